This is an optimization exercise on Yosys and OpenROAD, whose aim is small area, not a production implementation.
RTL that was checked went through simulation tests only; none was proved equivalent to the original.
The runs stand in the order in which they began. Some may have run side by side, so a run need not build on the results above it, and the first need not be the original design.
Some runs may be left out. An edit can pass the tests and still lose a function that they never use.
Function not checked in runs 1 and 2: the RTL went through the layout flow alone.
No activity file was given, so power comes from the tool's default toggle rates.

--- flow/config.mk ---
export PLATFORM = sky130hd
export DESIGN_NAME = KamppherGuard
export DESIGN_NICKNAME = KamppherGuard
export VERILOG_FILES = /design/flow/design.v
export SDC_FILE = /design/flow/constraint.sdc
export NUM_CORES = 4
export LEC_CHECK = 0
export CAP_MARGIN = 20
export CORE_MARGIN = 2
export CORE_UTILIZATION = 40
export SLEW_MARGIN = 20
--- flow/constraint.sdc ---
create_clock -name core_clock -period 10.0 [get_ports {clock}]
set_input_delay 2.0000 -clock core_clock [delete_from_list [all_inputs] [get_ports {clock}]]
set_output_delay 2.0000 -clock core_clock [all_outputs]
set_load 0.01 [all_outputs]
--- flow/design.v ---
module SpiSlaveReceiver(
  input         clock,
  input         reset,
  input  [7:0]  io_InputBuffer,
  input         io_BufferChanged,
  input  [31:0] io_DataBlockSize,
  output        io_CommandReadFinished,
  output        io_ArgumentReadFinished,
  output        io_ReadSuccess,
  output [5:0]  io_Command,
  output [31:0] io_CommandArgument,
  output [31:0] io_WritingAddress,
  output        io_WaitingWriteToken,
  output [2:0]  io____state
);
  reg  writestate_isMultiple;  
  reg [1:0] state;  
  reg [1:0] writestate;  
  reg  readSuccess;  
  reg  commandVec_0;  
  reg  commandVec_1;  
  reg  commandVec_2;  
  reg  commandVec_3;  
  reg  commandVec_4;  
  reg  commandVec_5;  
  reg  commandArgumentVec_0;  
  reg  commandArgumentVec_1;  
  reg  commandArgumentVec_2;  
  reg  commandArgumentVec_3;  
  reg  commandArgumentVec_4;  
  reg  commandArgumentVec_5;  
  reg  commandArgumentVec_6;  
  reg  commandArgumentVec_7;  
  reg  commandArgumentVec_8;  
  reg  commandArgumentVec_9;  
  reg  commandArgumentVec_10;  
  reg  commandArgumentVec_11;  
  reg  commandArgumentVec_12;  
  reg  commandArgumentVec_13;  
  reg  commandArgumentVec_14;  
  reg  commandArgumentVec_15;  
  reg  commandArgumentVec_16;  
  reg  commandArgumentVec_17;  
  reg  commandArgumentVec_18;  
  reg  commandArgumentVec_19;  
  reg  commandArgumentVec_20;  
  reg  commandArgumentVec_21;  
  reg  commandArgumentVec_22;  
  reg  commandArgumentVec_23;  
  reg  commandArgumentVec_24;  
  reg  commandArgumentVec_25;  
  reg  commandArgumentVec_26;  
  reg  commandArgumentVec_27;  
  reg  commandArgumentVec_28;  
  reg  commandArgumentVec_29;  
  reg  commandArgumentVec_30;  
  reg  commandArgumentVec_31;  
  wire [2:0] _T_2;  
  wire [2:0] _T_4;  
  wire [5:0] commandVecAsUInt;  
  wire [7:0] _T_12;  
  wire [15:0] _T_20;  
  wire [7:0] _T_27;  
  wire [15:0] _T_35;  
  wire [31:0] commandArgumentVecAsUInt;  
  reg [31:0] writingAddress;  
  reg [31:0] counter;  
  reg  _T_39;  
  wire  _T_40;  
  reg  _T_41;  
  wire  _T_42;  
  wire  _T_43;  
  wire  _T_44;  
  wire  _T_45;  
  wire  _T_46;  
  wire  _T_47;  
  wire  _T_49;  
  wire  _T_50;  
  wire  _T_51;  
  wire  _T_52;  
  wire  _T_53;  
  wire  _T_54;  
  wire  _T_55;  
  wire  _T_56;  
  wire  _T_57;  
  wire  _T_66;  
  wire  _T_75;  
  wire  _T_84;  
  wire [31:0] _T_94;  
  wire  _T_95;  
  wire  _T_106;  
  wire  _T_107;  
  wire  _T_108;  
  wire  _T_109;  
  wire  _T_110;  
  wire  _T_111;  
  wire  _T_112;  
  wire  _T_113;  
  wire  _T_114;  
  wire  _T_117;  
  wire  _T_118;  
  wire [31:0] _T_121;  
  assign _T_2 = {commandVec_2,commandVec_1,commandVec_0};  
  assign _T_4 = {commandVec_5,commandVec_4,commandVec_3};  
  assign commandVecAsUInt = {commandVec_5,commandVec_4,commandVec_3,commandVec_2,commandVec_1,commandVec_0};  
  assign _T_12 = {commandArgumentVec_7,commandArgumentVec_6,commandArgumentVec_5,commandArgumentVec_4,commandArgumentVec_3,commandArgumentVec_2,commandArgumentVec_1,commandArgumentVec_0};  
  assign _T_20 = {commandArgumentVec_15,commandArgumentVec_14,commandArgumentVec_13,commandArgumentVec_12,commandArgumentVec_11,commandArgumentVec_10,commandArgumentVec_9,commandArgumentVec_8,_T_12};  
  assign _T_27 = {commandArgumentVec_23,commandArgumentVec_22,commandArgumentVec_21,commandArgumentVec_20,commandArgumentVec_19,commandArgumentVec_18,commandArgumentVec_17,commandArgumentVec_16};  
  assign _T_35 = {commandArgumentVec_31,commandArgumentVec_30,commandArgumentVec_29,commandArgumentVec_28,commandArgumentVec_27,commandArgumentVec_26,commandArgumentVec_25,commandArgumentVec_24,_T_27};  
  assign commandArgumentVecAsUInt = {commandArgumentVec_31,commandArgumentVec_30,commandArgumentVec_29,commandArgumentVec_28,commandArgumentVec_27,commandArgumentVec_26,commandArgumentVec_25,commandArgumentVec_24,_T_27,_T_20};  
  assign _T_40 = io_BufferChanged & _T_39;  
  assign _T_42 = _T_41 == 1'h0;  
  assign _T_43 = _T_40 & _T_42;  
  assign _T_44 = 2'h0 == state;  
  assign _T_45 = io_InputBuffer[7];  
  assign _T_46 = _T_45 == 1'h0;  
  assign _T_47 = io_InputBuffer[6];  
  assign _T_49 = _T_46 & _T_47;  
  assign _T_50 = io_InputBuffer[0];  
  assign _T_51 = io_InputBuffer[1];  
  assign _T_52 = io_InputBuffer[2];  
  assign _T_53 = io_InputBuffer[3];  
  assign _T_54 = io_InputBuffer[4];  
  assign _T_55 = io_InputBuffer[5];  
  assign _T_56 = 2'h1 == state;  
  assign _T_57 = 32'h0 == counter;  
  assign _T_66 = 32'h1 == counter;  
  assign _T_75 = 32'h2 == counter;  
  assign _T_84 = 32'h3 == counter;  
  assign _T_94 = counter + 32'h1;  
  assign _T_95 = 2'h2 == state;  
  assign _T_106 = commandVecAsUInt == 6'h18;  
  assign _T_107 = commandVecAsUInt == 6'h19;  
  assign _T_108 = 2'h3 == state;  
  assign _T_109 = 2'h0 == writestate;  
  assign _T_110 = io_InputBuffer == 8'hfd;  
  assign _T_111 = io_InputBuffer == 8'hfc;  
  assign _T_112 = io_InputBuffer == 8'hfe;  
  assign _T_113 = 2'h1 == writestate;  
  assign _T_114 = counter == io_DataBlockSize;  
  assign _T_117 = 2'h2 == writestate;  
  assign _T_118 = counter == 32'h2;  
  assign _T_121 = writingAddress + io_DataBlockSize;  
  assign io_CommandReadFinished = state > 2'h0;  
  assign io_ArgumentReadFinished = state > 2'h1;  
  assign io_ReadSuccess = readSuccess;  
  assign io_Command = {_T_4,_T_2};  
  assign io_CommandArgument = {_T_35,_T_20};  
  assign io_WritingAddress = writingAddress;  
  assign io_WaitingWriteToken = writestate == 2'h0;  
  assign io____state = {{1'd0}, state};  
  always @(posedge clock) begin
    if (_T_43) begin
      if (!(_T_44)) begin
        if (!(_T_56)) begin
          if (_T_95) begin
            if (_T_50) begin
              if (_T_106) begin
                writestate_isMultiple <= 1'h0;
              end else begin
                writestate_isMultiple <= _T_107;
              end
            end
          end
        end
      end
    end
    if (reset) begin
      state <= 2'h0;
    end else begin
      if (_T_43) begin
        if (_T_44) begin
          if (_T_49) begin
            state <= 2'h1;
          end
        end else begin
          if (_T_56) begin
            if (!(_T_57)) begin
              if (!(_T_66)) begin
                if (!(_T_75)) begin
                  if (_T_84) begin
                    state <= 2'h2;
                  end
                end
              end
            end
          end else begin
            if (_T_95) begin
              if (_T_50) begin
                if (_T_106) begin
                  state <= 2'h3;
                end else begin
                  if (_T_107) begin
                    state <= 2'h3;
                  end else begin
                    state <= 2'h0;
                  end
                end
              end else begin
                state <= 2'h0;
              end
            end else begin
              if (_T_108) begin
                if (_T_109) begin
                  if (_T_110) begin
                    state <= 2'h0;
                  end
                end else begin
                  if (!(_T_113)) begin
                    if (_T_117) begin
                      if (_T_118) begin
                        if (writestate_isMultiple) begin
                          state <= 2'h3;
                        end else begin
                          state <= 2'h0;
                        end
                      end
                    end
                  end
                end
              end
            end
          end
        end
      end
    end
    if (reset) begin
      writestate <= 2'h0;
    end else begin
      if (_T_43) begin
        if (!(_T_44)) begin
          if (!(_T_56)) begin
            if (_T_95) begin
              if (_T_50) begin
                writestate <= 2'h0;
              end
            end else begin
              if (_T_108) begin
                if (_T_109) begin
                  if (!(_T_110)) begin
                    if (writestate_isMultiple) begin
                      if (_T_111) begin
                        writestate <= 2'h1;
                      end
                    end else begin
                      if (_T_112) begin
                        writestate <= 2'h1;
                      end
                    end
                  end
                end else begin
                  if (_T_113) begin
                    if (_T_114) begin
                      writestate <= 2'h2;
                    end
                  end else begin
                    if (_T_117) begin
                      if (_T_118) begin
                        writestate <= 2'h0;
                      end
                    end
                  end
                end
              end
            end
          end
        end
      end
    end
    if (reset) begin
      readSuccess <= 1'h0;
    end else begin
      if (_T_43) begin
        if (_T_44) begin
          readSuccess <= 1'h0;
        end else begin
          if (!(_T_56)) begin
            if (_T_95) begin
              readSuccess <= _T_50;
            end
          end
        end
      end
    end
    if (_T_43) begin
      if (_T_44) begin
        if (_T_49) begin
          commandVec_0 <= _T_50;
        end
      end
    end
    if (_T_43) begin
      if (_T_44) begin
        if (_T_49) begin
          commandVec_1 <= _T_51;
        end
      end
    end
    if (_T_43) begin
      if (_T_44) begin
        if (_T_49) begin
          commandVec_2 <= _T_52;
        end
      end
    end
    if (_T_43) begin
      if (_T_44) begin
        if (_T_49) begin
          commandVec_3 <= _T_53;
        end
      end
    end
    if (_T_43) begin
      if (_T_44) begin
        if (_T_49) begin
          commandVec_4 <= _T_54;
        end
      end
    end
    if (_T_43) begin
      if (_T_44) begin
        if (_T_49) begin
          commandVec_5 <= _T_55;
        end
      end
    end
    if (_T_43) begin
      if (!(_T_44)) begin
        if (_T_56) begin
          if (!(_T_57)) begin
            if (!(_T_66)) begin
              if (!(_T_75)) begin
                if (_T_84) begin
                  commandArgumentVec_0 <= _T_50;
                end
              end
            end
          end
        end
      end
    end
    if (_T_43) begin
      if (!(_T_44)) begin
        if (_T_56) begin
          if (!(_T_57)) begin
            if (!(_T_66)) begin
              if (!(_T_75)) begin
                if (_T_84) begin
                  commandArgumentVec_1 <= _T_51;
                end
              end
            end
          end
        end
      end
    end
    if (_T_43) begin
      if (!(_T_44)) begin
        if (_T_56) begin
          if (!(_T_57)) begin
            if (!(_T_66)) begin
              if (!(_T_75)) begin
                if (_T_84) begin
                  commandArgumentVec_2 <= _T_52;
                end
              end
            end
          end
        end
      end
    end
    if (_T_43) begin
      if (!(_T_44)) begin
        if (_T_56) begin
          if (!(_T_57)) begin
            if (!(_T_66)) begin
              if (!(_T_75)) begin
                if (_T_84) begin
                  commandArgumentVec_3 <= _T_53;
                end
              end
            end
          end
        end
      end
    end
    if (_T_43) begin
      if (!(_T_44)) begin
        if (_T_56) begin
          if (!(_T_57)) begin
            if (!(_T_66)) begin
              if (!(_T_75)) begin
                if (_T_84) begin
                  commandArgumentVec_4 <= _T_54;
                end
              end
            end
          end
        end
      end
    end
    if (_T_43) begin
      if (!(_T_44)) begin
        if (_T_56) begin
          if (!(_T_57)) begin
            if (!(_T_66)) begin
              if (!(_T_75)) begin
                if (_T_84) begin
                  commandArgumentVec_5 <= _T_55;
                end
              end
            end
          end
        end
      end
    end
    if (_T_43) begin
      if (!(_T_44)) begin
        if (_T_56) begin
          if (!(_T_57)) begin
            if (!(_T_66)) begin
              if (!(_T_75)) begin
                if (_T_84) begin
                  commandArgumentVec_6 <= _T_47;
                end
              end
            end
          end
        end
      end
    end
    if (_T_43) begin
      if (!(_T_44)) begin
        if (_T_56) begin
          if (!(_T_57)) begin
            if (!(_T_66)) begin
              if (!(_T_75)) begin
                if (_T_84) begin
                  commandArgumentVec_7 <= _T_45;
                end
              end
            end
          end
        end
      end
    end
    if (_T_43) begin
      if (!(_T_44)) begin
        if (_T_56) begin
          if (!(_T_57)) begin
            if (!(_T_66)) begin
              if (_T_75) begin
                commandArgumentVec_8 <= _T_50;
              end
            end
          end
        end
      end
    end
    if (_T_43) begin
      if (!(_T_44)) begin
        if (_T_56) begin
          if (!(_T_57)) begin
            if (!(_T_66)) begin
              if (_T_75) begin
                commandArgumentVec_9 <= _T_51;
              end
            end
          end
        end
      end
    end
    if (_T_43) begin
      if (!(_T_44)) begin
        if (_T_56) begin
          if (!(_T_57)) begin
            if (!(_T_66)) begin
              if (_T_75) begin
                commandArgumentVec_10 <= _T_52;
              end
            end
          end
        end
      end
    end
    if (_T_43) begin
      if (!(_T_44)) begin
        if (_T_56) begin
          if (!(_T_57)) begin
            if (!(_T_66)) begin
              if (_T_75) begin
                commandArgumentVec_11 <= _T_53;
              end
            end
          end
        end
      end
    end
    if (_T_43) begin
      if (!(_T_44)) begin
        if (_T_56) begin
          if (!(_T_57)) begin
            if (!(_T_66)) begin
              if (_T_75) begin
                commandArgumentVec_12 <= _T_54;
              end
            end
          end
        end
      end
    end
    if (_T_43) begin
      if (!(_T_44)) begin
        if (_T_56) begin
          if (!(_T_57)) begin
            if (!(_T_66)) begin
              if (_T_75) begin
                commandArgumentVec_13 <= _T_55;
              end
            end
          end
        end
      end
    end
    if (_T_43) begin
      if (!(_T_44)) begin
        if (_T_56) begin
          if (!(_T_57)) begin
            if (!(_T_66)) begin
              if (_T_75) begin
                commandArgumentVec_14 <= _T_47;
              end
            end
          end
        end
      end
    end
    if (_T_43) begin
      if (!(_T_44)) begin
        if (_T_56) begin
          if (!(_T_57)) begin
            if (!(_T_66)) begin
              if (_T_75) begin
                commandArgumentVec_15 <= _T_45;
              end
            end
          end
        end
      end
    end
    if (_T_43) begin
      if (!(_T_44)) begin
        if (_T_56) begin
          if (!(_T_57)) begin
            if (_T_66) begin
              commandArgumentVec_16 <= _T_50;
            end
          end
        end
      end
    end
    if (_T_43) begin
      if (!(_T_44)) begin
        if (_T_56) begin
          if (!(_T_57)) begin
            if (_T_66) begin
              commandArgumentVec_17 <= _T_51;
            end
          end
        end
      end
    end
    if (_T_43) begin
      if (!(_T_44)) begin
        if (_T_56) begin
          if (!(_T_57)) begin
            if (_T_66) begin
              commandArgumentVec_18 <= _T_52;
            end
          end
        end
      end
    end
    if (_T_43) begin
      if (!(_T_44)) begin
        if (_T_56) begin
          if (!(_T_57)) begin
            if (_T_66) begin
              commandArgumentVec_19 <= _T_53;
            end
          end
        end
      end
    end
    if (_T_43) begin
      if (!(_T_44)) begin
        if (_T_56) begin
          if (!(_T_57)) begin
            if (_T_66) begin
              commandArgumentVec_20 <= _T_54;
            end
          end
        end
      end
    end
    if (_T_43) begin
      if (!(_T_44)) begin
        if (_T_56) begin
          if (!(_T_57)) begin
            if (_T_66) begin
              commandArgumentVec_21 <= _T_55;
            end
          end
        end
      end
    end
    if (_T_43) begin
      if (!(_T_44)) begin
        if (_T_56) begin
          if (!(_T_57)) begin
            if (_T_66) begin
              commandArgumentVec_22 <= _T_47;
            end
          end
        end
      end
    end
    if (_T_43) begin
      if (!(_T_44)) begin
        if (_T_56) begin
          if (!(_T_57)) begin
            if (_T_66) begin
              commandArgumentVec_23 <= _T_45;
            end
          end
        end
      end
    end
    if (_T_43) begin
      if (!(_T_44)) begin
        if (_T_56) begin
          if (_T_57) begin
            commandArgumentVec_24 <= _T_50;
          end
        end
      end
    end
    if (_T_43) begin
      if (!(_T_44)) begin
        if (_T_56) begin
          if (_T_57) begin
            commandArgumentVec_25 <= _T_51;
          end
        end
      end
    end
    if (_T_43) begin
      if (!(_T_44)) begin
        if (_T_56) begin
          if (_T_57) begin
            commandArgumentVec_26 <= _T_52;
          end
        end
      end
    end
    if (_T_43) begin
      if (!(_T_44)) begin
        if (_T_56) begin
          if (_T_57) begin
            commandArgumentVec_27 <= _T_53;
          end
        end
      end
    end
    if (_T_43) begin
      if (!(_T_44)) begin
        if (_T_56) begin
          if (_T_57) begin
            commandArgumentVec_28 <= _T_54;
          end
        end
      end
    end
    if (_T_43) begin
      if (!(_T_44)) begin
        if (_T_56) begin
          if (_T_57) begin
            commandArgumentVec_29 <= _T_55;
          end
        end
      end
    end
    if (_T_43) begin
      if (!(_T_44)) begin
        if (_T_56) begin
          if (_T_57) begin
            commandArgumentVec_30 <= _T_47;
          end
        end
      end
    end
    if (_T_43) begin
      if (!(_T_44)) begin
        if (_T_56) begin
          if (_T_57) begin
            commandArgumentVec_31 <= _T_45;
          end
        end
      end
    end
    if (_T_43) begin
      if (!(_T_44)) begin
        if (!(_T_56)) begin
          if (_T_95) begin
            if (_T_50) begin
              if (_T_106) begin
                writingAddress <= commandArgumentVecAsUInt;
              end else begin
                if (_T_107) begin
                  writingAddress <= commandArgumentVecAsUInt;
                end
              end
            end
          end else begin
            if (_T_108) begin
              if (!(_T_109)) begin
                if (!(_T_113)) begin
                  if (_T_117) begin
                    if (_T_118) begin
                      writingAddress <= _T_121;
                    end
                  end
                end
              end
            end
          end
        end
      end
    end
    if (_T_43) begin
      if (_T_44) begin
        if (_T_49) begin
          counter <= 32'h0;
        end
      end else begin
        if (_T_56) begin
          counter <= _T_94;
        end else begin
          if (!(_T_95)) begin
            if (_T_108) begin
              if (_T_109) begin
                counter <= 32'h1;
              end else begin
                if (_T_113) begin
                  if (_T_114) begin
                    counter <= 32'h1;
                  end else begin
                    counter <= _T_94;
                  end
                end else begin
                  if (_T_117) begin
                    if (_T_118) begin
                      counter <= 32'h0;
                    end else begin
                      counter <= _T_94;
                    end
                  end
                end
              end
            end
          end
        end
      end
    end
    _T_39 <= io_BufferChanged;
    _T_41 <= _T_39;
  end
endmodule
module SpiController(
  input         clock,
  input         reset,
  input  [5:0]  io_SlaveCommand,
  input  [31:0] io_SlaveCommandArgument,
  input         io_SlaveCommandReadFinished,
  input         io_SlaveArgumentReadFinished,
  input         io_SlaveReadSuccess,
  output [31:0] io_DataBlockSize
);
  reg [31:0] dataBlockSize;  
  reg  _T;  
  wire  _T_1;  
  reg  _T_2;  
  wire  _T_3;  
  wire  _T_4;  
  wire  _T_5;  
  assign _T_1 = io_SlaveArgumentReadFinished & _T;  
  assign _T_3 = _T_2 == 1'h0;  
  assign _T_4 = _T_1 & _T_3;  
  assign _T_5 = 6'h10 == io_SlaveCommand;  
  assign io_DataBlockSize = dataBlockSize;  
  always @(posedge clock) begin
    if (reset) begin
      dataBlockSize <= 32'h200;
    end else begin
      if (_T_4) begin
        if (_T_5) begin
          dataBlockSize <= io_SlaveCommandArgument;
        end
      end
    end
    _T <= io_SlaveArgumentReadFinished;
    _T_2 <= _T;
  end
endmodule
module SpiMasterReceiver(
  input         clock,
  input         reset,
  input  [7:0]  io_InputBuffer,
  input         io_BufferChanged,
  input  [31:0] io_DataBlockSize,
  input         io_CommandReadFinished,
  input  [5:0]  io_Command,
  output [31:0] io_DataBlocksCount,
  output        io_IsDataReading,
  output [2:0]  io____state,
  output        io_IsBusy
);
  reg [2:0] state;  
  reg [31:0] counter;  
  reg  initialized;  
  reg  dataReading;  
  reg  _T_1;  
  wire  _T_2;  
  reg  _T_3;  
  wire  _T_4;  
  wire  _T_5;  
  wire  _T_6;  
  wire  _T_7;  
  wire  _T_8;  
  wire  _T_9;  
  wire  _T_10;  
  wire  _T_11;  
  wire  _T_12;  
  wire  _T_13;  
  wire  _T_14;  
  wire  _T_15;  
  wire  _T_16;  
  wire  _T_17;  
  wire  _T_18;  
  wire  _T_19;  
  wire  _T_20;  
  wire  _T_21;  
  wire  _T_22;  
  wire  _T_23;  
  wire  _T_24;  
  reg [5:0] _T_25;  
  wire  _T_26;  
  wire  _T_27;  
  wire [31:0] _T_29;  
  wire  _T_30;  
  wire  _T_31;  
  wire [7:0] _T_32;  
  wire  _T_33;  
  wire  _T_34;  
  reg [5:0] _T_35;  
  wire  _T_36;  
  wire  _T_41;  
  wire [31:0] _T_42;  
  wire  _T_43;  
  wire  _T_45;  
  reg [5:0] _T_46;  
  wire  _T_47;  
  wire  _T_57;  
  reg [5:0] _T_58;  
  wire  _T_59;  
  wire  _T_60;  
  assign _T_2 = io_BufferChanged & _T_1;  
  assign _T_4 = _T_3 == 1'h0;  
  assign _T_5 = _T_2 & _T_4;  
  assign _T_6 = initialized | io_CommandReadFinished;  
  assign _T_7 = 3'h0 == state;  
  assign _T_8 = io_InputBuffer == 8'hff;  
  assign _T_9 = 3'h1 == state;  
  assign _T_10 = io_InputBuffer[7];  
  assign _T_11 = _T_10 == 1'h0;  
  assign _T_12 = initialized & _T_11;  
  assign _T_13 = io_Command == 6'hc;  
  assign _T_14 = io_Command == 6'h8;  
  assign _T_15 = io_Command == 6'h3a;  
  assign _T_16 = _T_14 | _T_15;  
  assign _T_17 = io_Command == 6'h11;  
  assign _T_18 = io_Command == 6'h12;  
  assign _T_19 = _T_17 | _T_18;  
  assign _T_20 = io_Command == 6'h9;  
  assign _T_21 = _T_19 | _T_20;  
  assign _T_22 = io_Command == 6'ha;  
  assign _T_23 = _T_21 | _T_22;  
  assign _T_24 = 3'h2 == state;  
  assign _T_26 = io_Command != _T_25;  
  assign _T_27 = counter == 32'h3;  
  assign _T_29 = counter + 32'h1;  
  assign _T_30 = 3'h3 == state;  
  assign _T_31 = io_InputBuffer == 8'hfe;  
  assign _T_32 = io_InputBuffer & 8'he0;  
  assign _T_33 = _T_32 == 8'h0;  
  assign _T_34 = 3'h4 == state;  
  assign _T_36 = io_Command != _T_35;  
  assign _T_41 = _T_20 | _T_22;  
  assign _T_42 = _T_41 ? 32'h10 : io_DataBlockSize;  
  assign _T_43 = _T_29 == _T_42;  
  assign _T_45 = 3'h5 == state;  
  assign _T_47 = io_Command != _T_46;  
  assign _T_57 = 3'h6 == state;  
  assign _T_59 = io_Command != _T_58;  
  assign _T_60 = counter == 32'h0;  
  assign io_DataBlocksCount = counter;  
  assign io_IsDataReading = dataReading;  
  assign io____state = state;  
  assign io_IsBusy = state == 3'h0;  
  always @(posedge clock) begin
    if (reset) begin
      state <= 3'h1;
    end else begin
      if (_T_5) begin
        if (_T_7) begin
          if (_T_8) begin
            state <= 3'h1;
          end
        end else begin
          if (_T_9) begin
            if (_T_12) begin
              if (_T_13) begin
                state <= 3'h0;
              end else begin
                if (_T_16) begin
                  state <= 3'h2;
                end else begin
                  if (_T_23) begin
                    state <= 3'h3;
                  end else begin
                    state <= 3'h1;
                  end
                end
              end
            end
          end else begin
            if (_T_24) begin
              if (_T_26) begin
                state <= 3'h1;
              end else begin
                if (_T_27) begin
                  state <= 3'h1;
                end else begin
                  state <= 3'h2;
                end
              end
            end else begin
              if (_T_30) begin
                if (_T_31) begin
                  state <= 3'h4;
                end else begin
                  if (_T_33) begin
                    state <= 3'h1;
                  end
                end
              end else begin
                if (_T_34) begin
                  if (_T_36) begin
                    state <= 3'h1;
                  end else begin
                    if (_T_43) begin
                      state <= 3'h6;
                    end else begin
                      state <= 3'h5;
                    end
                  end
                end else begin
                  if (_T_45) begin
                    if (_T_47) begin
                      state <= 3'h1;
                    end else begin
                      if (_T_43) begin
                        state <= 3'h6;
                      end
                    end
                  end else begin
                    if (_T_57) begin
                      if (_T_59) begin
                        state <= 3'h1;
                      end else begin
                        if (_T_60) begin
                          state <= 3'h6;
                        end else begin
                          state <= 3'h1;
                        end
                      end
                    end
                  end
                end
              end
            end
          end
        end
      end
    end
    if (reset) begin
      counter <= 32'h0;
    end else begin
      if (_T_5) begin
        if (!(_T_7)) begin
          if (_T_9) begin
            counter <= 32'h0;
          end else begin
            if (_T_24) begin
              if (!(_T_26)) begin
                if (!(_T_27)) begin
                  counter <= _T_29;
                end
              end
            end else begin
              if (!(_T_30)) begin
                if (!(_T_34)) begin
                  if (_T_45) begin
                    if (!(_T_47)) begin
                      if (_T_43) begin
                        counter <= 32'h0;
                      end else begin
                        counter <= _T_29;
                      end
                    end
                  end else begin
                    if (_T_57) begin
                      if (!(_T_59)) begin
                        if (_T_60) begin
                          counter <= 32'h1;
                        end
                      end
                    end
                  end
                end
              end
            end
          end
        end
      end
    end
    if (reset) begin
      initialized <= 1'h0;
    end else begin
      if (_T_5) begin
        initialized <= _T_6;
      end
    end
    if (reset) begin
      dataReading <= 1'h0;
    end else begin
      if (_T_5) begin
        if (!(_T_7)) begin
          if (!(_T_9)) begin
            if (!(_T_24)) begin
              if (!(_T_30)) begin
                if (_T_34) begin
                  if (_T_36) begin
                    dataReading <= 1'h0;
                  end else begin
                    dataReading <= 1'h1;
                  end
                end else begin
                  if (_T_45) begin
                    if (_T_47) begin
                      dataReading <= 1'h0;
                    end
                  end else begin
                    if (_T_57) begin
                      dataReading <= 1'h0;
                    end
                  end
                end
              end
            end
          end
        end
      end
    end
    _T_1 <= io_BufferChanged;
    _T_3 <= _T_1;
    _T_25 <= io_Command;
    _T_35 <= io_Command;
    _T_46 <= io_Command;
    _T_58 <= io_Command;
  end
endmodule
module MBRProcessor(
  input         clock,
  input         reset,
  input         io_IsReading,
  input  [7:0]  io_Buffer,
  input  [31:0] io_MasterCommandArgument,
  input  [31:0] io_DataBlocksCount,
  output [31:0] io_Partition1Start,
  output [31:0] io_Partition2Start,
  output [31:0] io_Partition3Start,
  output [31:0] io_Partition4Start
);
  reg [31:0] prevDataBlocksCount;  
  reg [1:0] late;  
  reg [7:0] PartitionStart_0_0;  
  reg [7:0] PartitionStart_0_1;  
  reg [7:0] PartitionStart_0_2;  
  reg [7:0] PartitionStart_0_3;  
  reg [7:0] PartitionStart_1_0;  
  reg [7:0] PartitionStart_1_1;  
  reg [7:0] PartitionStart_1_2;  
  reg [7:0] PartitionStart_1_3;  
  reg [7:0] PartitionStart_2_0;  
  reg [7:0] PartitionStart_2_1;  
  reg [7:0] PartitionStart_2_2;  
  reg [7:0] PartitionStart_2_3;  
  reg [7:0] PartitionStart_3_0;  
  reg [7:0] PartitionStart_3_1;  
  reg [7:0] PartitionStart_3_2;  
  reg [7:0] PartitionStart_3_3;  
  wire [15:0] _T_5;  
  wire [15:0] _T_6;  
  wire [15:0] _T_8;  
  wire [15:0] _T_9;  
  wire [15:0] _T_11;  
  wire [15:0] _T_12;  
  wire [15:0] _T_14;  
  wire [15:0] _T_15;  
  reg [7:0] buf_;  
  reg [31:0] mca;  
  reg [31:0] dbc;  
  wire [31:0] currentLogicalBlock;  
  reg  _T_19;  
  wire  _T_20;  
  reg  _T_21;  
  wire  _T_22;  
  wire  _T_23;  
  wire  _T_24;  
  wire  _T_25;  
  wire  _T_26;  
  wire [1:0] _T_28;  
  wire  _T_29;  
  wire  _T_30;  
  wire  _T_31;  
  wire  _T_32;  
  wire  _T_33;  
  wire  _T_34;  
  wire  _T_35;  
  wire  _T_36;  
  wire  _T_37;  
  wire  _T_38;  
  wire  _T_39;  
  wire  _T_40;  
  wire  _T_41;  
  wire  _T_42;  
  wire  _T_43;  
  wire  _T_44;  
  wire  _T_45;  
  assign _T_5 = {PartitionStart_0_1,PartitionStart_0_0};  
  assign _T_6 = {PartitionStart_0_3,PartitionStart_0_2};  
  assign _T_8 = {PartitionStart_1_1,PartitionStart_1_0};  
  assign _T_9 = {PartitionStart_1_3,PartitionStart_1_2};  
  assign _T_11 = {PartitionStart_2_1,PartitionStart_2_0};  
  assign _T_12 = {PartitionStart_2_3,PartitionStart_2_2};  
  assign _T_14 = {PartitionStart_3_1,PartitionStart_3_0};  
  assign _T_15 = {PartitionStart_3_3,PartitionStart_3_2};  
  assign currentLogicalBlock = mca + dbc;  
  assign _T_20 = io_IsReading & _T_19;  
  assign _T_22 = _T_21 == 1'h0;  
  assign _T_23 = _T_20 & _T_22;  
  assign _T_24 = prevDataBlocksCount != io_DataBlocksCount;  
  assign _T_25 = _T_23 | _T_24;  
  assign _T_26 = late > 2'h1;  
  assign _T_28 = late - 2'h1;  
  assign _T_29 = late == 2'h1;  
  assign _T_30 = 32'h1c6 == currentLogicalBlock;  
  assign _T_31 = 32'h1c7 == currentLogicalBlock;  
  assign _T_32 = 32'h1c8 == currentLogicalBlock;  
  assign _T_33 = 32'h1c9 == currentLogicalBlock;  
  assign _T_34 = 32'h1d6 == currentLogicalBlock;  
  assign _T_35 = 32'h1d7 == currentLogicalBlock;  
  assign _T_36 = 32'h1d8 == currentLogicalBlock;  
  assign _T_37 = 32'h1d9 == currentLogicalBlock;  
  assign _T_38 = 32'h1e6 == currentLogicalBlock;  
  assign _T_39 = 32'h1e7 == currentLogicalBlock;  
  assign _T_40 = 32'h1e8 == currentLogicalBlock;  
  assign _T_41 = 32'h1e9 == currentLogicalBlock;  
  assign _T_42 = 32'h1f6 == currentLogicalBlock;  
  assign _T_43 = 32'h1f7 == currentLogicalBlock;  
  assign _T_44 = 32'h1f8 == currentLogicalBlock;  
  assign _T_45 = 32'h1f9 == currentLogicalBlock;  
  assign io_Partition1Start = {_T_6,_T_5};  
  assign io_Partition2Start = {_T_9,_T_8};  
  assign io_Partition3Start = {_T_12,_T_11};  
  assign io_Partition4Start = {_T_15,_T_14};  
  always @(posedge clock) begin
    prevDataBlocksCount <= io_DataBlocksCount;
    if (reset) begin
      late <= 2'h0;
    end else begin
      if (io_IsReading) begin
        if (_T_25) begin
          late <= 2'h3;
        end else begin
          if (_T_26) begin
            late <= _T_28;
          end else begin
            if (_T_29) begin
              late <= 2'h0;
            end
          end
        end
      end
    end
    if (reset) begin
      PartitionStart_0_0 <= 8'h0;
    end else begin
      if (io_IsReading) begin
        if (!(_T_25)) begin
          if (!(_T_26)) begin
            if (_T_29) begin
              if (_T_30) begin
                PartitionStart_0_0 <= buf_;
              end
            end
          end
        end
      end
    end
    if (reset) begin
      PartitionStart_0_1 <= 8'h0;
    end else begin
      if (io_IsReading) begin
        if (!(_T_25)) begin
          if (!(_T_26)) begin
            if (_T_29) begin
              if (!(_T_30)) begin
                if (_T_31) begin
                  PartitionStart_0_1 <= buf_;
                end
              end
            end
          end
        end
      end
    end
    if (reset) begin
      PartitionStart_0_2 <= 8'h0;
    end else begin
      if (io_IsReading) begin
        if (!(_T_25)) begin
          if (!(_T_26)) begin
            if (_T_29) begin
              if (!(_T_30)) begin
                if (!(_T_31)) begin
                  if (_T_32) begin
                    PartitionStart_0_2 <= buf_;
                  end
                end
              end
            end
          end
        end
      end
    end
    if (reset) begin
      PartitionStart_0_3 <= 8'h0;
    end else begin
      if (io_IsReading) begin
        if (!(_T_25)) begin
          if (!(_T_26)) begin
            if (_T_29) begin
              if (!(_T_30)) begin
                if (!(_T_31)) begin
                  if (!(_T_32)) begin
                    if (_T_33) begin
                      PartitionStart_0_3 <= buf_;
                    end
                  end
                end
              end
            end
          end
        end
      end
    end
    if (reset) begin
      PartitionStart_1_0 <= 8'h0;
    end else begin
      if (io_IsReading) begin
        if (!(_T_25)) begin
          if (!(_T_26)) begin
            if (_T_29) begin
              if (!(_T_30)) begin
                if (!(_T_31)) begin
                  if (!(_T_32)) begin
                    if (!(_T_33)) begin
                      if (_T_34) begin
                        PartitionStart_1_0 <= buf_;
                      end
                    end
                  end
                end
              end
            end
          end
        end
      end
    end
    if (reset) begin
      PartitionStart_1_1 <= 8'h0;
    end else begin
      if (io_IsReading) begin
        if (!(_T_25)) begin
          if (!(_T_26)) begin
            if (_T_29) begin
              if (!(_T_30)) begin
                if (!(_T_31)) begin
                  if (!(_T_32)) begin
                    if (!(_T_33)) begin
                      if (!(_T_34)) begin
                        if (_T_35) begin
                          PartitionStart_1_1 <= buf_;
                        end
                      end
                    end
                  end
                end
              end
            end
          end
        end
      end
    end
    if (reset) begin
      PartitionStart_1_2 <= 8'h0;
    end else begin
      if (io_IsReading) begin
        if (!(_T_25)) begin
          if (!(_T_26)) begin
            if (_T_29) begin
              if (!(_T_30)) begin
                if (!(_T_31)) begin
                  if (!(_T_32)) begin
                    if (!(_T_33)) begin
                      if (!(_T_34)) begin
                        if (!(_T_35)) begin
                          if (_T_36) begin
                            PartitionStart_1_2 <= buf_;
                          end
                        end
                      end
                    end
                  end
                end
              end
            end
          end
        end
      end
    end
    if (reset) begin
      PartitionStart_1_3 <= 8'h0;
    end else begin
      if (io_IsReading) begin
        if (!(_T_25)) begin
          if (!(_T_26)) begin
            if (_T_29) begin
              if (!(_T_30)) begin
                if (!(_T_31)) begin
                  if (!(_T_32)) begin
                    if (!(_T_33)) begin
                      if (!(_T_34)) begin
                        if (!(_T_35)) begin
                          if (!(_T_36)) begin
                            if (_T_37) begin
                              PartitionStart_1_3 <= buf_;
                            end
                          end
                        end
                      end
                    end
                  end
                end
              end
            end
          end
        end
      end
    end
    if (reset) begin
      PartitionStart_2_0 <= 8'h0;
    end else begin
      if (io_IsReading) begin
        if (!(_T_25)) begin
          if (!(_T_26)) begin
            if (_T_29) begin
              if (!(_T_30)) begin
                if (!(_T_31)) begin
                  if (!(_T_32)) begin
                    if (!(_T_33)) begin
                      if (!(_T_34)) begin
                        if (!(_T_35)) begin
                          if (!(_T_36)) begin
                            if (!(_T_37)) begin
                              if (_T_38) begin
                                PartitionStart_2_0 <= buf_;
                              end
                            end
                          end
                        end
                      end
                    end
                  end
                end
              end
            end
          end
        end
      end
    end
    if (reset) begin
      PartitionStart_2_1 <= 8'h0;
    end else begin
      if (io_IsReading) begin
        if (!(_T_25)) begin
          if (!(_T_26)) begin
            if (_T_29) begin
              if (!(_T_30)) begin
                if (!(_T_31)) begin
                  if (!(_T_32)) begin
                    if (!(_T_33)) begin
                      if (!(_T_34)) begin
                        if (!(_T_35)) begin
                          if (!(_T_36)) begin
                            if (!(_T_37)) begin
                              if (!(_T_38)) begin
                                if (_T_39) begin
                                  PartitionStart_2_1 <= buf_;
                                end
                              end
                            end
                          end
                        end
                      end
                    end
                  end
                end
              end
            end
          end
        end
      end
    end
    if (reset) begin
      PartitionStart_2_2 <= 8'h0;
    end else begin
      if (io_IsReading) begin
        if (!(_T_25)) begin
          if (!(_T_26)) begin
            if (_T_29) begin
              if (!(_T_30)) begin
                if (!(_T_31)) begin
                  if (!(_T_32)) begin
                    if (!(_T_33)) begin
                      if (!(_T_34)) begin
                        if (!(_T_35)) begin
                          if (!(_T_36)) begin
                            if (!(_T_37)) begin
                              if (!(_T_38)) begin
                                if (!(_T_39)) begin
                                  if (_T_40) begin
                                    PartitionStart_2_2 <= buf_;
                                  end
                                end
                              end
                            end
                          end
                        end
                      end
                    end
                  end
                end
              end
            end
          end
        end
      end
    end
    if (reset) begin
      PartitionStart_2_3 <= 8'h0;
    end else begin
      if (io_IsReading) begin
        if (!(_T_25)) begin
          if (!(_T_26)) begin
            if (_T_29) begin
              if (!(_T_30)) begin
                if (!(_T_31)) begin
                  if (!(_T_32)) begin
                    if (!(_T_33)) begin
                      if (!(_T_34)) begin
                        if (!(_T_35)) begin
                          if (!(_T_36)) begin
                            if (!(_T_37)) begin
                              if (!(_T_38)) begin
                                if (!(_T_39)) begin
                                  if (!(_T_40)) begin
                                    if (_T_41) begin
                                      PartitionStart_2_3 <= buf_;
                                    end
                                  end
                                end
                              end
                            end
                          end
                        end
                      end
                    end
                  end
                end
              end
            end
          end
        end
      end
    end
    if (reset) begin
      PartitionStart_3_0 <= 8'h0;
    end else begin
      if (io_IsReading) begin
        if (!(_T_25)) begin
          if (!(_T_26)) begin
            if (_T_29) begin
              if (!(_T_30)) begin
                if (!(_T_31)) begin
                  if (!(_T_32)) begin
                    if (!(_T_33)) begin
                      if (!(_T_34)) begin
                        if (!(_T_35)) begin
                          if (!(_T_36)) begin
                            if (!(_T_37)) begin
                              if (!(_T_38)) begin
                                if (!(_T_39)) begin
                                  if (!(_T_40)) begin
                                    if (!(_T_41)) begin
                                      if (_T_42) begin
                                        PartitionStart_3_0 <= buf_;
                                      end
                                    end
                                  end
                                end
                              end
                            end
                          end
                        end
                      end
                    end
                  end
                end
              end
            end
          end
        end
      end
    end
    if (reset) begin
      PartitionStart_3_1 <= 8'h0;
    end else begin
      if (io_IsReading) begin
        if (!(_T_25)) begin
          if (!(_T_26)) begin
            if (_T_29) begin
              if (!(_T_30)) begin
                if (!(_T_31)) begin
                  if (!(_T_32)) begin
                    if (!(_T_33)) begin
                      if (!(_T_34)) begin
                        if (!(_T_35)) begin
                          if (!(_T_36)) begin
                            if (!(_T_37)) begin
                              if (!(_T_38)) begin
                                if (!(_T_39)) begin
                                  if (!(_T_40)) begin
                                    if (!(_T_41)) begin
                                      if (!(_T_42)) begin
                                        if (_T_43) begin
                                          PartitionStart_3_1 <= buf_;
                                        end
                                      end
                                    end
                                  end
                                end
                              end
                            end
                          end
                        end
                      end
                    end
                  end
                end
              end
            end
          end
        end
      end
    end
    if (reset) begin
      PartitionStart_3_2 <= 8'h0;
    end else begin
      if (io_IsReading) begin
        if (!(_T_25)) begin
          if (!(_T_26)) begin
            if (_T_29) begin
              if (!(_T_30)) begin
                if (!(_T_31)) begin
                  if (!(_T_32)) begin
                    if (!(_T_33)) begin
                      if (!(_T_34)) begin
                        if (!(_T_35)) begin
                          if (!(_T_36)) begin
                            if (!(_T_37)) begin
                              if (!(_T_38)) begin
                                if (!(_T_39)) begin
                                  if (!(_T_40)) begin
                                    if (!(_T_41)) begin
                                      if (!(_T_42)) begin
                                        if (!(_T_43)) begin
                                          if (_T_44) begin
                                            PartitionStart_3_2 <= buf_;
                                          end
                                        end
                                      end
                                    end
                                  end
                                end
                              end
                            end
                          end
                        end
                      end
                    end
                  end
                end
              end
            end
          end
        end
      end
    end
    if (reset) begin
      PartitionStart_3_3 <= 8'h0;
    end else begin
      if (io_IsReading) begin
        if (!(_T_25)) begin
          if (!(_T_26)) begin
            if (_T_29) begin
              if (!(_T_30)) begin
                if (!(_T_31)) begin
                  if (!(_T_32)) begin
                    if (!(_T_33)) begin
                      if (!(_T_34)) begin
                        if (!(_T_35)) begin
                          if (!(_T_36)) begin
                            if (!(_T_37)) begin
                              if (!(_T_38)) begin
                                if (!(_T_39)) begin
                                  if (!(_T_40)) begin
                                    if (!(_T_41)) begin
                                      if (!(_T_42)) begin
                                        if (!(_T_43)) begin
                                          if (!(_T_44)) begin
                                            if (_T_45) begin
                                              PartitionStart_3_3 <= buf_;
                                            end
                                          end
                                        end
                                      end
                                    end
                                  end
                                end
                              end
                            end
                          end
                        end
                      end
                    end
                  end
                end
              end
            end
          end
        end
      end
    end
    if (reset) begin
      buf_ <= 8'h0;
    end else begin
      if (io_IsReading) begin
        if (_T_25) begin
          buf_ <= io_Buffer;
        end
      end
    end
    if (reset) begin
      mca <= 32'h0;
    end else begin
      if (io_IsReading) begin
        if (_T_25) begin
          mca <= io_MasterCommandArgument;
        end
      end
    end
    if (reset) begin
      dbc <= 32'h0;
    end else begin
      if (io_IsReading) begin
        if (_T_25) begin
          dbc <= io_DataBlocksCount;
        end
      end
    end
    _T_19 <= io_IsReading;
    _T_21 <= _T_19;
  end
endmodule
module AddressConverter(
  input         clock,
  input         reset,
  input  [31:0] io_InputPartition1Start,
  input  [31:0] io_InputPartition2Start,
  input  [31:0] io_InputPartition3Start,
  input  [31:0] io_InputPartition4Start,
  output [31:0] io_OutputPartition1Start,
  output [31:0] io_OutputPartition2Start,
  output [31:0] io_OutputPartition3Start,
  output [31:0] io_OutputPartition4Start
);
  wire [40:0] _T;  
  wire [31:0] p1conved;  
  wire [40:0] _T_2;  
  wire [31:0] p2conved;  
  wire [40:0] _T_4;  
  wire [31:0] p3conved;  
  wire [40:0] _T_6;  
  wire [31:0] p4conved;  
  wire  _T_8;  
  wire  _T_9;  
  wire  _T_11;  
  wire  _T_12;  
  wire  _T_14;  
  wire  _T_15;  
  wire  _T_17;  
  wire  _T_18;  
  assign _T = {io_InputPartition1Start, 9'h0};  
  assign p1conved = _T[31:0];  
  assign _T_2 = {io_InputPartition2Start, 9'h0};  
  assign p2conved = _T_2[31:0];  
  assign _T_4 = {io_InputPartition3Start, 9'h0};  
  assign p3conved = _T_4[31:0];  
  assign _T_6 = {io_InputPartition4Start, 9'h0};  
  assign p4conved = _T_6[31:0];  
  assign _T_8 = p1conved != 32'h0;  
  assign _T_9 = _T_8 == 1'h0;  
  assign _T_11 = p2conved != 32'h0;  
  assign _T_12 = _T_11 == 1'h0;  
  assign _T_14 = p3conved != 32'h0;  
  assign _T_15 = _T_14 == 1'h0;  
  assign _T_17 = p4conved != 32'h0;  
  assign _T_18 = _T_17 == 1'h0;  
  assign io_OutputPartition1Start = _T_9 ? 32'hffffffff : p1conved;  
  assign io_OutputPartition2Start = _T_12 ? 32'hffffffff : p2conved;  
  assign io_OutputPartition3Start = _T_15 ? 32'hffffffff : p3conved;  
  assign io_OutputPartition4Start = _T_18 ? 32'hffffffff : p4conved;  
endmodule
module WritingAddressVerifier(
  input         clock,
  input         reset,
  input  [5:0]  io_MasterCommand,
  input  [31:0] io_MasterWritingAddress,
  input         io_MasterCommandReadSuccess,
  input         io_PartitionWriteEnables_0,
  input         io_PartitionWriteEnables_1,
  input         io_PartitionWriteEnables_2,
  input         io_PartitionWriteEnables_3,
  input         io_PartitionWriteEnables_4,
  input  [31:0] io_Partition1Start,
  input  [31:0] io_Partition2Start,
  input  [31:0] io_Partition3Start,
  input  [31:0] io_Partition4Start,
  output        io_IsOk,
  output        io___dbgInfo_0,
  output        io___dbgInfo_1,
  output        io___dbgInfo_2,
  output        io___dbgInfo_3,
  output        io___dbgInfo_4
);
  wire  isInMBR;  
  wire  _T_1;  
  wire  _T_2;  
  wire  isInPartition1;  
  wire  _T_4;  
  wire  _T_5;  
  wire  isInPartition2;  
  wire  _T_7;  
  wire  _T_8;  
  wire  isInPartition3;  
  wire  isInPartition4;  
  wire  _T_11;  
  wire  _T_12;  
  wire  _T_13;  
  wire  _T_14;  
  wire  _T_15;  
  wire  _T_16;  
  wire  _T_17;  
  wire  _T_18;  
  wire  _T_19;  
  wire  _T_20;  
  wire  _T_21;  
  wire  _T_22;  
  wire  _T_23;  
  wire  _T_25;  
  wire  _T_26;  
  wire  _T_27;  
  wire  _T_28;  
  assign isInMBR = io_MasterWritingAddress < io_Partition1Start;  
  assign _T_1 = io_MasterWritingAddress >= io_Partition1Start;  
  assign _T_2 = io_MasterWritingAddress < io_Partition2Start;  
  assign isInPartition1 = _T_1 & _T_2;  
  assign _T_4 = io_MasterWritingAddress >= io_Partition2Start;  
  assign _T_5 = io_MasterWritingAddress < io_Partition3Start;  
  assign isInPartition2 = _T_4 & _T_5;  
  assign _T_7 = io_MasterWritingAddress >= io_Partition3Start;  
  assign _T_8 = io_MasterWritingAddress < io_Partition4Start;  
  assign isInPartition3 = _T_7 & _T_8;  
  assign isInPartition4 = io_MasterWritingAddress >= io_Partition4Start;  
  assign _T_11 = ~ isInMBR;  
  assign _T_12 = _T_11 | io_PartitionWriteEnables_0;  
  assign _T_13 = ~ isInPartition1;  
  assign _T_14 = _T_13 | io_PartitionWriteEnables_1;  
  assign _T_15 = _T_12 & _T_14;  
  assign _T_16 = ~ isInPartition2;  
  assign _T_17 = _T_16 | io_PartitionWriteEnables_2;  
  assign _T_18 = _T_15 & _T_17;  
  assign _T_19 = ~ isInPartition3;  
  assign _T_20 = _T_19 | io_PartitionWriteEnables_3;  
  assign _T_21 = _T_18 & _T_20;  
  assign _T_22 = ~ isInPartition4;  
  assign _T_23 = _T_22 | io_PartitionWriteEnables_4;  
  assign _T_25 = io_MasterCommand == 6'h18;  
  assign _T_26 = io_MasterCommand == 6'h19;  
  assign _T_27 = _T_25 | _T_26;  
  assign _T_28 = _T_27 & io_MasterCommandReadSuccess;  
  assign io_IsOk = _T_21 & _T_23;  
  assign io___dbgInfo_0 = _T_28 & isInMBR;  
  assign io___dbgInfo_1 = _T_28 & isInPartition1;  
  assign io___dbgInfo_2 = _T_28 & isInPartition2;  
  assign io___dbgInfo_3 = _T_28 & isInPartition3;  
  assign io___dbgInfo_4 = _T_28 & isInPartition4;  
endmodule
module KamppherGuard(
  input         clock,
  input         reset,
  input  [7:0]  io_MOSIBuffer,
  input  [7:0]  io_MISOBuffer,
  input         io_BufferChanged,
  input  [4:0]  io_PartitionWriteEnables,
  output        io_IsOk,
  output [4:0]  io_WriteRegion,
  output [5:0]  io_Command,
  output        io_CommandReadFinished,
  output        io_ArgumentReadFinished,
  output        io_ReadSuccess,
  output        io_WaitingWriteToken,
  output        io_IsDataReading,
  output        io_IsBusy,
  output [31:0] io_DataBlockSize,
  output [31:0] io_Partition1Start,
  output [31:0] io_Partition2Start,
  output [31:0] io_Partition3Start,
  output [31:0] io_Partition4Start
);
  wire        slave_CommandReadFinished;
  wire        slave_ArgumentReadFinished;
  wire        slave_ReadSuccess;
  wire [5:0]  slave_Command;
  wire [31:0] slave_CommandArgument;
  wire [31:0] slave_WritingAddress;
  wire        slave_WaitingWriteToken;
  wire [2:0]  slave_state;
  wire [31:0] ctrl_DataBlockSize;
  wire [31:0] master_DataBlocksCount;
  wire        master_IsDataReading;
  wire [2:0]  master_state;
  wire        master_IsBusy;
  wire [31:0] mbr_p1, mbr_p2, mbr_p3, mbr_p4;
  wire [31:0] conv_p1, conv_p2, conv_p3, conv_p4;
  wire        verif_IsOk;
  wire        verif_dbg0, verif_dbg1, verif_dbg2, verif_dbg3, verif_dbg4;
  SpiSlaveReceiver slave (
    .clock(clock),
    .reset(reset),
    .io_InputBuffer(io_MOSIBuffer),
    .io_BufferChanged(io_BufferChanged),
    .io_DataBlockSize(ctrl_DataBlockSize),
    .io_CommandReadFinished(slave_CommandReadFinished),
    .io_ArgumentReadFinished(slave_ArgumentReadFinished),
    .io_ReadSuccess(slave_ReadSuccess),
    .io_Command(slave_Command),
    .io_CommandArgument(slave_CommandArgument),
    .io_WritingAddress(slave_WritingAddress),
    .io_WaitingWriteToken(slave_WaitingWriteToken),
    .io____state(slave_state)
  );
  SpiController ctrl (
    .clock(clock),
    .reset(reset),
    .io_SlaveCommand(slave_Command),
    .io_SlaveCommandArgument(slave_CommandArgument),
    .io_SlaveCommandReadFinished(slave_CommandReadFinished),
    .io_SlaveArgumentReadFinished(slave_ArgumentReadFinished),
    .io_SlaveReadSuccess(slave_ReadSuccess),
    .io_DataBlockSize(ctrl_DataBlockSize)
  );
  SpiMasterReceiver master (
    .clock(clock),
    .reset(reset),
    .io_InputBuffer(io_MISOBuffer),
    .io_BufferChanged(io_BufferChanged),
    .io_DataBlockSize(ctrl_DataBlockSize),
    .io_CommandReadFinished(slave_CommandReadFinished),
    .io_Command(slave_Command),
    .io_DataBlocksCount(master_DataBlocksCount),
    .io_IsDataReading(master_IsDataReading),
    .io____state(master_state),
    .io_IsBusy(master_IsBusy)
  );
  MBRProcessor mbr (
    .clock(clock),
    .reset(reset),
    .io_IsReading(master_IsDataReading),
    .io_Buffer(io_MISOBuffer),
    .io_MasterCommandArgument(slave_CommandArgument),
    .io_DataBlocksCount(master_DataBlocksCount),
    .io_Partition1Start(mbr_p1),
    .io_Partition2Start(mbr_p2),
    .io_Partition3Start(mbr_p3),
    .io_Partition4Start(mbr_p4)
  );
  AddressConverter conv (
    .clock(clock),
    .reset(reset),
    .io_InputPartition1Start(mbr_p1),
    .io_InputPartition2Start(mbr_p2),
    .io_InputPartition3Start(mbr_p3),
    .io_InputPartition4Start(mbr_p4),
    .io_OutputPartition1Start(conv_p1),
    .io_OutputPartition2Start(conv_p2),
    .io_OutputPartition3Start(conv_p3),
    .io_OutputPartition4Start(conv_p4)
  );
  WritingAddressVerifier verif (
    .clock(clock),
    .reset(reset),
    .io_MasterCommand(slave_Command),
    .io_MasterWritingAddress(slave_WritingAddress),
    .io_MasterCommandReadSuccess(slave_ReadSuccess),
    .io_PartitionWriteEnables_0(io_PartitionWriteEnables[0]),
    .io_PartitionWriteEnables_1(io_PartitionWriteEnables[1]),
    .io_PartitionWriteEnables_2(io_PartitionWriteEnables[2]),
    .io_PartitionWriteEnables_3(io_PartitionWriteEnables[3]),
    .io_PartitionWriteEnables_4(io_PartitionWriteEnables[4]),
    .io_Partition1Start(conv_p1),
    .io_Partition2Start(conv_p2),
    .io_Partition3Start(conv_p3),
    .io_Partition4Start(conv_p4),
    .io_IsOk(verif_IsOk),
    .io___dbgInfo_0(verif_dbg0),
    .io___dbgInfo_1(verif_dbg1),
    .io___dbgInfo_2(verif_dbg2),
    .io___dbgInfo_3(verif_dbg3),
    .io___dbgInfo_4(verif_dbg4)
  );
  assign io_IsOk                 = verif_IsOk;
  assign io_WriteRegion          = {verif_dbg4, verif_dbg3, verif_dbg2, verif_dbg1, verif_dbg0};
  assign io_Command              = slave_Command;
  assign io_CommandReadFinished  = slave_CommandReadFinished;
  assign io_ArgumentReadFinished = slave_ArgumentReadFinished;
  assign io_ReadSuccess          = slave_ReadSuccess;
  assign io_WaitingWriteToken    = slave_WaitingWriteToken;
  assign io_IsDataReading        = master_IsDataReading;
  assign io_IsBusy               = master_IsBusy;
  assign io_DataBlockSize        = ctrl_DataBlockSize;
  assign io_Partition1Start      = mbr_p1;
  assign io_Partition2Start      = mbr_p2;
  assign io_Partition3Start      = mbr_p3;
  assign io_Partition4Start      = mbr_p4;
endmodule
--- flow/run.sh ---
#!/bin/bash
# synth_recipe.tcl (not shown) runs the flow's synth.tcl, then flattens the netlist and writes it again
# the make line also repeats each setting of config.mk as NAME=value (left out here)
make -C /OpenROAD-flow-scripts/flow DESIGN_CONFIG=/design/flow/config.mk WORK_HOME=/design/flow/orfs CLKGATE_MAP_FILE= SYNTH_SCRIPT=/design/flow/synth_recipe.tcl finish
==> impl_metrics.env, run 1 <==
export IMPL_grt_max_degree=91
export IMPL_die_w_um=257.8
export IMPL_initial_core_util_pct=40.24
export IMPL_skew_ns=0.02948
export IMPL_area_delta_synth_final_pct=16.40
export IMPL_hpwlAfterDp_um=66800
export IMPL_fin_cells=3910
export IMPL_syn_num_nets=3141
export IMPL_synth_area_leader_cell="dfxtp_1"
export IMPL_overflow=0
export IMPL_crit_required_ns=8.00
export IMPL_worstMarginPinSlew_ns=1.233
export IMPL_report_final_hold_viol_count=0
export IMPL_synth_top_area_share_pct=24.87
export IMPL_path_clk_slew_ns=0.06
export IMPL_vias=22920
export IMPL_die_y_um=257.8
export IMPL_cp_arrival_ns=5.42
export IMPL_dr_pass1_iters=5
export IMPL_drt_wl_total_um=90300
export IMPL_dieArea_um2=66440
export IMPL_cts_tree="yes"
export IMPL_synth_edf_count=103
export IMPL_hold_path_class="flop to flop"
export IMPL_layout_drive_gt1_share_pct=4.781
export IMPL_grt_usage_pct=26.50
export IMPL_path_class="flop to output pin"
export IMPL_synthDistinctLibCells=96
export IMPL_ys_ff_latch=423
export IMPL_setup_viol=0
export IMPL_synth_top_cells_by_count="340 x nand2_1, 334 x nor2_1, 320 x dfxtp_1"
export IMPL_fp_coreArea_um2=64000
export IMPL_hold_path_startpoint="ctrl._T"
export IMPL_first_global_vias=21850
export IMPL_startpoint_type="flop"
export IMPL_finalSetupTns_ns=0
export IMPL_status="complete, no violations"
export IMPL_wl_per_cell_um=23.09
export IMPL_cts_resized=0
export IMPL_antenna_found_initial=1
export IMPL_numCtsBuffers=49
export IMPL_clock_sinks=423
export IMPL_startpoint="mbr.PartitionStart_0_2[3]"
export IMPL_drc=0
export IMPL_synth_top_cells_by_area="dfxtp_1 25%, edfxtp_1 12%, ha_1 9.9%, mux2i_1 7.6%, nand2_1 5.0%"
export IMPL_crit_fanout=14
export IMPL_clockRootBuffer="clkbuf_16"
export IMPL_htree_levels=2
export IMPL_min_period_ns=7.423
export IMPL_nets=3246
export IMPL_rsz0062_at_grt="false"
export IMPL_synthArstFlopShare_pct=0
export IMPL_fillers=6129
export IMPL_setup_slack_ns=2.577
export IMPL_drtIter0Drc=2039
export IMPL_reg2reg_from="master.counter[0]"
export IMPL_rows=93
export IMPL_slew_limit_headroom_pct=17.20
export IMPL_slew_viol_final=0
export IMPL_cts_hold_buf=0
export IMPL_ys_seq_area_share_pct=36.88
export IMPL_clock_latency_ns=0.60
export IMPL_ant_nets=0
export IMPL_synth_area_um2=25760
export IMPL_synth_avg_cell_area_um2=8.848
export IMPL_synth_main_ff_cell="dfxtp_1"
export IMPL_fin_crit_sh_pct=74.23
export IMPL_synth_cells=2911
export IMPL_synth_most_common_cell="nand2_1"
export IMPL_max_cap_violations=0
export IMPL_pre_cts_ws_ns=3.215
export IMPL_grt_pass1_wl_um=136200
export IMPL_cts_buffer_depth=3
export IMPL_ios=202
export IMPL_cp_end_kind="output pin"
export IMPL_max_freq_mhz=134.7
export IMPL_place_congestion=0.9382
export IMPL_ys_warn_count=4
export IMPL_avgViaCountPerCell=5.862
export IMPL_portBuffers=201
export IMPL_dp_cells=3820
export IMPL_final_core_util_pct=46.84
export IMPL_post_cts_buffers=0
==> routing by layer <==
metal | track usage (%) | up-vias | share of wire (%)
met5 | 0 | - | 0
met4 | 9.136 | 0 | 3.6
met3 | 4.319 | 168 | 7.4
met2 | 41.41 | 921 | 44
met1 | 37.06 | 11100 | 45
li1 | - | 10730 | -
==> path summary, 6_finish.rpt <==
check                           depth (start not counted)  slack, ns            endpoint
worst max-delay path                                   15       2.58   io_WriteRegion[1]
worst min-delay path                                    0       0.35           ctrl._T_2
worst max register to register                         11       4.65  master.counter[26]
worst min register to register                          0       0.35           ctrl._T_2
==> worst max-delay path: stages (launching register included) <==
cell	delay, ns
dfxtp_1	0.33
nor4_1	0.35
nand4_1	0.14
nor2_1	0.59
buf_4	0.33
nor2_1	0.06
ha_1	0.29
nand4_1	0.13
nor2_1	0.17
nand3_1	0.12
or3_1	0.42
or2_2	0.32
or3_1	0.40
a21oi_1	0.41
and3_1	0.22
clkdlybuf4s50_1	0.54
==> placed cells by master, fill, tap and decap left out, types with 64 or more instances in the layout <==
cell type	netlist	routed
a21o_1	72	72
a21oi_1	131	131
clkdlybuf4s50_1	0	200
dfxtp_1	320	320
edfxtp_1	103	103
ha_1	204	203
inv_1	67	66
mux2i_1	195	195
nand2_1	340	339
nand3_1	70	70
nand4_1	74	74
nor2_1	334	334
o21ai_0	89	89
xnor2_1	126	126
xor2_1	64	64
==> stage by stage <==
stage	instance area [um2]	hold WS (ns)
2_1_floorplan	25760	0.3233
3_3_place_gp	28280	0.3287
3_5_place_dp	28280	0.3359
4_1_cts	29980	0.3496
5_1_grt	29980	0.3602
6_report	29980	0.3532
==> kinds of logic after synthesis <==
logic type,synth area share (%)
AOI/OAI and AO/OA,14.40
xor gates and xnor gates,6.548
adders and majority gates,10.07
buffers and inverters,3.833
DFF,36.88
muxes,7.622
and+or+nand+nor,20.65
==> state kept, by name, summed over array words and instances, names as in the netlist, 32 cells and up <==
register and count:
ctrl.dataBlockSize 32, mbr.prevDataBlocksCount 32, slave.counter 32, mbr.dbc 32, master.counter 32, slave.writingAddress 32, mbr.mca 32
==> cell type report <==
| class | count | area, um2 | area share [%] |
|---|---|---|---|
| multi-input combinational | 2253 | 15290 | 51.02 |
| sequential | 423 | 9499 | 31.69 |
| inverter | 67 | 254.0 | 0.8472 |
| timing repair buffer | 222 | 2167 | 7.229 |
| antenna | 1 | 2.502 | 0.008347 |
| clock inverter | 20 | 196.4 | 0.6553 |
| clock buffer | 69 | 1495 | 4.987 |
| tap | 855 | 1070 | 3.568 |
Power of run 1 is not shown: the default activity estimate is doubtful for this run.
==> run 2, diff against run 1 <==
==> flow/design.v (replaced) <==
module KamppherGuard(
  input         clock,
  input         reset,
  input  [7:0]  io_MOSIBuffer,
  input  [7:0]  io_MISOBuffer,
  input         io_BufferChanged,
  input  [4:0]  io_PartitionWriteEnables,
  output        io_IsOk,
  output [4:0]  io_WriteRegion,
  output [5:0]  io_Command,
  output        io_CommandReadFinished,
  output        io_ArgumentReadFinished,
  output        io_ReadSuccess,
  output        io_WaitingWriteToken,
  output        io_IsDataReading,
  output        io_IsBusy,
  output [31:0] io_DataBlockSize,
  output [31:0] io_Partition1Start,
  output [31:0] io_Partition2Start,
  output [31:0] io_Partition3Start,
  output [31:0] io_Partition4Start
);
  reg bc1, bc2;
  wire stb = io_BufferChanged & bc1 & ~bc2;
  always @(posedge clock) begin
    bc1 <= io_BufferChanged;
    bc2 <= bc1;
  end
  wire [7:0] mo = io_MOSIBuffer;
  wire [7:0] mi = io_MISOBuffer;
  reg  [1:0]  sstate;
  reg  [1:0]  wstate;
  reg         isMultiple;
  reg         readSuccess;
  reg  [5:0]  command;
  reg  [31:0] argument;
  reg  [31:0] writingAddress;
  reg  [31:0] scnt;
  reg  [31:0] dataBlockSize;
  wire s0 = sstate == 2'd0;
  wire s1 = sstate == 2'd1;
  wire s2 = sstate == 2'd2;
  wire s3 = sstate == 2'd3;
  wire w0 = wstate == 2'd0;
  wire w1 = wstate == 2'd1;
  wire w2 = wstate == 2'd2;
  wire cmdStart = ~mo[7] & mo[6];
  wire isCmd24 = command == 6'd24;
  wire isCmd25 = command == 6'd25;
  wire isWrite = isCmd24 | isCmd25;
  wire [31:0] scntInc = scnt + 32'd1;
  wire scntEqBs = scnt == dataBlockSize;
  wire argLast = scnt[1:0] == 2'd3;
  wire crcLast = scnt == 32'd2;
  wire tokenOk = isMultiple ? (mo == 8'hfc) : (mo == 8'hfe);
  always @(posedge clock) begin
    if (reset) begin
      sstate <= 2'd0;
    end else if (stb) begin
      case (sstate)
        2'd0: if (cmdStart) sstate <= 2'd1;
        2'd1: if (argLast) sstate <= 2'd2;
        2'd2: sstate <= (mo[0] & isWrite) ? 2'd3 : 2'd0;
        2'd3: begin
          if (w0) begin
            if (mo == 8'hfd) sstate <= 2'd0;
          end else if (w2 & crcLast) begin
            sstate <= isMultiple ? 2'd3 : 2'd0;
          end
        end
      endcase
    end
    if (reset) begin
      wstate <= 2'd0;
    end else if (stb) begin
      if (s2) begin
        if (mo[0]) wstate <= 2'd0;
      end else if (s3) begin
        if (w0) begin
          if (mo != 8'hfd && tokenOk) wstate <= 2'd1;
        end else if (w1) begin
          if (scntEqBs) wstate <= 2'd2;
        end else if (w2) begin
          if (crcLast) wstate <= 2'd0;
        end
      end
    end
    if (reset) begin
      readSuccess <= 1'b0;
    end else if (stb) begin
      if (s0) readSuccess <= 1'b0;
      else if (s2) readSuccess <= mo[0];
    end
    if (stb & s2 & mo[0]) isMultiple <= ~isCmd24 & isCmd25;
    if (stb & s0 & cmdStart) command <= mo[5:0];
    if (stb & s1) begin
      case (scnt[1:0])
        2'd0: argument[31:24] <= mo;
        2'd1: argument[23:16] <= mo;
        2'd2: argument[15:8] <= mo;
        2'd3: argument[7:0] <= mo;
      endcase
    end
    if (stb) begin
      if (s2) begin
        if (mo[0] & isWrite) writingAddress <= argument;
      end else if (s3 & w2 & crcLast) begin
        writingAddress <= writingAddress + dataBlockSize;
      end
    end
    if (stb) begin
      if (s0) begin
        if (cmdStart) scnt <= 32'd0;
      end else if (s1) begin
        scnt <= scntInc;
      end else if (s3) begin
        if (w0) scnt <= 32'd1;
        else if (w1) scnt <= scntEqBs ? 32'd1 : scntInc;
        else if (w2) scnt <= crcLast ? 32'd0 : scntInc;
      end
    end
  end
  wire argRead = sstate[1];
  reg arf1, arf2;
  always @(posedge clock) begin
    arf1 <= argRead;
    arf2 <= arf1;
    if (reset) dataBlockSize <= 32'h200;
    else if (argRead & arf1 & ~arf2 & (command == 6'd16)) dataBlockSize <= argument;
  end
  reg  [2:0]  mstate;
  reg  [31:0] mcnt;
  reg         initialized;
  reg         dataReading;
  reg         mcntChanged;
  wire m0 = mstate == 3'd0;
  wire m1 = mstate == 3'd1;
  wire m2 = mstate == 3'd2;
  wire m3 = mstate == 3'd3;
  wire m4 = mstate == 3'd4;
  wire m5 = mstate == 3'd5;
  wire m6 = mstate == 3'd6;
  wire isCsd = (command == 6'd9) | (command == 6'd10);
  wire [31:0] mcntInc = mcnt + 32'd1;
  wire packetEnd = mcntInc == (isCsd ? 32'd16 : dataBlockSize);
  wire mcntZero = mcnt == 32'd0;
  always @(posedge clock) begin
    if (reset) begin
      mstate <= 3'd1;
      mcnt <= 32'd0;
      initialized <= 1'b0;
      dataReading <= 1'b0;
    end else if (stb) begin
      initialized <= initialized | ~s0;
      case (mstate)
        3'd0: if (mi == 8'hff) mstate <= 3'd1;
        3'd1: begin
          mcnt <= 32'd0;
          if (initialized & ~mi[7]) begin
            if (command == 6'd12) mstate <= 3'd0;
            else if (command == 6'd8 || command == 6'd58) mstate <= 3'd2;
            else if (command == 6'd17 || command == 6'd18 || isCsd) mstate <= 3'd3;
            else mstate <= 3'd1;
          end
        end
        3'd2: begin
          if (mcnt == 32'd3) mstate <= 3'd1;
          else mcnt <= mcntInc;
        end
        3'd3: begin
          if (mi == 8'hfe) mstate <= 3'd4;
          else if (mi[7:5] == 3'd0) mstate <= 3'd1;
        end
        3'd4: begin
          dataReading <= 1'b1;
          mstate <= packetEnd ? 3'd6 : 3'd5;
        end
        3'd5: begin
          if (packetEnd) begin
            mstate <= 3'd6;
            mcnt <= 32'd0;
          end else begin
            mcnt <= mcntInc;
          end
        end
        3'd6: begin
          dataReading <= 1'b0;
          if (mcntZero) mcnt <= 32'd1;
          else mstate <= 3'd1;
        end
        default: ;
      endcase
    end
    if (reset) mcntChanged <= ~mcntZero;
    else if (stb) begin
      case (mstate)
        3'd1: mcntChanged <= ~mcntZero;
        3'd2: mcntChanged <= mcnt != 32'd3;
        3'd5: mcntChanged <= packetEnd ? ~mcntZero : 1'b1;
        3'd6: mcntChanged <= mcntZero;
        default: mcntChanged <= 1'b0;
      endcase
    end else mcntChanged <= 1'b0;
  end
  reg        rd1, rd2;
  reg  [1:0] late;
  reg  [7:0] capBuf;
  reg  [3:0] capSel;
  reg  [7:0] pstart [0:15];
  wire [31:0] byteAddr = argument + mcnt;
  wire addrHit = (byteAddr[31:6] == 26'h7) &
                 ((byteAddr[3:0] == 4'd6) | (byteAddr[3:0] == 4'd7) |
                  (byteAddr[3:0] == 4'd8) | (byteAddr[3:0] == 4'd9));
  wire [1:0] addrByte = byteAddr[3:0] - 4'd6;
  wire trig = (dataReading & rd1 & ~rd2) | mcntChanged;
  wire capture = dataReading & ~trig & (late == 2'd1);
  always @(posedge clock) begin
    rd1 <= dataReading;
    rd2 <= rd1;
    if (reset) begin
      late <= 2'd0;
    end else if (dataReading) begin
      if (trig) late <= addrHit ? 2'd3 : 2'd0;
      else if (late != 2'd0) late <= late - 2'd1;
    end
    if (dataReading & trig) begin
      capBuf <= mi;
      capSel <= {byteAddr[5:4], addrByte};
    end
  end
  genvar gi;
  generate
    for (gi = 0; gi < 16; gi = gi + 1) begin : g_pstart
      always @(posedge clock) begin
        if (reset) pstart[gi] <= 8'h00;
        else if (capture & (capSel == gi)) pstart[gi] <= capBuf;
      end
    end
  endgenerate
  wire [31:0] p1 = {pstart[3], pstart[2], pstart[1], pstart[0]};
  wire [31:0] p2 = {pstart[7], pstart[6], pstart[5], pstart[4]};
  wire [31:0] p3 = {pstart[11], pstart[10], pstart[9], pstart[8]};
  wire [31:0] p4 = {pstart[15], pstart[14], pstart[13], pstart[12]};
  wire addrMax = &writingAddress;
  wire [22:0] waHi = writingAddress[31:9];
  wire lt1 = (p1[22:0] == 23'd0) ? ~addrMax : (waHi < p1[22:0]);
  wire lt2 = (p2[22:0] == 23'd0) ? ~addrMax : (waHi < p2[22:0]);
  wire lt3 = (p3[22:0] == 23'd0) ? ~addrMax : (waHi < p3[22:0]);
  wire lt4 = (p4[22:0] == 23'd0) ? ~addrMax : (waHi < p4[22:0]);
  wire inMBR = lt1;
  wire inP1 = ~lt1 & lt2;
  wire inP2 = ~lt2 & lt3;
  wire inP3 = ~lt3 & lt4;
  wire inP4 = ~lt4;
  wire [4:0] pwe = io_PartitionWriteEnables;
  wire writeCmd = isWrite & readSuccess;
  assign io_IsOk = (~inMBR | pwe[0]) & (~inP1 | pwe[1]) & (~inP2 | pwe[2]) &
                   (~inP3 | pwe[3]) & (~inP4 | pwe[4]);
  assign io_WriteRegion = {5{writeCmd}} & {inP4, inP3, inP2, inP1, inMBR};
  assign io_Command              = command;
  assign io_CommandReadFinished  = ~s0;
  assign io_ArgumentReadFinished = argRead;
  assign io_ReadSuccess          = readSuccess;
  assign io_WaitingWriteToken    = w0;
  assign io_IsDataReading        = dataReading;
  assign io_IsBusy               = m0;
  assign io_DataBlockSize        = dataBlockSize;
  assign io_Partition1Start      = p1;
  assign io_Partition2Start      = p2;
  assign io_Partition3Start      = p3;
  assign io_Partition4Start      = p4;
endmodule
==> run 2 against run 1 <==
Effect of this change: sequential cell count decreased by 97; clock skew decreased by 0.0039 ns; non-clock buffer count decreased by 4; highest routed layer unchanged.
==> impl_metrics.env, run 2 <==
export IMPL_synth_most_common_cell="nor2_1"
export IMPL_antenna_cells=0
export IMPL_synthMuxAreaShare_pct=6.316
export IMPL_slew_viol_final=0
export IMPL_slew_limit_headroom_pct=33.25
export IMPL_synthDistinctLibCells=83
export IMPL_synth_cells=2344
export IMPL_synth_avg_cell_area_um2=8.739
export IMPL_min_period_ns=6.173
export IMPL_hpwlAfterDp_um=56170
export IMPL_synth_top_area_share_pct=20.62
export IMPL_grt_pass1_wl_um=113200
export IMPL_layout_drive_gt1_share_pct=4.228
export IMPL_cts_hold_buf=0
export IMPL_final_cell_mix="267 x nor2_1, 216 x nand2_1, 211 x dfxtp_1, 200 x clkdlybuf4s50_1, 161 x ha_1"
export IMPL_ios=202
export IMPL_portBuffers=201
export IMPL_synth_edf_count=115
export IMPL_synthAdderAreaFrac_pct=10.03
export IMPL_area_delta_synth_final_pct=18.95
export IMPL_ys_seq_area_share_pct=37.48
export IMPL_max_cap_violations=0
export IMPL_largest_reg_flops=128
export IMPL_critPathBufInv=1
export IMPL_place_congestion=0.9562
export IMPL_clock_sinks=326
export IMPL_hold_path_startpoint="bc1"
export IMPL_cts_tree="yes"
export IMPL_crit_fanout=6
export IMPL_hold_path_class="flop to flop"
export IMPL_status="complete, no violations"
export IMPL_avgViaCountPerCell=5.865
export IMPL_fin_cells=3203
export IMPL_synth_area_leader_cell="dfxtp_1"
export IMPL_clockRootBuffer="clkbuf_16"
export IMPL_vias=18780
export IMPL_ant_nets=0
export IMPL_wl_per_cell_um=23.44
export IMPL_rows=82
export IMPL_worstMarginPinSlew_ns=1.001
export IMPL_cp_top_family="compound AO/OA/AOI/OAI gates"
export IMPL_die_y_um=230.3
export IMPL_max_freq_mhz=162.0
export IMPL_regMostFlops="pstart"
export IMPL_drtIter0Drc=1757
export IMPL_grt_max_degree=88
export IMPL_finalSetupTns_ns=0
export IMPL_final_core_util_pct=48.37
export IMPL_syn_num_nets=2531
export IMPL_numCtsBuffers=40
export IMPL_grt_usage_pct=27.79
export IMPL_drc=0
export IMPL_synthArstFlopShare_pct=0
export IMPL_reg2reg_from="mcnt[1]"
export IMPL_cp_depth=13
export IMPL_cp_arrival_ns=4.17
export IMPL_synth_top_cells_by_area="dfxtp_1 21%, edfxtp_1 17%, ha_1 9.8%, mux2i_1 6.2%, nor2_1 4.9%"
export IMPL_setup_viol=0
export IMPL_fp_coreArea_um2=50380
export IMPL_report_final_hold_viol_count=0
export IMPL_first_global_vias=18070
export IMPL_synth_main_ff_cell="dfxtp_1"
export IMPL_startpoint="writingAddress[17]"
export IMPL_register_area_um2=7677
export IMPL_hold_depth=0
export IMPL_drt_wl_total_um=75070
export IMPL_ys_warn_count=2
export IMPL_dieArea_um2=53040
export IMPL_skew_ns=0.02556
export IMPL_multi_input_area_um2=11910
export IMPL_final_common_cell="nor2_1"
export IMPL_post_cts_buffers=0
export IMPL_overflow=0
export IMPL_synth_top_family_by_area="simple AND/OR/NAND/NOR gates"
export IMPL_cts_resized=0
export IMPL_rsz0062_at_grt="false"
export IMPL_synth_compound_area_share_pct=15.34
export IMPL_dp_cells=3131
export IMPL_synth_area_um2=20480
export IMPL_antenna_found_initial=0
export IMPL_fillers=4776
export IMPL_slowest_stage="o41ai_2"
export IMPL_ys_ff_latch=326
export IMPL_cts_buffer_depth=3
export IMPL_synth_top_cells_by_count="268 x nor2_1, 216 x nand2_1, 211 x dfxtp_1"
export IMPL_crit_required_ns=8.00
export IMPL_startpoint_type="flop"
export IMPL_clock_latency_ns=0.57
export IMPL_synth_xor_area_share_pct=6.896
export IMPL_initial_core_util_pct=40.66
export IMPL_path_clk_slew_ns=0.06
export IMPL_nets=2689
export IMPL_fin_crit_sh_pct=61.73
export IMPL_cp_end_kind="output pin"
export IMPL_synthSimpleGateAreaFrac_pct=19.39
export IMPL_die_w_um=230.3
export IMPL_cp_cell_sequence="ha_1 > a21oi_1 > nor2b_1 > o21ai_0 > nand2b_1 > a21oi_1 > nor2b_1 > o211ai_1 > a211oi_1 > o41ai_2 > mux2i_1 > nor3_1 > clkdlybuf4s50_1"
export IMPL_path_class="flop to output pin"
export IMPL_max_stage_delay_ns=0.68
export IMPL_dr_pass1_iters=5
export IMPL_htree_levels=2
export IMPL_reg2reg_depth=12
run 2: cell count changes after synthesis, moves of 32 or more:
cell | previous run | this run
clkbuf_1 | 129 | 85
dfxtp_1 | 320 | 211
nor2_1 | 334 | 268
xnor2_1 | 126 | 94
inv_1 | 67 | 136
ha_1 | 204 | 161
mux2i_1 | 195 | 127
nand2_1 | 340 | 216
run 2: layout make-up:
class / instances / share of cell area (%)
multi-input combinational: 1779 / 48.89
sequential: 326 / 31.51
timing repair buffer: 218 / 8.770
clock buffer: 46 / 4.282
tap: 672 / 3.451
inverter: 137 / 2.110
clock inverter: 25 / 0.9859
run 2: path summary, 6_finish.rpt:
| kind | slack (ns) | to |
|---|---|---|
| worst max register to register | 5.03 | mcnt[6] |
| worst min register to register | 0.35 | bc2 |
| worst min-delay path | 0.35 | bc2 |
| worst max-delay path | 3.83 | io_IsOk |
run 2: cell families after synthesis:
| kind of cell | count (synthesis) |
|---|---|
| xor gates and xnor gates | 158 |
| and+or+nand+nor | 831 |
| adders and majority gates | 163 |
| buffers and inverters | 239 |
| DFF | 326 |
| AOI/OAI and AO/OA | 498 |
| muxes | 129 |
run 2: through the flow:
stage                     setup WS [ns]  hold WS (ns)  instance area, um2
after detailed placement          4.110        0.3363               23070
after CTS                         3.476        0.3548               24350
final                             3.827        0.3516               24370
after global routing              3.461        0.3605               24370
after global placement            4.191        0.3360               23060
after floorplan                   4.562        0.3306               20480
run 2: routing by layer:
metal  GRT usage, %  vias to the layer above  wire [um]
met5              0                        -          0
met4          10.40                        0       2810
met3          4.750                      148       5273
li1               -                     8780          -
met1          36.87                     9096      32650
met2          45.24                      760      34330
Power of run 2 is not shown: the default activity estimate is doubtful for this run.
==> run 3, diff against run 2 <==
==> flow/design.v (replaced) <==
module SpiSlaveReceiver(
  input         clock,
  input         reset,
  input         io_Strobe,
  input  [7:0]  io_InputBuffer,
  input  [31:0] io_DataBlockSize,
  output        io_CommandReadFinished,
  output        io_ArgumentReadFinished,
  output        io_ReadSuccess,
  output [5:0]  io_Command,
  output [31:0] io_CommandArgument,
  output [31:0] io_WritingAddress,
  output        io_WaitingWriteToken
);
  function automatic [31:0] inc32(input [31:0] x);
    integer i;
    reg c;
    begin
      c = 1'b1;
      for (i = 0; i < 32; i = i + 1) begin
        inc32[i] = x[i] ^ c;
        c = c & x[i];
      end
    end
  endfunction
  function automatic [31:0] add32(input [31:0] a, input [31:0] b);
    integer i;
    reg c;
    begin
      c = 1'b0;
      for (i = 0; i < 32; i = i + 1) begin
        add32[i] = a[i] ^ b[i] ^ c;
        c = (a[i] & b[i]) | (c & (a[i] ^ b[i]));
      end
    end
  endfunction
  wire       stb = io_Strobe;
  wire [7:0] mo = io_InputBuffer;
  reg  [1:0]  state;
  reg  [1:0]  writestate;
  reg         isMultiple;
  reg         readSuccess;
  reg  [5:0]  command;
  reg  [31:0] argument;
  reg  [31:0] writingAddress;
  reg  [31:0] counter;
  wire s0 = state == 2'd0;
  wire s1 = state == 2'd1;
  wire s2 = state == 2'd2;
  wire s3 = state == 2'd3;
  wire w0 = writestate == 2'd0;
  wire w1 = writestate == 2'd1;
  wire w2 = writestate == 2'd2;
  wire cmdStart = ~mo[7] & mo[6];
  wire isCmd24 = command == 6'd24;
  wire isCmd25 = command == 6'd25;
  wire isWrite = isCmd24 | isCmd25;
  wire [31:0] counterInc = inc32(counter);
  wire blockEnd = counter == io_DataBlockSize;
  wire argLast = counter[1:0] == 2'd3;
  wire crcLast = counter == 32'd2;
  wire tokenOk = isMultiple ? (mo == 8'hfc) : (mo == 8'hfe);
  always @(posedge clock) begin
    if (reset) begin
      state <= 2'd0;
    end else if (stb) begin
      case (state)
        2'd0: if (cmdStart) state <= 2'd1;
        2'd1: if (argLast) state <= 2'd2;
        2'd2: state <= (mo[0] & isWrite) ? 2'd3 : 2'd0;
        2'd3: begin
          if (w0) begin
            if (mo == 8'hfd) state <= 2'd0;
          end else if (w2 & crcLast) begin
            state <= isMultiple ? 2'd3 : 2'd0;
          end
        end
      endcase
    end
    if (reset) begin
      writestate <= 2'd0;
    end else if (stb) begin
      if (s2) begin
        if (mo[0]) writestate <= 2'd0;
      end else if (s3) begin
        if (w0) begin
          if (tokenOk) writestate <= 2'd1;
        end else if (w1) begin
          if (blockEnd) writestate <= 2'd2;
        end else if (w2) begin
          if (crcLast) writestate <= 2'd0;
        end
      end
    end
    if (reset) begin
      readSuccess <= 1'b0;
    end else if (stb) begin
      if (s0) readSuccess <= 1'b0;
      else if (s2) readSuccess <= mo[0];
    end
    if (stb & s2 & mo[0]) isMultiple <= isCmd25;
    if (stb & s0 & cmdStart) command <= mo[5:0];
    if (stb & s1) begin
      case (counter[1:0])
        2'd0: argument[31:24] <= mo;
        2'd1: argument[23:16] <= mo;
        2'd2: argument[15:8] <= mo;
        2'd3: argument[7:0] <= mo;
      endcase
    end
    if (stb) begin
      if (s2) begin
        if (mo[0] & isWrite) writingAddress <= argument;
      end else if (s3 & w2 & crcLast) begin
        writingAddress <= add32(writingAddress, io_DataBlockSize);
      end
    end
    if (stb) begin
      if (s0) begin
        if (cmdStart) counter <= 32'd0;
      end else if (s1) begin
        counter <= counterInc;
      end else if (s3) begin
        if (w0) counter <= 32'd1;
        else if (w1) counter <= blockEnd ? 32'd1 : counterInc;
        else if (w2) counter <= crcLast ? 32'd0 : counterInc;
      end
    end
  end
  assign io_CommandReadFinished  = ~s0;
  assign io_ArgumentReadFinished = state[1];
  assign io_ReadSuccess          = readSuccess;
  assign io_Command              = command;
  assign io_CommandArgument      = argument;
  assign io_WritingAddress       = writingAddress;
  assign io_WaitingWriteToken    = w0;
endmodule
module SpiController(
  input         clock,
  input         reset,
  input  [5:0]  io_SlaveCommand,
  input  [31:0] io_SlaveCommandArgument,
  input         io_SlaveArgumentReadFinished,
  output [31:0] io_DataBlockSize
);
  reg [31:0] dataBlockSize;
  reg        arf1, arf2;
  wire load = io_SlaveArgumentReadFinished & arf1 & ~arf2 & (io_SlaveCommand == 6'd16);
  always @(posedge clock) begin
    arf1 <= io_SlaveArgumentReadFinished;
    arf2 <= arf1;
    if (reset | load)
      dataBlockSize <= reset ? 32'h200 : io_SlaveCommandArgument;
  end
  assign io_DataBlockSize = dataBlockSize;
endmodule
module SpiMasterReceiver(
  input         clock,
  input         reset,
  input         io_Strobe,
  input  [7:0]  io_InputBuffer,
  input  [31:0] io_DataBlockSize,
  input         io_CommandReadFinished,
  input  [5:0]  io_Command,
  output [31:0] io_DataBlocksCount,
  output        io_DataBlocksCountChanged,
  output        io_IsDataReading,
  output        io_IsBusy
);
  function automatic [31:0] inc32(input [31:0] x);
    integer i;
    reg c;
    begin
      c = 1'b1;
      for (i = 0; i < 32; i = i + 1) begin
        inc32[i] = x[i] ^ c;
        c = c & x[i];
      end
    end
  endfunction
  wire       stb = io_Strobe;
  wire [7:0] mi = io_InputBuffer;
  reg  [2:0]  state;
  reg  [31:0] counter;
  reg         initialized;
  reg         dataReading;
  reg         counterChanged;
  wire isCsd = (io_Command == 6'd9) | (io_Command == 6'd10);
  wire [31:0] counterInc = inc32(counter);
  wire packetEnd = counterInc == (isCsd ? 32'd16 : io_DataBlockSize);
  wire counterZero = counter == 32'd0;
  always @(posedge clock) begin
    if (reset) begin
      state <= 3'd1;
      counter <= 32'd0;
      initialized <= 1'b0;
      dataReading <= 1'b0;
    end else if (stb) begin
      initialized <= initialized | io_CommandReadFinished;
      case (state)
        3'd0: if (mi == 8'hff) state <= 3'd1;
        3'd1: begin
          counter <= 32'd0;
          if (initialized & ~mi[7]) begin
            if (io_Command == 6'd12) state <= 3'd0;
            else if (io_Command == 6'd8 || io_Command == 6'd58) state <= 3'd2;
            else if (io_Command == 6'd17 || io_Command == 6'd18 || isCsd) state <= 3'd3;
            else state <= 3'd1;
          end
        end
        3'd2: begin
          if (counter == 32'd3) state <= 3'd1;
          else counter <= counterInc;
        end
        3'd3: begin
          if (mi == 8'hfe) state <= 3'd4;
          else if (mi[7:5] == 3'd0) state <= 3'd1;
        end
        3'd4: begin
          dataReading <= 1'b1;
          state <= packetEnd ? 3'd6 : 3'd5;
        end
        3'd5: begin
          if (packetEnd) begin
            state <= 3'd6;
            counter <= 32'd0;
          end else begin
            counter <= counterInc;
          end
        end
        3'd6: begin
          dataReading <= 1'b0;
          if (counterZero) counter <= 32'd1;
          else state <= 3'd1;
        end
        default: ;
      endcase
    end
    if (reset) counterChanged <= ~counterZero;
    else if (stb) begin
      case (state)
        3'd1: counterChanged <= ~counterZero;
        3'd2: counterChanged <= counter != 32'd3;
        3'd5: counterChanged <= packetEnd ? ~counterZero : 1'b1;
        3'd6: counterChanged <= counterZero;
        default: counterChanged <= 1'b0;
      endcase
    end else counterChanged <= 1'b0;
  end
  assign io_DataBlocksCount = counter;
  assign io_DataBlocksCountChanged = counterChanged;
  assign io_IsDataReading = dataReading;
  assign io_IsBusy = state == 3'd0;
endmodule
module MBRProcessor(
  input         clock,
  input         reset,
  input         io_IsReading,
  input  [7:0]  io_Buffer,
  input  [31:0] io_MasterCommandArgument,
  input  [31:0] io_DataBlocksCount,
  input         io_DataBlocksCountChanged,
  output [31:0] io_Partition1Start,
  output [31:0] io_Partition2Start,
  output [31:0] io_Partition3Start,
  output [31:0] io_Partition4Start
);
  function automatic [31:0] add32(input [31:0] a, input [31:0] b);
    integer i;
    reg c;
    begin
      c = 1'b0;
      for (i = 0; i < 32; i = i + 1) begin
        add32[i] = a[i] ^ b[i] ^ c;
        c = (a[i] & b[i]) | (c & (a[i] ^ b[i]));
      end
    end
  endfunction
  reg        rd1, rd2;
  reg  [1:0] late;
  reg  [7:0] capBuf;
  reg  [3:0] capSel;
  reg  [7:0] pstart [0:15];
  wire [31:0] byteAddr = add32(io_MasterCommandArgument, io_DataBlocksCount);
  wire addrHit = (byteAddr[31:6] == 26'h7) &
                 ((byteAddr[3:0] == 4'd6) | (byteAddr[3:0] == 4'd7) |
                  (byteAddr[3:0] == 4'd8) | (byteAddr[3:0] == 4'd9));
  wire [1:0] addrByte = byteAddr[3:0] - 4'd6;
  wire trig = (io_IsReading & rd1 & ~rd2) | io_DataBlocksCountChanged;
  wire capture = io_IsReading & ~trig & (late == 2'd1);
  always @(posedge clock) begin
    rd1 <= io_IsReading;
    rd2 <= rd1;
    if (reset) begin
      late <= 2'd0;
    end else if (io_IsReading) begin
      if (trig) late <= addrHit ? 2'd3 : 2'd0;
      else if (late != 2'd0) late <= late - 2'd1;
    end
    if (io_IsReading & trig) begin
      capBuf <= io_Buffer;
      capSel <= {byteAddr[5:4], addrByte};
    end
  end
  wire [7:0] wdata = reset ? 8'h00 : capBuf;
  genvar gi;
  generate
    for (gi = 0; gi < 16; gi = gi + 1) begin : g_pstart
      always @(posedge clock) begin
        if (reset | (capture & (capSel == gi))) pstart[gi] <= wdata;
      end
    end
  endgenerate
  assign io_Partition1Start = {pstart[3], pstart[2], pstart[1], pstart[0]};
  assign io_Partition2Start = {pstart[7], pstart[6], pstart[5], pstart[4]};
  assign io_Partition3Start = {pstart[11], pstart[10], pstart[9], pstart[8]};
  assign io_Partition4Start = {pstart[15], pstart[14], pstart[13], pstart[12]};
endmodule
module AddressConverter(
  input  [31:0] io_InputPartition1Start,
  input  [31:0] io_InputPartition2Start,
  input  [31:0] io_InputPartition3Start,
  input  [31:0] io_InputPartition4Start,
  output [22:0] io_OutputPartition1Sector,
  output [22:0] io_OutputPartition2Sector,
  output [22:0] io_OutputPartition3Sector,
  output [22:0] io_OutputPartition4Sector,
  output [3:0]  io_OutputZero
);
  assign io_OutputPartition1Sector = io_InputPartition1Start[22:0];
  assign io_OutputPartition2Sector = io_InputPartition2Start[22:0];
  assign io_OutputPartition3Sector = io_InputPartition3Start[22:0];
  assign io_OutputPartition4Sector = io_InputPartition4Start[22:0];
  assign io_OutputZero = {io_InputPartition4Start[22:0] == 23'd0,
                          io_InputPartition3Start[22:0] == 23'd0,
                          io_InputPartition2Start[22:0] == 23'd0,
                          io_InputPartition1Start[22:0] == 23'd0};
endmodule
module WritingAddressVerifier(
  input  [5:0]  io_MasterCommand,
  input  [31:0] io_MasterWritingAddress,
  input         io_MasterCommandReadSuccess,
  input  [4:0]  io_PartitionWriteEnables,
  input  [22:0] io_Partition1Sector,
  input  [22:0] io_Partition2Sector,
  input  [22:0] io_Partition3Sector,
  input  [22:0] io_Partition4Sector,
  input  [3:0]  io_PartitionZero,
  output        io_IsOk,
  output [4:0]  io_WriteRegion
);
  function automatic lt23(input [22:0] a, input [22:0] b);
    integer i;
    reg c;
    begin
      c = 1'b0;
      for (i = 0; i < 23; i = i + 1)
        c = (~a[i] & b[i]) | (~a[i] & c) | (b[i] & c);
      lt23 = c;
    end
  endfunction
  wire [22:0] waHi = io_MasterWritingAddress[31:9];
  wire notMax = ~&io_MasterWritingAddress;
  wire lt1 = io_PartitionZero[0] ? notMax : lt23(waHi, io_Partition1Sector);
  wire lt2 = io_PartitionZero[1] ? notMax : lt23(waHi, io_Partition2Sector);
  wire lt3 = io_PartitionZero[2] ? notMax : lt23(waHi, io_Partition3Sector);
  wire lt4 = io_PartitionZero[3] ? notMax : lt23(waHi, io_Partition4Sector);
  wire inMBR = lt1;
  wire inP1 = ~lt1 & lt2;
  wire inP2 = ~lt2 & lt3;
  wire inP3 = ~lt3 & lt4;
  wire inP4 = ~lt4;
  wire [4:0] pwe = io_PartitionWriteEnables;
  wire writeCmd = ((io_MasterCommand == 6'd24) | (io_MasterCommand == 6'd25)) &
                  io_MasterCommandReadSuccess;
  assign io_IsOk = (~inMBR | pwe[0]) & (~inP1 | pwe[1]) & (~inP2 | pwe[2]) &
                   (~inP3 | pwe[3]) & (~inP4 | pwe[4]);
  assign io_WriteRegion = {5{writeCmd}} & {inP4, inP3, inP2, inP1, inMBR};
endmodule
module KamppherGuard(
  input         clock,
  input         reset,
  input  [7:0]  io_MOSIBuffer,
  input  [7:0]  io_MISOBuffer,
  input         io_BufferChanged,
  input  [4:0]  io_PartitionWriteEnables,
  output        io_IsOk,
  output [4:0]  io_WriteRegion,
  output [5:0]  io_Command,
  output        io_CommandReadFinished,
  output        io_ArgumentReadFinished,
  output        io_ReadSuccess,
  output        io_WaitingWriteToken,
  output        io_IsDataReading,
  output        io_IsBusy,
  output [31:0] io_DataBlockSize,
  output [31:0] io_Partition1Start,
  output [31:0] io_Partition2Start,
  output [31:0] io_Partition3Start,
  output [31:0] io_Partition4Start
);
  reg bc1, bc2;
  wire stb = io_BufferChanged & bc1 & ~bc2;
  always @(posedge clock) begin
    bc1 <= io_BufferChanged;
    bc2 <= bc1;
  end
  wire        slave_CommandReadFinished;
  wire        slave_ArgumentReadFinished;
  wire        slave_ReadSuccess;
  wire [5:0]  slave_Command;
  wire [31:0] slave_CommandArgument;
  wire [31:0] slave_WritingAddress;
  wire        slave_WaitingWriteToken;
  wire [31:0] ctrl_DataBlockSize;
  wire [31:0] master_DataBlocksCount;
  wire        master_DataBlocksCountChanged;
  wire        master_IsDataReading;
  wire        master_IsBusy;
  wire [31:0] mbr_p1, mbr_p2, mbr_p3, mbr_p4;
  wire [22:0] conv_s1, conv_s2, conv_s3, conv_s4;
  wire [3:0]  conv_zero;
  SpiSlaveReceiver slave (
    .clock(clock),
    .reset(reset),
    .io_Strobe(stb),
    .io_InputBuffer(io_MOSIBuffer),
    .io_DataBlockSize(ctrl_DataBlockSize),
    .io_CommandReadFinished(slave_CommandReadFinished),
    .io_ArgumentReadFinished(slave_ArgumentReadFinished),
    .io_ReadSuccess(slave_ReadSuccess),
    .io_Command(slave_Command),
    .io_CommandArgument(slave_CommandArgument),
    .io_WritingAddress(slave_WritingAddress),
    .io_WaitingWriteToken(slave_WaitingWriteToken)
  );
  SpiController ctrl (
    .clock(clock),
    .reset(reset),
    .io_SlaveCommand(slave_Command),
    .io_SlaveCommandArgument(slave_CommandArgument),
    .io_SlaveArgumentReadFinished(slave_ArgumentReadFinished),
    .io_DataBlockSize(ctrl_DataBlockSize)
  );
  SpiMasterReceiver master (
    .clock(clock),
    .reset(reset),
    .io_Strobe(stb),
    .io_InputBuffer(io_MISOBuffer),
    .io_DataBlockSize(ctrl_DataBlockSize),
    .io_CommandReadFinished(slave_CommandReadFinished),
    .io_Command(slave_Command),
    .io_DataBlocksCount(master_DataBlocksCount),
    .io_DataBlocksCountChanged(master_DataBlocksCountChanged),
    .io_IsDataReading(master_IsDataReading),
    .io_IsBusy(master_IsBusy)
  );
  MBRProcessor mbr (
    .clock(clock),
    .reset(reset),
    .io_IsReading(master_IsDataReading),
    .io_Buffer(io_MISOBuffer),
    .io_MasterCommandArgument(slave_CommandArgument),
    .io_DataBlocksCount(master_DataBlocksCount),
    .io_DataBlocksCountChanged(master_DataBlocksCountChanged),
    .io_Partition1Start(mbr_p1),
    .io_Partition2Start(mbr_p2),
    .io_Partition3Start(mbr_p3),
    .io_Partition4Start(mbr_p4)
  );
  AddressConverter conv (
    .io_InputPartition1Start(mbr_p1),
    .io_InputPartition2Start(mbr_p2),
    .io_InputPartition3Start(mbr_p3),
    .io_InputPartition4Start(mbr_p4),
    .io_OutputPartition1Sector(conv_s1),
    .io_OutputPartition2Sector(conv_s2),
    .io_OutputPartition3Sector(conv_s3),
    .io_OutputPartition4Sector(conv_s4),
    .io_OutputZero(conv_zero)
  );
  WritingAddressVerifier verif (
    .io_MasterCommand(slave_Command),
    .io_MasterWritingAddress(slave_WritingAddress),
    .io_MasterCommandReadSuccess(slave_ReadSuccess),
    .io_PartitionWriteEnables(io_PartitionWriteEnables),
    .io_Partition1Sector(conv_s1),
    .io_Partition2Sector(conv_s2),
    .io_Partition3Sector(conv_s3),
    .io_Partition4Sector(conv_s4),
    .io_PartitionZero(conv_zero),
    .io_IsOk(io_IsOk),
    .io_WriteRegion(io_WriteRegion)
  );
  assign io_Command              = slave_Command;
  assign io_CommandReadFinished  = slave_CommandReadFinished;
  assign io_ArgumentReadFinished = slave_ArgumentReadFinished;
  assign io_ReadSuccess          = slave_ReadSuccess;
  assign io_WaitingWriteToken    = slave_WaitingWriteToken;
  assign io_IsDataReading        = master_IsDataReading;
  assign io_IsBusy               = master_IsBusy;
  assign io_DataBlockSize        = ctrl_DataBlockSize;
  assign io_Partition1Start      = mbr_p1;
  assign io_Partition2Start      = mbr_p2;
  assign io_Partition3Start      = mbr_p3;
  assign io_Partition4Start      = mbr_p4;
endmodule
--- a/flow/config.mk
+++ b/flow/config.mk
@@ -7,2 +7,3 @@
 export LEC_CHECK = 0
+export ABC_AREA = 1
 export CAP_MARGIN = 20
==> run 3 against run 2 <==
Effect of this change: the layout now fails its checks (negative setup slack); largest cell class is now registers; utilization grew 2.6 points; setup slack got worse by 6.3 ns; sequential share of layout area rose by 12 points; hold slack worse by 0.0030 ns; non-clock buffer count increased by 31; count of clock-buffer cells in the layout up 3; area after synthesis fell by 17%; critical path type is now flop to flop.
==> impl_metrics.env, run 3 <==
export IMPL_status="failed layout checks"
export IMPL_failed_checks="negative setup slack"
export IMPL_met1_usage_pct=30.26
export IMPL_clock_latency_ns=0.55
export IMPL_crit_fanout=2
export IMPL_startpoint_type="flop"
export IMPL_drc=0
export IMPL_clkPwrFrac_pct=43.7
export IMPL_dieArea_um2=44340
export IMPL_grt_usage_pct=22.95
export IMPL_p_per_area_nw_per_um2=147.4
export IMPL_nets=2083
export IMPL_final_cell_mix="324 x nand2_1, 286 x inv_1, 275 x edfxtp_1, 200 x clkdlybuf4s50_1, 130 x nor2_1"
export IMPL_finalPower_mw=3.160
export IMPL_stdcell_area_um2=21430
export IMPL_hold_path_class="flop to flop"
export IMPL_r2r_slack_ns=-2.44
export IMPL_p_seq_share_pct=49.0
export IMPL_vdd_drop_max_uv=101.4
export IMPL_placed_area_um2=20160
export IMPL_setup_viol=8
export IMPL_synthArstFlopShare_pct=0
export IMPL_drtIter0Drc=1094
export IMPL_synth_main_ff_cell="edfxtp_1"
export IMPL_slowest_stage="fa_1"
export IMPL_max_freq_mhz=80.42
export IMPL_rsz0062_at_grt="true"
export IMPL_p_switching_mw=0.7281
export IMPL_grtUsageMet3_pct=4.485
export IMPL_ant_nets=0
export IMPL_antenna_found_initial=0
export IMPL_ys_seq_area_share_pct=54.37
export IMPL_swShare_pct=23.04
export IMPL_synth_top_area_share_pct=48.38
export IMPL_antenna_cells=0
export IMPL_synthDistinctLibCells=50
export IMPL_cts_hold_buf=0
export IMPL_p_int_mw=2.431
export IMPL_drt_wl_total_um=50600
export IMPL_die_y_um=210.6
export IMPL_dr_pass1_iters=5
export IMPL_setup_slack_ns=-2.435
export IMPL_hold_depth=0
export IMPL_pre_cts_ws_ns=-2.572
export IMPL_use_met2_pct=38.14
export IMPL_synth_cells=1677
export IMPL_report_final_hold_viol_count=0
export IMPL_grt_pass1_wl_um=76290
export IMPL_fillers=3778
export IMPL_portBuffers=201
export IMPL_gr_max_usage_layer="met2"
export IMPL_fin_crit_sh_pct=124.4
export IMPL_area_delta_synth_final_pct=25.57
export IMPL_avgViaCountPerCell=5.191
export IMPL_worstMarginPinSlew_ns=1.141
export IMPL_cp_arrival_ns=12.88
export IMPL_hpwlAfterDp_um=38600
export IMPL_slew_limit_headroom_pct=23.90
export IMPL_startpoint="slave.argument[0]"
export IMPL_path_class="flop to flop"
export IMPL_synth_edf_count=275
export IMPL_fin_hold_ws_ns=0.3487
export IMPL_synth_area_um2=17070
export IMPL_p_leak_nw=8.785
export IMPL_syn_num_nets=1829
export IMPL_min_period_ns=12.44
export IMPL_reg2reg_from="slave.argument[0]"
export IMPL_fp_coreArea_um2=42040
export IMPL_max_cap_violations=0
export IMPL_numCtsBuffers=37
export IMPL_synth_most_common_cell="nand2_1"
export IMPL_cts_tree="yes"
export IMPL_synth_top_cells_by_count="325 x nand2_1, 292 x inv_1, 275 x edfxtp_1"
export IMPL_clockRootBuffer="clkbuf_16"
export IMPL_place_congestion=0.9039
export IMPL_crit_required_ns=10.45
export IMPL_wl_per_cell_um=20.26
export IMPL_cts_buffer_depth=3
export IMPL_rows=75
export IMPL_synth_area_leader_cell="edfxtp_1"
export IMPL_ios=202
export IMPL_clock_sinks=326
export IMPL_overflow=0
export IMPL_cp_endpoint="mbr.late[1]"
export IMPL_ys_ff_latch=326
export IMPL_initial_core_util_pct=40.60
export IMPL_slew_viol_final=0
export IMPL_path_clk_slew_ns=0.06
export IMPL_layout_drive_gt1_share_pct=11.33
export IMPL_final_common_cell="nand2_1"
export IMPL_reg2reg_depth=39
export IMPL_grt_max_degree=74
export IMPL_htree_levels=2
export IMPL_path_common_cell="fa_2"
export IMPL_first_global_vias=12930
export IMPL_cp_end_kind="flop"
export IMPL_vias=12970
export IMPL_r2r_end="mbr.late[1]"
export IMPL_ys_warn_count=7
export IMPL_p_comb_share_pct=7.2
export IMPL_die_w_um=210.6
export IMPL_largest_reg_flops=128
export IMPL_regMostFlops="mbr.pstart"
export IMPL_skew_ns=0.01908
export IMPL_max_stage_delay_ns=0.48
export IMPL_synth_avg_cell_area_um2=10.18
export IMPL_synth_top_cells_by_area="edfxtp_1 48%, nand2_1 7.1%, fa_1 7.0%, inv_1 6.4%, dfxtp_1 6.0%"
## run 3: changes by cell type after synthesis, moves of 53 or more
cell	delta
dfxtp_1	-160
edfxtp_1	+160
inv_1	+156
nor2_1	-129
mux2i_1	-127
nand2_1	+109
a21oi_1	-94
ha_1	-93
fa_1	+58
clkbuf_1	-57
o22ai_1	+55
a21o_1	-54
xnor2_1	-53
## run 3: logic make-up after synthesis
kind of cell,synth area share (%)
simple gates,16.03
buf+inv,7.426
flops,54.37
compound gates,7.338
fa+ha+maj,12.02
xor+xnor,2.822
## run 3: what timing repair did
| action | 4_1_cts | 5_1_grt |
|---|---|---|
| endpoints found under the setup margin | 8 | 9 |
| buffers inserted | 1 | 0 |
| gates resized for setup | 10 | 2 |
| pin swaps | 2 | 4 |
## run 3: how the worst min path moves through the flow
stage          startpoint      end  slack (ns)
2_1_floorplan         bc1      bc2        0.33
3_3_place_gp      mbr.rd1  mbr.rd2        0.34
3_5_place_dp      mbr.rd1  mbr.rd2        0.34
4_1_cts           mbr.rd1  mbr.rd2        0.35
5_1_grt           mbr.rd1  mbr.rd2        0.35
6_report          mbr.rd1  mbr.rd2        0.35
## run 3: worst max-delay path, delay by kind of cell, from the launching register on
kind            cells  cell delay, ns
compound gates      1            0.24
fa+ha+maj          31           10.75
buf+inv             4            0.19
flops               1            0.39
simple gates        3            0.74
## run 3: final cells by class
class                   instances  area, um2  share of cell area [%]
well taps                     539      674.4                   3.147
multi-input cells            1021       6770                   31.59
repair buffers                249       2367                   11.05
flip-flops and latches        326       9279                   43.30
clock inverters                18      183.9                  0.8582
inverters                     296       1114                   5.196
clock buffers                  49       1044                   4.869
## run 3: power groups by stage
stage	sequential [mW]	combinational (mW)	clock (mW)
detailed placement	1.58	0.228	0
CTS	1.55	0.230	1.41
floorplan	1.58	0.0950	0
finish	1.55	0.229	1.38
global placement	1.58	0.224	0
global route	1.55	0.251	1.46
## run 3: layer usage
metal | part of all wire, % | wire [um]
met1 | 42 | 21250
met2 | 47 | 23910
met3 | 7.5 | 3794
met4 | 3.3 | 1652
met5 | 0 | 0
## run 3: metrics by stage
| step | instances | TNS [ns] | utilization (%) |
|---|---|---|---|
| 2_1_floorplan | 1677 | -8.097 | - |
| 3_3_place_gp | 2430 | -10.07 | 47.94 |
| 3_5_place_dp | 2430 | -10.84 | 47.95 |
| 4_1_cts | 2498 | -11.33 | 50.93 |
| 5_1_grt | 2498 | -13.70 | 50.98 |
| 6_report | 2498 | -11.25 | 50.98 |
==> run 4, diff against run 3 <==
--- a/flow/design.v
+++ b/flow/design.v
@@ -25,3 +25,3 @@
   endfunction
-  function automatic [31:0] add32(input [31:0] a, input [31:0] b);
+  function automatic [16:0] add16(input [15:0] a, input [15:0] b, input cin);
     integer i;
@@ -29,7 +29,8 @@
     begin
-      c = 1'b0;
-      for (i = 0; i < 32; i = i + 1) begin
-        add32[i] = a[i] ^ b[i] ^ c;
+      c = cin;
+      for (i = 0; i < 16; i = i + 1) begin
+        add16[i] = a[i] ^ b[i] ^ c;
         c = (a[i] & b[i]) | (c & (a[i] ^ b[i]));
       end
+      add16[16] = c;
     end
@@ -46,2 +47,3 @@
   reg  [31:0] counter;
+  reg         addCarry;
   wire s0 = state == 2'd0;
@@ -60,5 +62,8 @@
   wire argLast = counter[1:0] == 2'd3;
-  wire crcLast = counter == 32'd2;
+  wire crcLast = counter[1];
+  wire [16:0] addLo = add16(writingAddress[15:0], io_DataBlockSize[15:0], 1'b0);
+  wire [16:0] addHi = add16(writingAddress[31:16], io_DataBlockSize[31:16], addCarry);
   wire tokenOk = isMultiple ? (mo == 8'hfc) : (mo == 8'hfe);
   always @(posedge clock) begin
+    addCarry <= addLo[16];
     if (reset) begin
@@ -114,3 +119,3 @@
       end else if (s3 & w2 & crcLast) begin
-        writingAddress <= add32(writingAddress, io_DataBlockSize);
+        writingAddress <= {addHi[15:0], addLo[15:0]};
       end
@@ -211,3 +216,3 @@
         3'd2: begin
-          if (counter == 32'd3) state <= 3'd1;
+          if (counter[1:0] == 2'd3) state <= 3'd1;
           else counter <= counterInc;
@@ -232,3 +237,3 @@
           dataReading <= 1'b0;
-          if (counterZero) counter <= 32'd1;
+          if (~counter[0]) counter <= 32'd1;
           else state <= 3'd1;
@@ -242,5 +247,5 @@
         3'd1: counterChanged <= ~counterZero;
-        3'd2: counterChanged <= counter != 32'd3;
+        3'd2: counterChanged <= counter[1:0] != 2'd3;
         3'd5: counterChanged <= packetEnd ? ~counterZero : 1'b1;
-        3'd6: counterChanged <= counterZero;
+        3'd6: counterChanged <= ~counter[0];
         default: counterChanged <= 1'b0;
@@ -267,3 +272,3 @@
 );
-  function automatic [31:0] add32(input [31:0] a, input [31:0] b);
+  function automatic [6:0] add6(input [5:0] a, input [5:0] b);
     integer i;
@@ -272,6 +277,21 @@
       c = 1'b0;
-      for (i = 0; i < 32; i = i + 1) begin
-        add32[i] = a[i] ^ b[i] ^ c;
+      for (i = 0; i < 6; i = i + 1) begin
+        add6[i] = a[i] ^ b[i] ^ c;
         c = (a[i] & b[i]) | (c & (a[i] ^ b[i]));
       end
+      add6[6] = c;
+    end
+  endfunction
+  function automatic is7(input [25:0] x, input [25:0] y, input cin);
+    integer i;
+    reg [25:0] k;
+    reg [25:0] p;
+    reg ok;
+    begin
+      k = 26'd7;
+      p = x ^ y;
+      ok = cin == (p[0] ^ k[0]);
+      for (i = 0; i < 25; i = i + 1)
+        ok = ok & ((k[i] ? (x[i] & y[i]) : (x[i] | y[i])) == (p[i + 1] ^ k[i + 1]));
+      is7 = ok;
     end
@@ -283,4 +303,5 @@
   reg  [7:0] pstart [0:15];
-  wire [31:0] byteAddr = add32(io_MasterCommandArgument, io_DataBlocksCount);
-  wire addrHit = (byteAddr[31:6] == 26'h7) &
+  wire [6:0] addrLo = add6(io_MasterCommandArgument[5:0], io_DataBlocksCount[5:0]);
+  wire [5:0] byteAddr = addrLo[5:0];
+  wire addrHit = is7(io_MasterCommandArgument[31:6], io_DataBlocksCount[31:6], addrLo[6]) &
                  ((byteAddr[3:0] == 4'd6) | (byteAddr[3:0] == 4'd7) |
==> run 4 against run 3 <==
Effect of this change: the run now finishes clean; cell count is 0.40% lower; area after synthesis increased by 0.12%; first-iteration DRC count down 4.4%; hold slack improved by 0.0034 ns; clock skew increased by 0.0035 ns; non-clock buffer count down 31; utilization fell by 1.1 points; via count decreased by 0.93%; critical endpoint is now master.counter[2].
==> impl_metrics.env, run 4 <==
export IMPL_min_period_ns=8.574
export IMPL_path_common_cell="ha_1"
export IMPL_die_y_um=210.7
export IMPL_ys_seq_area_share_pct=54.42
export IMPL_ant_nets=0
export IMPL_skew_ns=0.02262
export IMPL_synth_cells=1701
export IMPL_htree_levels=2
export IMPL_synthDistinctLibCells=44
export IMPL_startpoint="master.counter[0]"
export IMPL_largest_reg_flops=128
export IMPL_drt_wl_total_um=50650
export IMPL_reg2reg_from="master.counter[0]"
export IMPL_synth_main_ff_cell="edfxtp_1"
export IMPL_fin_hold_ws_ns=0.3521
export IMPL_place_congestion=0.8880
export IMPL_area_delta_synth_final_pct=22.74
export IMPL_synth_avg_cell_area_um2=10.05
export IMPL_finalSetupTns_ns=0
export IMPL_crit_required_ns=10.46
export IMPL_dieArea_um2=44390
export IMPL_synth_area_leader_cell="edfxtp_1"
export IMPL_drc=0
export IMPL_ios=202
export IMPL_max_stage_delay_ns=0.66
export IMPL_max_freq_mhz=116.6
export IMPL_vdd_drop_max_uv=95.21
export IMPL_ys_ff_latch=327
export IMPL_synth_top_cells_by_count="326 x nand2_1, 311 x inv_1, 275 x edfxtp_1"
export IMPL_numCtsBuffers=38
export IMPL_rows=75
export IMPL_setup_viol=0
export IMPL_max_cap_violations=0
export IMPL_r2r_end="master.counter[2]"
export IMPL_synth_edf_count=275
export IMPL_p_leak_nw=8.684
export IMPL_path_clk_slew_ns=0.06
export IMPL_antenna_found_initial=0
export IMPL_r2r_slack_ns=1.43
export IMPL_grt_pass1_wl_um=75460
export IMPL_setup_slack_ns=1.426
export IMPL_wl_met3_um=3355
export IMPL_drtIter0Drc=1046
export IMPL_critPathBufInv=1
export IMPL_hold_path_class="flop to flop"
export IMPL_cp_depth=41
export IMPL_cp_end_kind="flop"
export IMPL_die_w_um=210.7
export IMPL_clock_latency_ns=0.55
export IMPL_rsz0062_at_grt="false"
export IMPL_synth_top_cells_by_area="edfxtp_1 48%, nand2_1 7.2%, ha_1 6.9%, inv_1 6.8%, dfxtp_1 6.1%"
export IMPL_slew_viol_final=0
export IMPL_worstMarginPinSlew_ns=1.170
export IMPL_synth_area_um2=17090
export IMPL_wl_per_cell_um=20.36
export IMPL_clockRootBuffer="clkbuf_16"
export IMPL_synth_most_common_cell="nand2_1"
export IMPL_path_class="flop to flop"
export IMPL_fp_coreArea_um2=42040
export IMPL_synth_top_area_share_pct=48.33
export IMPL_cp_top_family="adder cells"
export IMPL_wl_met1_um=21860
export IMPL_startpoint_type="flop"
export IMPL_avgViaCountPerCell=5.164
export IMPL_portBuffers=201
export IMPL_cts_hold_buf=0
export IMPL_crit_fanout=16
export IMPL_vias=12850
export IMPL_ys_warn_count=7
export IMPL_syn_num_nets=1854
export IMPL_p_per_area_nw_per_um2=146.0
export IMPL_dr_pass1_iters=5
export IMPL_cts_buffer_depth=3
export IMPL_reg2reg_depth=41
export IMPL_regMostFlops="mbr.pstart"
export IMPL_slew_limit_headroom_pct=21.29
export IMPL_final_common_cell="nand2_1"
export IMPL_cts_tree="yes"
export IMPL_overflow=0
export IMPL_initial_core_util_pct=40.65
export IMPL_nets=2075
export IMPL_first_global_vias=12570
export IMPL_antenna_cells=0
export IMPL_grt_usage_pct=22.73
export IMPL_cp_arrival_ns=9.03
export IMPL_layout_drive_gt1_share_pct=5.285
export IMPL_cts_resized=0
export IMPL_clock_sinks=327
export IMPL_status="complete, no violations"
export IMPL_hpwlAfterDp_um=38210
export IMPL_report_final_hold_viol_count=0
export IMPL_dr_wl_met2_um=23810
export IMPL_synthArstFlopShare_pct=0
export IMPL_cp_endpoint="master.counter[2]"
export IMPL_post_cts_buffers=0
export IMPL_slowest_stage="nor3b_4"
export IMPL_fin_crit_sh_pct=85.74
export IMPL_final_cell_mix="326 x nand2_1, 311 x inv_1, 275 x edfxtp_1, 200 x clkdlybuf4s50_1, 106 x nor2_1"
export IMPL_top_layer="met4"
export IMPL_grt_max_degree=71
export IMPL_pre_cts_ws_ns=1.190
run 4: cell types whose count changed after synthesis, sizes merged, moves of 4 or more:
cell   change
a31oi      -4
xnor2     +24
nand3      +7
nor2      -28
nand4      -6
xor2       +4
o22ai      +7
or2        -5
nor3       -9
inv       +19
fa        -25
ha        +26
run 4: stage by stage:
step / instances / power (mW) / area [um2] / utilization (%)
detailed placement: 2420 / 1.776 / 19780 / 47.05
floorplan: 1701 / 1.657 / 17090 / -
CTS: 2487 / 3.095 / 20940 / 49.80
global placement: 2420 / 1.772 / 19780 / 47.05
global route: 2488 / 3.164 / 20970 / 49.89
finish: 2488 / 3.061 / 20970 / 49.89
run 4: area by class of cell:
| type | instances | area, um2 |
|---|---|---|
| clock buffers | 46 | 991.0 |
| clock inverters | 21 | 163.9 |
| fillers | 3871 | 21070 |
| inverters | 318 | 1194 |
| multi-input cells | 1019 | 6496 |
| flip-flops and latches | 327 | 9299 |
| well taps | 539 | 674.4 |
| repair buffers | 218 | 2155 |
run 4: worst min-delay path by stage:
stage | startpoint | endpoint | depth (start not counted)
floorplan | bc1 | bc2 | 0
global placement | ctrl.arf1 | ctrl.arf2 | 0
detailed placement | ctrl.arf1 | ctrl.arf2 | 0
CTS | ctrl.arf1 | ctrl.arf2 | 0
global route | bc1 | bc2 | 0
finish | bc1 | bc2 | 0
run 4: logic make-up (layout without fill, tap and decap cells):
kind of cell | count (synthesis) | count (layout) | synth area share [%]
AOI/OAI and AO/OA | 223 | 223 | 7.600
and+or+nand+nor | 584 | 584 | 14.74
adders and majority gates | 129 | 129 | 10.98
xor gates and xnor gates | 83 | 83 | 4.254
buffers and inverters | 355 | 603 | 8.003
DFF | 327 | 327 | 54.42
run 4: routing by layer:
layer | track usage [%] | vias to the layer above
met5 | 0 | -
met4 | 7.455 | 0
met3 | 4.074 | 88
met2 | 37.61 | 458
met1 | 30.34 | 6147
li1 | - | 6154
run 4: report_power, final:
part / internal [mW] / switching [mW]
logic: 0.0908 / 0.111
registers: 1.51 / 0.0351
clock network: 0.758 / 0.557
total: 2.36 / 0.703
==> run 5, diff against run 4 <==
==> flow/flow/run.sh (new file) <==
#!/bin/bash
# Standard layout, with the port buffers made from the smallest buffer.
cp standard.sh standard.sh.txt 2>/dev/null
export BUFFER_PORTS_ARGS="-buffer_cell sky130_fd_sc_hd__buf_1"
bash standard.sh > standard.log 2>&1
==> flow/standard.sh (new file) <==
#!/bin/bash
# synth_recipe.tcl (not shown) runs the flow's synth.tcl, then flattens the netlist and writes it again
# the make line also repeats each setting of config.mk as NAME=value (left out here)
make -C /OpenROAD-flow-scripts/flow DESIGN_CONFIG=/design/flow/config.mk WORK_HOME=/design/flow/orfs CLKGATE_MAP_FILE= SYNTH_SCRIPT=/design/flow/synth_recipe.tcl "${@:-finish}"
removed: flow/run.sh
==> run 5 against run 4 <==
Effect of this change: still clean; global-route usage decreased by 0.24 points; sequential share of layout area rose by 2.3 points; combinational power shrank 18%; die area did not move; sequential power hardly changed; setup slack gained 0.31 ns; hold slack improved by 0.0011 ns; routed wire length fell by 1.8%; register-to-register slack gained 0.31 ns; via count shrank 0.53%; largest power group unchanged.
==> impl_metrics.env, run 5 <==
export IMPL_status="complete, no violations"
export IMPL_die_w_um=210.7
export IMPL_clkPwrFrac_pct=47.1
export IMPL_slowest_stage="dfxtp_1"
export IMPL_synth_cells=1701
export IMPL_antenna_cells=0
export IMPL_setup_viol=0
export IMPL_wl_per_cell_um=19.91
export IMPL_max_cap_violations=0
export IMPL_grt_max_degree=72
export IMPL_synth_area_leader_cell="edfxtp_1"
export IMPL_synth_avg_cell_area_um2=10.05
export IMPL_p_leak_nw=8.266
export IMPL_rows=75
export IMPL_portBuffers=201
export IMPL_post_cts_buffers=0
export IMPL_finalSetupTns_ns=0
export IMPL_vdd_drop_max_uv=95.84
export IMPL_drtIter0Drc=885
export IMPL_regMostFlops="mbr.pstart"
export IMPL_cts_resized=0
export IMPL_synthDistinctLibCells=44
export IMPL_startpoint_type="flop"
export IMPL_layout_drive_gt1_share_pct=5.924
export IMPL_synthAdderAreaFrac_pct=10.98
export IMPL_hpwlAfterDp_um=37410
export IMPL_cts_tree="yes"
export IMPL_final_cell_mix="326 x nand2_1, 311 x inv_1, 275 x edfxtp_1, 200 x buf_1, 106 x nor2_1"
export IMPL_grt_pass1_wl_um=74910
export IMPL_numCtsBuffers=39
export IMPL_htree_levels=2
export IMPL_hold_path_class="flop to flop"
export IMPL_fin_crit_sh_pct=82.63
export IMPL_clockRootBuffer="clkbuf_16"
export IMPL_synthMuxAreaShare_pct=0
export IMPL_cp_arrival_ns=8.66
export IMPL_fp_coreArea_um2=42040
export IMPL_p_switching_mw=0.7302
export IMPL_synth_most_common_cell="nand2_1"
export IMPL_skew_ns=0.02678
export IMPL_first_global_vias=12590
export IMPL_area_delta_synth_final_pct=16.75
export IMPL_slew_viol_final=0
export IMPL_clock_sinks=327
export IMPL_cp_end_kind="flop"
export IMPL_initial_core_util_pct=40.65
export IMPL_fillers=3993
export IMPL_p_int_mw=2.495
export IMPL_vias=12780
export IMPL_p_per_area_nw_per_um2=161.6
export IMPL_largest_reg_flops=128
export IMPL_synth_main_ff_cell="edfxtp_1"
export IMPL_ios=202
export IMPL_fin_hold_ws_ns=0.3532
export IMPL_synthArstFlopShare_pct=0
export IMPL_worstMarginPinSlew_ns=1.046
export IMPL_synthSimpleGateAreaFrac_pct=14.74
export IMPL_synth_compound_area_share_pct=7.600
export IMPL_grt_usage_pct=22.49
export IMPL_place_congestion=0.8693
export IMPL_p_seq_share_pct=47.8
export IMPL_clock_latency_ns=0.56
export IMPL_ys_ff_latch=327
export IMPL_slew_limit_headroom_pct=30.19
export IMPL_drc=0
export IMPL_max_stage_delay_ns=0.36
export IMPL_ys_seq_area_share_pct=54.42
export IMPL_avgViaCountPerCell=5.118
export IMPL_antenna_found_initial=0
export IMPL_p_comb_share_pct=5.1
export IMPL_path_clk_slew_ns=0.06
export IMPL_dr_pass1_iters=5
export IMPL_die_y_um=210.7
export IMPL_cts_buffer_depth=3
export IMPL_synth_top_area_share_pct=48.33
export IMPL_syn_num_nets=1854
export IMPL_ys_warn_count=7
export IMPL_synth_area_um2=17090
export IMPL_dieArea_um2=44390
export IMPL_min_period_ns=8.263
export IMPL_path_common_cell="ha_1"
export IMPL_drt_wl_total_um=49720
export IMPL_synth_top_cells_by_count="326 x nand2_1, 311 x inv_1, 275 x edfxtp_1"
export IMPL_final_common_cell="nand2_1"
export IMPL_synth_top_family_by_area="simple AND/OR/NAND/NOR gates"
export IMPL_rsz0062_at_grt="false"
export IMPL_crit_required_ns=10.40
export IMPL_report_final_hold_viol_count=0
export IMPL_nets=2081
export IMPL_synth_xor_area_share_pct=4.254
export IMPL_swShare_pct=22.64
export IMPL_path_class="flop to flop"
export IMPL_crit_fanout=16
export IMPL_overflow=0
export IMPL_ant_nets=0
export IMPL_max_freq_mhz=121.0
export IMPL_synth_edf_count=275
export IMPL_synth_top_cells_by_area="edfxtp_1 48%, nand2_1 7.2%, ha_1 6.9%, inv_1 6.8%, dfxtp_1 6.1%"
export IMPL_cts_hold_buf=0
==> run 5: cell count changes in the layout (fill, tap and decap cells not counted), moves of 2 or more <==
cell             before  now
bufinv_16             2    7
clkdlybuf4s50_1     200    0
o21ai_1              11    6
o21ai_0              67   72
buf_1                 0  200
buf_4                16   20
clkinv_1             13    8
clkbuf_16            38   40
==> run 5: cell families (layout without fill, tap and decap cells) <==
group | count (synthesis) | in the layout
and+or+nand+nor | 584 | 584
xor gates and xnor gates | 83 | 83
adders and majority gates | 129 | 129
buffers and inverters | 355 | 612
DFF | 327 | 327
AOI/OAI and AO/OA | 223 | 223
==> run 5: final cells by class <==
cell class,count,area [um2],area share (%)
Inverter,318,1194,5.983
Sequential cell,327,9299,46.61
Clock buffer,50,1059,5.306
Timing Repair Buffer,223,938.4,4.704
Tap cell,539,674.4,3.381
Multi-Input combinational cell,1019,6490,32.53
Clock inverter,21,295.3,1.480
==> run 5: per-layer routing <==
layer  wire length (um)  share of wire [%]  GRT usage, %
met4               1003                2.0         5.780
met1              22010                 44         30.60
met3               2705                5.4         2.929
met2              24000                 48         38.14
met5                  0                  0             0
==> run 5: power by group through the flow <==
| stage | sequential, mW | combinational, mW | clock [mW] |
|---|---|---|---|
| after floorplan | 1.57 | 0.0848 | 0 |
| after global placement | 1.57 | 0.162 | 0 |
| after detailed placement | 1.57 | 0.165 | 0 |
| after CTS | 1.54 | 0.166 | 1.54 |
| after global routing | 1.55 | 0.184 | 1.60 |
| final | 1.54 | 0.164 | 1.52 |
==> run 5: worst max-delay path, delay by kind of cell, from the launching register on <==
kind	cells	cell delay, ns
buffers and inverters	1	0.21
AO/OA/AOI/OAI	1	0.06
adder cells (fa/ha/maj)	30	6.04
flip-flops	1	0.36
XOR/XNOR	2	0.33
AND/OR/NAND/NOR	7	1.11
==> run 5: per-stage QoR <==
step                      power [mW]  cell area (um2)  setup WS [ns]  instances  utilization [%]
after floorplan                1.657            17090          2.496       1701                -
after global placement         1.733            18550          1.327       2423            44.13
after detailed placement       1.737            18590          1.150       2425            44.21
after CTS                      3.253            19940          1.161       2496            47.43
after global routing           3.329            19950          1.219       2497            47.45
final                          3.225            19950          1.737       2497            47.45
==> run 5: worst paths after layout <==
| check | from | end | slack [ns] | depth (start not counted) |
|---|---|---|---|---|
| setup reg to reg | master.counter[0] | master.counter[7] | 1.74 | 41 |
| hold / removal | bc1 | bc2 | 0.35 | 0 |
| setup / recovery | master.counter[0] | master.counter[7] | 1.74 | 41 |
| hold reg to reg | bc1 | bc2 | 0.35 | 0 |
==> run 6, diff against run 5 <==
==> flow/flow/run.sh (replaced) <==
#!/bin/bash
# The standard layout (standard.sh), with three changes to how it is made:
# - synthesis maps logic with the ABC script in flow/abc_area.script, which
#   recovers more area than ORFS's (registers are mapped before ABC runs,
#   so they are the standard synthesis's);
# - port buffers are the smallest buffer, buf_1;
# - clock tree synthesis uses larger sink clusters and no dummy loads.
set -euo pipefail
rm -rf scripts_local
cp -r "$FLOW_HOME/scripts" scripts_local
cp flow/abc_area.script scripts_local/abc_area.script
export BUFFER_PORTS_ARGS="-buffer_cell sky130_fd_sc_hd__buf_1"
export CTS_ARGS="-sink_clustering_enable -repair_clock_nets -dont_use_dummy_load -sink_clustering_size 24 -sink_clustering_max_diameter 60 -buf_list sky130_fd_sc_hd__clkbuf_16"
bash standard.sh SCRIPTS_DIR="$PWD/scripts_local" finish > standard.log 2>&1
==> flow/flow/abc_area.script (new file) <==
strash
dc2
strash
&get -n
&dch -f
&nf -R 1000
&put
topo
stime -c
dnsize -c
==> run 6 against run 5 <==
Effect of this change: clock power down 36%; still clean; largest cell class unchanged; via count is 8.4% lower; largest power group unchanged; combinational power grew 6%; fmax fell by 7.4%; routed wire length down 4.4%; area after synthesis decreased by 6.2%; clock skew rose by 0.016 ns; critical endpoint is now master.state[1].
==> impl_metrics.env, run 6 <==
export IMPL_grt_max_degree=84
export IMPL_initial_core_util_pct=40.42
export IMPL_crit_required_ns=10.39
export IMPL_dr_pass1_iters=6
export IMPL_ys_warn_count=7
export IMPL_p_leak_nw=6.557
export IMPL_r2r_slack_ns=1.08
export IMPL_cp_end_kind="flop"
export IMPL_wl_per_cell_um=22.91
export IMPL_avgViaCountPerCell=5.640
export IMPL_worstMarginPinSlew_ns=1.106
export IMPL_setup_viol=0
export IMPL_synth_cells=1295
export IMPL_cts_resized=0
export IMPL_startpoint_type="flop"
export IMPL_first_global_vias=11280
export IMPL_synth_avg_cell_area_um2=12.37
export IMPL_rsz0062_at_grt="false"
export IMPL_pre_cts_ws_ns=1.237
export IMPL_drtIter0Drc=1167
export IMPL_ys_seq_area_share_pct=58.03
export IMPL_dieArea_um2=41680
export IMPL_slew_viol_final=0
export IMPL_fin_crit_sh_pct=89.24
export IMPL_die_w_um=204.2
export IMPL_status="complete, no violations"
export IMPL_slowest_stage="nor4_1"
export IMPL_grt_usage_pct=22.23
export IMPL_hold_path_startpoint="ctrl.arf1"
export IMPL_synth_edf_count=275
export IMPL_path_class="flop to flop"
export IMPL_max_stage_delay_ns=0.64
export IMPL_hold_path_class="flop to flop"
export IMPL_synth_area_um2=16020
export IMPL_worstHoldEndpoint="ctrl.arf2"
export IMPL_finalPower_mw=2.716
export IMPL_cts_buffer_depth=3
export IMPL_report_final_hold_viol_count=0
export IMPL_nets=1705
export IMPL_clockRootBuffer="clkbuf_16"
export IMPL_setup_slack_ns=1.076
export IMPL_drc=0
export IMPL_r2r_end="master.state[1]"
export IMPL_antenna_cells=0
export IMPL_crit_fanout=7
export IMPL_synth_top_cells_by_count="275 x edfxtp_1, 115 x nor2_1, 104 x clkinv_1"
export IMPL_vias=11700
export IMPL_overflow=0
export IMPL_ios=202
export IMPL_place_congestion=0.8862
export IMPL_final_core_util_pct=46.47
export IMPL_synthDistinctLibCells=52
export IMPL_antenna_found_initial=0
export IMPL_max_freq_mhz=112.1
export IMPL_synth_main_ff_cell="edfxtp_1"
export IMPL_fp_coreArea_um2=39640
export IMPL_portBuffers=201
export IMPL_max_cap_violations=0
export IMPL_slew_limit_headroom_pct=25.49
export IMPL_final_cell_mix="275 x edfxtp_1, 200 x buf_1, 115 x nor2_1, 104 x clkinv_1, 94 x ha_1"
export IMPL_vdd_drop_max_uv=109.7
export IMPL_die_y_um=204.2
export IMPL_synth_top_cells_by_area="edfxtp_1 52%, ha_1 7.3%, dfxtp_1 6.5%, fa_1 4.4%, xor2_1 3.0%"
export IMPL_rows=73
export IMPL_finalSetupTns_ns=0
export IMPL_cp_arrival_ns=9.31
export IMPL_synth_area_leader_cell="edfxtp_1"
export IMPL_grt_pass1_wl_um=69590
export IMPL_synth_top_area_share_pct=51.53
export IMPL_reg2reg_depth=38
export IMPL_p_per_area_nw_per_um2=147.4
export IMPL_numCtsBuffers=29
export IMPL_dp_cells=2046
export IMPL_hold_depth=0
export IMPL_area_delta_synth_final_pct=14.97
export IMPL_reg2reg_from="master.counter[0]"
export IMPL_fin_cells=2075
export IMPL_cts_hold_buf=0
export IMPL_path_clk_slew_ns=0.07
export IMPL_cts_tree="yes"
export IMPL_clock_sinks=327
export IMPL_synth_most_common_cell="edfxtp_1"
export IMPL_drt_wl_total_um=47550
export IMPL_ys_ff_latch=327
export IMPL_syn_num_nets=1448
export IMPL_clock_latency_ns=0.58
export IMPL_regMostFlops="mbr.pstart"
export IMPL_largest_reg_flops=128
export IMPL_layout_drive_gt1_share_pct=4.129
export IMPL_path_common_cell="ha_1"
export IMPL_htree_levels=1
export IMPL_ant_nets=0
export IMPL_skew_ns=0.04253
export IMPL_hpwlAfterDp_um=34890
export IMPL_synthArstFlopShare_pct=0
export IMPL_final_common_cell="edfxtp_1"
export IMPL_min_period_ns=8.924
export IMPL_post_cts_buffers=0
[run 6: cell types whose count changed in the layout (fill, tap and decap cells not counted), moves of 32 or more]
cell | previous run | this run
xor2_1 | 18 | 54
a22oi_1 | 0 | 55
o22ai_1 | 64 | 32
clkinv_1 | 8 | 104
o21ai_0 | 72 | 36
and3_1 | 2 | 36
nand2_1 | 326 | 73
inv_1 | 311 | 0
[run 6: kinds of logic (layout without fill, tap and decap cells)]
logic type	Yosys count	count (layout)	share of synthesized area, %
compound gates	253	253	10.60
mux	8	8	0.5544
buf+inv	104	359	2.436
xor+xnor	90	90	4.919
flops	327	327	58.03
fa+ha+maj	129	129	11.71
simple gates	384	384	11.75
[run 6: layout make-up]
cell class / count / area, um2
multi-input combinational: 864 / 6407
timing repair buffer: 226 / 943.4
clock buffer: 29 / 725.7
inverter: 104 / 390.4
tap: 525 / 656.9
fill: 3720 / 21220
sequential: 327 / 9299
[run 6: how the worst max path moves through the flow]
stage | start | to | slack [ns] | depth (start not counted)
global placement | master.counter[0] | master.state[1] | 1.42 | 38
finish | master.counter[0] | master.state[1] | 1.08 | 38
detailed placement | master.counter[0] | master.state[1] | 1.24 | 38
floorplan | master.counter[0] | master.counter[10] | 1.24 | 39
global route | master.counter[0] | master.state[1] | 0.73 | 38
CTS | master.counter[0] | master.state[1] | 1.17 | 38
[run 6: where the power goes]
part	switching, mW	internal [mW]
registers	0.0502	1.52
clock network	0.465	0.506
logic	0.114	0.0599
total	0.629	2.09
[run 6: critical path, delay by kind of cell, from the launching register on]
| kind | cells | cell delay, ns |
|---|---|---|
| AOI/OAI and AO/OA | 1 | 0.06 |
| xor gates and xnor gates | 1 | 0.16 |
| adders and majority gates | 30 | 6.20 |
| DFF | 1 | 0.39 |
| and+or+nand+nor | 6 | 1.93 |
[run 6: stage by stage]
step / cell area, um2 / hold slack [ns]
floorplan: 16020 / 0.3306
global placement: 17690 / 0.3351
detailed placement: 17690 / 0.3370
CTS: 18420 / 0.3496
global route: 18420 / 0.3557
finish: 18420 / 0.3493
[run 6: per-layer routing]
| layer | track usage [%] | vias to the layer above | wire (um) |
|---|---|---|---|
| met2 | 36.34 | 436 | 22260 |
| met3 | 3.221 | 47 | 3375 |
| li1 | - | 5374 | - |
| met1 | 31.67 | 5847 | 21130 |
| met4 | 4.374 | 0 | 779 |
| met5 | 0 | - | 0 |
==> run 7, diff against run 6 <==
--- a/flow/flow/run.sh
+++ b/flow/flow/run.sh
@@ -12,3 +12,3 @@
 export BUFFER_PORTS_ARGS="-buffer_cell sky130_fd_sc_hd__buf_1"
-export CTS_ARGS="-sink_clustering_enable -repair_clock_nets -dont_use_dummy_load -sink_clustering_size 24 -sink_clustering_max_diameter 60 -buf_list sky130_fd_sc_hd__clkbuf_16"
+export CTS_ARGS="-sink_clustering_enable -repair_clock_nets -dont_use_dummy_load -sink_clustering_size 16 -sink_clustering_max_diameter 60 -buf_list sky130_fd_sc_hd__clkbuf_8"
 bash standard.sh SCRIPTS_DIR="$PWD/scripts_local" finish > standard.log 2>&1
==> run 7 against run 6 <==
Effect of this change: routed wire length is 0.16% lower; critical path depth did not move; setup slack improved by 0.0020 ns; combinational power hardly changed; clock power decreased by 28%; global-route usage hardly changed; largest cell class unchanged; largest power group unchanged.
==> impl_metrics.env, run 7 <==
export IMPL_status="complete, no violations"
export IMPL_path_class="flop to flop"
export IMPL_die_w_um=204.2
export IMPL_r2r_slack_ns=1.08
export IMPL_portBuffers=201
export IMPL_grt_pass1_wl_um=69500
export IMPL_drc=0
export IMPL_startpoint_type="flop"
export IMPL_cts_buffer_depth=3
export IMPL_pre_cts_ws_ns=1.237
export IMPL_first_global_vias=11270
export IMPL_synth_avg_cell_area_um2=12.37
export IMPL_wl_met1_um=20980
export IMPL_p_per_area_nw_per_um2=134.7
export IMPL_layout_drive_gt1_share_pct=4.191
export IMPL_rows=73
export IMPL_synthArstFlopShare_pct=0
export IMPL_max_stage_delay_ns=0.66
export IMPL_drt_wl_total_um=47470
export IMPL_cts_hold_buf=0
export IMPL_vdd_drop_max_uv=79.21
export IMPL_fp_coreArea_um2=39640
export IMPL_clock_latency_ns=0.63
export IMPL_grt_max_degree=84
export IMPL_wl_met3_um=3502
export IMPL_htree_levels=1
export IMPL_synthDistinctLibCells=52
export IMPL_min_period_ns=8.922
export IMPL_hpwlAfterDp_um=34890
export IMPL_initial_core_util_pct=40.42
export IMPL_slew_limit_headroom_pct=28.35
export IMPL_cp_endpoint="master.state[1]"
export IMPL_crit_fanout=7
export IMPL_synth_area_um2=16020
export IMPL_ys_warn_count=7
export IMPL_reg2reg_depth=38
export IMPL_slew_viol_final=0
export IMPL_final_core_util_pct=45.69
export IMPL_max_cap_violations=0
export IMPL_synth_edf_count=275
export IMPL_hold_path_class="flop to flop"
export IMPL_synth_main_ff_cell="edfxtp_1"
export IMPL_startpoint="master.counter[0]"
export IMPL_synth_area_leader_cell="edfxtp_1"
export IMPL_dieArea_um2=41680
export IMPL_ys_ff_latch=327
export IMPL_ant_nets=0
export IMPL_final_common_cell="edfxtp_1"
export IMPL_top_layer="met4"
export IMPL_antenna_cells=0
export IMPL_finalSetupTns_ns=0
export IMPL_syn_num_nets=1448
export IMPL_reg2reg_from="master.counter[0]"
export IMPL_r2r_end="master.state[1]"
export IMPL_max_freq_mhz=112.1
export IMPL_die_y_um=204.2
export IMPL_final_cell_mix="275 x edfxtp_1, 200 x buf_1, 115 x nor2_1, 104 x clkinv_1, 94 x ha_1"
export IMPL_synth_most_common_cell="edfxtp_1"
export IMPL_worstMarginPinSlew_ns=1.063
export IMPL_drtIter0Drc=1112
export IMPL_dr_pass1_iters=5
export IMPL_fin_cells=2076
export IMPL_crit_required_ns=10.44
export IMPL_path_clk_slew_ns=0.09
export IMPL_regMostFlops="mbr.pstart"
export IMPL_setup_slack_ns=1.078
export IMPL_skew_ns=0.05464
export IMPL_setup_viol=0
export IMPL_avgViaCountPerCell=5.663
export IMPL_clock_sinks=327
export IMPL_fillers=3772
export IMPL_grt_usage_pct=22.20
export IMPL_antenna_found_initial=0
export IMPL_largest_reg_flops=128
export IMPL_synth_top_area_share_pct=51.53
export IMPL_numCtsBuffers=30
export IMPL_wl_per_cell_um=22.87
export IMPL_area_delta_synth_final_pct=13.02
export IMPL_synth_top_cells_by_count="275 x edfxtp_1, 115 x nor2_1, 104 x clkinv_1"
export IMPL_cts_tree="yes"
export IMPL_post_cts_buffers=0
export IMPL_report_final_hold_viol_count=0
export IMPL_fin_crit_sh_pct=89.22
export IMPL_rsz0062_at_grt="false"
export IMPL_cp_end_kind="flop"
export IMPL_synth_cells=1295
export IMPL_place_congestion=0.8862
export IMPL_slowest_stage="nor4_1"
export IMPL_vias=11760
export IMPL_dp_cells=2046
export IMPL_p_leak_nw=6.415
export IMPL_overflow=0
export IMPL_path_common_cell="ha_1"
export IMPL_cp_arrival_ns=9.36
export IMPL_ys_seq_area_share_pct=58.03
export IMPL_clockRootBuffer="clkbuf_8"
export IMPL_ios=202
export IMPL_cts_resized=0
export IMPL_nets=1706
export IMPL_dr_wl_met2_um=22010
export IMPL_synth_top_cells_by_area="edfxtp_1 52%, ha_1 7.3%, dfxtp_1 6.5%, fa_1 4.4%, xor2_1 3.0%"
## run 7: cells by family after synthesis
family / Yosys count / share of synthesized area, %
buf+inv: 104 / 2.436
mux: 8 / 0.5544
fa+ha+maj: 129 / 11.71
compound gates: 253 / 10.60
flops: 327 / 58.03
simple gates: 384 / 11.75
xor+xnor: 90 / 4.919
## run 7: layout make-up
type,count,area [um2],area share (%)
Sequential cell,327,9299,51.35
Multi-Input combinational cell,864,6407,35.38
Timing Repair Buffer,226,943.4,5.209
Tap cell,525,656.9,3.627
Clock buffer,30,412.9,2.280
Inverter,104,390.4,2.156
## run 7: metrics by stage
step                      total power [mW]  hold slack (ns)  cell area [um2]
after floorplan                      1.677           0.3306            16020
after global placement               1.770           0.3351            17690
after detailed placement             1.773           0.3370            17690
after CTS                            2.463           0.3523            18100
after global routing                 2.524           0.3588            18110
final                                2.440           0.3517            18110
## run 7: power breakdown
part | switching (mW) | internal [mW] | total (mW) | leakage [nW]
registers | 0.0501 | 1.52 | 1.57 | 3.04
clock network | 0.431 | 0.266 | 0.697 | 0.216
logic | 0.114 | 0.0599 | 0.174 | 3.16
total | 0.595 | 1.85 | 2.44 | 6.42
## run 7: worst max-delay path: cells and delay by family (launching register included)
family / cells / cell delay [ns]
DFF: 1 / 0.40
AOI/OAI and AO/OA: 1 / 0.06
xor gates and xnor gates: 1 / 0.16
adders and majority gates: 30 / 6.20
and+or+nand+nor: 6 / 1.93
## run 7: metal layers
layer | track usage, % | up-vias
met2 | 35.82 | 468
met3 | 3.524 | 65
met5 | 0 | -
li1 | - | 5374
met4 | 5.280 | 0
met1 | 31.46 | 5850
## run 7: worst min path at each step
stage	start	end	slack, ns	depth (start not counted)
6_report	ctrl.arf1	ctrl.arf2	0.35	0
3_3_place_gp	bc1	bc2	0.34	0
3_5_place_dp	ctrl.arf1	ctrl.arf2	0.34	0
4_1_cts	ctrl.arf1	ctrl.arf2	0.35	0
2_1_floorplan	bc1	bc2	0.33	0
5_1_grt	ctrl.arf1	ctrl.arf2	0.36	0
==> run 8, diff against run 7 <==
==> flow/flow/abc_area.script (replaced) <==
strash
dc2
strash
&get -n
&deepsyn -T 40
&dch -f
&nf -R 1000
&put
topo
stime -c
dnsize -c
==> run 8 against run 7 <==
Effect of this change: design area decreased by 1.4%; first-iteration DRC count grew 4.9%; combinational power about the same; largest power group unchanged; still clean on timing, DRC and antenna; critical endpoint is now io_IsOk; critical path type is now flop to output pin; highest routed layer unchanged.
==> impl_metrics.env, run 8 <==
export IMPL_status="complete, no violations"
export IMPL_drt_wl_total_um=49200
export IMPL_ys_ff_latch=327
export IMPL_clock_latency_ns=0.64
export IMPL_place_congestion=0.8988
export IMPL_finalSetupTns_ns=0
export IMPL_startpoint="slave.writingAddress[10]"
export IMPL_overflow=0
export IMPL_startpoint_type="flop"
export IMPL_grt_max_degree=59
export IMPL_use_met2_pct=38.28
export IMPL_worstHoldEndpoint="mbr.rd2"
export IMPL_path_clk_slew_ns=0.10
export IMPL_post_cts_buffers=0
export IMPL_slew_limit_headroom_pct=26.64
export IMPL_portBuffers=201
export IMPL_nets=1667
export IMPL_crit_required_ns=8.00
export IMPL_hpwlAfterDp_um=37900
export IMPL_reg2reg_from="master.counter[0]"
export IMPL_grt_pass1_wl_um=72440
export IMPL_initial_core_util_pct=40.72
export IMPL_max_cap_violations=0
export IMPL_reg2reg_depth=40
export IMPL_hold_path_startpoint="mbr.rd1"
export IMPL_synth_cells=1263
export IMPL_ios=202
export IMPL_setup_viol=0
export IMPL_die_w_um=203.1
export IMPL_area_delta_synth_final_pct=12.66
export IMPL_drc=0
export IMPL_cts_tree="yes"
export IMPL_synth_area_um2=15850
export IMPL_setup_slack_ns=0.9716
export IMPL_synth_top_cells_by_area="edfxtp_1 52%, ha_1 7.4%, dfxtp_1 6.6%, fa_1 4.4%, clkinv_1 3.6%"
export IMPL_p_switching_mw=0.5854
export IMPL_clock_sinks=327
export IMPL_dp_cells=1999
export IMPL_cts_resized=0
export IMPL_first_global_vias=11200
export IMPL_skew_ns=0.08624
export IMPL_clkPwrFrac_pct=28.4
export IMPL_numCtsBuffers=30
export IMPL_largest_reg_flops=128
export IMPL_pre_cts_ws_ns=1.148
export IMPL_grtUsageMet3_pct=2.809
export IMPL_synth_most_common_cell="edfxtp_1"
export IMPL_final_cell_mix="275 x edfxtp_1, 200 x buf_1, 154 x clkinv_1, 94 x ha_1, 77 x nor2_1"
export IMPL_ant_nets=0
export IMPL_dr_pass1_iters=6
export IMPL_r2r_slack_ns=0.98
export IMPL_synth_main_ff_cell="edfxtp_1"
export IMPL_gr_max_usage_layer="met2"
export IMPL_avgViaCountPerCell=5.684
export IMPL_fp_coreArea_um2=38920
export IMPL_r2r_end="master.counter[31]"
export IMPL_synth_area_leader_cell="edfxtp_1"
export IMPL_worstMarginPinSlew_ns=1.089
export IMPL_synth_top_area_share_pct=52.10
export IMPL_vias=11540
export IMPL_report_final_hold_viol_count=0
export IMPL_p_comb_share_pct=7.2
export IMPL_stdcell_area_um2=17860
export IMPL_drtIter0Drc=1166
export IMPL_fin_crit_sh_pct=90.28
export IMPL_final_common_cell="edfxtp_1"
export IMPL_p_leak_nw=6.020
export IMPL_p_seq_share_pct=64.4
export IMPL_cts_buffer_depth=3
export IMPL_layout_drive_gt1_share_pct=3.505
export IMPL_fin_hold_ws_ns=0.3308
export IMPL_regMostFlops="mbr.pstart"
export IMPL_max_freq_mhz=110.8
export IMPL_cp_end_kind="output pin"
export IMPL_fin_cells=2030
export IMPL_placed_area_um2=17420
export IMPL_dieArea_um2=41230
export IMPL_path_class="flop to output pin"
export IMPL_swShare_pct=24.10
export IMPL_cts_hold_buf=0
export IMPL_vdd_drop_max_uv=94.20
export IMPL_hold_path_class="flop to flop"
export IMPL_p_int_mw=1.844
export IMPL_synth_avg_cell_area_um2=12.55
export IMPL_grt_usage_pct=23.56
export IMPL_synth_top_cells_by_count="275 x edfxtp_1, 154 x clkinv_1, 94 x ha_1"
export IMPL_synthDistinctLibCells=52
export IMPL_synth_edf_count=275
export IMPL_htree_levels=1
export IMPL_wl_per_cell_um=24.24
export IMPL_slew_viol_final=0
export IMPL_ys_seq_area_share_pct=58.67
export IMPL_min_period_ns=9.028
export IMPL_hold_depth=0
export IMPL_antenna_cells=0
export IMPL_die_y_um=203.1
export IMPL_rsz0062_at_grt="false"
export IMPL_synthArstFlopShare_pct=0
export IMPL_finalPower_mw=2.429
export IMPL_clockRootBuffer="clkbuf_8"
export IMPL_syn_num_nets=1416
export IMPL_rows=72
export IMPL_met1_usage_pct=33.91
export IMPL_fillers=3668
export IMPL_p_per_area_nw_per_um2=136.0
export IMPL_final_core_util_pct=45.88
export IMPL_antenna_found_initial=0
export IMPL_cp_arrival_ns=7.03
export IMPL_crit_fanout=6
export IMPL_ys_warn_count=7
## run 8: changes by cell type in the layout (fill, tap and decap cells not counted), moves of 14 or more
cell / previous run / this run
a22o_1: 1 / 23
a22oi_1: 55 / 12
and2_0: 3 / 38
and3_1: 36 / 3
clkinv_1: 104 / 154
maj3_1: 0 / 32
nor2_1: 115 / 77
nor3_1: 24 / 10
xnor2_1: 36 / 12
xor2_1: 54 / 6
## run 8: cell type report
type	instances	area (um2)	area share, %
clock buffers	30	412.9	2.312
inverters	154	578.1	3.237
multi-input cells	782	6007	33.64
flip-flops and latches	327	9299	52.08
well taps	518	648.1	3.630
repair buffers	219	910.9	5.101
## run 8: power by group through the flow
stage	clock [mW]	combinational, mW	sequential (mW)
floorplan	0	0.0773	1.60
global placement	0	0.174	1.59
detailed placement	0	0.175	1.60
CTS	0.710	0.176	1.56
global route	0.754	0.193	1.57
finish	0.689	0.175	1.56
## run 8: worst max-delay path by stage
stage | to | slack [ns]
2_1_floorplan | master.counter[10] | 1.42
3_3_place_gp | master.counter[4] | 1.16
3_5_place_dp | master.counter[4] | 1.15
4_1_cts | io_IsOk | 0.92
5_1_grt | master.counter[31] | 0.46
6_report | io_IsOk | 0.97
## run 8: kinds of logic (layout without fill, tap and decap cells)
logic type,after synthesis,after routing,share of synthesized area [%]
and+or+nand+nor,309,309,10.00
buffers and inverters,154,403,3.647
xor gates and xnor gates,18,18,0.9947
adders and majority gates,161,161,13.86
muxes,9,9,0.6237
AOI/OAI and AO/OA,285,285,12.20
DFF,327,327,58.67
## run 8: routing by layer
metal  part of all wire, %  up-vias  routed length (um)
li1                      -     5266                   -
met1                    45     5780               21920
met2                    47      429               23150
met3                   6.4       64                3160
met4                   2.0        0                 965
met5                     0        -                   0
## run 8: worst max-delay path, stage by stage (launching register included)
cell and delay (ns):
edfxtp_1 0.41, clkinv_1 0.19, maj3_1 0.39, maj3_1 0.36
maj3_1 0.40, o21ai_0 0.11, a21o_1 0.14, a21oi_1 0.06
a221oi_1 0.23, a21oi_1 0.08, maj3_1 0.36, maj3_1 0.38
maj3_1 0.37, maj3_1 0.36, maj3_1 0.37, maj3_1 0.38
maj3_1 0.37, maj3_1 0.36, o21ai_0 0.09, a21o_1 0.13
and3_1 0.14, o221ai_1 0.17, or2_0 0.28, nor2_1 0.10
nor4_1 0.06, buf_1 0.13
==> run 9, diff against run 8 <==
--- a/flow/flow/run.sh
+++ b/flow/flow/run.sh
@@ -12,3 +12,3 @@
 export BUFFER_PORTS_ARGS="-buffer_cell sky130_fd_sc_hd__buf_1"
-export CTS_ARGS="-sink_clustering_enable -repair_clock_nets -dont_use_dummy_load -sink_clustering_size 16 -sink_clustering_max_diameter 60 -buf_list sky130_fd_sc_hd__clkbuf_8"
+export CTS_ARGS="-sink_clustering_enable -repair_clock_nets -dont_use_dummy_load -sink_clustering_size 8 -sink_clustering_max_diameter 40 -buf_list sky130_fd_sc_hd__clkbuf_4"
 bash standard.sh SCRIPTS_DIR="$PWD/scripts_local" finish > standard.log 2>&1
==> run 9 against run 8 <==
Effect of this change: still clean; clock skew is 0.056 ns higher; setup slack worse by 0.15 ns; utilization about the same; via count is 1.1% higher; hold slack worse by 0.023 ns; fmax fell by 1.7%; cell count rose by 1.4%; area after synthesis unchanged; die area stayed put; largest cell class unchanged; highest routed layer unchanged.
==> impl_metrics.env, run 9 <==
export IMPL_r2r_slack_ns=0.98
export IMPL_post_cts_buffers=0
export IMPL_grt_usage_pct=24.02
export IMPL_synth_top_family_by_area="adder cells"
export IMPL_synth_top_cells_by_count="275 x edfxtp_1, 154 x clkinv_1, 94 x ha_1"
export IMPL_p_per_area_nw_per_um2=136.8
export IMPL_initial_core_util_pct=40.72
export IMPL_nets=1692
export IMPL_cp_end_kind="output pin"
export IMPL_numCtsBuffers=55
export IMPL_synthArstFlopShare_pct=0
export IMPL_synth_cells=1263
export IMPL_ios=202
export IMPL_dr_pass1_iters=7
export IMPL_die_y_um=203.1
export IMPL_fin_crit_sh_pct=91.81
export IMPL_overflow=0
export IMPL_p_int_mw=1.828
export IMPL_drc=0
export IMPL_p_switching_mw=0.6159
export IMPL_placed_area_um2=17420
export IMPL_dr_wl_met2_um=23220
export IMPL_finalSetupTns_ns=0
export IMPL_cts_buffer_depth=3
export IMPL_vdd_drop_max_uv=70.57
export IMPL_p_leak_nw=6.057
export IMPL_p_seq_share_pct=64.0
export IMPL_synth_area_leader_cell="edfxtp_1"
export IMPL_synth_xor_area_share_pct=0.9947
export IMPL_top_layer="met4"
export IMPL_path_clk_slew_ns=0.09
export IMPL_hold_path_class="flop to flop"
export IMPL_syn_num_nets=1416
export IMPL_drt_wl_total_um=49700
export IMPL_die_w_um=203.1
export IMPL_clock_latency_ns=0.84
export IMPL_area_delta_synth_final_pct=12.71
export IMPL_synth_avg_cell_area_um2=12.55
export IMPL_drtIter0Drc=1182
export IMPL_wl_met1_um=21880
export IMPL_layout_drive_gt1_share_pct=5.075
export IMPL_cp_arrival_ns=7.18
export IMPL_crit_required_ns=8.00
export IMPL_ys_ff_latch=327
export IMPL_report_final_hold_viol_count=0
export IMPL_htree_levels=2
export IMPL_clock_sinks=327
export IMPL_grt_pass1_wl_um=73310
export IMPL_synthSimpleGateAreaFrac_pct=10.00
export IMPL_status="complete, no violations"
export IMPL_first_global_vias=11420
export IMPL_rows=72
export IMPL_swShare_pct=25.21
export IMPL_setup_viol=0
export IMPL_min_period_ns=9.181
export IMPL_portBuffers=201
export IMPL_synth_compound_area_share_pct=12.20
export IMPL_clkPwrFrac_pct=28.8
export IMPL_cts_resized=0
export IMPL_wl_met3_um=3559
export IMPL_worstMarginPinSlew_ns=1.094
export IMPL_wl_per_cell_um=24.15
export IMPL_slew_viol_final=0
export IMPL_synth_main_ff_cell="edfxtp_1"
export IMPL_p_comb_share_pct=7.2
export IMPL_antenna_found_initial=2
export IMPL_stdcell_area_um2=17860
export IMPL_slew_limit_headroom_pct=26.27
export IMPL_synthAdderAreaFrac_pct=13.86
export IMPL_grt_max_degree=59
export IMPL_fp_coreArea_um2=38920
export IMPL_cts_tree="yes"
export IMPL_hpwlAfterDp_um=37900
export IMPL_ant_nets=0
export IMPL_ys_seq_area_share_pct=58.67
export IMPL_synth_top_area_share_pct=52.10
export IMPL_ys_warn_count=7
export IMPL_final_common_cell="edfxtp_1"
export IMPL_rsz0062_at_grt="false"
export IMPL_path_class="flop to output pin"
export IMPL_avgViaCountPerCell=5.667
export IMPL_finalPower_mw=2.444
export IMPL_startpoint_type="flop"
export IMPL_largest_reg_flops=128
export IMPL_final_cell_mix="275 x edfxtp_1, 200 x buf_1, 154 x clkinv_1, 94 x ha_1, 77 x nor2_1"
export IMPL_place_congestion=0.8988
export IMPL_synth_edf_count=275
export IMPL_max_cap_violations=0
export IMPL_crit_fanout=3
export IMPL_synthMuxAreaShare_pct=0.6237
export IMPL_synthDistinctLibCells=52
export IMPL_cts_hold_buf=0
export IMPL_clockRootBuffer="clkbuf_4"
export IMPL_synth_area_um2=15850
export IMPL_vias=11660
export IMPL_skew_ns=0.1425
export IMPL_dieArea_um2=41230
export IMPL_regMostFlops="mbr.pstart"
export IMPL_synth_top_cells_by_area="edfxtp_1 52%, ha_1 7.4%, dfxtp_1 6.6%, fa_1 4.4%, clkinv_1 3.6%"
export IMPL_max_freq_mhz=108.9
export IMPL_synth_most_common_cell="edfxtp_1"
## run 9: cell counts after synthesis
No cell type changed its count.
## run 9: through the flow
step | hold slack (ns) | setup WS, ns | instances | utilization, %
finish | 0.3082 | 0.8191 | 2058 | 45.90
detailed placement | 0.3378 | 1.148 | 1999 | 44.75
floorplan | 0.3306 | 1.418 | 1263 | -
global route | 0.3173 | 0.4622 | 2058 | 45.90
global placement | 0.3331 | 1.163 | 1999 | 44.75
CTS | 0.3137 | 0.7755 | 2054 | 45.81
## run 9: final cells by class
class / instances / area [um2]
clock buffers: 55 / 412.9
fillers: 3691 / 21050
multi-input cells: 782 / 6007
inverters: 154 / 578.1
flip-flops and latches: 327 / 9299
well taps: 518 / 648.1
diodes: 3 / 7.507
repair buffers: 219 / 910.9
## run 9: worst paths after layout
check | cells after the start | to | startpoint
worst min register to register | 0 | mbr.rd2 | mbr.rd1
worst min-delay path | 0 | mbr.rd2 | mbr.rd1
worst max register to register | 41 | master.counter[5] | master.counter[0]
worst max-delay path | 25 | io_IsOk | mbr.pstart[0][0]
## run 9: worst max-delay path: stages, from the launching register on
cell,delay [ns]
edfxtp_1,0.42
nor2b_1,0.16
maj3_1,0.35
maj3_1,0.36
maj3_1,0.40
o21ai_0,0.11
a21o_1,0.14
a21oi_1,0.06
a221oi_1,0.22
a21oi_1,0.08
maj3_1,0.36
maj3_1,0.39
maj3_1,0.37
maj3_1,0.36
maj3_1,0.37
maj3_1,0.38
maj3_1,0.37
maj3_1,0.36
o21ai_0,0.09
a21o_1,0.13
and3_1,0.14
o221ai_1,0.17
or2_0,0.28
nor2_1,0.10
nor4_1,0.06
buf_1,0.13
## run 9: cells by family after synthesis
family,Yosys count
flops,327
simple gates,309
compound gates,285
fa+ha+maj,161
buf+inv,154
xor+xnor,18
mux,9
## run 9: layer usage
layer | global-route usage, % | up-vias
met5 | 0 | -
met4 | 6.204 | 0
met3 | 4.302 | 80
met2 | 38.45 | 473
met1 | 33.83 | 5764
li1 | - | 5346
## run 9: power by group through the flow
stage / registers, mW / logic [mW] / clock network [mW]
floorplan: 1.60 / 0.0773 / 0
global placement: 1.59 / 0.174 / 0
detailed placement: 1.60 / 0.175 / 0
CTS: 1.56 / 0.176 / 0.725
global route: 1.57 / 0.193 / 0.776
finish: 1.56 / 0.176 / 0.703
==> run 10, diff against run 9 <==
--- a/flow/flow/run.sh
+++ b/flow/flow/run.sh
@@ -5,2 +5,4 @@
 #   so they are the standard synthesis's);
+#   ABC also maps the adders (ADDER_MAP_FILE is left empty), instead of
+#   Yosys's full- and half-adder extraction;
 # - port buffers are the smallest buffer, buf_1;
@@ -12,3 +14,3 @@
 export BUFFER_PORTS_ARGS="-buffer_cell sky130_fd_sc_hd__buf_1"
-export CTS_ARGS="-sink_clustering_enable -repair_clock_nets -dont_use_dummy_load -sink_clustering_size 8 -sink_clustering_max_diameter 40 -buf_list sky130_fd_sc_hd__clkbuf_4"
-bash standard.sh SCRIPTS_DIR="$PWD/scripts_local" finish > standard.log 2>&1
+export CTS_ARGS="-sink_clustering_enable -repair_clock_nets -dont_use_dummy_load -sink_clustering_size 16 -sink_clustering_max_diameter 60 -buf_list sky130_fd_sc_hd__clkbuf_8"
+bash standard.sh SCRIPTS_DIR="$PWD/scripts_local" ADDER_MAP_FILE= finish > standard.log 2>&1
==> run 10 against run 9 <==
Effect of this change: still clean; clock skew is 0.041 ns lower; utilization is 0.068 points lower; global-route usage is 1.0 points lower; die area is 0.58% lower; sequential share of layout area is 0.32 points higher; critical endpoint is now master.counter[8].
==> impl_metrics.env, run 10 <==
export IMPL_hold_path_class="flop to flop"
export IMPL_clock_sinks=327
export IMPL_fin_crit_sh_pct=72.04
export IMPL_worstMarginPinSlew_ns=1.060
export IMPL_synth_cells=1445
export IMPL_drc=0
export IMPL_slew_limit_headroom_pct=29.17
export IMPL_avgViaCountPerCell=5.803
export IMPL_finalPower_mw=2.405
export IMPL_place_congestion=0.9166
export IMPL_cp_end_kind="flop"
export IMPL_overflow=0
export IMPL_grt_usage_pct=23.02
export IMPL_syn_num_nets=1469
export IMPL_clock_latency_ns=0.67
export IMPL_synth_top_cells_by_area="edfxtp_1 52%, dfxtp_1 6.6%, nand2_1 3.9%, xnor2_1 3.3%, o21ai_0 2.9%"
export IMPL_hold_depth=0
export IMPL_cp_arrival_ns=7.63
export IMPL_portBuffers=201
export IMPL_fp_coreArea_um2=38740
export IMPL_nets=1717
export IMPL_synthDistinctLibCells=59
export IMPL_antenna_found_initial=0
export IMPL_die_y_um=202.5
export IMPL_cts_buffer_depth=3
export IMPL_setup_viol=0
export IMPL_fin_cells=2210
export IMPL_synthArstFlopShare_pct=0
export IMPL_area_delta_synth_final_pct=12.69
export IMPL_cts_tree="yes"
export IMPL_slowest_stage="nand2_1"
export IMPL_path_class="flop to flop"
export IMPL_synth_top_area_share_pct=52.41
export IMPL_max_stage_delay_ns=0.78
export IMPL_ios=202
export IMPL_ant_nets=0
export IMPL_status="complete, no violations"
export IMPL_crit_required_ns=10.43
export IMPL_dr_pass1_iters=7
export IMPL_grt_pass1_wl_um=72480
export IMPL_startpoint_type="flop"
export IMPL_cts_resized=0
export IMPL_synth_edf_count=275
export IMPL_reg2reg_depth=26
export IMPL_synth_most_common_cell="edfxtp_1"
export IMPL_drtIter0Drc=1168
export IMPL_grt_max_degree=51
export IMPL_vias=12820
export IMPL_drt_wl_total_um=48270
export IMPL_setup_slack_ns=2.796
export IMPL_numCtsBuffers=30
export IMPL_dp_cells=2178
export IMPL_ys_seq_area_share_pct=59.02
export IMPL_hpwlAfterDp_um=35870
export IMPL_die_w_um=202.5
export IMPL_cts_hold_buf=0
export IMPL_synth_area_um2=15760
export IMPL_crit_fanout=32
export IMPL_fin_hold_ws_ns=0.3406
export IMPL_dieArea_um2=40990
export IMPL_slew_viol_final=0
export IMPL_first_global_vias=11920
export IMPL_max_freq_mhz=138.8
export IMPL_synth_avg_cell_area_um2=10.90
export IMPL_skew_ns=0.1014
export IMPL_ys_warn_count=7
export IMPL_r2r_slack_ns=2.80
export IMPL_synth_area_leader_cell="edfxtp_1"
export IMPL_synth_main_ff_cell="edfxtp_1"
export IMPL_layout_drive_gt1_share_pct=3.430
export IMPL_max_cap_violations=0
export IMPL_regMostFlops="mbr.pstart"
export IMPL_p_per_area_nw_per_um2=135.5
export IMPL_reg2reg_from="master.counter[0]"
export IMPL_rsz0062_at_grt="false"
export IMPL_ys_ff_latch=327
export IMPL_final_cell_mix="275 x edfxtp_1, 200 x buf_1, 165 x nand2_1, 106 x nor2_1, 88 x o21ai_0"
export IMPL_htree_levels=1
export IMPL_p_leak_nw=5.764
export IMPL_initial_core_util_pct=40.67
export IMPL_r2r_end="master.counter[8]"
export IMPL_worstHoldEndpoint="bc2"
export IMPL_finalSetupTns_ns=0
export IMPL_hold_path_startpoint="bc1"
export IMPL_rows=72
export IMPL_synth_top_cells_by_count="275 x edfxtp_1, 165 x nand2_1, 106 x nor2_1"
export IMPL_pre_cts_ws_ns=2.969
export IMPL_path_clk_slew_ns=0.09
export IMPL_clockRootBuffer="clkbuf_8"
export IMPL_wl_per_cell_um=21.84
export IMPL_min_period_ns=7.204
export IMPL_largest_reg_flops=128
export IMPL_vdd_drop_max_uv=97.68
export IMPL_final_common_cell="edfxtp_1"
export IMPL_report_final_hold_viol_count=0
export IMPL_path_common_cell="nand3_1"
export IMPL_post_cts_buffers=0
run 10: cell count changes after synthesis, moves of 25 or more:
cell / delta
a21oi_1: +25
clkinv_1: -80
fa_1: -35
ha_1: -94
nand2_1: +105
nor2_1: +28
nor2b_1: +33
nor3_1: +38
o21ai_0: +34
xnor2_1: +48
xor2_1: +41
run 10: routing by layer:
layer / GRT usage, % / part of all wire [%] / vias up
met5: 0 / 0 / -
met4: 7.612 / 3.0 / 0
met3: 2.825 / 6.4 / 86
met1: 32.20 / 44 / 6306
met2: 37.30 / 47 / 476
li1: - / - / 5956
run 10: cells by family (layout without fill, tap and decap cells):
kind of cell	after synthesis	in the layout	share of synthesized area (%)
AOI/OAI and AO/OA	391	391	16.04
xor gates and xnor gates	107	107	5.948
adders and majority gates	9	9	0.5718
buffers and inverters	74	320	1.763
DFF	327	327	59.02
muxes	2	2	0.1271
other	0	1	0
and+or+nand+nor	535	535	16.53
run 10: worst max-delay path, delay by kind of cell, from the launching register on:
family,cells,cell delay [ns]
AND/OR/NAND/NOR,21,5.48
XOR/XNOR,2,0.48
flip-flops,1,0.63
AO/OA/AOI/OAI,3,0.35
run 10: final cells by class:
class,instances,area [um2]
clock buffers,30,412.9
well taps,518,648.1
diodes,1,2.502
fillers,3702,20980
repair buffers,216,888.4
flip-flops and latches,327,9299
multi-input cells,1044,6226
inverters,74,277.8
run 10: worst max-delay path by stage:
stage,from,to,cells past startpoint
2_1_floorplan,io_BufferChanged,slave.counter[0],5
4_1_cts,master.counter[0],master.counter[8],26
5_1_grt,master.counter[0],master.counter[7],26
6_report,master.counter[0],master.counter[8],26
3_5_place_dp,master.counter[0],master.counter[21],26
3_3_place_gp,master.counter[0],master.counter[21],26
run 10: metrics by stage:
stage	utilization [%]	cell area (um2)
final	45.83	17750
after global routing	45.83	17750
after CTS	45.73	17710
after detailed placement	44.66	17300
after global placement	44.65	17300
after floorplan	-	15760
run 10: report_power, final:
part / total (mW) / internal (mW) / switching (mW)
sequential: 1.55 / 1.51 / 0.0455
clock: 0.695 / 0.265 / 0.430
combinational: 0.156 / 0.0539 / 0.102
total: 2.41 / 1.83 / 0.577
==> run 11, diff against run 10 <==
--- a/flow/flow/run.sh
+++ b/flow/flow/run.sh
@@ -14,3 +14,3 @@
 export BUFFER_PORTS_ARGS="-buffer_cell sky130_fd_sc_hd__buf_1"
-export CTS_ARGS="-sink_clustering_enable -repair_clock_nets -dont_use_dummy_load -sink_clustering_size 16 -sink_clustering_max_diameter 60 -buf_list sky130_fd_sc_hd__clkbuf_8"
+export CTS_ARGS="-sink_clustering_enable -repair_clock_nets -dont_use_dummy_load -sink_clustering_size 20 -sink_clustering_max_diameter 60 -buf_list sky130_fd_sc_hd__clkbuf_8"
 bash standard.sh SCRIPTS_DIR="$PWD/scripts_local" ADDER_MAP_FILE= finish > standard.log 2>&1
==> flow/flow/abc_area.script (replaced) <==
strash
dc2
strash
&get -n
&deepsyn -T 40
&dch -f
&nf -R 1000
&put
strash
&get -n
&dch -f
&nf -R 1000
&put
topo
stime -c
dnsize -c
==> run 11 against run 10 <==
Effect of this change: fmax decreased by 0.38%; clock power decreased by 2%; register-to-register slack improved by 0.48 ns; via count decreased by 1.8%; setup slack got worse by 0.028 ns; total power decreased by 1.5%; die area decreased by 0.38%; combinational power decreased by 7%; non-clock buffer count increased by 2; critical path type is now flop to output pin; largest cell class unchanged; routed wire length increased by 1.7%.
==> impl_metrics.env, run 11 <==
export IMPL_status="complete, no violations"
export IMPL_synthArstFlopShare_pct=0
export IMPL_p_per_area_nw_per_um2=134.0
export IMPL_fin_crit_sh_pct=72.32
export IMPL_area_delta_synth_final_pct=12.71
export IMPL_synth_compound_area_share_pct=14.72
export IMPL_finalPower_mw=2.370
export IMPL_clkPwrFrac_pct=28.6
export IMPL_report_final_hold_viol_count=0
export IMPL_synth_cells=1433
export IMPL_cp_arrival_ns=5.23
export IMPL_vias=12590
export IMPL_clockRootBuffer="clkbuf_8"
export IMPL_cts_hold_buf=0
export IMPL_htree_levels=1
export IMPL_p_comb_share_pct=6.1
export IMPL_p_seq_share_pct=65.3
export IMPL_first_global_vias=11930
export IMPL_numCtsBuffers=28
export IMPL_startpoint_type="flop"
export IMPL_final_cell_mix="275 x edfxtp_1, 200 x buf_1, 152 x nand2_1, 115 x nor2_1, 97 x o21ai_0"
export IMPL_synth_most_common_cell="edfxtp_1"
export IMPL_placed_area_um2=17290
export IMPL_layout_drive_gt1_share_pct=3.276
export IMPL_cts_tree="yes"
export IMPL_swShare_pct=23.88
export IMPL_pre_cts_ws_ns=3.496
export IMPL_synth_top_area_share_pct=52.62
export IMPL_synthSimpleGateAreaFrac_pct=16.69
export IMPL_ant_nets=0
export IMPL_p_leak_nw=5.624
export IMPL_synthAdderAreaFrac_pct=0.9567
export IMPL_grt_max_degree=53
export IMPL_min_period_ns=7.232
export IMPL_ios=202
export IMPL_synth_area_um2=15690
export IMPL_final_core_util_pct=45.77
export IMPL_clock_latency_ns=0.65
export IMPL_p_int_mw=1.804
export IMPL_syn_num_nets=1457
export IMPL_initial_core_util_pct=40.61
export IMPL_synth_area_leader_cell="edfxtp_1"
export IMPL_hold_path_class="flop to flop"
export IMPL_crit_fanout=6
export IMPL_cts_resized=0
export IMPL_post_cts_buffers=0
export IMPL_die_y_um=202.1
export IMPL_hpwlAfterDp_um=36500
export IMPL_place_congestion=0.9517
export IMPL_max_cap_violations=0
export IMPL_drtIter0Drc=1252
export IMPL_worstMarginPinSlew_ns=1.035
export IMPL_synth_edf_count=275
export IMPL_die_w_um=202.1
export IMPL_wl_per_cell_um=22.34
export IMPL_max_freq_mhz=138.3
export IMPL_ys_warn_count=7
export IMPL_cts_buffer_depth=3
export IMPL_avgViaCountPerCell=5.732
export IMPL_regMostFlops="mbr.pstart"
export IMPL_grt_pass1_wl_um=73620
export IMPL_slowest_stage="edfxtp_1"
export IMPL_antenna_found_initial=1
export IMPL_p_switching_mw=0.5659
export IMPL_synth_main_ff_cell="edfxtp_1"
export IMPL_cp_end_kind="output pin"
export IMPL_antenna_cells=0
export IMPL_path_class="flop to output pin"
export IMPL_ys_seq_area_share_pct=59.25
export IMPL_path_clk_slew_ns=0.12
export IMPL_largest_reg_flops=128
export IMPL_ys_ff_latch=327
export IMPL_slew_limit_headroom_pct=30.70
export IMPL_synth_xor_area_share_pct=6.530
export IMPL_synth_top_cells_by_area="edfxtp_1 53%, dfxtp_1 6.6%, xnor2_1 4.2%, nand2_1 3.6%, o21ai_0 3.1%"
export IMPL_drc=0
export IMPL_drt_wl_total_um=49070
export IMPL_finalSetupTns_ns=0
export IMPL_synthDistinctLibCells=54
export IMPL_clock_sinks=327
export IMPL_dieArea_um2=40830
export IMPL_final_common_cell="edfxtp_1"
export IMPL_stdcell_area_um2=17690
export IMPL_setup_viol=0
export IMPL_rows=72
export IMPL_synth_avg_cell_area_um2=10.95
export IMPL_crit_required_ns=8.00
export IMPL_skew_ns=0.1148
export IMPL_grt_usage_pct=23.59
export IMPL_synth_top_family_by_area="simple AND/OR/NAND/NOR gates"
export IMPL_synthMuxAreaShare_pct=0.1993
export IMPL_path_common_cell="a21oi_1"
export IMPL_max_stage_delay_ns=0.42
export IMPL_portBuffers=201
export IMPL_setup_slack_ns=2.768
export IMPL_nets=1705
export IMPL_fp_coreArea_um2=38650
export IMPL_rsz0062_at_grt="false"
export IMPL_dr_pass1_iters=8
export IMPL_synth_top_cells_by_count="275 x edfxtp_1, 152 x nand2_1, 115 x nor2_1"
export IMPL_overflow=0
export IMPL_slew_viol_final=0
export IMPL_vdd_drop_max_uv=95.66
run 11: final cells by class:
type	instances	area, um2
Timing Repair Buffer	218	903.4
Clock buffer	28	385.4
Inverter	69	259.0
Fill cell	3690	20960
Sequential cell	327	9299
Multi-Input combinational cell	1037	6193
Tap cell	518	648.1
run 11: final timing paths:
check	start	end	slack, ns	cells past startpoint
setup / recovery	slave.writingAddress[10]	io_IsOk	2.77	25
hold / removal	bc1	bc2	0.36	0
setup reg to reg	master.counter[0]	master.counter[4]	3.28	27
hold reg to reg	bc1	bc2	0.36	0
run 11: logic make-up (layout without fill, tap and decap cells):
group / count (synthesis) / count (layout)
AOI/OAI and AO/OA: 365 / 365
muxes: 3 / 3
buffers and inverters: 69 / 315
DFF: 327 / 327
adders and majority gates: 15 / 15
xor gates and xnor gates: 117 / 117
and+or+nand+nor: 537 / 537
run 11: metal layers:
metal / GRT usage, % / part of all wire, % / vias to the layer above / wire (um)
met4: 7.353 / 2.9 / 0 / 1399
met2: 37.21 / 46 / 512 / 22430
met5: 0 / 0 / - / 0
met3: 3.370 / 7.4 / 78 / 3616
met1: 33.68 / 44 / 6092 / 21630
li1: - / - / 5912 / -
run 11: power groups by stage:
stage	Combinational, mW	Clock [mW]	Sequential (mW)
5_1_grt	0.159	0.736	1.55
4_1_cts	0.145	0.699	1.55
6_report	0.145	0.678	1.55
2_1_floorplan	0.0699	0	1.57
3_5_place_dp	0.145	0	1.58
3_3_place_gp	0.142	0	1.58
run 11: critical path, delay by kind of cell, from the launching register on:
| kind | cells | cell delay (ns) |
|---|---|---|
| flip-flops | 1 | 0.42 |
| adder cells (fa/ha/maj) | 3 | 1.12 |
| AO/OA/AOI/OAI | 17 | 2.31 |
| buffers and inverters | 2 | 0.36 |
| AND/OR/NAND/NOR | 3 | 0.35 |
run 11: through the flow:
step                std cells  hold WS [ns]
floorplan                1433        0.3306
global placement         2168        0.3352
detailed placement       2169        0.3450
CTS                      2197        0.3564
global route             2197        0.3677
finish                   2197        0.3592
==> run 12, diff against run 11 <==
--- a/flow/flow/run.sh
+++ b/flow/flow/run.sh
@@ -14,3 +14,3 @@
 export BUFFER_PORTS_ARGS="-buffer_cell sky130_fd_sc_hd__buf_1"
-export CTS_ARGS="-sink_clustering_enable -repair_clock_nets -dont_use_dummy_load -sink_clustering_size 20 -sink_clustering_max_diameter 60 -buf_list sky130_fd_sc_hd__clkbuf_8"
+export CTS_ARGS="-sink_clustering_enable -repair_clock_nets -dont_use_dummy_load -sink_clustering_size 20 -sink_clustering_max_diameter 45 -buf_list sky130_fd_sc_hd__clkbuf_8"
 bash standard.sh SCRIPTS_DIR="$PWD/scripts_local" ADDER_MAP_FILE= finish > standard.log 2>&1
==> run 12 against run 11 <==
Effect of this change: design area increased by 1.1%; area after synthesis did not move; cell count up 0.64%; first-iteration DRC count up 4.7%; largest cell class unchanged; largest power group unchanged; via count up 1.8%; fmax rose by 1.4%; count of clock-buffer cells in the layout rose by 14; critical path depth is the same; combinational power hardly changed; register-to-register slack gained 0.05 ns; clock skew is 0.020 ns lower; sequential cell count did not move.
==> impl_metrics.env, run 12 <==
export IMPL_numCtsBuffers=42
export IMPL_hold_path_class="flop to flop"
export IMPL_overflow=0
export IMPL_drt_wl_total_um=49510
export IMPL_largest_reg_flops=128
export IMPL_cts_hold_buf=0
export IMPL_synth_avg_cell_area_um2=10.95
export IMPL_report_final_hold_viol_count=0
export IMPL_fillers=3695
export IMPL_cts_tree="yes"
export IMPL_status="complete, no violations"
export IMPL_nets=1719
export IMPL_cp_end_kind="output pin"
export IMPL_place_congestion=0.9517
export IMPL_ys_seq_area_share_pct=59.25
export IMPL_slew_viol_final=0
export IMPL_p_leak_nw=5.725
export IMPL_path_class="flop to output pin"
export IMPL_grt_max_degree=53
export IMPL_hpwlAfterDp_um=36500
export IMPL_pre_cts_ws_ns=3.496
export IMPL_layout_drive_gt1_share_pct=4.076
export IMPL_fin_crit_sh_pct=71.31
export IMPL_p_per_area_nw_per_um2=141.5
export IMPL_rows=72
export IMPL_dr_pass1_iters=5
export IMPL_ys_warn_count=7
export IMPL_grt_pass1_wl_um=74330
export IMPL_max_cap_violations=0
export IMPL_syn_num_nets=1457
export IMPL_cts_buffer_depth=3
export IMPL_synth_cells=1433
export IMPL_die_w_um=202.1
export IMPL_synth_area_leader_cell="edfxtp_1"
export IMPL_synth_main_ff_cell="edfxtp_1"
export IMPL_dp_cells=2169
export IMPL_slew_limit_headroom_pct=31.46
export IMPL_setup_viol=0
export IMPL_post_cts_buffers=0
export IMPL_clock_latency_ns=0.61
export IMPL_synth_edf_count=275
export IMPL_area_delta_synth_final_pct=13.94
export IMPL_synthArstFlopShare_pct=0
export IMPL_rsz0062_at_grt="false"
export IMPL_vdd_drop_max_uv=121.6
export IMPL_path_clk_slew_ns=0.07
export IMPL_cp_arrival_ns=5.13
export IMPL_htree_levels=2
export IMPL_grt_usage_pct=23.85
export IMPL_max_freq_mhz=140.2
export IMPL_drtIter0Drc=1311
export IMPL_clockRootBuffer="clkbuf_8"
export IMPL_placed_area_um2=17290
export IMPL_initial_core_util_pct=40.61
export IMPL_final_common_cell="edfxtp_1"
export IMPL_ios=202
export IMPL_final_cell_mix="275 x edfxtp_1, 200 x buf_1, 152 x nand2_1, 115 x nor2_1, 97 x o21ai_0"
export IMPL_stdcell_area_um2=17880
export IMPL_fin_cells=2211
export IMPL_worstMarginPinSlew_ns=1.024
export IMPL_finalSetupTns_ns=0
export IMPL_first_global_vias=12070
export IMPL_crit_fanout=6
export IMPL_synth_top_cells_by_count="275 x edfxtp_1, 152 x nand2_1, 115 x nor2_1"
export IMPL_dieArea_um2=40830
export IMPL_die_y_um=202.1
export IMPL_synth_top_area_share_pct=52.62
export IMPL_ys_ff_latch=327
export IMPL_synth_top_cells_by_area="edfxtp_1 53%, dfxtp_1 6.6%, xnor2_1 4.2%, nand2_1 3.6%, o21ai_0 3.1%"
export IMPL_wl_per_cell_um=22.39
export IMPL_antenna_cells=0
export IMPL_skew_ns=0.09457
export IMPL_fp_coreArea_um2=38650
export IMPL_antenna_found_initial=1
export IMPL_regMostFlops="mbr.pstart"
export IMPL_vias=12820
export IMPL_avgViaCountPerCell=5.800
export IMPL_cts_resized=0
export IMPL_clock_sinks=327
export IMPL_portBuffers=201
export IMPL_crit_required_ns=8.00
export IMPL_finalPower_mw=2.530
export IMPL_ant_nets=0
export IMPL_synth_most_common_cell="edfxtp_1"
export IMPL_synth_area_um2=15690
export IMPL_synthDistinctLibCells=54
export IMPL_drc=0
export IMPL_startpoint_type="flop"
export IMPL_setup_slack_ns=2.869
export IMPL_min_period_ns=7.131
[run 12: cell types whose count changed in the layout (fill, tap and decap cells not counted)]
cell      delta
clkbuf_8    +14
[run 12: stage by stage]
stage | hold slack (ns) | util [%]
2_1_floorplan | 0.3306 | -
3_3_place_gp | 0.3352 | 44.65
3_5_place_dp | 0.3450 | 44.73
4_1_cts | 0.2736 | 46.23
5_1_grt | 0.2803 | 46.27
6_report | 0.2823 | 46.27
[run 12: final cells by class]
| class | instances | area [um2] | area share, % |
|---|---|---|---|
| Tap cell | 518 | 648.1 | 3.625 |
| Clock buffer | 42 | 578.1 | 3.233 |
| Sequential cell | 327 | 9299 | 52.00 |
| Timing Repair Buffer | 218 | 903.4 | 5.052 |
| Multi-Input combinational cell | 1037 | 6193 | 34.64 |
| Inverter | 69 | 259.0 | 1.448 |
[run 12: cell families after synthesis]
family	after synthesis	share of synthesized area, %
and+or+nand+nor	537	16.69
AOI/OAI and AO/OA	365	14.72
DFF	327	59.25
xor gates and xnor gates	117	6.530
buffers and inverters	69	1.650
adders and majority gates	15	0.9567
muxes	3	0.1993
[run 12: path summary, 6_finish.rpt]
kind                                               start                end  slack, ns  depth (start not counted)
worst max-delay path            slave.writingAddress[10]            io_IsOk       2.87                         25
worst min-delay path                           ctrl.arf1          ctrl.arf2       0.28                          0
worst max register to register         master.counter[0]  master.counter[1]       3.33                         27
worst min register to register                 ctrl.arf1          ctrl.arf2       0.28                          0
[run 12: per-layer routing]
metal | vias up | GRT usage [%] | routed length [um]
met5 | - | 0 | 0
met4 | 0 | 7.117 | 1196
met3 | 68 | 4.015 | 4187
met2 | 603 | 37.56 | 22600
met1 | 6218 | 33.84 | 21530
li1 | 5935 | - | -
[run 12: report_power, final]
| group | internal [mW] | switching [mW] | total, mW | leakage, nW |
|---|---|---|---|---|
| combinational | 0.0486 | 0.0965 | 0.145 | 2.31 |
| clock | 0.372 | 0.464 | 0.836 | 0.302 |
| sequential | 1.51 | 0.0407 | 1.55 | 3.11 |
| total | 1.93 | 0.601 | 2.53 | 5.72 |
[run 12: worst max-delay path, cell delays in order (launching register included)]
cell and delay, ns:
edfxtp_1 0.40, clkinv_1 0.19, maj3_1 0.39, a21oi_1 0.12, nor2_1 0.06, a221oi_1 0.21
o2bb2ai_1 0.11, a21oi_1 0.14, a21oi_1 0.06, maj3_1 0.37, maj3_1 0.36, o21ai_0 0.09
o2bb2ai_1 0.14, a21oi_1 0.09, a221o_1 0.26, o221ai_1 0.07, a31oi_1 0.14, o21ai_0 0.20
o221ai_1 0.14, o221ai_1 0.09, a21oi_1 0.09, a221o_1 0.29, nand2b_1 0.10, o22ai_1 0.08
nor3_1 0.20, buf_1 0.18
==> run 13, diff against run 12 <==
--- a/flow/flow/run.sh
+++ b/flow/flow/run.sh
@@ -14,3 +14,3 @@
 export BUFFER_PORTS_ARGS="-buffer_cell sky130_fd_sc_hd__buf_1"
-export CTS_ARGS="-sink_clustering_enable -repair_clock_nets -dont_use_dummy_load -sink_clustering_size 20 -sink_clustering_max_diameter 45 -buf_list sky130_fd_sc_hd__clkbuf_8"
+export CTS_ARGS="-sink_clustering_enable -repair_clock_nets -dont_use_dummy_load -sink_clustering_size 16 -sink_clustering_max_diameter 60 -buf_list sky130_fd_sc_hd__clkbuf_8"
 bash standard.sh SCRIPTS_DIR="$PWD/scripts_local" ADDER_MAP_FILE= finish > standard.log 2>&1
==> run 13 against run 12 <==
Effect of this change: sequential power is essentially flat; setup slack lost 0.067 ns; design area shrank 0.92%; sequential cell count is the same; still clean on timing, DRC and antenna; area after synthesis is the same; register-to-register slack is essentially flat; utilization shrank 0.43 points; via count shrank 0.80%; non-clock buffer count is the same; synthesized cell count is the same.
==> impl_metrics.env, run 13 <==
export IMPL_synth_avg_cell_area_um2=10.95
export IMPL_p_leak_nw=5.639
export IMPL_vias=12720
export IMPL_antenna_cells=0
export IMPL_startpoint_type="flop"
export IMPL_cts_resized=0
export IMPL_dp_cells=2169
export IMPL_r2r_end="master.counter[4]"
export IMPL_clkPwrFrac_pct=29.2
export IMPL_fp_coreArea_um2=38650
export IMPL_post_cts_buffers=0
export IMPL_p_switching_mw=0.5702
export IMPL_numCtsBuffers=30
export IMPL_place_congestion=0.9517
export IMPL_max_cap_violations=0
export IMPL_synthDistinctLibCells=54
export IMPL_die_w_um=202.1
export IMPL_initial_core_util_pct=40.61
export IMPL_syn_num_nets=1457
export IMPL_path_clk_slew_ns=0.09
export IMPL_cts_buffer_depth=3
export IMPL_avgViaCountPerCell=5.785
export IMPL_skew_ns=0.07937
export IMPL_swShare_pct=23.85
export IMPL_hpwlAfterDp_um=36500
export IMPL_final_cell_mix="275 x edfxtp_1, 200 x buf_1, 152 x nand2_1, 115 x nor2_1, 97 x o21ai_0"
export IMPL_r2r_slack_ns=3.34
export IMPL_layout_drive_gt1_share_pct=3.391
export IMPL_die_y_um=202.1
export IMPL_setup_slack_ns=2.802
export IMPL_regMostFlops="mbr.pstart"
export IMPL_status="complete, no violations"
export IMPL_cp_endpoint="io_IsOk"
export IMPL_overflow=0
export IMPL_pre_cts_ws_ns=3.496
export IMPL_report_final_hold_viol_count=0
export IMPL_final_common_cell="edfxtp_1"
export IMPL_wl_per_cell_um=22.39
export IMPL_path_class="flop to output pin"
export IMPL_placed_area_um2=17290
export IMPL_synth_area_um2=15690
export IMPL_rows=72
export IMPL_synth_top_cells_by_count="275 x edfxtp_1, 152 x nand2_1, 115 x nor2_1"
export IMPL_synth_area_leader_cell="edfxtp_1"
export IMPL_cp_arrival_ns=5.20
export IMPL_cp_end_kind="output pin"
export IMPL_grt_usage_pct=23.65
export IMPL_worstMarginPinSlew_ns=1.042
export IMPL_vdd_drop_max_uv=100.9
export IMPL_synthArstFlopShare_pct=0
export IMPL_grt_pass1_wl_um=73980
export IMPL_synth_main_ff_cell="edfxtp_1"
export IMPL_setup_viol=0
export IMPL_stdcell_area_um2=17720
export IMPL_ys_seq_area_share_pct=59.25
export IMPL_grt_max_degree=53
export IMPL_finalSetupTns_ns=0
export IMPL_startpoint="slave.writingAddress[10]"
export IMPL_ys_warn_count=7
export IMPL_cts_tree="yes"
export IMPL_drt_wl_total_um=49230
export IMPL_synth_edf_count=275
export IMPL_area_delta_synth_final_pct=12.88
export IMPL_ant_nets=0
export IMPL_synth_most_common_cell="edfxtp_1"
export IMPL_dr_pass1_iters=5
export IMPL_p_seq_share_pct=64.7
export IMPL_first_global_vias=11930
export IMPL_fin_cells=2199
export IMPL_drtIter0Drc=1267
export IMPL_nets=1707
export IMPL_reg2reg_from="master.counter[0]"
export IMPL_largest_reg_flops=128
export IMPL_drc=0
export IMPL_crit_fanout=6
export IMPL_fin_crit_sh_pct=71.98
export IMPL_ios=202
export IMPL_reg2reg_depth=27
export IMPL_finalPower_mw=2.391
export IMPL_hold_path_class="flop to flop"
export IMPL_synth_top_area_share_pct=52.62
export IMPL_slew_limit_headroom_pct=30.23
export IMPL_slew_viol_final=0
export IMPL_clockRootBuffer="clkbuf_8"
export IMPL_clock_latency_ns=0.64
export IMPL_htree_levels=1
export IMPL_clock_sinks=327
export IMPL_p_int_mw=1.821
export IMPL_dieArea_um2=40830
export IMPL_p_per_area_nw_per_um2=135.0
export IMPL_p_comb_share_pct=6.1
export IMPL_portBuffers=201
export IMPL_synth_cells=1433
export IMPL_max_freq_mhz=138.9
export IMPL_crit_required_ns=8.00
export IMPL_min_period_ns=7.198
export IMPL_synth_top_cells_by_area="edfxtp_1 53%, dfxtp_1 6.6%, xnor2_1 4.2%, nand2_1 3.6%, o21ai_0 3.1%"
export IMPL_ys_ff_latch=327
export IMPL_rsz0062_at_grt="false"
export IMPL_antenna_found_initial=1
export IMPL_cts_hold_buf=0
==> run 13: cell counts after synthesis <==
Identical to the previous run, type by type.
==> run 13: logic make-up after synthesis <==
| logic type | after synthesis | share of synthesized area, % |
|---|---|---|
| AOI/OAI and AO/OA | 365 | 14.72 |
| xor gates and xnor gates | 117 | 6.530 |
| DFF | 327 | 59.25 |
| muxes | 3 | 0.1993 |
| adders and majority gates | 15 | 0.9567 |
| buffers and inverters | 69 | 1.650 |
| and+or+nand+nor | 537 | 16.69 |
==> run 13: power by group through the flow <==
| stage | registers, mW | clock network (mW) | logic [mW] |
|---|---|---|---|
| 3_5_place_dp | 1.58 | 0 | 0.145 |
| 2_1_floorplan | 1.57 | 0 | 0.0699 |
| 4_1_cts | 1.55 | 0.719 | 0.145 |
| 3_3_place_gp | 1.58 | 0 | 0.142 |
| 6_report | 1.55 | 0.699 | 0.145 |
| 5_1_grt | 1.55 | 0.760 | 0.159 |
==> run 13: per-stage QoR <==
step / utilization [%] / hold WS (ns)
5_1_grt: 45.84 / 0.2894
3_3_place_gp: 44.65 / 0.3352
6_report: 45.84 / 0.3067
4_1_cts: 45.80 / 0.2823
3_5_place_dp: 44.73 / 0.3450
2_1_floorplan: - / 0.3306
==> run 13: worst min path at each step <==
stage / from / cells past startpoint / end / slack, ns
CTS: ctrl.arf1 / 0 / ctrl.arf2 / 0.28
global route: ctrl.arf1 / 0 / ctrl.arf2 / 0.29
detailed placement: mbr.rd1 / 0 / mbr.rd2 / 0.35
global placement: ctrl.arf1 / 0 / ctrl.arf2 / 0.34
floorplan: bc1 / 0 / bc2 / 0.33
finish: ctrl.arf1 / 0 / ctrl.arf2 / 0.31
==> run 13: layout make-up <==
cell class                 instances  area, um2
timing repair buffer             218      903.4
inverter                          69      259.0
sequential                       327       9299
multi-input combinational       1037       6193
tap                              518      648.1
clock buffer                      30      412.9
fill                            3692      20930
==> run 13: metal layers <==
| layer | track usage (%) | part of all wire [%] |
|---|---|---|
| met1 | 33.91 | 44 |
| met2 | 37.58 | 46 |
| met3 | 3.257 | 7.7 |
| met4 | 6.591 | 2.5 |
| met5 | 0 | 0 |
==> run 13: worst max-delay path, cell delays in order (launching register included) <==
cell and delay, ns:
edfxtp_1 0.41, clkinv_1 0.19, maj3_1 0.39, a21oi_1 0.12, nor2_1 0.06, a221oi_1 0.21, o2bb2ai_1 0.11, a21oi_1 0.13
a21oi_1 0.06, maj3_1 0.37, maj3_1 0.36, o21ai_0 0.09, o2bb2ai_1 0.14, a21oi_1 0.09, a221o_1 0.26, o221ai_1 0.07
a31oi_1 0.13, o21ai_0 0.20, o221ai_1 0.14, o221ai_1 0.10, a21oi_1 0.09, a221o_1 0.29, nand2b_1 0.10, o22ai_1 0.08
nor3_1 0.20, buf_1 0.18
==> run 14, diff against run 13 <==
--- a/flow/flow/run.sh
+++ b/flow/flow/run.sh
@@ -14,3 +14,3 @@
 export BUFFER_PORTS_ARGS="-buffer_cell sky130_fd_sc_hd__buf_1"
-export CTS_ARGS="-sink_clustering_enable -repair_clock_nets -dont_use_dummy_load -sink_clustering_size 16 -sink_clustering_max_diameter 60 -buf_list sky130_fd_sc_hd__clkbuf_8"
+export CTS_ARGS="-sink_clustering_enable -repair_clock_nets -dont_use_dummy_load -sink_clustering_size 18 -sink_clustering_max_diameter 50 -buf_list sky130_fd_sc_hd__clkbuf_8"
 bash standard.sh SCRIPTS_DIR="$PWD/scripts_local" ADDER_MAP_FILE= finish > standard.log 2>&1
==> run 14 against run 13 <==
Effect of this change: still clean on timing, DRC and antenna; clock skew increased by 0.018 ns; total power grew 4.5%; routed wire length hardly changed; area after synthesis unchanged; cell count up 0.41%; fmax up 0.16%; setup slack better by 0.011 ns; register-to-register slack got worse by 0.04 ns; critical endpoint unchanged; largest cell class unchanged; largest power group unchanged; highest routed layer unchanged.
==> impl_metrics.env, run 14 <==
export IMPL_crit_fanout=6
export IMPL_setup_viol=0
export IMPL_max_stage_delay_ns=0.40
export IMPL_ys_seq_area_share_pct=59.25
export IMPL_crit_required_ns=8.00
export IMPL_cts_hold_buf=0
export IMPL_syn_num_nets=1457
export IMPL_portBuffers=201
export IMPL_synthArstFlopShare_pct=0
export IMPL_met1_usage_pct=33.62
export IMPL_layout_drive_gt1_share_pct=3.905
export IMPL_path_class="flop to output pin"
export IMPL_avgViaCountPerCell=5.732
export IMPL_antenna_cells=0
export IMPL_overflow=0
export IMPL_slew_limit_headroom_pct=30.31
export IMPL_cts_tree="yes"
export IMPL_numCtsBuffers=39
export IMPL_fin_cells=2208
export IMPL_pre_cts_ws_ns=3.496
export IMPL_cp_arrival_ns=5.19
export IMPL_path_clk_slew_ns=0.08
export IMPL_grt_max_degree=53
export IMPL_post_cts_buffers=0
export IMPL_synth_top_cells_by_count="275 x edfxtp_1, 152 x nand2_1, 115 x nor2_1"
export IMPL_drt_wl_total_um=49280
export IMPL_rows=72
export IMPL_grtUsageMet3_pct=4.273
export IMPL_reg2reg_from="master.counter[0]"
export IMPL_final_common_cell="edfxtp_1"
export IMPL_ios=202
export IMPL_cts_buffer_depth=3
export IMPL_fin_crit_sh_pct=71.86
export IMPL_place_congestion=0.9517
export IMPL_synth_top_cells_by_area="edfxtp_1 53%, dfxtp_1 6.6%, xnor2_1 4.2%, nand2_1 3.6%, o21ai_0 3.1%"
export IMPL_vdd_drop_max_uv=94.83
export IMPL_cp_end_kind="output pin"
export IMPL_clock_sinks=327
export IMPL_fp_coreArea_um2=38650
export IMPL_first_global_vias=12030
export IMPL_drtIter0Drc=1239
export IMPL_synth_edf_count=275
export IMPL_r2r_end="master.counter[1]"
export IMPL_hold_path_class="flop to flop"
export IMPL_hold_depth=0
export IMPL_grt_usage_pct=23.85
export IMPL_stdcell_area_um2=17840
export IMPL_ant_nets=0
export IMPL_regMostFlops="mbr.pstart"
export IMPL_largest_reg_flops=128
export IMPL_reg2reg_depth=27
export IMPL_ys_ff_latch=327
export IMPL_wl_per_cell_um=22.32
export IMPL_startpoint="slave.writingAddress[10]"
export IMPL_worstHoldEndpoint="ctrl.arf2"
export IMPL_synth_cells=1433
export IMPL_rsz0062_at_grt="false"
export IMPL_area_delta_synth_final_pct=13.67
export IMPL_max_freq_mhz=139.2
export IMPL_synth_area_leader_cell="edfxtp_1"
export IMPL_synth_top_area_share_pct=52.62
export IMPL_fin_hold_ws_ns=0.3122
export IMPL_synth_main_ff_cell="edfxtp_1"
export IMPL_nets=1716
export IMPL_initial_core_util_pct=40.61
export IMPL_r2r_slack_ns=3.30
export IMPL_clockRootBuffer="clkbuf_8"
export IMPL_slowest_stage="edfxtp_1"
export IMPL_status="complete, no violations"
export IMPL_p_leak_nw=5.703
export IMPL_final_core_util_pct=46.16
export IMPL_hold_path_startpoint="ctrl.arf1"
export IMPL_die_w_um=202.1
export IMPL_dieArea_um2=40830
export IMPL_finalPower_mw=2.498
export IMPL_die_y_um=202.1
export IMPL_synth_area_um2=15690
export IMPL_final_cell_mix="275 x edfxtp_1, 200 x buf_1, 152 x nand2_1, 115 x nor2_1, 97 x o21ai_0"
export IMPL_path_common_cell="a21oi_1"
export IMPL_hpwlAfterDp_um=36500
export IMPL_ys_warn_count=7
export IMPL_max_cap_violations=0
export IMPL_htree_levels=2
export IMPL_cts_resized=0
export IMPL_synth_most_common_cell="edfxtp_1"
export IMPL_placed_area_um2=17290
export IMPL_clock_latency_ns=0.62
export IMPL_vias=12660
export IMPL_drc=0
export IMPL_report_final_hold_viol_count=0
export IMPL_finalSetupTns_ns=0
export IMPL_dr_pass1_iters=7
export IMPL_min_period_ns=7.186
export IMPL_fillers=3702
export IMPL_use_met2_pct=37.11
export IMPL_skew_ns=0.09723
export IMPL_grt_pass1_wl_um=74080
export IMPL_gr_max_usage_layer="met2"
export IMPL_slew_viol_final=0
export IMPL_dp_cells=2169
export IMPL_antenna_found_initial=1
export IMPL_synth_avg_cell_area_um2=10.95
export IMPL_p_per_area_nw_per_um2=140.0
export IMPL_startpoint_type="flop"
export IMPL_worstMarginPinSlew_ns=1.041
export IMPL_setup_slack_ns=2.814
export IMPL_synthDistinctLibCells=54
[run 14: cell counts after synthesis]
Identical to the previous run, type by type.
[run 14: layout make-up]
| type | instances | area [um2] | area share, % |
|---|---|---|---|
| Timing Repair Buffer | 218 | 903.4 | 5.064 |
| Clock buffer | 39 | 536.8 | 3.009 |
| Inverter | 69 | 259.0 | 1.452 |
| Tap cell | 518 | 648.1 | 3.633 |
| Multi-Input combinational cell | 1037 | 6193 | 34.72 |
| Sequential cell | 327 | 9299 | 52.13 |
[run 14: layer usage]
metal / part of all wire (%) / wire, um
met1: 43 / 21280
met5: 0 / 0
met4: 3.1 / 1545
met2: 45 / 22290
met3: 8.4 / 4161
[run 14: how the worst max path moves through the flow]
stage               slack (ns)           endpoint  depth (start not counted)
floorplan                 3.98            io_IsOk                         24
global placement          3.53            io_IsOk                         25
detailed placement        3.50  master.counter[8]                         27
CTS                       2.86            io_IsOk                         25
global route              2.22            io_IsOk                         25
finish                    2.81            io_IsOk                         25
[run 14: worst max-delay path: cells and delay by family, from the launching register on]
| kind | cells | cell delay [ns] |
|---|---|---|
| buf+inv | 2 | 0.37 |
| fa+ha+maj | 3 | 1.12 |
| simple gates | 3 | 0.36 |
| flops | 1 | 0.40 |
| compound gates | 17 | 2.37 |
[run 14: report_power, final]
group | switching, mW | internal, mW
sequential | 0.0404 | 1.51
clock | 0.460 | 0.346
combinational | 0.0961 | 0.0486
[run 14: cells by family (layout without fill, tap and decap cells)]
group	count (synthesis)	in the layout	synth area share, %
buffers and inverters	69	326	1.650
multiplexers	3	3	0.1993
XOR/XNOR	117	117	6.530
flip-flops	327	327	59.25
AND/OR/NAND/NOR	537	537	16.69
AO/OA/AOI/OAI	365	365	14.72
adder cells (fa/ha/maj)	15	15	0.9567
==> run 15, diff against run 14 <==
--- a/flow/flow/run.sh
+++ b/flow/flow/run.sh
@@ -14,3 +14,3 @@
 export BUFFER_PORTS_ARGS="-buffer_cell sky130_fd_sc_hd__buf_1"
-export CTS_ARGS="-sink_clustering_enable -repair_clock_nets -dont_use_dummy_load -sink_clustering_size 18 -sink_clustering_max_diameter 50 -buf_list sky130_fd_sc_hd__clkbuf_8"
+export CTS_ARGS="-sink_clustering_enable -repair_clock_nets -dont_use_dummy_load -sink_clustering_size 16 -sink_clustering_max_diameter 60 -buf_list sky130_fd_sc_hd__clkbuf_8"
 bash standard.sh SCRIPTS_DIR="$PWD/scripts_local" ADDER_MAP_FILE= finish > standard.log 2>&1
--- a/flow/config.mk
+++ b/flow/config.mk
@@ -10,3 +10,3 @@
 export CORE_MARGIN = 2
-export CORE_UTILIZATION = 40
+export CORE_UTILIZATION = 50
 export SLEW_MARGIN = 20
==> run 15 against run 14 <==
Effect of this change: critical endpoint unchanged; clock skew down 0.038 ns; setup slack better by 0.12 ns; highest routed layer unchanged; clock power down 5.6%; fmax up 1.8%; hold slack better by 0.037 ns; sequential power about the same; critical path depth unchanged.
==> impl_metrics.env, run 15 <==
export IMPL_place_congestion=0.9704
export IMPL_cts_resized=0
export IMPL_hold_path_class="flop to flop"
export IMPL_nets=1713
export IMPL_crit_required_ns=8.00
export IMPL_crit_fanout=6
export IMPL_slowest_stage="edfxtp_1"
export IMPL_finalSetupTns_ns=0
export IMPL_die_w_um=181.2
export IMPL_overflow=0
export IMPL_regMostFlops="mbr.pstart"
export IMPL_clockRootBuffer="clkbuf_8"
export IMPL_wl_per_cell_um=23.00
export IMPL_worstHoldEndpoint="bc2"
export IMPL_worstMarginPinSlew_ns=0.8435
export IMPL_path_clk_slew_ns=0.07
export IMPL_vdd_drop_max_uv=130.3
export IMPL_synth_edf_count=275
export IMPL_synth_most_common_cell="edfxtp_1"
export IMPL_dieArea_um2=32820
export IMPL_reg2reg_from="master.counter[0]"
export IMPL_setup_viol=0
export IMPL_avgViaCountPerCell=6.073
export IMPL_hold_depth=0
export IMPL_ant_nets=0
export IMPL_max_freq_mhz=141.6
export IMPL_die_y_um=181.2
export IMPL_path_common_cell="a21oi_1"
export IMPL_cts_tree="yes"
export IMPL_synthDistinctLibCells=54
export IMPL_cts_buffer_depth=3
export IMPL_p_per_area_nw_per_um2=139.0
export IMPL_syn_num_nets=1457
export IMPL_slew_viol_final=0
export IMPL_layout_drive_gt1_share_pct=3.616
export IMPL_vias=12650
export IMPL_ys_seq_area_share_pct=59.25
export IMPL_slew_limit_headroom_pct=43.42
export IMPL_cp_arrival_ns=5.06
export IMPL_report_final_hold_viol_count=0
export IMPL_clock_latency_ns=0.56
export IMPL_cp_end_kind="output pin"
export IMPL_ys_warn_count=7
export IMPL_fp_coreArea_um2=30750
export IMPL_skew_ns=0.05960
export IMPL_r2r_slack_ns=3.27
export IMPL_fin_crit_sh_pct=70.62
export IMPL_drc=0
export IMPL_final_cell_mix="275 x edfxtp_1, 200 x buf_1, 152 x nand2_1, 115 x nor2_1, 97 x o21ai_0"
export IMPL_drtIter0Drc=1224
export IMPL_post_cts_buffers=0
export IMPL_hpwlAfterDp_um=34950
export IMPL_grt_usage_pct=28.94
export IMPL_clock_sinks=327
export IMPL_synth_top_area_share_pct=52.62
export IMPL_antenna_found_initial=1
export IMPL_ys_ff_latch=327
export IMPL_max_cap_violations=0
export IMPL_finalPower_mw=2.450
export IMPL_synth_main_ff_cell="edfxtp_1"
export IMPL_startpoint_type="flop"
export IMPL_cts_hold_buf=0
export IMPL_antenna_cells=0
export IMPL_drt_wl_total_um=47900
export IMPL_initial_core_util_pct=51.04
export IMPL_rsz0062_at_grt="false"
export IMPL_synth_top_cells_by_area="edfxtp_1 53%, dfxtp_1 6.6%, xnor2_1 4.2%, nand2_1 3.6%, o21ai_0 3.1%"
export IMPL_rows=64
export IMPL_ios=202
export IMPL_largest_reg_flops=128
export IMPL_synthArstFlopShare_pct=0
export IMPL_p_leak_nw=5.680
export IMPL_synth_top_cells_by_count="275 x edfxtp_1, 152 x nand2_1, 115 x nor2_1"
export IMPL_final_common_cell="edfxtp_1"
export IMPL_synth_avg_cell_area_um2=10.95
export IMPL_max_stage_delay_ns=0.41
export IMPL_min_period_ns=7.062
export IMPL_portBuffers=201
export IMPL_synth_area_leader_cell="edfxtp_1"
export IMPL_r2r_end="master.counter[19]"
export IMPL_dr_pass1_iters=7
export IMPL_status="complete, no violations"
export IMPL_htree_levels=2
export IMPL_first_global_vias=11710
export IMPL_numCtsBuffers=35
export IMPL_area_delta_synth_final_pct=12.33
export IMPL_grt_max_degree=53
export IMPL_hold_path_startpoint="bc1"
export IMPL_path_class="flop to output pin"
export IMPL_reg2reg_depth=26
export IMPL_synth_area_um2=15690
export IMPL_fillers=2746
export IMPL_synth_cells=1433
export IMPL_grt_pass1_wl_um=72300
==> run 15: cell type report <==
| type | instances | area (um2) | area share [%] |
|---|---|---|---|
| inverters | 69 | 259.0 | 1.469 |
| flip-flops and latches | 327 | 9299 | 52.75 |
| multi-input cells | 1037 | 6182 | 35.07 |
| repair buffers | 219 | 910.9 | 5.167 |
| well taps | 396 | 495.5 | 2.811 |
| clock buffers | 35 | 481.7 | 2.733 |
==> run 15: worst max-delay path by stage <==
stage,end,cells after the start,start
final,io_IsOk,25,slave.writingAddress[10]
after CTS,master.counter[19],26,master.counter[0]
after floorplan,io_IsOk,24,mbr.pstart[8][0]
after global routing,io_IsOk,25,slave.writingAddress[10]
after global placement,master.counter[7],26,master.counter[0]
after detailed placement,master.counter[19],26,master.counter[0]
==> run 15: critical path: cells and delay by family (launching register included) <==
kind | cells | cell delay [ns]
AO/OA/AOI/OAI | 17 | 2.30
adder cells (fa/ha/maj) | 3 | 1.11
flip-flops | 1 | 0.41
buffers and inverters | 2 | 0.38
AND/OR/NAND/NOR | 3 | 0.35
==> run 15: per-stage QoR <==
stage	instance area [um2]	std cells	util (%)	setup WS, ns	hold WS [ns]
4_1_cts	17590	2082	57.19	2.925	0.3522
2_1_floorplan	15690	1433	-	3.975	0.3306
3_5_place_dp	17100	2047	55.62	2.999	0.3403
6_report	17630	2083	57.33	2.938	0.3490
5_1_grt	17630	2083	57.33	2.431	0.3574
3_3_place_gp	17100	2047	55.62	3.138	0.3331
==> run 15: layer usage <==
metal / global-route usage [%] / up-vias / part of all wire (%)
met1: 41.38 / 6139 / 44
li1: - / 5919 / -
met3: 4.273 / 74 / 7.6
met2: 47.10 / 519 / 47
met5: 0 / - / 0
met4: 6.309 / 0 / 1.9
==> run 15: logic make-up (layout without fill, tap and decap cells) <==
kind of cell,count (synthesis),after routing,synth area share [%]
simple gates,537,537,16.69
flops,327,327,59.25
compound gates,365,365,14.72
xor+xnor,117,117,6.530
buf+inv,69,323,1.650
fa+ha+maj,15,15,0.9567
mux,3,3,0.1993
==> run 15: report_power, final <==
| part | internal (mW) | switching [mW] | total [mW] |
|---|---|---|---|
| registers | 1.51 | 0.0371 | 1.54 |
| clock network | 0.313 | 0.448 | 0.761 |
| logic | 0.0488 | 0.0969 | 0.146 |
| total | 1.87 | 0.582 | 2.45 |
==> run 16, diff against run 15 <==
--- a/flow/design.v
+++ b/flow/design.v
@@ -41,3 +41,2 @@
   reg  [1:0]  writestate;
-  reg         isMultiple;
   reg         readSuccess;
@@ -59,2 +58,3 @@
   wire isWrite = isCmd24 | isCmd25;
+  wire isMultiple = isCmd25;
   wire [31:0] counterInc = inc32(counter);
@@ -105,3 +105,2 @@
     end
-    if (stb & s2 & mo[0]) isMultiple <= isCmd25;
     if (stb & s0 & cmdStart) command <= mo[5:0];
@@ -190,4 +189,4 @@
   reg         initialized;
-  reg         dataReading;
   reg         counterChanged;
+  wire dataReading = (state == 3'd5) | ((state == 3'd6) & ~counter[0]);
   wire isCsd = (io_Command == 6'd9) | (io_Command == 6'd10);
@@ -201,3 +200,2 @@
       initialized <= 1'b0;
-      dataReading <= 1'b0;
     end else if (stb) begin
@@ -224,3 +222,2 @@
         3'd4: begin
-          dataReading <= 1'b1;
           state <= packetEnd ? 3'd6 : 3'd5;
@@ -236,3 +233,2 @@
         3'd6: begin
-          dataReading <= 1'b0;
           if (~counter[0]) counter <= 32'd1;
--- a/flow/config.mk
+++ b/flow/config.mk
@@ -10,3 +10,3 @@
 export CORE_MARGIN = 2
-export CORE_UTILIZATION = 50
+export CORE_UTILIZATION = 40
 export SLEW_MARGIN = 20
==> run 16 against run 15 <==
Effect of this change: first-iteration DRC count grew 9.8%; non-clock buffer count down 6; global-route usage decreased by 3.9 points; sequential power about the same; clock power hardly changed; clock skew is 0.011 ns lower; die area is 24% higher; highest routed layer unchanged.
==> impl_metrics.env, run 16 <==
export IMPL_slowest_stage="edfxtp_1"
export IMPL_die_w_um=201.8
export IMPL_avgViaCountPerCell=5.935
export IMPL_startpoint_type="flop"
export IMPL_regMostFlops="mbr.pstart"
export IMPL_status="complete, no violations"
export IMPL_skew_ns=0.04894
export IMPL_vdd_drop_max_uv=88.24
export IMPL_clock_sinks=325
export IMPL_synth_top_cells_by_area="edfxtp_1 53%, dfxtp_1 6.5%, xnor2_1 3.7%, o21ai_0 3.1%, nor2_1 2.8%"
export IMPL_clock_latency_ns=0.60
export IMPL_layout_drive_gt1_share_pct=3.463
export IMPL_setup_viol=0
export IMPL_dr_pass1_iters=6
export IMPL_final_core_util_pct=45.78
export IMPL_synth_area_um2=15650
export IMPL_synth_cells=1398
export IMPL_drc=0
export IMPL_synthDistinctLibCells=55
export IMPL_overflow=0
export IMPL_crit_required_ns=8.00
export IMPL_antenna_cells=0
export IMPL_p_per_area_nw_per_um2=139.6
export IMPL_ant_nets=0
export IMPL_max_cap_violations=0
export IMPL_synth_area_leader_cell="edfxtp_1"
export IMPL_ys_warn_count=7
export IMPL_min_period_ns=7.362
export IMPL_multi_input_area_um2=6186
export IMPL_path_class="flop to output pin"
export IMPL_reg2reg_depth=27
export IMPL_die_y_um=201.8
export IMPL_path_clk_slew_ns=0.08
export IMPL_ys_ff_latch=325
export IMPL_fin_crit_sh_pct=73.62
export IMPL_r2r_slack_ns=2.77
export IMPL_synth_top_cells_by_count="274 x edfxtp_1, 116 x nor2_1, 112 x nand2_1"
export IMPL_final_cell_mix="274 x edfxtp_1, 200 x buf_1, 116 x nor2_1, 112 x nand2_1, 97 x o21ai_0"
export IMPL_path_common_cell="maj3_1"
export IMPL_nets=1672
export IMPL_synth_main_ff_cell="edfxtp_1"
export IMPL_hold_path_class="flop to flop"
export IMPL_crit_fanout=4
export IMPL_worstMarginPinSlew_ns=1.077
export IMPL_synthArstFlopShare_pct=0
export IMPL_clockRootBuffer="clkbuf_8"
export IMPL_finalSetupTns_ns=0
export IMPL_rsz0062_at_grt="false"
export IMPL_report_final_hold_viol_count=0
export IMPL_hpwlAfterDp_um=37660
export IMPL_dieArea_um2=40730
export IMPL_final_common_cell="edfxtp_1"
export IMPL_initial_core_util_pct=40.50
export IMPL_synth_avg_cell_area_um2=11.20
export IMPL_cts_tree="yes"
export IMPL_synth_most_common_cell="edfxtp_1"
export IMPL_place_congestion=0.9392
export IMPL_hold_depth=0
export IMPL_slew_limit_headroom_pct=27.87
export IMPL_fin_hold_ws_ns=0.3547
export IMPL_first_global_vias=11960
export IMPL_cp_arrival_ns=5.36
export IMPL_fp_coreArea_um2=38650
export IMPL_portBuffers=201
export IMPL_antenna_found_initial=1
export IMPL_cts_buffer_depth=3
export IMPL_wl_per_cell_um=23.81
export IMPL_cp_end_kind="output pin"
export IMPL_max_freq_mhz=135.8
export IMPL_vias=12840
export IMPL_area_delta_synth_final_pct=13.04
export IMPL_largest_reg_flops=128
export IMPL_slew_viol_final=0
export IMPL_htree_levels=2
export IMPL_grt_pass1_wl_um=76680
export IMPL_fillers=3694
export IMPL_numCtsBuffers=35
export IMPL_synth_top_area_share_pct=52.57
export IMPL_post_cts_buffers=0
export IMPL_cts_hold_buf=0
export IMPL_grt_max_degree=71
export IMPL_syn_num_nets=1422
export IMPL_synth_edf_count=274
export IMPL_p_leak_nw=5.645
export IMPL_register_area_um2=9249
export IMPL_cts_resized=0
export IMPL_max_stage_delay_ns=0.41
export IMPL_rows=72
export IMPL_drtIter0Drc=1344
export IMPL_ios=202
export IMPL_drt_wl_total_um=51530
export IMPL_grt_usage_pct=25.07
export IMPL_ys_seq_area_share_pct=59.09
run 16: changes by cell type after synthesis, sizes merged, moves of 5 or more:
cell and delta:
nand2 -40, nand3 -15, o22ai -14, a21o +11, xnor2 -10, maj3 +9
o221ai +8, a31oi -6, a31o +5, and2 +5
run 16: per-layer routing:
layer  share of wire (%)  global-route usage [%]  wire length, um
met5                   0                       0                0
met4                 2.3                   6.723             1203
met3                 7.2                   4.144             3712
met2                  46                   39.10            23740
met1                  44                   36.27            22880
run 16: kinds of logic (layout without fill, tap and decap cells):
logic type               count (synthesis)  after routing  share of synthesized area, %
AO/OA/AOI/OAI                          392            392                         16.52
buffers and inverters                   70            318                         1.679
multiplexers                             1              1                       0.06395
AND/OR/NAND/NOR                        483            483                         15.35
flip-flops                             325            325                         59.09
adder cells (fa/ha/maj)                 24             24                         1.535
XOR/XNOR                               103            103                         5.763
run 16: worst max-delay path: cells and delay by family (launching register included):
family,cells,cell delay (ns)
buffers and inverters,3,0.44
AOI/OAI and AO/OA,15,1.49
adders and majority gates,5,1.87
and+or+nand+nor,4,0.57
DFF,1,0.41
run 16: area by class of cell:
cell class	instances	area share, %
repair buffers	213	4.894
clock buffers	35	2.723
flip-flops and latches	325	52.27
well taps	518	3.663
multi-input cells	1003	34.96
inverters	70	1.485
run 16: where the power goes:
part / internal (mW) / total, mW / leakage [nW] / switching (mW)
sequential: 1.50 / 1.55 / 3.09 / 0.0456
combinational: 0.0555 / 0.161 / 2.30 / 0.105
clock: 0.313 / 0.761 / 0.252 / 0.448
run 16: per-stage QoR:
stage / worst slack, ns / cell area [um2] / power, mW / instances
after floorplan: 3.706 / 15650 / 1.653 / 1398
after global placement: 3.278 / 17170 / 1.734 / 2128
after detailed placement: 2.960 / 17170 / 1.737 / 2128
after CTS: 2.667 / 17650 / 2.493 / 2163
after global routing: 2.182 / 17690 / 2.560 / 2164
final: 2.638 / 17690 / 2.470 / 2164
run 16: worst paths after layout:
check / startpoint / end
max: slave.writingAddress[10] / io_IsOk
min: bc1 / bc2
max reg2reg: master.counter[0] / master.counter[28]
min reg2reg: bc1 / bc2
==> run 17, diff against run 16 <==
--- a/flow/flow/run.sh
+++ b/flow/flow/run.sh
@@ -14,3 +14,3 @@
 export BUFFER_PORTS_ARGS="-buffer_cell sky130_fd_sc_hd__buf_1"
-export CTS_ARGS="-sink_clustering_enable -repair_clock_nets -dont_use_dummy_load -sink_clustering_size 16 -sink_clustering_max_diameter 60 -buf_list sky130_fd_sc_hd__clkbuf_8"
+export CTS_ARGS="-sink_clustering_enable -repair_clock_nets -dont_use_dummy_load -sink_clustering_size 24 -sink_clustering_max_diameter 60 -buf_list \"sky130_fd_sc_hd__clkbuf_8 sky130_fd_sc_hd__clkbuf_16\""
 bash standard.sh SCRIPTS_DIR="$PWD/scripts_local" ADDER_MAP_FILE= finish > standard.log 2>&1
==> run 17 against run 16 <==
Effect of this change: still clean on timing, DRC and antenna; via count is 0.62% lower; clock power grew about 30%; count of clock-buffer cells in the layout down 5; clock skew is 0.011 ns higher; critical path depth is 1 lower; non-clock buffer count increased by 14; highest routed layer unchanged.
==> impl_metrics.env, run 17 <==
export IMPL_status="complete, no violations"
export IMPL_slew_limit_headroom_pct=26.35
export IMPL_worstMarginPinSlew_ns=1.097
export IMPL_r2r_end="master.counter[2]"
export IMPL_synth_avg_cell_area_um2=11.05
export IMPL_dr_wl_met2_um=22100
export IMPL_hpwlAfterDp_um=37000
export IMPL_drtIter0Drc=1286
export IMPL_syn_num_nets=1444
export IMPL_ant_nets=0
export IMPL_path_clk_slew_ns=0.06
export IMPL_dp_cells=2164
export IMPL_synth_top_cells_by_area="edfxtp_1 52%, dfxtp_1 6.5%, xnor2_1 3.8%, o21ai_0 3.1%, nand2_1 3.1%"
export IMPL_cts_buffer_depth=3
export IMPL_synth_most_common_cell="edfxtp_1"
export IMPL_synth_top_area_share_pct=52.42
export IMPL_ys_ff_latch=325
export IMPL_die_w_um=202.1
export IMPL_synthSimpleGateAreaFrac_pct=16.53
export IMPL_synth_top_cells_by_count="274 x edfxtp_1, 128 x nand2_1, 112 x nor2_1"
export IMPL_finalPower_mw=2.758
export IMPL_top_layer="met4"
export IMPL_synth_compound_area_share_pct=15.20
export IMPL_cp_arrival_ns=6.16
export IMPL_hold_path_startpoint="bc1"
export IMPL_synth_xor_area_share_pct=6.138
export IMPL_first_global_vias=11990
export IMPL_fin_crit_sh_pct=81.63
export IMPL_r2r_slack_ns=2.33
export IMPL_synthAdderAreaFrac_pct=1.467
export IMPL_ys_seq_area_share_pct=58.93
export IMPL_synthArstFlopShare_pct=0
export IMPL_crit_required_ns=8.00
export IMPL_reg2reg_depth=28
export IMPL_die_y_um=202.1
export IMPL_portBuffers=201
export IMPL_p_per_area_nw_per_um2=152.2
export IMPL_dr_pass1_iters=8
export IMPL_drt_wl_total_um=49820
export IMPL_reg2reg_from="master.counter[0]"
export IMPL_final_cell_mix="274 x edfxtp_1, 200 x buf_1, 128 x nand2_1, 111 x nor2_1, 89 x o21ai_0"
export IMPL_fin_hold_ws_ns=0.3526
export IMPL_finalSetupTns_ns=0
export IMPL_overflow=0
export IMPL_p_leak_nw=5.759
export IMPL_area_delta_synth_final_pct=15.47
export IMPL_setup_viol=0
export IMPL_hold_path_class="flop to flop"
export IMPL_register_area_um2=9249
export IMPL_antenna_cells=0
export IMPL_htree_levels=1
export IMPL_fin_cells=2195
export IMPL_synth_area_um2=15700
export IMPL_startpoint="slave.writingAddress[10]"
export IMPL_worstHoldEndpoint="bc2"
export IMPL_cts_resized=0
export IMPL_skew_ns=0.06017
export IMPL_vdd_drop_max_uv=128.9
export IMPL_grt_usage_pct=24.06
export IMPL_largest_reg_flops=128
export IMPL_max_freq_mhz=122.5
export IMPL_report_final_hold_viol_count=0
export IMPL_multi_input_area_um2=6222
export IMPL_synth_main_ff_cell="edfxtp_1"
export IMPL_wl_per_cell_um=22.70
export IMPL_wl_met3_um=3805
export IMPL_regMostFlops="mbr.pstart"
export IMPL_rows=72
export IMPL_ios=202
export IMPL_clock_latency_ns=0.59
export IMPL_hold_depth=0
export IMPL_ys_warn_count=7
export IMPL_fillers=3651
export IMPL_cp_end_kind="output pin"
export IMPL_rsz0062_at_grt="false"
export IMPL_place_congestion=0.9526
export IMPL_wl_met1_um=22760
export IMPL_initial_core_util_pct=40.61
export IMPL_synth_top_family_by_area="simple AND/OR/NAND/NOR gates"
export IMPL_numCtsBuffers=30
export IMPL_startpoint_type="flop"
export IMPL_vias=12760
export IMPL_slew_viol_final=0
export IMPL_grt_max_degree=53
export IMPL_max_cap_violations=0
export IMPL_nets=1703
export IMPL_path_class="flop to output pin"
export IMPL_drc=0
export IMPL_clockRootBuffer="clkbuf_16"
export IMPL_final_common_cell="edfxtp_1"
export IMPL_clock_sinks=325
export IMPL_synthDistinctLibCells=55
export IMPL_post_cts_buffers=0
export IMPL_cts_tree="yes"
export IMPL_fp_coreArea_um2=38650
export IMPL_synth_area_leader_cell="edfxtp_1"
export IMPL_min_period_ns=8.163
export IMPL_crit_fanout=5
export IMPL_synth_cells=1420
export IMPL_synthMuxAreaShare_pct=0.06378
export IMPL_synth_edf_count=274
export IMPL_cts_hold_buf=0
export IMPL_layout_drive_gt1_share_pct=3.757
export IMPL_grt_pass1_wl_um=75120
export IMPL_dieArea_um2=40840
export IMPL_avgViaCountPerCell=5.815
export IMPL_antenna_found_initial=0
[run 17: cell count changes in the layout (fill, tap and decap cells not counted), moves of 13 or more]
cell,before,now
clkbuf_8,35,0
nand3_1,17,31
clkbuf_16,0,30
buf_4,11,24
nand2_1,112,128
[run 17: through the flow]
stage	util (%)	worst slack [ns]	instance area [um2]
floorplan	-	2.905	15700
global placement	44.79	2.544	17310
detailed placement	44.88	2.471	17340
CTS	46.82	1.831	18090
global route	46.90	1.399	18120
finish	46.90	1.837	18120
[run 17: critical path, cell delays in order, from the launching register on]
cell and delay, ns:
edfxtp_1 0.42, clkinv_1 0.16, maj3_1 0.38, a21oi_1 0.14
o2bb2ai_1 0.09, a21oi_1 0.11, nor2_1 0.06, a221oi_1 0.22
a21oi_1 0.08, maj3_1 0.37, maj3_1 0.38, maj3_1 0.37
a21oi_1 0.13, o2bb2ai_1 0.10, a221oi_1 0.27, o211a_1 0.22
nor2_1 0.06, a221oi_1 0.21, o2bb2ai_1 0.11, maj3_1 0.36
maj3_1 0.36, maj3_1 0.35, o21ai_0 0.14, nand4_1 0.17
o22ai_1 0.15, nor3_1 0.06, buf_1 0.13
[run 17: how the worst max path moves through the flow]
stage | to | depth (start not counted)
2_1_floorplan | io_IsOk | 24
3_5_place_dp | io_IsOk | 26
3_3_place_gp | io_IsOk | 25
6_report | io_IsOk | 26
4_1_cts | io_IsOk | 26
5_1_grt | io_IsOk | 26
[run 17: layer usage]
metal / GRT usage (%) / vias to the layer above
li1: - / 5947
met1: 35.49 / 6239
met2: 37.14 / 514
met3: 3.418 / 64
met4: 6.434 / 0
met5: 0 / -
[run 17: logic make-up after synthesis]
group / after synthesis
DFF: 325
xor gates and xnor gates: 110
adders and majority gates: 23
buffers and inverters: 70
and+or+nand+nor: 521
AOI/OAI and AO/OA: 370
muxes: 1
[run 17: area by class of cell]
class / instances / area share, %
timing repair buffer: 227 / 5.468
inverter: 70 / 1.450
multi-input combinational: 1025 / 34.33
sequential: 325 / 51.03
clock buffer: 30 / 4.142
tap: 518 / 3.576
[run 17: report_power, final]
part	switching (mW)	internal (mW)	total, mW
Clock	0.464	0.522	0.987
Combinational	0.125	0.0690	0.194
Sequential	0.0581	1.52	1.58
==> run 18, diff against run 17 <==
--- a/flow/flow/run.sh
+++ b/flow/flow/run.sh
@@ -14,3 +14,3 @@
 export BUFFER_PORTS_ARGS="-buffer_cell sky130_fd_sc_hd__buf_1"
-export CTS_ARGS="-sink_clustering_enable -repair_clock_nets -dont_use_dummy_load -sink_clustering_size 24 -sink_clustering_max_diameter 60 -buf_list \"sky130_fd_sc_hd__clkbuf_8 sky130_fd_sc_hd__clkbuf_16\""
+export CTS_ARGS="-sink_clustering_enable -repair_clock_nets -dont_use_dummy_load -sink_clustering_size 32 -sink_clustering_max_diameter 60 -buf_list sky130_fd_sc_hd__clkbuf_16"
 bash standard.sh SCRIPTS_DIR="$PWD/scripts_local" ADDER_MAP_FILE= finish > standard.log 2>&1
==> run 18 against run 17 <==
Effect of this change: still clean on timing, DRC and antenna; sequential cell count is the same; clock power is 1% higher; fmax shrank 6.4%; cell count down 0.50%; hold slack got worse by 0.0024 ns; synthesized cell count is essentially flat; critical path type unchanged; critical endpoint unchanged.
==> impl_metrics.env, run 18 <==
export IMPL_ant_nets=0
export IMPL_reg2reg_depth=30
export IMPL_avgViaCountPerCell=5.862
export IMPL_placed_area_um2=17200
export IMPL_synth_edf_count=274
export IMPL_htree_levels=1
export IMPL_synth_top_area_share_pct=52.58
export IMPL_synth_area_leader_cell="edfxtp_1"
export IMPL_finalSetupTns_ns=0
export IMPL_grt_usage_pct=23.77
export IMPL_area_delta_synth_final_pct=14.99
export IMPL_hold_path_startpoint="bc1"
export IMPL_p_switching_mw=0.6521
export IMPL_numCtsBuffers=30
export IMPL_clock_latency_ns=0.59
export IMPL_cts_buffer_depth=3
export IMPL_swShare_pct=23.64
export IMPL_crit_required_ns=8.00
export IMPL_synth_top_cells_by_area="edfxtp_1 53%, dfxtp_1 6.5%, xnor2_1 4.1%, nor2_1 3.2%, o21ai_0 3.2%"
export IMPL_layout_drive_gt1_share_pct=3.601
export IMPL_slew_limit_headroom_pct=28.14
export IMPL_fp_coreArea_um2=38650
export IMPL_p_int_mw=2.107
export IMPL_hold_path_class="flop to flop"
export IMPL_ys_ff_latch=325
export IMPL_dieArea_um2=40720
export IMPL_synth_cells=1419
export IMPL_clockRootBuffer="clkbuf_16"
export IMPL_cp_arrival_ns=6.72
export IMPL_drt_wl_total_um=49500
export IMPL_skew_ns=0.04836
export IMPL_synthArstFlopShare_pct=0
export IMPL_hpwlAfterDp_um=36300
export IMPL_reg2reg_from="master.counter[0]"
export IMPL_max_cap_violations=0
export IMPL_synth_top_cells_by_count="274 x edfxtp_1, 134 x nor2_1, 114 x nand2_1"
export IMPL_final_common_cell="edfxtp_1"
export IMPL_largest_reg_flops=128
export IMPL_wl_per_cell_um=22.66
export IMPL_ys_warn_count=7
export IMPL_p_comb_share_pct=6.8
export IMPL_regMostFlops="mbr.pstart"
export IMPL_hold_depth=0
export IMPL_syn_num_nets=1443
export IMPL_path_clk_slew_ns=0.07
export IMPL_portBuffers=201
export IMPL_drtIter0Drc=1318
export IMPL_max_freq_mhz=114.7
export IMPL_final_cell_mix="274 x edfxtp_1, 200 x buf_1, 133 x nor2_1, 114 x nand2_1, 98 x a21oi_1"
export IMPL_p_leak_nw=5.656
export IMPL_grt_pass1_wl_um=74160
export IMPL_stdcell_area_um2=17990
export IMPL_cp_end_kind="output pin"
export IMPL_ios=202
export IMPL_vias=12800
export IMPL_overflow=0
export IMPL_cts_tree="yes"
export IMPL_synth_most_common_cell="edfxtp_1"
export IMPL_clkPwrFrac_pct=36.1
export IMPL_synthDistinctLibCells=53
export IMPL_ys_seq_area_share_pct=59.10
export IMPL_multi_input_area_um2=6200
export IMPL_cts_resized=0
export IMPL_p_seq_share_pct=57.0
export IMPL_synth_main_ff_cell="edfxtp_1"
export IMPL_worstHoldEndpoint="bc2"
export IMPL_rsz0062_at_grt="false"
export IMPL_nets=1692
export IMPL_r2r_slack_ns=2.97
export IMPL_drc=0
export IMPL_dr_pass1_iters=6
export IMPL_grt_max_degree=55
export IMPL_vdd_drop_max_uv=121.3
export IMPL_startpoint_type="flop"
export IMPL_antenna_found_initial=1
export IMPL_die_y_um=201.8
export IMPL_initial_core_util_pct=40.49
export IMPL_register_area_um2=9249
export IMPL_synth_avg_cell_area_um2=11.03
export IMPL_place_congestion=0.9303
export IMPL_p_per_area_nw_per_um2=153.3
export IMPL_path_class="flop to output pin"
export IMPL_first_global_vias=11940
export IMPL_report_final_hold_viol_count=0
export IMPL_r2r_end="master.counter[8]"
export IMPL_status="complete, no violations"
export IMPL_cts_hold_buf=0
export IMPL_fin_crit_sh_pct=87.18
export IMPL_crit_fanout=3
export IMPL_die_w_um=201.8
export IMPL_worstMarginPinSlew_ns=1.067
export IMPL_clock_sinks=325
export IMPL_synth_area_um2=15650
export IMPL_rows=72
export IMPL_post_cts_buffers=0
export IMPL_setup_viol=0
export IMPL_fillers=3589
export IMPL_antenna_cells=0
export IMPL_min_period_ns=8.718
export IMPL_slew_viol_final=0
-- run 18: cell types whose count changed after synthesis, moves of 6 or more --
cell	change
nor2_1	+22
o221ai_1	-9
o2bb2ai_1	-9
nand2_1	-14
and2_0	-6
a21oi_1	+15
a22oi_1	-8
maj3_1	+8
-- run 18: area by class of cell --
type                            instances  share of cell area, %
Tap cell                              518                  3.602
Timing Repair Buffer                  217                  4.978
Inverter                               67                  1.398
Clock buffer                           30                  4.172
Sequential cell                       325                  51.40
Multi-Input combinational cell       1027                  34.45
-- run 18: power by group through the flow --
stage	Combinational [mW]	Sequential (mW)	Clock, mW
2_1_floorplan	0.0887	1.60	0
3_3_place_gp	0.185	1.60	0
3_5_place_dp	0.187	1.60	0
4_1_cts	0.188	1.57	1.01
5_1_grt	0.206	1.58	1.05
6_report	0.189	1.57	0.997
-- run 18: worst max-delay path: stages, from the launching register on --
cell and delay (ns):
edfxtp_1 0.41, nor2b_1 0.15, maj3_1 0.36, maj3_1 0.36, maj3_1 0.36, a21oi_1 0.12
o2bb2ai_1 0.09, maj3_1 0.37, maj3_1 0.39, maj3_1 0.37, maj3_1 0.36, maj3_1 0.36
maj3_1 0.36, o21ai_0 0.10, a21oi_1 0.10, a221o_1 0.28, o221ai_1 0.10, a31oi_1 0.13
a221oi_1 0.27, o21a_1 0.18, nor2_1 0.04, a221o_1 0.28, nand2_1 0.11, o311ai_0 0.13
nor3_1 0.18, buf_1 0.18
-- run 18: worst max-delay path by stage --
stage	from	cells after the start	slack (ns)	endpoint
after global placement	slave.writingAddress[10]	25	1.99	io_IsOk
after global routing	slave.writingAddress[10]	25	0.90	io_IsOk
after CTS	slave.writingAddress[10]	25	1.33	io_IsOk
after detailed placement	slave.writingAddress[10]	25	1.95	io_IsOk
final	mbr.pstart[12][0]	25	1.28	io_IsOk
after floorplan	mbr.pstart[12][0]	24	2.35	io_IsOk
-- run 18: through the flow --
| stage | setup WS, ns | hold WS (ns) | utilization [%] | power [mW] | std cells |
|---|---|---|---|---|---|
| 2_1_floorplan | 2.349 | 0.3306 | - | 1.689 | 1419 |
| 3_3_place_gp | 1.993 | 0.3324 | 44.50 | 1.784 | 2153 |
| 3_5_place_dp | 1.949 | 0.3357 | 44.51 | 1.788 | 2153 |
| 4_1_cts | 1.325 | 0.3501 | 46.45 | 2.774 | 2183 |
| 5_1_grt | 0.8982 | 0.3582 | 46.56 | 2.838 | 2184 |
| 6_report | 1.282 | 0.3502 | 46.56 | 2.759 | 2184 |
-- run 18: routing by layer --
layer	global-route usage [%]	up-vias	wire, um
met5	0	-	0
met4	6.907	0	1297
met3	3.047	81	3824
met2	38.16	579	22950
met1	33.85	6245	21420
li1	-	5898	-
-- run 18: logic make-up after synthesis --
| kind of cell | synth area share (%) |
|---|---|
| AO/OA/AOI/OAI | 15.10 |
| XOR/XNOR | 6.157 |
| adder cells (fa/ha/maj) | 1.983 |
| buffers and inverters | 1.607 |
| flip-flops | 59.10 |
| multiplexers | 0.06397 |
| AND/OR/NAND/NOR | 15.98 |
==> run 19, diff against run 18 <==
--- a/flow/flow/run.sh
+++ b/flow/flow/run.sh
@@ -14,3 +14,3 @@
 export BUFFER_PORTS_ARGS="-buffer_cell sky130_fd_sc_hd__buf_1"
-export CTS_ARGS="-sink_clustering_enable -repair_clock_nets -dont_use_dummy_load -sink_clustering_size 32 -sink_clustering_max_diameter 60 -buf_list sky130_fd_sc_hd__clkbuf_16"
+export CTS_ARGS="-sink_clustering_enable -repair_clock_nets -dont_use_dummy_load -sink_clustering_size 16 -sink_clustering_max_diameter 60 -buf_list sky130_fd_sc_hd__clkbuf_8"
 bash standard.sh SCRIPTS_DIR="$PWD/scripts_local" ADDER_MAP_FILE= finish > standard.log 2>&1
--- a/flow/config.mk
+++ b/flow/config.mk
@@ -8,5 +8,5 @@
 export ABC_AREA = 1
-export CAP_MARGIN = 20
+export CAP_MARGIN = 5
 export CORE_MARGIN = 2
 export CORE_UTILIZATION = 40
-export SLEW_MARGIN = 20
+export SLEW_MARGIN = 5
==> run 19 against run 18 <==
Effect of this change: still clean; utilization is 0.93 points lower; die area is the same; non-clock buffer count did not move; global-route usage is 0.19 points lower; synthesized cell count stayed put; critical endpoint unchanged; largest cell class unchanged; highest routed layer unchanged.
==> impl_metrics.env, run 19 <==
export IMPL_status="complete, no violations"
export IMPL_p_leak_nw=5.499
export IMPL_hold_path_startpoint="bc1"
export IMPL_reg2reg_depth=30
export IMPL_worstMarginPinSlew_ns=1.185
export IMPL_path_clk_slew_ns=0.09
export IMPL_skew_ns=0.04418
export IMPL_dieArea_um2=40720
export IMPL_place_congestion=0.9303
export IMPL_drc=0
export IMPL_startpoint_type="flop"
export IMPL_hold_path_class="flop to flop"
export IMPL_finalPower_mw=2.470
export IMPL_cts_hold_buf=0
export IMPL_grt_max_degree=55
export IMPL_r2r_slack_ns=2.74
export IMPL_synthAdderAreaFrac_pct=1.983
export IMPL_reg2reg_from="master.counter[0]"
export IMPL_portBuffers=201
export IMPL_clock_sinks=325
export IMPL_synth_area_leader_cell="edfxtp_1"
export IMPL_synth_area_um2=15650
export IMPL_drt_wl_total_um=49440
export IMPL_clock_latency_ns=0.63
export IMPL_grt_usage_pct=23.58
export IMPL_synthDistinctLibCells=53
export IMPL_initial_core_util_pct=40.49
export IMPL_setup_viol=0
export IMPL_p_comb_share_pct=7.6
export IMPL_synthSimpleGateAreaFrac_pct=15.98
export IMPL_ys_warn_count=7
export IMPL_nets=1693
export IMPL_max_cap_violations=0
export IMPL_crit_fanout=4
export IMPL_fp_coreArea_um2=38650
export IMPL_fillers=3655
export IMPL_vias=12760
export IMPL_avgViaCountPerCell=5.839
export IMPL_path_common_cell="maj3_1"
export IMPL_min_period_ns=8.732
export IMPL_cts_tree="yes"
export IMPL_register_area_um2=9249
export IMPL_ant_nets=0
export IMPL_hold_depth=0
export IMPL_grt_pass1_wl_um=73550
export IMPL_slowest_stage="edfxtp_1"
export IMPL_p_seq_share_pct=63.6
export IMPL_first_global_vias=11930
export IMPL_ys_seq_area_share_pct=59.10
export IMPL_cp_end_kind="output pin"
export IMPL_crit_required_ns=8.00
export IMPL_cp_top_family="adder cells"
export IMPL_overflow=0
export IMPL_largest_reg_flops=128
export IMPL_synth_main_ff_cell="edfxtp_1"
export IMPL_synth_edf_count=274
export IMPL_max_freq_mhz=114.5
export IMPL_ys_ff_latch=325
export IMPL_p_per_area_nw_per_um2=140.0
export IMPL_final_cell_mix="274 x edfxtp_1, 200 x buf_1, 134 x nor2_1, 114 x nand2_1, 100 x o21ai_0"
export IMPL_dr_pass1_iters=8
export IMPL_clkPwrFrac_pct=28.7
export IMPL_synth_cells=1419
export IMPL_cts_resized=0
export IMPL_rows=72
export IMPL_finalSetupTns_ns=0
export IMPL_p_int_mw=1.856
export IMPL_p_switching_mw=0.6136
export IMPL_antenna_found_initial=2
export IMPL_slew_limit_headroom_pct=20.15
export IMPL_synthMuxAreaShare_pct=0.06396
export IMPL_synthArstFlopShare_pct=0
export IMPL_area_delta_synth_final_pct=12.70
export IMPL_layout_drive_gt1_share_pct=3.419
export IMPL_fin_crit_sh_pct=87.32
export IMPL_final_common_cell="edfxtp_1"
export IMPL_synth_top_area_share_pct=52.58
export IMPL_synth_top_cells_by_area="edfxtp_1 53%, dfxtp_1 6.5%, xnor2_1 4.1%, nor2_1 3.2%, o21ai_0 3.2%"
export IMPL_slew_viol_final=0
export IMPL_die_y_um=201.8
export IMPL_cp_arrival_ns=6.73
export IMPL_synth_avg_cell_area_um2=11.03
export IMPL_numCtsBuffers=31
export IMPL_htree_levels=1
export IMPL_pre_cts_ws_ns=1.951
export IMPL_report_final_hold_viol_count=0
export IMPL_regMostFlops="mbr.pstart"
export IMPL_wl_per_cell_um=22.62
export IMPL_path_class="flop to output pin"
export IMPL_synth_top_family_by_area="simple AND/OR/NAND/NOR gates"
export IMPL_stdcell_area_um2=17640
export IMPL_swShare_pct=24.84
export IMPL_setup_slack_ns=1.268
export IMPL_ios=202
export IMPL_synth_most_common_cell="edfxtp_1"
export IMPL_cts_buffer_depth=3
export IMPL_synth_top_cells_by_count="274 x edfxtp_1, 134 x nor2_1, 114 x nand2_1"
export IMPL_rsz0062_at_grt="false"
export IMPL_placed_area_um2=17200
export IMPL_critPathBufInv=2
export IMPL_synth_xor_area_share_pct=6.157
export IMPL_syn_num_nets=1443
export IMPL_r2r_end="master.counter[8]"
export IMPL_multi_input_area_um2=6186
export IMPL_post_cts_buffers=0
export IMPL_worstHoldEndpoint="bc2"
export IMPL_synth_compound_area_share_pct=15.10
export IMPL_clockRootBuffer="clkbuf_8"
export IMPL_max_stage_delay_ns=0.42
export IMPL_hpwlAfterDp_um=36290
export IMPL_die_w_um=201.8
export IMPL_drtIter0Drc=1339
export IMPL_vdd_drop_max_uv=95.05
## run 19: cell counts after synthesis
Identical to the previous run, type by type.
## run 19: worst reg2reg max path, delay by kind of cell (launching register included)
| family | cells | cell delay, ns |
|---|---|---|
| flip-flops | 1 | 0.58 |
| AO/OA/AOI/OAI | 6 | 1.73 |
| AND/OR/NAND/NOR | 22 | 4.59 |
| buffers and inverters | 2 | 0.23 |
## run 19: layer usage
| layer | track usage [%] | wire length (um) | vias up |
|---|---|---|---|
| met1 | 32.86 | 21060 | 6209 |
| met3 | 3.934 | 4148 | 94 |
| met4 | 8.062 | 1727 | 0 |
| met5 | 0 | 0 | - |
| li1 | - | - | 5880 |
| met2 | 37.42 | 22500 | 581 |
## run 19: worst max path at each step
stage	from	to	slack, ns	cells past startpoint
final	slave.writingAddress[10]	io_IsOk	1.27	25
after global routing	slave.writingAddress[10]	io_IsOk	0.84	25
after CTS	slave.writingAddress[10]	io_IsOk	1.26	25
after detailed placement	slave.writingAddress[9]	io_IsOk	1.95	25
after global placement	slave.writingAddress[10]	io_IsOk	1.99	25
after floorplan	mbr.pstart[12][0]	io_IsOk	2.35	24
## run 19: cells by family (layout without fill, tap and decap cells)
kind of cell,Yosys count,after routing
xor+xnor,110,110
simple gates,511,511
fa+ha+maj,31,31
mux,1,1
compound gates,374,374
other cells,0,1
buf+inv,67,315
flops,325,325
## run 19: power groups by stage
stage / Sequential (mW) / Combinational [mW] / Clock, mW
6_report: 1.57 / 0.188 / 0.710
3_3_place_gp: 1.60 / 0.185 / 0
2_1_floorplan: 1.60 / 0.0887 / 0
4_1_cts: 1.57 / 0.188 / 0.725
3_5_place_dp: 1.60 / 0.187 / 0
5_1_grt: 1.58 / 0.205 / 0.772
## run 19: layout make-up
class / count / share of cell area [%]
Antenna cell: 1 / 0.01419
Clock buffer: 31 / 2.419
Inverter: 67 / 1.426
Multi-Input combinational cell: 1027 / 35.07
Sequential cell: 325 / 52.44
Tap cell: 518 / 3.675
Timing Repair Buffer: 217 / 4.952
## run 19: stage by stage
step	utilization, %	instances	hold slack, ns
5_1_grt	45.64	2186	0.3638
6_report	45.64	2186	0.3550
4_1_cts	45.60	2184	0.3547
3_5_place_dp	44.50	2153	0.3357
2_1_floorplan	-	1419	0.3306
3_3_place_gp	44.50	2153	0.3324

[what the ideal ports hide]
Ports are ideal in the flow. The routed layouts listed here were re-timed in OpenROAD.
Step 1 (the two cells are an assumption about what drives the block):
set clk [get_ports {clock}]
set_driving_cell -lib_cell sky130_fd_sc_hd__clkbuf_16 $clk
set_driving_cell -lib_cell sky130_fd_sc_hd__buf_2 [delete_from_list [all_inputs] $clk]
Step 2, shift: input delay + t, output delay - t, t = (earliest + latest rising clock arrival at the registers) / 2. This alone moves slack from input paths to output paths.
Slacks: no drivers / after step 1 / after step 2; pairs: no drivers / after step 1.
run | shift t [ns] | slack for setup (ns) | worst setup path at the end | clock arrival spread, ns | slew at the worst register clock pin (ns)
run 1 | 0.650 | 2.577 / 2.516 / 3.166 | register to output | 0.030 / 0.030 | 0.07 / 0.07
run 2 | 0.617 | 3.827 / 3.770 / 4.387 | register to output | 0.025 / 0.026 | 0.07 / 0.07
run 3 | 0.595 | -2.435 / -2.435 / -2.435 | register to register | 0.019 / 0.019 | 0.07 / 0.07
run 4 | 0.593 | 1.426 / 1.426 / 1.426 | register to register | 0.023 / 0.023 | 0.06 / 0.06
run 5 | 0.600 | 1.737 / 1.737 / 1.737 | register to register | 0.028 / 0.028 | 0.06 / 0.06
run 6 | 0.607 | 1.076 / 1.076 / 1.076 | register to register | 0.043 / 0.042 | 0.08 / 0.08
run 7 | 0.651 | 1.078 / 1.078 / 1.078 | register to register | 0.055 / 0.055 | 0.10 / 0.10
run 8 | 0.648 | 0.972 / 0.919 / 0.981 | register to register | 0.086 / 0.086 | 0.11 / 0.11
run 9 | 0.819 | 0.819 / 0.768 / 0.978 | register to register | 0.145 / 0.145 | 0.10 / 0.10
run 10 | 0.664 | 2.796 / 2.796 / 2.796 | register to register | 0.101 / 0.101 | 0.11 / 0.11
run 11 | 0.642 | 2.768 / 2.720 / 3.284 | register to register | 0.123 / 0.124 | 0.12 / 0.12
run 12 | 0.614 | 2.869 / 2.822 / 3.332 | register to register | 0.100 / 0.100 | 0.09 / 0.09
run 13 | 0.648 | 2.802 / 2.754 / 3.335 | register to register | 0.080 / 0.080 | 0.11 / 0.11
run 14 | 0.611 | 2.814 / 2.768 / 3.301 | register to register | 0.097 / 0.097 | 0.11 / 0.11
run 15 | 0.578 | 2.938 / 2.889 / 3.274 | register to register | 0.061 / 0.060 | 0.10 / 0.10
run 16 | 0.627 | 2.638 / 2.592 / 2.771 | register to register | 0.067 / 0.067 | 0.10 / 0.10
run 17 | 0.623 | 1.837 / 1.785 / 2.328 | register to register | 0.081 / 0.081 | 0.09 / 0.09
run 18 | 0.612 | 1.282 / 1.234 / 1.846 | register to output | 0.050 / 0.050 | 0.08 / 0.08
run 19 | 0.661 | 1.268 / 1.215 / 1.876 | register to output | 0.045 / 0.045 | 0.10 / 0.10
